Source: an optimization exercise on an open RTL-to-GDS flow (aim: small area and a short achievable clock period). Production flows keep margins and buffers that such runs may drop. Where RTL was checked, it was by simulation tests only, not by an equivalence proof against the original. Runs are listed by start time; runs that overlapped did not see each other's results, and the first one shown may already differ from the original design. Not every run is shown, and edits may drop behaviour that the tests do not exercise. Only the layout flow was run in runs 2, 3, 6 to 8, 10, 15 and 16; the RTL was not checked for function there. The clock cells of runs 8 to 10 and 12 to 32 come from the design's own scripts or RTL, not from TritonCTS. No driver is modelled on the clock port, so clock power and skew are understated where the tree is cut down; a real chip needs a root buffer or a tree. No activity file was given, so power comes from the tool's default toggle rates.

--- design/flow/constraint.sdc ---
create_clock -name core_clock -period 5.0 [get_ports {ACLK}]
set_input_delay 1.0000 -clock core_clock [delete_from_list [all_inputs] [get_ports {ACLK}]]
set_output_delay 1.0000 -clock core_clock [all_outputs]
set_load 0.01 [all_outputs]
--- design/flow/config.mk ---
export PLATFORM = sky130hd
export DESIGN_NAME = axi_csr_fifo_top
export DESIGN_NICKNAME = axi_csr_fifo_top
export VERILOG_FILES = /design/flow/design.v
export SDC_FILE = /design/flow/constraint.sdc
export NUM_CORES = 4
export LEC_CHECK = 0
export CAP_MARGIN = 20
export CORE_MARGIN = 2
export CORE_UTILIZATION = 40
export SLEW_MARGIN = 20
--- design/flow/run.sh ---
#!/bin/bash
# synth_recipe.tcl (not shown) runs the flow's synth.tcl, then flattens the netlist and writes it again
# the make line also repeats each setting of config.mk as NAME=value (left out here)
make -C /OpenROAD-flow-scripts/flow DESIGN_CONFIG=/design/flow/config.mk WORK_HOME=/design/flow/orfs CLKGATE_MAP_FILE= SYNTH_SCRIPT=/design/flow/synth_recipe.tcl finish
--- design/flow/design.v ---
`timescale 1ns / 1ps
module axi4_lite_slave #(
    parameter ADDR_WIDTH = 12,
    parameter DATA_WIDTH = 32
)(
    input  wire                     ACLK,
    input  wire                     ARESETn,
    input  wire [ADDR_WIDTH-1:0]    S_AXI_AWADDR,
    input  wire                     S_AXI_AWVALID,
    output reg                      S_AXI_AWREADY,
    input  wire [DATA_WIDTH-1:0]    S_AXI_WDATA,
    input  wire [(DATA_WIDTH/8)-1:0]S_AXI_WSTRB,
    input  wire                     S_AXI_WVALID,
    output reg                      S_AXI_WREADY,
    output reg  [1:0]               S_AXI_BRESP,
    output reg                      S_AXI_BVALID,
    input  wire                     S_AXI_BREADY,
    input  wire [ADDR_WIDTH-1:0]    S_AXI_ARADDR,
    input  wire                     S_AXI_ARVALID,
    output reg                      S_AXI_ARREADY,
    output reg  [DATA_WIDTH-1:0]    S_AXI_RDATA,
    output reg  [1:0]               S_AXI_RRESP,
    output reg                      S_AXI_RVALID,
    input  wire                     S_AXI_RREADY,
    input  wire                         fifo_empty_i,
    input  wire                         fifo_full_i,
    input  wire [DATA_WIDTH - 1:0]      fifo_level_i,
    output wire [DATA_WIDTH - 1:0]      CONTROL_o
);
    localparam RESP_OKAY   = 2'b00;
    localparam RESP_SLVERR = 2'b10;
    localparam CONTROL_ADDR    = 12'h000;
    localparam STATUS_ADDR     = 12'h004;
    localparam FIFO_LEVEL_ADDR = 12'h008;
    reg [DATA_WIDTH-1:0] CONTROL_reg;
    assign CONTROL_o = CONTROL_reg;
    wire [DATA_WIDTH-1:0] STATUS_reg;
    assign STATUS_reg[0]      = fifo_empty_i;
    assign STATUS_reg[1]      = fifo_full_i;
    assign STATUS_reg[7:2]    = 6'd0;
    assign STATUS_reg[15:8]   = fifo_level_i[7:0];
    assign STATUS_reg[31:16]  = 16'd0;
    reg [ADDR_WIDTH-1:0] awaddr_reg;
    reg [ADDR_WIDTH-1:0] araddr_reg;
    reg aw_en;
    always @(posedge ACLK or negedge ARESETn) begin
        if (!ARESETn) begin
            S_AXI_AWREADY <= 1'b0;
            aw_en         <= 1'b1;
        end else if (!S_AXI_AWREADY && S_AXI_AWVALID && S_AXI_WVALID && aw_en) begin
            S_AXI_AWREADY <= 1'b1;
            awaddr_reg    <= S_AXI_AWADDR;
            aw_en         <= 1'b0;
        end else if (S_AXI_BVALID && S_AXI_BREADY) begin
            aw_en         <= 1'b1;
            S_AXI_AWREADY <= 1'b0;
        end else begin
            S_AXI_AWREADY <= 1'b0;
        end
    end
    always @(posedge ACLK or negedge ARESETn) begin
        if (!ARESETn)
            S_AXI_WREADY <= 1'b0;
        else if (!S_AXI_WREADY && S_AXI_WVALID && S_AXI_AWVALID && aw_en)
            S_AXI_WREADY <= 1'b1;
        else
            S_AXI_WREADY <= 1'b0;
    end
    wire wr_en = S_AXI_AWREADY && S_AXI_AWVALID &&
                 S_AXI_WREADY  && S_AXI_WVALID;
    wire [DATA_WIDTH-1:0] wmask = {
        {8{S_AXI_WSTRB[3]}},
        {8{S_AXI_WSTRB[2]}},
        {8{S_AXI_WSTRB[1]}},
        {8{S_AXI_WSTRB[0]}}
    };
    always @(posedge ACLK or negedge ARESETn) begin
        if (!ARESETn) begin
            CONTROL_reg <= {DATA_WIDTH{1'b0}};
        end else if (wr_en) begin
            case (awaddr_reg)
                CONTROL_ADDR:
                    CONTROL_reg <= (CONTROL_reg & ~wmask) |
                                   (S_AXI_WDATA & wmask);
                default: ;
            endcase
        end
    end
    always @(posedge ACLK or negedge ARESETn) begin
        if (!ARESETn) begin
            S_AXI_BVALID <= 1'b0;
            S_AXI_BRESP  <= RESP_OKAY;
        end else if (wr_en && !S_AXI_BVALID) begin
            S_AXI_BVALID <= 1'b1;
            S_AXI_BRESP  <= (awaddr_reg == CONTROL_ADDR) ?
                             RESP_OKAY : RESP_SLVERR;
        end else if (S_AXI_BVALID && S_AXI_BREADY) begin
            S_AXI_BVALID <= 1'b0;
        end
    end
    always @(posedge ACLK or negedge ARESETn) begin
        if (!ARESETn) begin
            S_AXI_ARREADY <= 1'b0;
        end else if (!S_AXI_ARREADY && S_AXI_ARVALID && !S_AXI_RVALID) begin
            S_AXI_ARREADY <= 1'b1;
            araddr_reg    <= S_AXI_ARADDR;
        end else begin
            S_AXI_ARREADY <= 1'b0;
        end
    end
    reg [DATA_WIDTH-1:0] rdata_reg;
    reg [1:0]            rresp_reg;
    always @(*) begin
        case (araddr_reg)
            CONTROL_ADDR:    begin rdata_reg = CONTROL_reg;     rresp_reg = RESP_OKAY;   end
            STATUS_ADDR:     begin rdata_reg = STATUS_reg;      rresp_reg = RESP_OKAY;   end
            FIFO_LEVEL_ADDR: begin rdata_reg = fifo_level_i;    rresp_reg = RESP_OKAY;   end
            default:         begin rdata_reg = 32'h0;           rresp_reg = RESP_SLVERR; end
        endcase
    end
    always @(posedge ACLK or negedge ARESETn) begin
        if (!ARESETn) begin
            S_AXI_RVALID <= 1'b0;
            S_AXI_RDATA  <= 32'h0;
            S_AXI_RRESP  <= RESP_OKAY;
        end else if (S_AXI_ARREADY && S_AXI_ARVALID && !S_AXI_RVALID) begin
            S_AXI_RVALID <= 1'b1;
            S_AXI_RDATA  <= rdata_reg;
            S_AXI_RRESP  <= rresp_reg;
        end else if (S_AXI_RVALID && S_AXI_RREADY) begin
            S_AXI_RVALID <= 1'b0;
        end
    end
endmodule
`timescale 1ns / 1ps
module fifo_sync
#(
    parameter FIFO_DEPTH = 16,
    parameter DATA_WIDTH = 32,
    parameter FIFO_DEPTH_LOG = $clog2(FIFO_DEPTH)
)
(
    input                           clk,
    input                           rst_n,
    input                           cs,
    input                           wr_en,
    input                           rd_en,
    input  [DATA_WIDTH-1:0]         data_in,
    output reg [DATA_WIDTH-1:0]     data_out,
    output                          fifo_empty,
    output                          fifo_full,
    output [DATA_WIDTH-1:0]         fifo_level
);
    reg [DATA_WIDTH-1:0] fifo_mem [0:FIFO_DEPTH-1];
    reg [FIFO_DEPTH_LOG:0] write_pointer;
    reg [FIFO_DEPTH_LOG:0] read_pointer;
    always @(posedge clk or negedge rst_n) begin
        if (!rst_n) begin
            write_pointer <= 0;
        end
        else if (cs && wr_en && !fifo_full) begin
            fifo_mem[write_pointer[FIFO_DEPTH_LOG-1:0]] <= data_in;
            write_pointer <= write_pointer + 1'b1;
        end
    end
    always @(posedge clk or negedge rst_n) begin
        if (!rst_n) begin
            read_pointer <= 0;
            data_out     <= 0;
        end
        else if (cs && rd_en && !fifo_empty) begin
            data_out <= fifo_mem[read_pointer[FIFO_DEPTH_LOG-1:0]];
            read_pointer <= read_pointer + 1'b1;
        end
    end
    assign fifo_empty = (write_pointer == read_pointer);
    assign fifo_full =
        (write_pointer[FIFO_DEPTH_LOG]     != read_pointer[FIFO_DEPTH_LOG]) &&
        (write_pointer[FIFO_DEPTH_LOG-1:0] == read_pointer[FIFO_DEPTH_LOG-1:0]);
    reg [FIFO_DEPTH_LOG:0] level_count;
    always @(posedge clk) begin
        if (!rst_n)
            level_count <= 0;
        else begin
            case ({cs && wr_en && !fifo_full,
                   cs && rd_en && !fifo_empty})
                2'b10: level_count <= level_count + 1;   
                2'b01: level_count <= level_count - 1;   
                default: level_count <= level_count;     
            endcase
        end
    end
    assign fifo_level = {{(DATA_WIDTH-(FIFO_DEPTH_LOG+1)){1'b0}}, level_count};
endmodule
`timescale 1ns / 1ps
module axi_csr_fifo_top #(
    parameter ADDR_WIDTH = 12,
    parameter DATA_WIDTH = 32,
    parameter FIFO_DEPTH = 16
)(
    input  wire                         ACLK,
    input  wire                         ARESETn,
    input  wire [ADDR_WIDTH - 1:0]      S_AXI_AWADDR,
    input  wire                         S_AXI_AWVALID,
    output wire                         S_AXI_AWREADY,
    input  wire [DATA_WIDTH - 1:0]      S_AXI_WDATA,
    input  wire [(DATA_WIDTH/8) - 1:0]  S_AXI_WSTRB,
    input  wire                         S_AXI_WVALID,
    output wire                         S_AXI_WREADY,
    output wire [1:0]                   S_AXI_BRESP,
    output wire                         S_AXI_BVALID,
    input  wire                         S_AXI_BREADY,
    input  wire [ADDR_WIDTH - 1:0]      S_AXI_ARADDR,
    input  wire                         S_AXI_ARVALID,
    output wire                         S_AXI_ARREADY,
    output wire [DATA_WIDTH - 1:0]      S_AXI_RDATA,
    output wire [1:0]                   S_AXI_RRESP,
    output wire                         S_AXI_RVALID,
    input  wire                         S_AXI_RREADY,
    input  wire                         wr_en,
    input  wire                         rd_en,
    input  wire [DATA_WIDTH - 1:0]      data_in,
    output wire [DATA_WIDTH - 1:0]      data_out
);
    wire fifo_empty;
    wire fifo_full;
    wire [DATA_WIDTH- 1:0]              fifo_level;
    wire [DATA_WIDTH - 1:0]             CONTROL_reg;
    wire fifo_cs;
    assign fifo_cs = CONTROL_reg[0];
    axi4_lite_slave #(
        .ADDR_WIDTH(ADDR_WIDTH),
        .DATA_WIDTH(DATA_WIDTH)
    ) csr_inst (
        .ACLK            (ACLK),
        .ARESETn         (ARESETn),
        .S_AXI_AWADDR    (S_AXI_AWADDR),
        .S_AXI_AWVALID   (S_AXI_AWVALID),
        .S_AXI_AWREADY   (S_AXI_AWREADY),
        .S_AXI_WDATA     (S_AXI_WDATA),
        .S_AXI_WSTRB     (S_AXI_WSTRB),
        .S_AXI_WVALID    (S_AXI_WVALID),
        .S_AXI_WREADY    (S_AXI_WREADY),
        .S_AXI_BRESP     (S_AXI_BRESP),
        .S_AXI_BVALID    (S_AXI_BVALID),
        .S_AXI_BREADY    (S_AXI_BREADY),
        .S_AXI_ARADDR    (S_AXI_ARADDR),
        .S_AXI_ARVALID   (S_AXI_ARVALID),
        .S_AXI_ARREADY   (S_AXI_ARREADY),
        .S_AXI_RDATA     (S_AXI_RDATA),
        .S_AXI_RRESP     (S_AXI_RRESP),
        .S_AXI_RVALID    (S_AXI_RVALID),
        .S_AXI_RREADY    (S_AXI_RREADY),
        .fifo_empty_i    (fifo_empty),
        .fifo_full_i     (fifo_full),
        .fifo_level_i    (fifo_level),
        .CONTROL_o       (CONTROL_reg)
    );
    fifo_sync #(
        .FIFO_DEPTH (FIFO_DEPTH),
        .DATA_WIDTH (DATA_WIDTH)
    ) fifo_inst (
        .clk        (ACLK),
        .rst_n      (ARESETn),
        .cs         (fifo_cs),
        .wr_en      (wr_en),
        .rd_en      (rd_en),
        .data_in    (data_in),
        .data_out   (data_out),
        .fifo_empty (fifo_empty),
        .fifo_full  (fifo_full),
        .fifo_level (fifo_level)
    );
endmodule
==> run_results.csv, run 1 <==
group,metric,value,unit
worst_setup_path,cp_max_fo,28,
yosys,syn_area,25200,sq um
drt,drt_iter0_drc,1342,
floorplan,core_area,62700,sq um
placement,place_inst,2523,
yosys,ys_types,65,
global_route,antenna_found_initial,0,
finish,area_delta_synth_final,20.4,%
global_route,grt_util_all_layers,19.8,%
global_route,use_met3,4.12,%
yosys,yosysTopAreaCell,"edfxtp_1",
global_route,grt_pass1_vias,14800,
worst_setup_path,worst_setup_path_end_kind,"register",
power_and_ir_drop,peakVddDrop,0.000289,V
timing,relSlewSlack,28.8,%
yosys,ys_warn_count,3,
yosys,synthArstFlopShare,17.4,%
timing,slew_viol_final,0,
drt,first_pass_iters,6,
finish,final_common_cell,"edfxtp_1",
global_route,gr-total-overflow,0,
timing,tightest_slew,1.07,ns
worst_setup_path,arrival,4.24,ns
drt,routed_via_density,5.64,
global_route,grt_pass1_wl,95.6,mm
power_and_ir_drop,leakagePower,0.0104,uW
finish,largest_register_ffs,512,
global_route,grt-busiest-layer,"met2",
timing,rsz0062_at_grt,"no",
floorplan,die_w,255,um
floorplan,die_area,65100,sq um
placement,place.gp.congestion,0.781,
yosys,synth_top_area_share,63.8,%
clock_network,cts-root-buf,"clkbuf_16",
drt,drtAntennaViolNets,0,
finish,diodes,0,
drt,drc,0,
clock_network,ctsHoldBuffers,0,
yosys,syn_inst,1579,
status,outcome,"complete, no violations",
timing,fmax,0.270,GHz
job,drv_cap,0,
yosys,ys_top_cells_by_area,"edfxtp_1 (64%), dfrtp_1 (11%), mux2i_1 (2.5%), mux2_2 (1.9%), a22o_1 (1.8%)",
global_route,grt.met1_usage,27.9,%
worst_setup_path,cp_slowest_cell,"dfrtp_4",
finish,final_layout_size_suffix_gt1_share,12.0,%
timing,min_period,3.70,ns
clock_network,clock_latency,0.62,ns
yosys,synth_top_flop_cell,"edfxtp_1",
clock_network,cts_tree,"built",
drt,vias,15000,
worst_setup_path,crit_path_start,"fifo_inst.read_pointer[3]",
yosys,synth_edf_count,536,
yosys,avgSynthCellArea,16.0,sq um
global_route,grt_max_degree,165,
clock_network,cts_max_path_buffers,3,
yosys,yosysSeqAreaShare,75.5,%
worst_setup_path,crit_type,"register to register",
finish,instances_no_fill,2654,
drt,wire_per_inst,24.3,um
clock_network,path_clk_slew,0.06,ns
floorplan,ios,174,
floorplan,num_rows,92,
hold_path,min_path_type,"primary input to asynchronous set/reset pin",
worst_setup_path,cp-start-kind,"register",
drt,routed_wl,64.6,mm
placement,hpwlAfterDp,36.5,mm
clock_network,post_cts_resized,0,
clock_network,h-tree-depth,3,
timing,hold_viol,0,
finish,nets,1863,
worst_setup_path,r2r-start,"fifo_inst.read_pointer[3]",
yosys,ys_seq_elements,655,
worst_setup_path,crit_chain,"xor2_1 -> nor4_4 -> a21o_2 -> clkinv_1 -> ha_1 -> xor2_1 -> ha_1 -> o21a_1 -> o21ai_0 -> nand2b_1 -> a211oi_1 -> mux2i_1",
floorplan,die_y,255,um
clock_network,tritoncts.num_buffers,71,
global_route,gr-usage-met2,31.4,%
clock_network,postCtsSetupBuffers,0,
timing,finClkSkew,0.0297,ns
timing,period_share,74.0,%
power_and_ir_drop,power_density,373,nW/um^2
timing,tns,0,ns
clock_network,cts.sinks,655,
worst_setup_path,critPathMaxStageDelay,0.65,ns
worst_setup_path,crit_required,5.54,ns
floorplan,start_util,40.2,%
timing,setup_violations,0,
placement,port_buffers,171,
finish,layout_common_cells,"edfxtp_1 (536), clkdlybuf4s50_1 (170), dfrtp_1 (111)",
[cells in the mapped netlist, types with 16 or more instances]
| cell | count |
|---|---|
| a21oi_1 | 48 |
| a211oi_1 | 21 |
| a22o_1 | 53 |
| edfxtp_1 | 536 |
| nand2_1 | 103 |
| buf_2 | 23 |
| a311oi_1 | 16 |
| clkbuf_1 | 70 |
| o21ai_0 | 36 |
| nand3_1 | 37 |
| nor2_1 | 76 |
| mux2i_1 | 62 |
| a221oi_1 | 38 |
| o31ai_1 | 18 |
| dfrtp_1 | 113 |
| a22oi_1 | 50 |
| mux2_2 | 42 |
[worst max-delay path, delay by kind of cell (launching register included)]
kind | cells | cell delay, ns
xor gates and xnor gates | 2 | 0.43
buffers and inverters | 1 | 0.35
adders and majority gates | 2 | 0.70
and+or+nand+nor | 2 | 0.47
AOI/OAI and AO/OA | 4 | 0.83
DFF | 1 | 0.65
muxes | 1 | 0.20
[power by group]
part / switching (uW) / internal (uW)
Combinational: 114 / 78.6
Clock: 2150 / 3060
Sequential: 5.24 / 5920
Total: 2260 / 9060
[layer usage]
layer  wire [um]  share of wire [%]
met5           0                  0
met1       28400                 44
met4        1260                2.0
met2       29900                 46
met3        5010                7.8
[cell type report]
cell class,count,area [sq um]
fillers,5280,32400
flip-flops and latches,655,19100
multi-input cells,806,5820
repair buffers,206,2050
clock buffers,99,1990
well taps,846,1060
clock inverters,32,342
inverters,10,37.5
[metrics by stage]
stage               cell area [sq um]  hold WS [ns]  power [uW]  setup WS [ns]  utilization [%]
floorplan                       25200         0.433        6050          0.777                -
global placement                28000         0.445        6220          0.941             44.7
detailed placement              28000         0.455        6230          0.970             44.7
CTS                             30400         0.393       11400           1.30             48.4
global route                    30400         0.414       11600           1.01             48.4
finish                          30400         0.399       11300           1.30             48.4
[worst paths after layout]
kind | cells past startpoint | to | slack, ns
max in group asynchronous | 2 | csr_inst.S_AXI_RDATA[1] | 3.77
min | 1 | fifo_inst.data_out[6] | 0.40
max reg2reg | 12 | fifo_inst.level_count[4] | 1.30
min reg2reg | 1 | csr_inst.S_AXI_WREADY | 0.46
min in group core_clock | 1 | csr_inst.S_AXI_WREADY | 0.46
max | 12 | fifo_inst.level_count[4] | 1.30
[cells by family after synthesis]
group	count (synthesis)	share of synthesized area [%]
AO/OA/AOI/OAI	382	11.3
XOR/XNOR	19	0.660
adder cells (fa/ha/maj)	12	0.595
buffers and inverters	119	2.05
flip-flops	655	75.5
multiplexers	107	4.60
other	1	0.0149
AND/OR/NAND/NOR	284	5.22
==> run 2: changes to the inputs <==
==> design/flow/design.v (replaced) <==
`timescale 1ns / 1ps
module axi_csr_fifo_top #(
    parameter ADDR_WIDTH = 12,
    parameter DATA_WIDTH = 32,
    parameter FIFO_DEPTH = 16
)(
    input  wire                         ACLK,
    input  wire                         ARESETn,
    input  wire [ADDR_WIDTH - 1:0]      S_AXI_AWADDR,
    input  wire                         S_AXI_AWVALID,
    output wire                         S_AXI_AWREADY,
    input  wire [DATA_WIDTH - 1:0]      S_AXI_WDATA,
    input  wire [(DATA_WIDTH/8) - 1:0]  S_AXI_WSTRB,
    input  wire                         S_AXI_WVALID,
    output wire                         S_AXI_WREADY,
    output wire [1:0]                   S_AXI_BRESP,
    output wire                         S_AXI_BVALID,
    input  wire                         S_AXI_BREADY,
    input  wire [ADDR_WIDTH - 1:0]      S_AXI_ARADDR,
    input  wire                         S_AXI_ARVALID,
    output wire                         S_AXI_ARREADY,
    output wire [DATA_WIDTH - 1:0]      S_AXI_RDATA,
    output wire [1:0]                   S_AXI_RRESP,
    output wire                         S_AXI_RVALID,
    input  wire                         S_AXI_RREADY,
    input  wire                         wr_en,
    input  wire                         rd_en,
    input  wire [DATA_WIDTH - 1:0]      data_in,
    output reg  [DATA_WIDTH - 1:0]      data_out
);
    reg        wready;
    reg        aw_en;
    reg        bvalid;
    reg        bresp1;
    reg [31:0] control;
    wire accept   = !wready && S_AXI_AWVALID && S_AXI_WVALID && aw_en;
    wire wr_fire  = wready && S_AXI_AWVALID && S_AXI_WVALID;
    wire bhs      = bvalid && S_AXI_BREADY;
    wire aw_is0   = (S_AXI_AWADDR == 12'h000);
    always @(posedge ACLK or negedge ARESETn) begin
        if (!ARESETn) begin
            wready <= 1'b0;
            aw_en  <= 1'b1;
            bvalid <= 1'b0;
        end else begin
            wready <= accept;
            if (accept)
                aw_en <= 1'b0;
            else if (bhs)
                aw_en <= 1'b1;
            if (wr_fire && !bvalid)
                bvalid <= 1'b1;
            else if (bhs)
                bvalid <= 1'b0;
        end
    end
    always @(posedge ACLK)
        if (wr_fire && !bvalid)
            bresp1 <= !aw_is0;
    integer b;
    always @(posedge ACLK or negedge ARESETn) begin
        if (!ARESETn)
            control <= 32'h0;
        else if (wr_fire && aw_is0)
            for (b = 0; b < 4; b = b + 1)
                if (S_AXI_WSTRB[b])
                    control[b*8 +: 8] <= S_AXI_WDATA[b*8 +: 8];
    end
    assign S_AXI_AWREADY = wready;
    assign S_AXI_WREADY  = wready;
    assign S_AXI_BVALID  = bvalid;
    assign S_AXI_BRESP   = {bresp1, 1'b0};
    reg [31:0] mem [0:15];
    reg [4:0]  wp, rp;
    wire       cs    = control[0];
    wire       empty = (wp == rp);
    wire       full  = (wp[4] != rp[4]) && (wp[3:0] == rp[3:0]);
    wire [4:0] level = wp - rp;
    wire       we    = cs && wr_en && !full;
    wire       re    = cs && rd_en && !empty;
    always @(posedge ACLK or negedge ARESETn) begin
        if (!ARESETn) begin
            wp <= 5'd0;
            rp <= 5'd0;
        end else begin
            if (we) wp <= wp + 5'd1;
            if (re) rp <= rp + 5'd1;
        end
    end
    always @(posedge ACLK)
        if (we)
            mem[wp[3:0]] <= data_in;
    always @(posedge ACLK or negedge ARESETn) begin
        if (!ARESETn)
            data_out <= 32'h0;
        else if (re)
            data_out <= mem[rp[3:0]];
    end
    reg        arready;
    reg        rvalid;
    reg        rresp1;
    reg [31:0] rdata;
    wire rd_fire = arready && S_AXI_ARVALID && !rvalid;
    wire ar_lo   = (S_AXI_ARADDR[11:4] == 8'h00) && (S_AXI_ARADDR[1:0] == 2'b00);
    wire ar_is0  = ar_lo && (S_AXI_ARADDR[3:2] == 2'd0);
    wire ar_is4  = ar_lo && (S_AXI_ARADDR[3:2] == 2'd1);
    wire ar_is8  = ar_lo && (S_AXI_ARADDR[3:2] == 2'd2);
    wire [31:0] status_v = {16'd0, 3'd0, level, 6'd0, full, empty};
    wire [31:0] level_v  = {27'd0, level};
    wire [31:0] rd_val   = ({32{ar_is0}} & control) |
                           ({32{ar_is4}} & status_v) |
                           ({32{ar_is8}} & level_v);
    always @(posedge ACLK or negedge ARESETn) begin
        if (!ARESETn) begin
            arready <= 1'b0;
            rvalid  <= 1'b0;
        end else begin
            arready <= !arready && S_AXI_ARVALID && !rvalid;
            if (rd_fire)
                rvalid <= 1'b1;
            else if (rvalid && S_AXI_RREADY)
                rvalid <= 1'b0;
        end
    end
    always @(posedge ACLK)
        if (rd_fire) begin
            rdata  <= rd_val;
            rresp1 <= !(ar_is0 || ar_is4 || ar_is8);
        end
    assign S_AXI_ARREADY = arready;
    assign S_AXI_RVALID  = rvalid;
    assign S_AXI_RDATA   = rdata;
    assign S_AXI_RRESP   = {rresp1, 1'b0};
endmodule
==> run 2 against run 1 <==
  * Clock power fell by 5.6%
  * Critical path type unchanged
  * Highest routed layer is now met5
  * Via count decreased by 16%
  * Largest cell class unchanged
  * Final area fell by 4.4%
  * Die area shrank 4.3%
  * Non-clock buffer count fell by 2
  * Register-to-register slack worse by 0.14 ns
  * Still clean
  * Global-route usage fell by 1.7 points
  * Sequential power decreased by 3.7%
==> run_results.csv, run 2 <==
group,metric,value,unit
status,outcome,"complete, no violations",
drt,routed_via_density,5.35,
yosys,ys_seq_elements,625,
floorplan,ios,174,
floorplan,die_area,62300,sq um
clock_network,h-tree-depth,3,
floorplan,num_rows,89,
drt,wire_per_inst,23.8,um
timing,slew_viol_final,0,
worst_setup_path,cp_slowest_cell,"nor2_4",
timing,fmax,0.261,GHz
clock_network,path_clk_slew,0.06,ns
yosys,ys_warn_count,1,
yosys,synth_top_flop_cell,"edfxtp_1",
finish,area_delta_synth_final,20.4,%
finish,final_layout_size_suffix_gt1_share,14.2,%
clock_network,ctsHoldBuffers,0,
drt,vias,12600,
yosys,synth_xor_area_share,0.400,%
clock_network,post_cts_resized,0,
timing,min_period,3.84,ns
yosys,syn_inst,1333,
yosys,synth_top_area_share,68.0,%
drt,drc,0,
power_and_ir_drop,power_density,374,nW/um^2
clock_network,clock_latency,0.60,ns
yosys,avgSynthCellArea,18.1,sq um
timing,hold_viol,0,
global_route,gr-total-overflow,0,
power_and_ir_drop,peakVddDrop,0.000292,V
global_route,grt_pass1_wl,83.8,mm
yosys,synth.most_common_cell,"edfxtp_1",
worst_setup_path,cp-start-kind,"register",
clock_network,cts_tree,"built",
placement,hpwlAfterDp,32.3,mm
yosys,synth_compound_area_share,4.97,%
timing,setup_violations,0,
placement,dpl_cell_area,26800,sq um
finish,layout_common_cells,"edfxtp_1 (546), mux2i_1 (195), clkdlybuf4s50_1 (170)",
finish,largest_register_ffs,512,
drt,drt_iter0_drc,956,
floorplan,die_w,250,um
floorplan,die_y,250,um
placement,port_buffers,171,
clock_network,postCtsSetupBuffers,0,
worst_setup_path,critPathMaxStageDelay,0.79,ns
yosys,synth_commonest_cells,"edfxtp_1 (546), mux2i_1 (195), dfrtp_1 (78)",
finish,final_area,29000,sq um
yosys,yosysSeqAreaShare,76.2,%
timing,tns,0,ns
worst_setup_path,cp_max_fo,25,
finish,multi_input_area,5440,sq um
yosys,syn_area,24100,sq um
global_route,grt_pass1_vias,13100,
finish,fill_cells,4899,
worst_setup_path,crit_chain,"inv_1 -> ha_1 -> and4_1 -> a21oi_1 -> nand3_1 -> nor2_4 -> buf_4",
yosys,synth-simple-area-share,3.64,%
worst_setup_path,r2r-start,"rp[2]",
job,drv_cap,0,
drt,first_pass_iters,5,
clock_network,cts-root-buf,"clkbuf_16",
timing,tightest_slew,1.16,ns
worst_setup_path,crit_type,"register to register",
floorplan,start_util,40.6,%
clock_network,cts.sinks,625,
timing,finClkSkew,0.0251,ns
yosys,synthAdderAreaFrac,0.550,%
hold_path,hp-start,"arready",
drt,routed_wl,56.1,mm
placement,place.gp.congestion,0.751,
yosys,ys_types,52,
hold_path,min_path_type,"register to register",
finish,ff_latch_area,18400,sq um
global_route,grt_max_degree,104,
worst_setup_path,reg2reg_slack,1.16,ns
yosys,yosysTopAreaCell,"edfxtp_1",
global_route,grt_util_all_layers,18.1,%
worst_setup_path,crit_path_start,"rp[2]",
finish,final_common_cell,"edfxtp_1",
worst_setup_path,arrival,4.14,ns
global_route,antenna_found_initial,2,
worst_setup_path,crit_required,5.30,ns
clock_network,tritoncts.num_buffers,68,
clock_network,cts_max_path_buffers,3,
finish,nets,1646,
yosys,synth_top_family_by_area,"multiplexers",
yosys,muxShareOfSynthArea,12.7,%
yosys,ys_top_cells_by_area,"edfxtp_1 (68%), dfrtp_1 (8.1%), mux2i_1 (8.1%), mux4_2 (3.0%), o22ai_1 (1.7%)",
timing,rsz0062_at_grt,"no",
yosys,synth_edf_count,546,
drt,drtAntennaViolNets,0,
worst_setup_path,worst_setup_path_end_kind,"register",
timing,relSlewSlack,22.6,%
timing,period_share,76.8,%
yosys,synthArstFlopShare,12.6,%
floorplan,core_area,59400,sq um
power_and_ir_drop,leakagePower,0.0106,uW
## run 2: path summary, 6_finish.rpt
path                           endpoint  cells past startpoint
max                         mem[12][20]                      7
min                             arready                      1
max reg2reg                 mem[12][20]                      7
min reg2reg                     arready                      1
max in group asynchronous  data_out[10]                      2
min in group asynchronous   control[25]                      1
## run 2: worst max-delay path, delay by kind of cell, from the launching register on
kind            cells  cell delay, ns
flops               1            0.70
fa+ha+maj           1            0.33
simple gates        3            1.42
compound gates      1            0.68
buf+inv             2            0.40
## run 2: kinds of logic (layout without fill, tap and decap cells)
group / after synthesis / in the layout
other: 1 / 3
and+or+nand+nor: 159 / 159
xor gates and xnor gates: 11 / 11
buffers and inverters: 85 / 337
AOI/OAI and AO/OA: 183 / 183
adders and majority gates: 10 / 10
muxes: 259 / 259
DFF: 625 / 625
## run 2: per-layer routing
metal / global-route usage, % / up-vias / wire, um
met5: 0 / - / 15
met2: 28.7 / 393 / 26200
met3: 4.05 / 68 / 3740
met4: 5.30 / 2 / 940
li1: - / 5723 / -
met1: 25.0 / 6448 / 25200
## run 2: stage by stage
stage                     hold WS [ns]  util, %  power (uW)  cells  setup WS (ns)
after floorplan                  0.464        -        5840   1334          0.881
after global placement           0.444     45.2        6030   2237          0.998
after detailed placement         0.455     45.2        6040   2237          0.961
after CTS                        0.462     48.9       11000   2358           1.16
after global routing             0.505     48.9       11200   2360          0.992
final                            0.470     48.9       10800   2360           1.16
## run 2: area by class of cell
type / count / area share, %
clock buffers: 92 / 6.64
repair buffers: 204 / 6.85
clock inverters: 29 / 0.927
multi-input cells: 624 / 18.7
diodes: 1 / 0.00862
well taps: 773 / 3.33
inverters: 12 / 0.155
flip-flops and latches: 625 / 63.3
## run 2: report_power, final
part | leakage, uW | total, uW | internal (uW) | switching (uW)
clock | 0.00107 | 4920 | 2920 | 2000
sequential | 0.00598 | 5700 | 5690 | 6.28
combinational | 0.00353 | 226 | 103 | 123
total | 0.0106 | 10800 | 8720 | 2130
==> run 3: changes to the inputs <==
--- a/design/flow/config.mk
+++ b/design/flow/config.mk
@@ -9,3 +9,4 @@
 export CORE_MARGIN = 2
 export CORE_UTILIZATION = 40
+export SETUP_SLACK_MARGIN = 3.0
 export SLEW_MARGIN = 20
==> run 3 against run 2 <==
  * Critical path type unchanged
  * Die area unchanged
  * Critical endpoint is now mem[3][11]
  * Still clean
  * Critical path depth increased by 3
  * Highest routed layer unchanged
  * Register-to-register slack improved by 1.4 ns
==> run_results.csv, run 3 <==
group,metric,value,unit
drt,vias,14300,
drt,drc,0,
job,drv_cap,0,
worst_setup_path,critPathMaxStageDelay,0.50,ns
placement,port_buffers,171,
placement,place_inst,2221,
floorplan,die_area,62300,sq um
finish,area_delta_synth_final,35.2,%
clock_network,tritoncts.num_buffers,68,
global_route,gr-total-overflow,0,
timing,hold_viol,0,
finish,final_common_cell,"edfxtp_1",
timing,setup_violations,0,
drt,routed_wl,70.7,mm
worst_setup_path,worst_setup_path_end_kind,"register",
drt,wl_met2,33.6,mm
floorplan,start_util,40.6,%
yosys,ys_types,52,
yosys,avgSynthCellArea,18.1,sq um
finish,largest_register_ffs,512,
worst_setup_path,cp_top_family,"buffers and inverters",
floorplan,die_w,250,um
finish,layout_common_cells,"edfxtp_1 (546), mux2i_1 (194), clkbuf_16 (87)",
floorplan,num_rows,89,
global_route,grt_util_all_layers,21.0,%
worst_setup_path,crit_chain,"inv_4 -> ha_4 -> and4_4 -> a21oi_4 -> buf_6 -> nor3b_4 -> buf_6 -> buf_6 -> and2_4 -> buf_12",
drt,drtAntennaViolNets,0,
yosys,ys_top_cells_by_area,"edfxtp_1 (68%), dfrtp_1 (8.1%), mux2i_1 (8.1%), mux4_2 (3.0%), o22ai_1 (1.7%)",
drt,drt_iter0_drc,1479,
global_route,antenna_found_initial,4,
clock_network,clock_latency,0.61,ns
drt,wire_per_inst,27.4,um
power_and_ir_drop,switching_share,19.7,%
power_and_ir_drop,power_density,334,nW/um^2
clock_network,cts.sinks,625,
timing,rsz0062_at_grt,"yes",
yosys,synth_edf_count,546,
yosys,synth_top_flop_cell,"edfxtp_1",
global_route,grt_pass1_wl,94.6,mm
yosys,syn_area,24100,sq um
worst_setup_path,cp_max_fo,6,
drt,routed_via_density,5.53,
timing,fmax,0.411,GHz
timing,slew_viol_final,0,
yosys,ys_seq_elements,625,
yosys,synth_top_area_share,68.0,%
finish,instances_no_fill,2584,
worst_setup_path,arrival,2.73,ns
floorplan,die_y,250,um
power_and_ir_drop,internal_power,8730,uW
timing,relSlewSlack,30.0,%
yosys,synth_commonest_cells,"edfxtp_1 (546), mux2i_1 (195), dfrtp_1 (78)",
power_and_ir_drop,seqPwrFrac,52.4,%
worst_setup_path,cp-start-kind,"register",
drt,top_layer_used,"met5",
floorplan,ios,174,
yosys,synthArstFlopShare,12.6,%
drt,first_pass_iters,6,
clock_network,ctsHoldBuffers,0,
power_and_ir_drop,leakagePower,0.0124,uW
worst_setup_path,cp_slowest_cell,"dfrtp_4",
power_and_ir_drop,p_sw,2140,uW
power_and_ir_drop,peakVddDrop,0.000284,V
finish,final_layout_size_suffix_gt1_share,33.9,%
timing,tightest_slew,1.05,ns
worst_setup_path,crit_required,5.30,ns
timing,tns,0,ns
power_and_ir_drop,p_clk_share,45.7,%
yosys,ys_warn_count,1,
finish,nets,1866,
status,outcome,"complete, no violations",
timing,period_share,48.6,%
placement,place.gp.congestion,0.750,
clock_network,cts_tree,"built",
worst_setup_path,crit_buf_inv,5,
timing,min_period,2.43,ns
yosys,syn_inst,1333,
worst_setup_path,cpMostUsedCell,"buf_6",
global_route,grt_pass1_vias,14200,
drt,wl_met1,28.0,mm
timing,finClkSkew,0.0315,ns
worst_setup_path,crit_type,"register to register",
hold_path,min_path_type,"register to register",
global_route,grt_max_degree,61,
clock_network,cts_max_path_buffers,3,
yosys,yosysTopAreaCell,"edfxtp_1",
clock_network,path_clk_slew,0.06,ns
yosys,yosysSeqAreaShare,76.2,%
power_and_ir_drop,p_comb_share,1.9,%
drt,wl_met3,6.40,mm
clock_network,h-tree-depth,3,
clock_network,cts-root-buf,"clkbuf_16",
floorplan,core_area,59400,sq um
placement,hpwlAfterDp,29.4,mm
yosys,synth.most_common_cell,"edfxtp_1",
run 3: cell counts after synthesis:
No cell type changed its count.
run 3: final cells by class:
cell class                      instances  area (sq um)
Tap cell                              773           967
Timing Repair Buffer                  408          4860
Clock buffer                           96          1920
Multi-Input combinational cell        640          6100
Sequential cell                       625         18400
Fill cell                            4515         26800
Inverter                               12          55.1
Antenna cell                            2          5.00
Clock inverter                         28           297
run 3: per-stage QoR:
| stage | hold slack [ns] | utilization [%] | cell area (sq um) | power [uW] | setup WS, ns |
|---|---|---|---|---|---|
| 2_1_floorplan | 0.464 | - | 24300 | 5840 | 2.30 |
| 3_3_place_gp | 0.439 | 45.1 | 26800 | 6020 | 1.62 |
| 3_5_place_dp | 0.452 | 45.1 | 26800 | 6030 | 1.60 |
| 4_1_cts | 0.448 | 52.9 | 31400 | 10900 | 2.70 |
| 5_1_grt | 0.478 | 54.9 | 32600 | 11200 | 2.53 |
| 6_report | 0.446 | 54.9 | 32600 | 10900 | 2.57 |
run 3: cells by family (layout without fill, tap and decap cells):
logic type               after synthesis  in the layout  share of synthesized area (%)
AO/OA/AOI/OAI                        183            184                           4.97
XOR/XNOR                              11             11                          0.400
adder cells (fa/ha/maj)               10             10                          0.550
buffers and inverters                 85            544                           1.52
flip-flops                           625            625                           76.2
multiplexers                         259            259                           12.7
other                                  1              4                         0.0156
AND/OR/NAND/NOR                      159            174                           3.64
run 3: path summary, 6_finish.rpt:
path | start | end | slack [ns] | depth (start not counted)
setup / recovery | rp[3] | mem[3][11] | 2.57 | 10
hold / removal | arready | arready | 0.45 | 1
setup reg to reg | rp[3] | mem[3][11] | 2.57 | 10
hold reg to reg | arready | arready | 0.45 | 1
max in group asynchronous | ARESETn | aw_en | 3.44 | 2
min in group asynchronous | ARESETn | control[5] | 0.56 | 1
run 3: power groups by stage:
stage	Sequential, uW	Combinational [uW]	Clock [uW]
2_1_floorplan	5820	17.6	0
3_5_place_dp	5810	217	0
3_3_place_gp	5810	212	0
5_1_grt	5700	220	5270
4_1_cts	5700	203	5040
6_report	5700	203	4970
run 3: metal layers:
layer,vias to the layer above,track usage (%)
li1,6186,-
met2,678,33.9
met4,4,7.71
met1,7256,27.3
met3,163,5.45
met5,-,0
run 3: timing repair:
action | 4_1_cts | 5_1_grt
buffers inserted | 153 | 37
pin swaps | 30 | 27
resized for setup | 492 | 113
gates cloned | 27 | 20
endpoints found under the setup margin | 691 | 717
run 3: worst reg2reg max path: stages (launching register included):
cell     delay, ns
dfrtp_4       0.50
inv_4         0.08
ha_4          0.20
and4_4        0.19
a21oi_4       0.16
buf_6         0.14
nor3b_4       0.23
buf_6         0.14
buf_6         0.12
and2_4        0.21
buf_12        0.15
==> run 4: changes to the inputs <==
--- a/design/flow/design.v
+++ b/design/flow/design.v
@@ -72,28 +72,37 @@
     assign S_AXI_BRESP   = {bresp1, 1'b0};
     reg [31:0] mem [0:15];
-    reg [4:0]  wp, rp;
+    reg [3:0]  wp, rp;
+    reg        full, empty;
     wire       cs    = control[0];
-    wire       empty = (wp == rp);
-    wire       full  = (wp[4] != rp[4]) && (wp[3:0] == rp[3:0]);
-    wire [4:0] level = wp - rp;
+    wire [3:0] diff  = wp - rp;
+    wire [4:0] level = {full, diff};
     wire       we    = cs && wr_en && !full;
     wire       re    = cs && rd_en && !empty;
     always @(posedge ACLK or negedge ARESETn) begin
         if (!ARESETn) begin
-            wp <= 5'd0;
-            rp <= 5'd0;
+            wp    <= 4'd0;
+            rp    <= 4'd0;
+            full  <= 1'b0;
+            empty <= 1'b1;
         end else begin
-            if (we) wp <= wp + 5'd1;
-            if (re) rp <= rp + 5'd1;
+            if (we) wp <= wp + 4'd1;
+            if (re) rp <= rp + 4'd1;
+            if (we && !re) begin
+                full  <= (diff == 4'd15);
+                empty <= 1'b0;
+            end else if (re && !we) begin
+                full  <= 1'b0;
+                empty <= (diff == 4'd1);
+            end
         end
     end
     always @(posedge ACLK)
         if (we)
-            mem[wp[3:0]] <= data_in;
+            mem[wp] <= data_in;
     always @(posedge ACLK or negedge ARESETn) begin
         if (!ARESETn)
             data_out <= 32'h0;
         else if (re)
-            data_out <= mem[rp[3:0]];
+            data_out <= mem[rp];
     end
     reg        arready;
--- a/design/flow/config.mk
+++ b/design/flow/config.mk
@@ -8,5 +8,6 @@
 export CAP_MARGIN = 20
 export CORE_MARGIN = 2
-export CORE_UTILIZATION = 40
+export CORE_UTILIZATION = 65
+export PLACE_DENSITY = 0.75
 export SETUP_SLACK_MARGIN = 3.0
 export SLEW_MARGIN = 20
==> run 4 against run 3 <==
  * Synthesized area down 0.42%
  * Core utilization up 29 points
  * Via count down 2.0%
  * Power down 4.3%
  * Worst hold slack better by 0.038 ns
  * Worst setup slack better by 0.19 ns
  * Combinational power up 6%
  * First-iteration DRC count up 25%
  * Fmax up 8.4%
  * Clock-buffer cell count down 13
  * Critical path depth down 9
==> run_results.csv, run 4 <==
group,metric,value,unit
finish,largest_register_ffs,512,
yosys,synth-simple-area-share,3.17,%
finish,multi_input_area,5870,sq um
timing,period_share,44.9,%
clock_network,clock_latency,0.64,ns
finish,fill_cells,1559,
yosys,ys_types,52,
clock_network,cts_tree,"built",
yosys,muxShareOfSynthArea,16.2,%
timing,holdWs,0.485,ns
worst_setup_path,reg2reg_to,"mem[14][16]",
yosys,syn_inst,1137,
timing,slew_viol_final,0,
yosys,synth_top_area_share,68.3,%
yosys,ys_warn_count,1,
drt,wire_per_inst,35.7,um
global_route,antenna_found_initial,2,
power_and_ir_drop,switching_share,20.5,%
worst_setup_path,reg2reg_slack,2.87,ns
yosys,ys_seq_elements,625,
yosys,synthArstFlopShare,12.6,%
timing,finClkSkew,0.0223,ns
finish,layout_common_cells,"edfxtp_1 (546), mux4_2 (125), clkdlybuf4s50_1 (79)",
global_route,grt_max_degree,62,
clock_network,path_clk_slew,0.07,ns
global_route,grt_pass1_vias,13600,
yosys,synthAdderAreaFrac,0.552,%
timing,tightest_slew,0.980,ns
yosys,synth_xor_area_share,0.328,%
worst_setup_path,crit_path_end,"data_out[9]",
yosys,synth_top_flop_cell,"edfxtp_1",
finish,ff_latch_area,18400,sq um
worst_setup_path,crit_buf_inv,1,
power_and_ir_drop,peakVddDrop,0.000395,V
power_and_ir_drop,internal_power,8270,uW
timing,tns,0,ns
worst_setup_path,r2r_cells,2,
timing,fmax,0.446,GHz
clock_network,cts.sinks,625,
yosys,synth.most_common_cell,"edfxtp_1",
drt,drc,0,
worst_setup_path,crit_required,4.00,ns
finish,nets,1600,
global_route,grt_pass1_wl,93.8,mm
placement,place_inst,1727,
finish,area_delta_synth_final,27.2,%
power_and_ir_drop,power_density,340,nW/um^2
worst_setup_path,crit_type,"register to output pin",
floorplan,core_area,36500,sq um
placement,port_buffers,171,
worst_setup_path,cp-start-kind,"register",
drt,routed_wl,71.7,mm
finish,instances_no_fill,2010,
job,drv_cap,0,
yosys,syn_area,24000,sq um
drt,drt_iter0_drc,1853,
placement,place.gp.congestion,0.779,
drt,drtAntennaViolNets,0,
worst_setup_path,r2r-start,"wp[1]",
global_route,gr-total-overflow,0,
status,outcome,"complete, no violations",
floorplan,ios,174,
power_and_ir_drop,total_power,10400,uW
finish,final_util,83.6,%
clock_network,tritoncts.num_buffers,59,
worst_setup_path,arrival,1.24,ns
worst_setup_path,cp_top_family,"flip-flops",
timing,min_period,2.24,ns
worst_setup_path,cp_max_fo,2,
yosys,synth_commonest_cells,"edfxtp_1 (546), mux4_2 (125), dfrtp_1 (77)",
floorplan,num_rows,70,
yosys,yosysSeqAreaShare,76.5,%
floorplan,die_y,196,um
yosys,yosysTopAreaCell,"edfxtp_1",
worst_setup_path,critPathMaxStageDelay,0.44,ns
finish,final_common_cell,"edfxtp_1",
clock_network,h-tree-depth,2,
yosys,synth_top_family_by_area,"multiplexers",
timing,setup_violations,0,
worst_setup_path,crit_chain,"buf_2",
worst_setup_path,cp_slowest_cell,"dfrtp_1",
clock_network,cts-root-buf,"clkbuf_16",
finish,final_layout_size_suffix_gt1_share,37.7,%
clock_network,cts_max_path_buffers,3,
power_and_ir_drop,p_comb_share,2.1,%
yosys,synth_edf_count,546,
yosys,synth_compound_area_share,1.94,%
global_route,grt_util_all_layers,34.6,%
timing,rsz0062_at_grt,"yes",
drt,vias,14000,
placement,hpwlAfterDp,27.1,mm
power_and_ir_drop,p_sw,2130,uW
worst_setup_path,cp_num_cells,1,
yosys,ys_top_cells_by_area,"edfxtp_1 (68%), mux4_2 (12%), dfrtp_1 (8.0%), mux2i_1 (2.8%), mux2_2 (1.2%)",
power_and_ir_drop,p_clk_share,43.2,%
clock_network,ctsHoldBuffers,0,
power_and_ir_drop,leakagePower,0.0112,uW
drt,first_pass_iters,9,
power_and_ir_drop,seqPwrFrac,54.8,%
yosys,avgSynthCellArea,21.1,sq um
hold_path,min_path_type,"register to register",
worst_setup_path,worst_setup_path_end_kind,"output pin",
floorplan,die_area,38500,sq um
timing,hold_viol,0,
worst_setup_path,crit_path_start,"data_out[9]",
timing,relSlewSlack,34.7,%
drt,routed_via_density,6.97,
floorplan,die_w,196,um
floorplan,start_util,65.7,%
run 4: how the worst min path moves through the flow:
stage | startpoint | to | depth (start not counted)
after floorplan | control[31] | control[31] | 1
after global placement | arready | arready | 1
after detailed placement | arready | arready | 1
after CTS | data_out[25] | data_out[25] | 2
after global routing | control[19] | control[19] | 1
final | data_out[26] | data_out[26] | 2
run 4: cell families (layout without fill, tap and decap cells):
kind of cell | Yosys count | count (layout)
buffers and inverters | 69 | 451
and+or+nand+nor | 137 | 156
DFF | 625 | 625
adders and majority gates | 10 | 10
AOI/OAI and AO/OA | 59 | 59
xor gates and xnor gates | 9 | 9
other | 1 | 5
muxes | 227 | 227
run 4: power by group through the flow:
stage               sequential (uW)  combinational (uW)  clock, uW
floorplan                      5820                19.5          0
global placement               5810                 212          0
detailed placement             5810                 218          0
CTS                            5700                 206       4390
global route                   5700                 228       4660
finish                         5700                 215       4490
run 4: routing by layer:
layer	share of wire [%]	vias up	GRT usage (%)
met5	0	-	0
met4	5.6	0	13.7
met3	12	258	7.05
met2	49	1208	55.8
met1	34	7141	47.7
li1	-	5394	-
run 4: per-stage QoR:
step / setup slack (ns) / cell area (sq um)
floorplan: 2.30 / 24300
global placement: 1.71 / 26300
detailed placement: 1.66 / 26300
CTS: 2.77 / 30000
global route: 2.75 / 30500
finish: 2.76 / 30500
run 4: timing repair:
item                       CTS  global route
cloned                      26             7
pin swaps                   14            25
setup buffers              108            28
setup endpoints to repair  683           506
resized for setup          393            51
run 4: area by class of cell:
type,count,share of cell area (%)
sequential,625,60.2
multi-input combinational,463,19.2
timing repair buffer,331,12.3
clock buffer,83,5.36
tap,468,1.92
clock inverter,28,0.827
inverter,8,0.168
timing repair inverter,1,0.0287
antenna,3,0.0246
==> run 5: changes to the inputs <==
--- a/design/flow/config.mk
+++ b/design/flow/config.mk
@@ -8,6 +8,5 @@
 export CAP_MARGIN = 20
 export CORE_MARGIN = 2
-export CORE_UTILIZATION = 65
-export PLACE_DENSITY = 0.75
+export CORE_UTILIZATION = 40
 export SETUP_SLACK_MARGIN = 3.0
 export SLEW_MARGIN = 20
==> run 5 against run 4 <==
  * Power rose by 3.4%
  * First-iteration DRC count shrank 43%
  * Final area grew 0.79%
  * Die area rose by 61%
  * Highest routed layer is now met5
  * Flip-flop and latch count stayed put
  * Global-route usage shrank 15 points
==> run_results.csv, run 5 <==
group,metric,value,unit
worst_setup_path,crit_required,4.00,ns
finish,layout_common_cells,"edfxtp_1 (546), mux4_2 (125), clkdlybuf4s50_1 (79)",
finish,instances_no_fill,2296,
global_route,antenna_found_initial,3,
hold_path,min_path_type,"primary input to asynchronous set/reset pin",
finish,final_util,52.1,%
drt,first_pass_iters,5,
power_and_ir_drop,p_clk_share,45.1,%
finish,fill_cells,4612,
clock_network,path_clk_slew,0.06,ns
floorplan,die_w,249,um
power_and_ir_drop,seqPwrFrac,53.0,%
worst_setup_path,crit_chain,"buf_6",
yosys,ys_top_cells_by_area,"edfxtp_1 (68%), mux4_2 (12%), dfrtp_1 (8.0%), mux2i_1 (2.8%), mux2_2 (1.2%)",
worst_setup_path,crit_type,"register to output pin",
timing,hold_viol,0,
finish,nets,1585,
worst_setup_path,cp_top_family,"flip-flops",
floorplan,ios,174,
worst_setup_path,worst_setup_path_end_kind,"output pin",
yosys,syn_area,24000,sq um
power_and_ir_drop,power_density,349,nW/um^2
clock_network,tritoncts.num_buffers,66,
power_and_ir_drop,peakVddDrop,0.000256,V
yosys,ys_types,52,
yosys,synth_top_area_share,68.3,%
drt,wire_per_inst,27.0,um
global_route,grt_util_all_layers,20.0,%
yosys,ys_warn_count,1,
clock_network,h-tree-depth,3,
worst_setup_path,cp_max_fo,2,
timing,tightest_slew,0.726,ns
floorplan,start_util,40.6,%
worst_setup_path,cp-start-kind,"register",
drt,routed_wl,61.9,mm
power_and_ir_drop,internal_power,8660,uW
finish,final_area,30800,sq um
timing,tns,0,ns
clock_network,cts-root-buf,"clkbuf_16",
yosys,synth_edf_count,546,
timing,finClkSkew,0.0268,ns
timing,fmax,0.463,GHz
yosys,ys_seq_elements,625,
placement,place.gp.congestion,0.732,
floorplan,num_rows,89,
drt,drc,0,
power_and_ir_drop,p_sw,2090,uW
floorplan,core_area,59100,sq um
yosys,synth.most_common_cell,"edfxtp_1",
power_and_ir_drop,switching_share,19.4,%
timing,slew_viol_final,0,
worst_setup_path,crit_buf_inv,1,
yosys,yosysSeqAreaShare,76.5,%
timing,min_period,2.16,ns
yosys,synthArstFlopShare,12.6,%
yosys,avgSynthCellArea,21.1,sq um
drt,routed_via_density,5.50,
placement,port_buffers,171,
power_and_ir_drop,p_comb_share,1.9,%
floorplan,die_y,249,um
drt,drt_iter0_drc,1050,
worst_setup_path,cp_slowest_cell,"dfrtp_2",
clock_network,clock_latency,0.60,ns
global_route,grt_pass1_vias,13200,
timing,rsz0062_at_grt,"yes",
finish,area_delta_synth_final,28.2,%
timing,setup_violations,0,
yosys,synth_commonest_cells,"edfxtp_1 (546), mux4_2 (125), dfrtp_1 (77)",
placement,hpwlAfterDp,28.6,mm
finish,largest_register_ffs,512,
worst_setup_path,critPathMaxStageDelay,0.44,ns
clock_network,cts_max_path_buffers,3,
drt,drtAntennaViolNets,0,
finish,final_common_cell,"edfxtp_1",
yosys,syn_inst,1137,
global_route,grt_pass1_wl,90.7,mm
timing,period_share,43.2,%
placement,dpl_cell_area,26700,sq um
status,outcome,"complete, no violations",
job,drv_cap,0,
yosys,yosysTopAreaCell,"edfxtp_1",
timing,holdWs,0.473,ns
placement,place_inst,2030,
timing,relSlewSlack,51.6,%
finish,diodes,0,
clock_network,cts.sinks,625,
finish,final_layout_size_suffix_gt1_share,36.3,%
drt,vias,12600,
global_route,gr-total-overflow,0,
yosys,synth_top_flop_cell,"edfxtp_1",
global_route,grt_max_degree,48,
clock_network,cts_tree,"built",
floorplan,die_area,62000,sq um
worst_setup_path,arrival,1.16,ns
power_and_ir_drop,leakagePower,0.0111,uW
## run 5: cell counts after synthesis
Identical to the previous run, type by type.
## run 5: layout make-up
| class | instances | area (sq um) | share of cell area (%) |
|---|---|---|---|
| clock inverters | 23 | 239 | 0.776 |
| inverters | 8 | 57.6 | 0.187 |
| flip-flops and latches | 625 | 18400 | 59.7 |
| clock buffers | 94 | 1890 | 6.14 |
| well taps | 773 | 967 | 3.14 |
| repair inverters | 2 | 15.0 | 0.0488 |
| repair buffers | 307 | 3430 | 11.1 |
| multi-input cells | 464 | 5800 | 18.8 |
## run 5: worst paths after layout
kind / from / end / slack (ns) / cells after the start
max reg2reg: rp[1] / rdata[11] / 3.06 / 6
max in group asynchronous: ARESETn / rp[0] / 3.42 / 2
max: data_out[22] / data_out[22] / 2.84 / 1
min in group core_clock: control[20] / control[20] / 0.50 / 1
min reg2reg: control[20] / control[20] / 0.50 / 1
min: ARESETn / control[9] / 0.47 / 1
## run 5: power by group through the flow
stage	logic [uW]	clock network (uW)	registers, uW
2_1_floorplan	19.5	0	5820
3_3_place_gp	215	0	5810
3_5_place_dp	221	0	5810
4_1_cts	205	4920	5700
5_1_grt	222	5150	5700
6_report	205	4850	5700
## run 5: routing by layer
metal / track usage [%] / routed length, um / part of all wire [%] / vias to the layer above
met5: 0 / 31 / 0.050 / -
met4: 5.47 / 1590 / 2.6 / 4
met3: 4.00 / 4160 / 6.7 / 96
met2: 33.1 / 30400 / 49 / 482
met1: 27.3 / 25800 / 42 / 6700
li1: - / - / - / 5343
## run 5: metrics by stage
step                      total power [uW]  worst slack [ns]
final                                10800              2.84
after global routing                 11100              2.79
after CTS                            10800              2.79
after detailed placement              6030              1.61
after global placement                6020              1.65
after floorplan                       5840              2.30
## run 5: kinds of logic (layout without fill, tap and decap cells)
group	Yosys count	in the layout	synth area share [%]
flops	625	625	76.5
compound gates	59	59	1.94
xor+xnor	9	9	0.328
fa+ha+maj	10	10	0.552
mux	227	227	16.2
simple gates	137	157	3.17
other cells	1	2	0.0156
buf+inv	69	434	1.20
## run 5: what timing repair did
item	in CTS	in global routing
setup endpoints to repair	694	184
hold buffers	0	0
resized for setup	389	31
cloned	21	5
pin swaps	8	15
buffers inserted	105	18
==> run 6: changes to the inputs <==
--- a/design/flow/design.v
+++ b/design/flow/design.v
@@ -33,9 +33,9 @@
     reg        bvalid;
     reg        bresp1;
+    reg        aw_is0;       
     reg [31:0] control;
-    wire accept   = !wready && S_AXI_AWVALID && S_AXI_WVALID && aw_en;
-    wire wr_fire  = wready && S_AXI_AWVALID && S_AXI_WVALID;
-    wire bhs      = bvalid && S_AXI_BREADY;
-    wire aw_is0   = (S_AXI_AWADDR == 12'h000);
+    wire accept  = !wready && S_AXI_AWVALID && S_AXI_WVALID && aw_en;
+    wire wr_fire = wready && S_AXI_AWVALID && S_AXI_WVALID;
+    wire bhs     = bvalid && S_AXI_BREADY;
     always @(posedge ACLK or negedge ARESETn) begin
         if (!ARESETn) begin
@@ -55,7 +55,10 @@
         end
     end
-    always @(posedge ACLK)
+    always @(posedge ACLK) begin
+        if (accept)
+            aw_is0 <= (S_AXI_AWADDR == 12'h000);
         if (wr_fire && !bvalid)
             bresp1 <= !aw_is0;
+    end
     integer b;
     always @(posedge ACLK or negedge ARESETn) begin
@@ -100,19 +103,31 @@
         if (we)
             mem[wp] <= data_in;
+    reg [31:0] rd_next;
+    integer k;
+    always @(*) begin
+        rd_next = {32{!re}} & data_out;
+        for (k = 0; k < 16; k = k + 1)
+            rd_next = rd_next | ({32{re && (rp == k)}} & mem[k]);
+    end
     always @(posedge ACLK or negedge ARESETn) begin
         if (!ARESETn)
             data_out <= 32'h0;
-        else if (re)
-            data_out <= mem[rp];
+        else
+            data_out <= rd_next;
     end
     reg        arready;
     reg        rvalid;
     reg        rresp1;
+    reg        ar_is0, ar_is4, ar_is8;    
     reg [31:0] rdata;
+    wire ar_take = !arready && S_AXI_ARVALID && !rvalid;
     wire rd_fire = arready && S_AXI_ARVALID && !rvalid;
     wire ar_lo   = (S_AXI_ARADDR[11:4] == 8'h00) && (S_AXI_ARADDR[1:0] == 2'b00);
-    wire ar_is0  = ar_lo && (S_AXI_ARADDR[3:2] == 2'd0);
-    wire ar_is4  = ar_lo && (S_AXI_ARADDR[3:2] == 2'd1);
-    wire ar_is8  = ar_lo && (S_AXI_ARADDR[3:2] == 2'd2);
+    always @(posedge ACLK)
+        if (ar_take) begin
+            ar_is0 <= ar_lo && (S_AXI_ARADDR[3:2] == 2'd0);
+            ar_is4 <= ar_lo && (S_AXI_ARADDR[3:2] == 2'd1);
+            ar_is8 <= ar_lo && (S_AXI_ARADDR[3:2] == 2'd2);
+        end
     wire [31:0] status_v = {16'd0, 3'd0, level, 6'd0, full, empty};
     wire [31:0] level_v  = {27'd0, level};
@@ -125,5 +140,5 @@
             rvalid  <= 1'b0;
         end else begin
-            arready <= !arready && S_AXI_ARVALID && !rvalid;
+            arready <= ar_take;
             if (rd_fire)
                 rvalid <= 1'b1;
==> run 6 against run 5 <==
  * Still clean on timing, DRC and antenna
  * First-iteration DRC count rose by 84%
  * Clock power up 5.4%
  * Critical path depth is 8 higher
  * Highest routed layer unchanged
==> run_results.csv, run 6 <==
group,metric,value,unit
worst_setup_path,crit_required,5.49,ns
global_route,grt_pass1_vias,15300,
status,outcome,"complete, no violations",
yosys,yosysTopAreaCell,"edfxtp_1",
floorplan,ios,174,
clock_network,path_clk_slew,0.06,ns
yosys,ys_warn_count,1,
timing,fmax,0.439,GHz
clock_network,ctsHoldBuffers,0,
yosys,synth_top_flop_cell,"edfxtp_1",
placement,hpwlAfterDp,34.5,mm
yosys,ys_types,62,
global_route,antenna_found_initial,3,
timing,tns,0,ns
drt,drc,0,
floorplan,start_util,40.6,%
drt,drtAntennaViolNets,0,
global_route,grt_max_degree,58,
floorplan,die_y,246,um
finish,layout_common_cells,"edfxtp_1 (550), a22oi_1 (130), buf_4 (122)",
drt,wire_per_inst,30.4,um
drt,routed_via_density,6.01,
yosys,synth_top_area_share,70.2,%
finish,final_layout_size_suffix_gt1_share,35.3,%
drt,routed_wl,77.8,mm
yosys,syn_inst,1295,
yosys,yosysSeqAreaShare,78.6,%
drt,first_pass_iters,5,
global_route,grt_util_all_layers,25.5,%
drt,vias,15400,
clock_network,tritoncts.num_buffers,67,
power_and_ir_drop,peakVddDrop,0.000308,V
worst_setup_path,cp_max_fo,20,
finish,final_util,55.0,%
drt,drt_iter0_drc,1937,
placement,port_buffers,171,
worst_setup_path,crit_type,"register to register",
finish,largest_register_ffs,512,
clock_network,cts-root-buf,"clkbuf_16",
timing,relSlewSlack,38.9,%
worst_setup_path,crit_path_start,"empty",
hold_path,min_path_type,"register to register",
timing,min_period,2.28,ns
clock_network,cts_max_path_buffers,3,
timing,period_share,45.6,%
yosys,ys_top_cells_by_area,"edfxtp_1 (70%), dfrtp_1 (8.2%), a22oi_1 (5.3%), mux2_2 (2.1%), a22o_1 (1.4%)",
yosys,avgSynthCellArea,18.2,sq um
global_route,grt_pass1_wl,109,mm
worst_setup_path,r2r-start,"empty",
clock_network,cts_tree,"built",
finish,area_delta_synth_final,35.4,%
yosys,synthArstFlopShare,12.6,%
timing,tightest_slew,0.917,ns
clock_network,cts.sinks,629,
worst_setup_path,cp-start-kind,"register",
timing,worst_slack,2.72,ns
finish,final_common_cell,"edfxtp_1",
worst_setup_path,arrival,2.77,ns
power_and_ir_drop,power_density,347,nW/um^2
placement,pre_cts_ws,1.34,ns
yosys,syn_area,23500,sq um
finish,nets,1850,
floorplan,core_area,57900,sq um
job,drv_cap,0,
timing,rsz0062_at_grt,"yes",
yosys,ys_seq_elements,629,
yosys,synth_commonest_cells,"edfxtp_1 (550), a22oi_1 (165), dfrtp_1 (77)",
placement,place.gp.congestion,0.751,
finish,final_area,31800,sq um
timing,finClkSkew,0.0296,ns
floorplan,num_rows,88,
placement,dpl_cell_area,26100,sq um
clock_network,clock_latency,0.63,ns
clock_network,h-tree-depth,3,
power_and_ir_drop,leakagePower,0.0113,uW
yosys,synth_edf_count,550,
hold_path,hp-start,"mem[0][31]",
timing,setup_violations,0,
power_and_ir_drop,total_power,11100,uW
timing,hold_viol,0,
floorplan,die_w,246,um
yosys,synth.most_common_cell,"edfxtp_1",
worst_setup_path,worst_setup_path_end_kind,"register",
global_route,gr-total-overflow,0,
finish,fill_cells,4425,
timing,slew_viol_final,0,
floorplan,die_area,60800,sq um
[run 6: changes by cell type in the layout (fill, tap and decap cells not counted), sizes merged, moves of 20 or more]
| cell | change |
|---|---|
| a221oi | +25 |
| buf | +103 |
| a22oi | +165 |
| a222oi | +20 |
| nand4 | +30 |
| mux4 | -125 |
| a22o | +37 |
| o221ai | -30 |
| mux2i | -63 |
| nand2 | -21 |
[run 6: layout make-up]
| class | instances | area, sq um | area share (%) |
|---|---|---|---|
| Timing Repair Buffer | 422 | 4700 | 14.7 |
| Clock inverter | 36 | 459 | 1.44 |
| Tap cell | 765 | 957 | 3.01 |
| Antenna cell | 1 | 2.50 | 0.00786 |
| Inverter | 14 | 67.6 | 0.212 |
| Sequential cell | 629 | 18500 | 58.1 |
| Clock buffer | 87 | 1790 | 5.63 |
| Multi-Input combinational cell | 602 | 5360 | 16.8 |
[run 6: path summary, 6_finish.rpt]
path,depth (start not counted),to,slack [ns]
min in group asynchronous,1,control[8],0.51
max,9,data_out[10],2.72
max in group asynchronous,2,data_out[21],3.49
max reg2reg,9,data_out[10],2.72
min reg2reg,2,data_out[31],0.48
min,2,data_out[31],0.48
[run 6: power breakdown]
part           total (uW)  internal, uW  switching [uW]  leakage (uW)
logic                 205          88.6             117       0.00422
registers            5750          5730            14.0       0.00601
clock network        5110          2990            2130       0.00110
total               11100          8810            2260        0.0113
[run 6: critical path, stage by stage, from the launching register on]
cell and delay [ns]:
dfstp_4 0.63, buf_6 0.12, buf_6 0.09, nand2b_4 0.16, buf_12 0.12, nor2_2 0.05, buf_6 0.20, a22oi_2 0.26
nand2_1 0.11, or3_1 0.39
[run 6: cells by family (layout without fill, tap and decap cells)]
family / after synthesis / after routing / share of synthesized area, %
flip-flops: 629 / 629 / 78.6
AO/OA/AOI/OAI: 302 / 302 / 10.0
AND/OR/NAND/NOR: 211 / 228 / 6.04
buffers and inverters: 82 / 559 / 1.94
multiplexers: 48 / 48 / 2.27
adder cells (fa/ha/maj): 13 / 13 / 0.723
XOR/XNOR: 9 / 9 / 0.335
other: 1 / 3 / 0.0159
[run 6: per-stage QoR]
stage | instances | hold WS, ns
after global routing | 2556 | 0.499
after detailed placement | 2191 | 0.468
final | 2556 | 0.482
after CTS | 2522 | 0.481
after global placement | 2191 | 0.465
after floorplan | 1296 | 0.444
[run 6: routing by layer]
metal	routed length, um	track usage [%]
met5	22	0
met4	4170	12.0
met3	9620	6.25
met2	35000	39.4
met1	29000	34.0
[run 6: repair_timing]
| action | in CTS | in global routing |
|---|---|---|
| pin swaps | 67 | 43 |
| endpoints found under the setup margin | 655 | 581 |
| setup buffers | 181 | 32 |
| gates resized for setup | 455 | 61 |
| cloned | 27 | 1 |
==> run 7: changes to the inputs <==
--- a/design/flow/config.mk
+++ b/design/flow/config.mk
@@ -9,4 +9,4 @@
 export CORE_MARGIN = 2
 export CORE_UTILIZATION = 40
-export SETUP_SLACK_MARGIN = 3.0
+export SETUP_SLACK_MARGIN = 2.8
 export SLEW_MARGIN = 20
==> run 7 against run 6 <==
  * Synthesized cell count is the same
  * Register-to-register slack better by 0.12 ns
  * Combinational power is essentially flat
  * Non-clock buffer count shrank 105
  * Critical path type is now register to output pin
  * Critical endpoint is now data_out[13]
  * Largest cell class unchanged
==> run_results.csv, run 7 <==
group,metric,value,unit
yosys,synth_top_area_share,70.2,%
yosys,synth_top_flop_cell,"edfxtp_1",
global_route,grt_util_all_layers,23.2,%
worst_setup_path,cp_slowest_cell,"dfrtp_1",
timing,relSlewSlack,37.8,%
floorplan,die_y,246,um
timing,rsz0062_at_grt,"yes",
timing,worst_slack,2.78,ns
yosys,synth.most_common_cell,"edfxtp_1",
finish,fill_cells,4691,
yosys,ys_seq_elements,629,
drt,wire_per_inst,29.4,um
worst_setup_path,crit_buf_inv,1,
timing,fmax,0.451,GHz
timing,slew_viol_final,0,
worst_setup_path,critPathMaxStageDelay,0.43,ns
floorplan,start_util,40.6,%
floorplan,die_w,246,um
worst_setup_path,crit_path_start,"data_out[13]",
timing,setup_violations,0,
finish,area_delta_synth_final,27.1,%
drt,routed_wl,71.8,mm
power_and_ir_drop,peakVddDrop,0.000271,V
clock_network,h-tree-depth,3,
worst_setup_path,cp_top_family,"flip-flops",
drt,vias,14400,
global_route,grt_pass1_vias,14000,
global_route,grt_pass1_wl,99.7,mm
yosys,yosysSeqAreaShare,78.6,%
worst_setup_path,cp_max_fo,2,
placement,hpwlAfterDp,34.7,mm
yosys,ys_warn_count,1,
worst_setup_path,cp-start-kind,"register",
clock_network,tritoncts.num_buffers,66,
yosys,ys_top_cells_by_area,"edfxtp_1 (70%), dfrtp_1 (8.2%), a22oi_1 (5.3%), mux2_2 (2.1%), a22o_1 (1.4%)",
drt,first_pass_iters,6,
yosys,synth_edf_count,550,
finish,largest_register_ffs,512,
placement,place.gp.congestion,0.753,
clock_network,path_clk_slew,0.06,ns
yosys,synth_commonest_cells,"edfxtp_1 (550), a22oi_1 (165), dfrtp_1 (77)",
placement,dpl_cell_area,26100,sq um
power_and_ir_drop,seqPwrFrac,54.2,%
placement,port_buffers,171,
placement,pre_cts_ws,1.32,ns
clock_network,clock_latency,0.62,ns
clock_network,cts-root-buf,"clkbuf_16",
yosys,yosysTopAreaCell,"edfxtp_1",
placement,place_inst,2190,
worst_setup_path,crit_required,4.00,ns
floorplan,core_area,57900,sq um
clock_network,ctsHoldBuffers,0,
yosys,synthArstFlopShare,12.6,%
drt,drtAntennaViolNets,0,
global_route,gr-total-overflow,0,
worst_setup_path,crit_chain,"buf_2",
floorplan,num_rows,88,
power_and_ir_drop,internal_power,8460,uW
worst_setup_path,arrival,1.22,ns
timing,hold_viol,0,
floorplan,die_area,60800,sq um
job,drv_cap,0,
worst_setup_path,crit_type,"register to output pin",
global_route,grt_max_degree,57,
timing,tns,0,ns
hold_path,hp-start,"mem[10][21]",
power_and_ir_drop,leakagePower,0.0104,uW
floorplan,ios,174,
finish,final_area,29900,sq um
power_and_ir_drop,p_comb_share,1.9,%
timing,tightest_slew,0.933,ns
drt,routed_via_density,5.90,
power_and_ir_drop,total_power,10600,uW
timing,min_period,2.22,ns
yosys,syn_area,23500,sq um
clock_network,cts.sinks,629,
power_and_ir_drop,switching_share,20.2,%
finish,layout_common_cells,"edfxtp_1 (550), a22oi_1 (160), clkdlybuf4s50_1 (97)",
timing,period_share,44.3,%
worst_setup_path,worst_setup_path_end_kind,"output pin",
finish,instances_no_fill,2445,
finish,final_layout_size_suffix_gt1_share,26.7,%
clock_network,cts_max_path_buffers,3,
power_and_ir_drop,p_clk_share,43.9,%
drt,drt_iter0_drc,1900,
clock_network,cts_tree,"built",
power_and_ir_drop,power_density,355,nW/um^2
timing,finClkSkew,0.0372,ns
drt,drc,0,
global_route,antenna_found_initial,2,
worst_setup_path,r2r-start,"empty",
power_and_ir_drop,p_sw,2140,uW
yosys,ys_types,62,
yosys,avgSynthCellArea,18.2,sq um
finish,nets,1743,
finish,final_common_cell,"edfxtp_1",
hold_path,min_path_type,"register to register",
status,outcome,"complete, no violations",
yosys,syn_inst,1295,
==> run 7: power groups by stage <==
| stage | combinational [uW] | sequential [uW] | clock [uW] |
|---|---|---|---|
| 2_1_floorplan | 22.1 | 5860 | 0 |
| 3_3_place_gp | 212 | 5860 | 0 |
| 3_5_place_dp | 217 | 5860 | 0 |
| 4_1_cts | 208 | 5750 | 4700 |
| 5_1_grt | 218 | 5750 | 4910 |
| 6_report | 202 | 5750 | 4650 |
==> run 7: final timing paths <==
path / endpoint / slack (ns) / cells past startpoint
worst max-delay path: data_out[13] / 2.78 / 1
worst min-delay path: data_out[21] / 0.48 / 2
worst max register to register: data_out[10] / 2.84 / 8
worst min register to register: data_out[21] / 0.48 / 2
max in group asynchronous: data_out[25] / 3.41 / 2
min in group asynchronous: data_out[19] / 0.52 / 1
==> run 7: timing repair <==
item,CTS,global route
endpoints found under the setup margin,635,193
cloned,19,2
resized for setup,328,38
pin swaps,26,6
buffers inserted,92,23
==> run 7: final cells by class <==
cell class                 instances  area (sq um)  share of cell area (%)
tap                              765           957                    3.20
inverter                          14          52.6                   0.176
antenna                            2          5.00                  0.0167
clock buffer                     100          1860                    6.22
sequential                       629         18500                    61.9
clock inverter                    17           164                   0.548
timing repair buffer             317          3370                    11.3
multi-input combinational        601          4970                    16.6
==> run 7: per-layer routing <==
| layer | up-vias | routed length [um] | global-route usage, % |
|---|---|---|---|
| met1 | 7380 | 29300 | 32.8 |
| li1 | 6007 | - | - |
| met4 | 0 | 1930 | 7.41 |
| met5 | - | 0 | 0 |
| met2 | 895 | 32600 | 35.4 |
| met3 | 134 | 7950 | 5.76 |
==> run 7: cell families (layout without fill, tap and decap cells) <==
kind of cell / count (synthesis) / count (layout) / share of synthesized area, %
flip-flops: 629 / 629 / 78.6
multiplexers: 48 / 48 / 2.27
buffers and inverters: 82 / 448 / 1.94
XOR/XNOR: 9 / 9 / 0.335
adder cells (fa/ha/maj): 13 / 13 / 0.723
AO/OA/AOI/OAI: 302 / 302 / 10.0
other: 1 / 4 / 0.0159
AND/OR/NAND/NOR: 211 / 227 / 6.04
==> run 7: stage by stage <==
stage / hold slack [ns] / util [%]
after detailed placement: 0.460 / 45.1
after global placement: 0.451 / 45.1
final: 0.483 / 51.6
after floorplan: 0.444 / -
after global routing: 0.499 / 51.6
after CTS: 0.476 / 51.0
==> run 7: worst register-to-register path, stage by stage (launching register included) <==
cell	delay, ns
dfstp_4	0.65
buf_4	0.16
nand2b_2	0.26
nor2_4	0.07
buf_12	0.16
buf_4	0.17
a22oi_1	0.18
nand4_1	0.10
or3_1	0.32
==> run 8: changes to the inputs <==
==> design/flow/flow/run.sh (new file) <==
#!/bin/bash
# The standard layout, with two changes:
#  - ports are buffered with buf_2 instead of the default pick;
#  - the clock tree is a balanced two-level tree built by flow/pre_cts.tcl
#    (4 root buffers fed by the clock port, each driving leaf buffers that
#    drive equal-sized spatial clusters of flip-flops).
set -euo pipefail
here=$(pwd)
export PRE_CTS_TCL=$here/flow/pre_cts.tcl
export BUFFER_PORTS_ARGS="-buffer_cell sky130_fd_sc_hd__buf_2"
bash standard.sh > standard.log 2>&1
==> design/flow/flow/clock_tree.tcl (new file) <==
# Two-level clock tree built before the standard CTS step, which is then
# skipped: clock port -> NROOT root buffers -> NLEAF leaf buffers -> flops.
# Flops are split into NLEAF spatial clusters of (nearly) equal size, each
# driven by one leaf buffer at its centre; leaves are split the same way
# among the root buffers. Every flop sees the same two buffer stages.

proc ct_centres {pts k} {
  # k-means seeds spread along the sorted point list
  set n [llength $pts]
  set cs {}
  for {set i 0} {$i < $k} {incr i} { lappend cs [lindex $pts [expr {int(($i + 0.5) * $n / $k)}]] }
  return $cs
}

# Capacity-limited k-means: every cluster gets at most cap points.
proc ct_cluster {pts k iters} {
  set n [llength $pts]
  set cap [expr {int(ceil(double($n) / $k))}]
  set cs [ct_centres [lsort -real -index 0 $pts] $k]
  set asg {}
  for {set it 0} {$it < $iters} {incr it} {
    set pairs {}
    set j 0
    foreach p $pts {
      lassign $p x y
      set c 0
      foreach q $cs {
        lassign $q cx cy
        lappend pairs [list [expr {($x-$cx)*($x-$cx)+($y-$cy)*($y-$cy)}] $j $c]
        incr c
      }
      incr j
    }
    set pairs [lsort -real -index 0 $pairs]
    set asg [lrepeat $n -1]
    set cnt [lrepeat $k 0]
    set left $n
    foreach pr $pairs {
      lassign $pr d j c
      if {[lindex $asg $j] >= 0 || [lindex $cnt $c] >= $cap} continue
      lset asg $j $c
      lset cnt $c [expr {[lindex $cnt $c] + 1}]
      if {[incr left -1] == 0} break
    }
    set sx [lrepeat $k 0.0]; set sy [lrepeat $k 0.0]
    set j 0
    foreach p $pts {
      set a [lindex $asg $j]
      lset sx $a [expr {[lindex $sx $a] + [lindex $p 0]}]
      lset sy $a [expr {[lindex $sy $a] + [lindex $p 1]}]
      incr j
    }
    set ncs {}
    for {set c 0} {$c < $k} {incr c} {
      set m [lindex $cnt $c]
      if {$m > 0} {
        lappend ncs [list [expr {[lindex $sx $c] / $m}] [expr {[lindex $sy $c] / $m}]]
      } else {
        lappend ncs [lindex $cs $c]
      }
    }
    set cs $ncs
  }
  return [list $asg $cs]
}

proc ct_place {inst xy} {
  lassign $xy x y
  set m [$inst getMaster]
  $inst setLocation [expr {int($x - [$m getWidth] / 2)}] [expr {int($y - [$m getHeight] / 2)}]
  $inst setPlacementStatus PLACED
}

proc ct_build {clkport nleaf nroot leafbuf rootbuf} {
  set db [ord::get_db]
  set block [ord::get_db_block]
  set clknet [$block findNet $clkport]
  set sinks {}
  set pts {}
  foreach it [$clknet getITerms] {
    set bb [[$it getInst] getBBox]
    lappend sinks $it
    lappend pts [list [expr {([$bb xMin] + [$bb xMax]) / 2.0}] [expr {([$bb yMin] + [$bb yMax]) / 2.0}]]
  }
  puts "clock_tree: [llength $sinks] sinks, $nleaf leaves, $nroot roots"
  lassign [ct_cluster $pts $nleaf 12] asg cs
  set leaves {}
  for {set c 0} {$c < $nleaf} {incr c} {
    set inst [odb::dbInst_create $block [$db findMaster $leafbuf] "clkbuf_leaf_$c"]
    ct_place $inst [lindex $cs $c]
    set net [odb::dbNet_create $block "clknet_leaf_$c"]
    $net setSigType CLOCK
    [$inst findITerm X] connect $net
    lappend leaves $inst
  }
  set j 0
  foreach it $sinks {
    $it disconnect
    $it connect [$block findNet "clknet_leaf_[lindex $asg $j]"]
    incr j
  }
  lassign [ct_cluster $cs $nroot 12] rasg rcs
  for {set r 0} {$r < $nroot} {incr r} {
    set inst [odb::dbInst_create $block [$db findMaster $rootbuf] "clkbuf_root_$r"]
    ct_place $inst [lindex $rcs $r]
    set net [odb::dbNet_create $block "clknet_root_$r"]
    $net setSigType CLOCK
    [$inst findITerm X] connect $net
    [$inst findITerm A] connect $clknet
  }
  set j 0
  foreach l $leaves {
    [$l findITerm A] connect [$block findNet "clknet_root_[lindex $rasg $j]"]
    incr j
  }
  $clknet setSigType CLOCK
}
==> design/flow/flow/pre_cts.tcl (new file) <==
# Runs before the standard CTS step: build the clock tree here and turn the
# standard clock_tree_synthesis call into a no-op.
source [file join [file dirname [info script]] clock_tree.tcl]
ct_build ACLK 28 4 sky130_fd_sc_hd__clkbuf_16 sky130_fd_sc_hd__clkbuf_16
rename clock_tree_synthesis ct_standard_cts
proc clock_tree_synthesis {args} {
  puts "clock_tree_synthesis skipped: the tree was built by pre_cts.tcl"
  set_propagated_clock [all_clocks]
}
==> design/flow/standard.sh (new file) <==
#!/bin/bash
# synth_recipe.tcl (not shown) runs the flow's synth.tcl, then flattens the netlist and writes it again
# the make line also repeats each setting of config.mk as NAME=value (left out here)
make -C /OpenROAD-flow-scripts/flow DESIGN_CONFIG=/design/flow/config.mk WORK_HOME=/design/flow/orfs CLKGATE_MAP_FILE= SYNTH_SCRIPT=/design/flow/synth_recipe.tcl "${@:-finish}"
--- a/design/flow/config.mk
+++ b/design/flow/config.mk
@@ -9,4 +9,4 @@
 export CORE_MARGIN = 2
 export CORE_UTILIZATION = 40
-export SETUP_SLACK_MARGIN = 2.8
+export SETUP_SLACK_MARGIN = 3.1
 export SLEW_MARGIN = 20
removed: design/flow/run.sh
==> run 8 against run 7 <==
  * Power shrank 19%
  * Final area increased by 2.5%
  * Clock skew decreased by 0.0058 ns
  * Synthesized cell count did not move
  * First-iteration DRC count increased by 21%
  * Highest routed layer is now met5
  * Via count grew 5.0%
  * Synthesized area did not move
  * Largest cell class unchanged
  * Fmax rose by 1.8%
  * Still clean on timing, DRC and antenna
  * Final cell count up 1.1%
==> run_results.csv, run 8 <==
group,metric,value,unit
floorplan,num_rows,88,
finish,final_area,30600,sq um
drt,drc,0,
worst_setup_path,crit_chain,"ha_4 -> buf_12 -> nand2b_4 -> nor4_4 -> buf_6 -> buf_12 -> a222oi_1 -> and3_1 -> nand4_1",
yosys,yosysSeqAreaShare,78.6,%
power_and_ir_drop,peakVddDrop,0.000252,V
drt,routed_via_density,6.12,
hold_path,min_path_type,"register to register",
finish,ff_latch_area,18500,sq um
global_route,grt_pass1_wl,106,mm
timing,hold_viol,0,
finish,instances_no_fill,2473,
yosys,yosysTopAreaCell,"edfxtp_1",
timing,holdWs,0.487,ns
worst_setup_path,cp_slowest_cell,"dfrtp_2",
timing,tightest_slew,1.03,ns
finish,nets,1823,
worst_setup_path,r2r-start,"rp[1]",
timing,finClkSkew,0.0314,ns
power_and_ir_drop,leakagePower,0.0108,uW
drt,vias,15100,
global_route,gr-total-overflow,0,
finish,multi_input_area,5530,sq um
timing,slew_viol_final,0,
hold_path,hp-start,"mem[13][13]",
drt,drt_iter0_drc,2308,
finish,area_delta_synth_final,30.3,%
worst_setup_path,crit_buf_inv,3,
floorplan,ios,174,
drt,first_pass_iters,6,
global_route,grt_pass1_vias,14400,
worst_setup_path,reg2reg_slack,2.82,ns
drt,wire_per_inst,31.6,um
finish,fill_cells,4532,
worst_setup_path,cp-start-kind,"register",
timing,relSlewSlack,31.3,%
yosys,synth_top_area_share,70.2,%
worst_setup_path,cp_max_fo,19,
hold_path,hold_path_depth,2,
timing,fmax,0.459,GHz
yosys,ys_types,62,
clock_network,path_clk_slew,0.10,ns
worst_setup_path,crit_required,5.26,ns
yosys,synth_edf_count,550,
yosys,ys_seq_elements,629,
floorplan,start_util,40.6,%
yosys,syn_area,23500,sq um
worst_setup_path,reg2reg_to,"data_out[21]",
floorplan,core_area,57900,sq um
timing,rsz0062_at_grt,"yes",
timing,min_period,2.18,ns
job,drv_cap,0,
finish,final_util,52.9,%
worst_setup_path,critPathMaxStageDelay,0.49,ns
floorplan,die_w,246,um
placement,port_buffers,171,
finish,final_layout_size_suffix_gt1_share,40.2,%
worst_setup_path,worst_setup_path_end_kind,"register",
floorplan,die_y,246,um
yosys,syn_inst,1295,
placement,hpwlAfterDp,34.6,mm
hold_path,worstHoldEndpoint,"data_out[13]",
clock_network,ctsHoldBuffers,0,
worst_setup_path,cp_top_family,"flip-flops",
finish,largest_register_ffs,512,
floorplan,die_area,60800,sq um
power_and_ir_drop,power_density,280,nW/um^2
placement,place_inst,2190,
clock_network,clock_latency,0.39,ns
timing,setup_violations,0,
yosys,synthArstFlopShare,12.6,%
worst_setup_path,r2r_cells,9,
yosys,synth_top_flop_cell,"edfxtp_1",
global_route,grt_max_degree,62,
yosys,ys_warn_count,1,
finish,final_common_cell,"edfxtp_1",
yosys,synth_commonest_cells,"edfxtp_1 (550), a22oi_1 (165), dfrtp_1 (77)",
placement,dpl_cell_area,25300,sq um
yosys,avgSynthCellArea,18.2,sq um
yosys,synth.most_common_cell,"edfxtp_1",
global_route,grt_util_all_layers,24.5,%
yosys,ys_top_cells_by_area,"edfxtp_1 (70%), dfrtp_1 (8.2%), a22oi_1 (5.3%), mux2_2 (2.1%), a22o_1 (1.4%)",
placement,place.gp.congestion,0.744,
drt,routed_wl,78.1,mm
global_route,antenna_found_initial,3,
status,outcome,"complete, no violations",
timing,period_share,43.5,%
drt,drtAntennaViolNets,0,
worst_setup_path,cpMostUsedCell,"buf_12",
worst_setup_path,arrival,2.44,ns
worst_setup_path,crit_type,"register to register",
finish,layout_common_cells,"edfxtp_1 (550), buf_2 (159), a22oi_1 (122)",
timing,tns,0,ns
==> run 8: tightest hold or removal path, stage by stage (launching register included) <==
cell and delay [ns]:
edfxtp_1 0.34, a22oi_1 0.06, nand3_1 0.08
==> run 8: report_power, final <==
group	internal [uW]	switching (uW)	leakage, uW
clock network	1150	1540	0.000394
logic	49.9	115	0.00444
registers	5720	13.8	0.00601
==> run 8: layout make-up <==
cell class / count / share of cell area (%)
Tap cell: 765 / 3.12
Sequential cell: 629 / 60.4
Buffer: 32 / 2.61
Timing Repair Buffer: 428 / 15.6
Antenna cell: 1 / 0.00817
Inverter: 14 / 0.233
Multi-Input combinational cell: 603 / 18.0
Timing Repair inverter: 1 / 0.0286
==> run 8: worst max-delay path by stage <==
stage | from | cells after the start | endpoint
floorplan | rd_en | 9 | empty
global placement | rd_en | 7 | data_out[8]
detailed placement | rd_en | 7 | data_out[21]
CTS | empty | 8 | data_out[20]
global route | rp[0] | 10 | data_out[20]
finish | rp[1] | 9 | data_out[21]
==> run 8: per-layer routing <==
layer / global-route usage (%) / vias up / wire length [um]
li1: - / 6123 / -
met1: 33.9 / 7625 / 29100
met2: 37.9 / 1169 / 35000
met3: 5.68 / 222 / 10100
met4: 9.18 / 2 / 3760
met5: 0 / - / 12
==> run 8: what timing repair did <==
action	CTS	global route
cloned	32	8
endpoints found under the setup margin	618	617
buffers inserted	175	35
pin swaps	67	44
gates resized for setup	235	70
==> run 8: metrics by stage <==
| stage | setup slack [ns] | total power (uW) |
|---|---|---|
| after floorplan | 2.70 | 5880 |
| after global placement | 1.69 | 6010 |
| after detailed placement | 1.72 | 6010 |
| after CTS | 2.95 | 8580 |
| after global routing | 2.77 | 8790 |
| final | 2.82 | 8590 |
==> run 8: cells by family (layout without fill, tap and decap cells) <==
logic type,after synthesis,after routing,synth area share [%]
other cells,1,3,0.0159
fa+ha+maj,13,13,0.723
simple gates,211,229,6.04
buf+inv,82,475,1.94
xor+xnor,9,9,0.335
compound gates,302,302,10.0
flops,629,629,78.6
mux,48,48,2.27
==> run 9: changes to the inputs <==
==> design/flow/design.v: back to that of run 4 <==
==> run 9 against run 8 <==
  * Die area increased by 2.0%
  * Highest routed layer unchanged
  * Sequential power down 0.9%
  * Clock skew fell by 0.0060 ns
  * Combinational power increased by 8%
  * Critical path type is now primary input to register
  * Critical endpoint is now mem[2][19]
  * Sequential share of layout area decreased by 0.53 points
  * Fmax shrank 5.3%
==> run_results.csv, run 9 <==
group,metric,value,unit
drt,drtAntennaViolNets,0,
hold_path,min_path_type,"register to register",
power_and_ir_drop,internal_power,6890,uW
power_and_ir_drop,switching_share,19.3,%
timing,min_period,2.30,ns
timing,hold_viol,0,
timing,fmax,0.435,GHz
worst_setup_path,crit_required,5.11,ns
clock_network,clock_latency,0.37,ns
floorplan,start_util,40.6,%
power_and_ir_drop,p_sw,1650,uW
drt,drc,0,
global_route,grt_pass1_wl,89.3,mm
worst_setup_path,critPathMaxStageDelay,0.28,ns
worst_setup_path,reg2reg_slack,2.84,ns
timing,tns,0,ns
power_and_ir_drop,power_density,278,nW/um^2
placement,place_inst,2029,
yosys,yosysSeqAreaShare,76.5,%
placement,place.gp.congestion,0.748,
global_route,grt_util_all_layers,19.5,%
power_and_ir_drop,leakagePower,0.0112,uW
timing,rsz0062_at_grt,"yes",
finish,diodes,0,
timing,slew_viol_final,0,
floorplan,core_area,59100,sq um
floorplan,die_area,62000,sq um
status,outcome,"complete, no violations",
placement,pre_cts_ws,2.01,ns
floorplan,ios,174,
yosys,ys_seq_elements,625,
drt,vias,12900,
yosys,synth_top_flop_cell,"edfxtp_1",
worst_setup_path,crit_chain,"buf_6 -> and3b_2 -> buf_6 -> nor3b_4 -> buf_12 -> buf_12 -> and2_4 -> buf_6 -> buf_12",
drt,first_pass_iters,5,
timing,relSlewSlack,43.9,%
worst_setup_path,cp_slowest_cell,"nor3b_4",
yosys,synth_edf_count,546,
yosys,synthArstFlopShare,12.6,%
floorplan,die_y,249,um
yosys,ys_types,52,
worst_setup_path,arrival,2.41,ns
finish,final_area,30700,sq um
worst_setup_path,cp_max_fo,5,
yosys,yosysTopAreaCell,"edfxtp_1",
timing,period_share,46.0,%
global_route,grt_max_degree,57,
yosys,ys_top_cells_by_area,"edfxtp_1 (68%), mux4_2 (12%), dfrtp_1 (8.0%), mux2i_1 (2.8%), mux2_2 (1.2%)",
finish,final_layout_size_suffix_gt1_share,44.3,%
clock_network,path_clk_slew,0.09,ns
worst_setup_path,worst_setup_path_end_kind,"register",
timing,tightest_slew,0.842,ns
global_route,gr-total-overflow,0,
finish,final_common_cell,"edfxtp_1",
power_and_ir_drop,p_comb_share,2.1,%
placement,port_buffers,171,
finish,area_delta_synth_final,27.9,%
yosys,syn_area,24000,sq um
global_route,antenna_found_initial,2,
floorplan,die_w,249,um
drt,drt_iter0_drc,1492,
finish,layout_common_cells,"edfxtp_1 (546), buf_2 (151), mux4_2 (125)",
power_and_ir_drop,peakVddDrop,0.000300,V
yosys,synth_commonest_cells,"edfxtp_1 (546), mux4_2 (125), dfrtp_1 (77)",
placement,hpwlAfterDp,28.0,mm
yosys,synth.most_common_cell,"edfxtp_1",
yosys,ys_warn_count,1,
drt,wire_per_inst,28.7,um
yosys,avgSynthCellArea,21.1,sq um
yosys,syn_inst,1137,
yosys,synth_top_area_share,68.3,%
finish,largest_register_ffs,512,
drt,routed_wl,65.7,mm
worst_setup_path,cp-start-kind,"primary input",
timing,finClkSkew,0.0255,ns
worst_setup_path,crit_type,"primary input to register",
placement,dpl_cell_area,25800,sq um
drt,routed_via_density,5.65,
finish,nets,1624,
timing,setup_violations,0,
finish,fill_cells,4559,
job,drv_cap,0,
finish,instances_no_fill,2284,
floorplan,num_rows,89,
timing,worst_slack,2.70,ns
global_route,grt_pass1_vias,12900,
power_and_ir_drop,p_clk_share,31.3,%
timing,holdWs,0.505,ns
power_and_ir_drop,seqPwrFrac,66.6,%
[run 9: cell types whose count changed after synthesis, sizes merged, moves of 21 or more]
cell    delta
buf       -21
o221ai    +30
nand4     -30
mux4     +125
a22oi    -165
nand2     +22
a221oi    -25
a22o      -37
mux2i     +63
[run 9: final timing paths]
check,endpoint,from,cells past startpoint
worst max-delay path,mem[2][19],wr_en,9
worst min-delay path,control[28],control[28],1
worst max register to register,mem[2][19],full,8
worst min register to register,control[28],control[28],1
max in group asynchronous,data_out[2],ARESETn,2
min in group asynchronous,arready,ARESETn,1
[run 9: repair_timing]
action	CTS	global route
buffers inserted	130	31
hold buffers	0	0
pin swaps	14	39
setup endpoints to repair	667	679
resized for setup	145	58
gates cloned	43	19
[run 9: layout make-up]
class                   count  area [sq um]  share of cell area, %
repair inverters            1          8.76                 0.0285
inverters                   8          56.3                  0.183
repair buffers            380          4600                   15.0
flip-flops and latches    625         18400                   59.9
well taps                 773           967                   3.15
multi-input cells         465          5900                   19.2
plain buffers              32           801                   2.61
[run 9: cell families after synthesis]
logic type      Yosys count  synth area share, %
compound gates           59                 1.94
xor+xnor                  9                0.328
fa+ha+maj                10                0.552
buf+inv                  69                 1.20
flops                   625                 76.5
mux                     227                 16.2
other cells               1               0.0156
simple gates            137                 3.17
[run 9: critical path, delay by kind of cell]
family                 cells  cell delay, ns
and+or+nand+nor            3            0.73
buffers and inverters      6            0.67
[run 9: per-layer routing]
layer	vias up	share of wire (%)	routed length, um	GRT usage, %
met1	6824	40	26000	27.1
li1	5400	-	-	-
met5	-	0.012	8	0
met4	2	3.2	2130	4.81
met2	587	49	32000	32.7
met3	101	8.4	5490	2.79
[run 9: power by group through the flow]
stage	logic (uW)	registers, uW	clock network (uW)
2_1_floorplan	20.5	5820	0
3_3_place_gp	158	5810	0
3_5_place_dp	165	5810	0
4_1_cts	175	5690	2720
5_1_grt	194	5690	2890
6_report	178	5690	2670
[run 9: per-stage QoR]
step                utilization (%)  power, uW
floorplan                         -       5840
global placement               43.7       5960
detailed placement             43.7       5970
CTS                            50.3       8580
global route                   51.9       8780
finish                         51.9       8530
==> run 10: changes to the inputs <==
--- a/design/flow/design.v
+++ b/design/flow/design.v
@@ -33,9 +33,9 @@
     reg        bvalid;
     reg        bresp1;
+    reg        aw_is0;       
     reg [31:0] control;
-    wire accept   = !wready && S_AXI_AWVALID && S_AXI_WVALID && aw_en;
-    wire wr_fire  = wready && S_AXI_AWVALID && S_AXI_WVALID;
-    wire bhs      = bvalid && S_AXI_BREADY;
-    wire aw_is0   = (S_AXI_AWADDR == 12'h000);
+    wire accept  = !wready && S_AXI_AWVALID && S_AXI_WVALID && aw_en;
+    wire wr_fire = wready && S_AXI_AWVALID && S_AXI_WVALID;
+    wire bhs     = bvalid && S_AXI_BREADY;
     always @(posedge ACLK or negedge ARESETn) begin
         if (!ARESETn) begin
@@ -55,7 +55,10 @@
         end
     end
-    always @(posedge ACLK)
+    always @(posedge ACLK) begin
+        if (accept)
+            aw_is0 <= (S_AXI_AWADDR == 12'h000);
         if (wr_fire && !bvalid)
             bresp1 <= !aw_is0;
+    end
     integer b;
     always @(posedge ACLK or negedge ARESETn) begin
@@ -100,19 +103,31 @@
         if (we)
             mem[wp] <= data_in;
+    reg [31:0] rd_word;
+    integer k;
+    always @(*) begin
+        rd_word = 32'h0;
+        for (k = 0; k < 16; k = k + 1)
+            rd_word = rd_word | ({32{rp == k}} & mem[k]);
+    end
     always @(posedge ACLK or negedge ARESETn) begin
         if (!ARESETn)
             data_out <= 32'h0;
         else if (re)
-            data_out <= mem[rp];
+            data_out <= rd_word;
     end
     reg        arready;
     reg        rvalid;
     reg        rresp1;
+    reg        ar_is0, ar_is4, ar_is8;    
     reg [31:0] rdata;
+    wire ar_take = !arready && S_AXI_ARVALID && !rvalid;
     wire rd_fire = arready && S_AXI_ARVALID && !rvalid;
     wire ar_lo   = (S_AXI_ARADDR[11:4] == 8'h00) && (S_AXI_ARADDR[1:0] == 2'b00);
-    wire ar_is0  = ar_lo && (S_AXI_ARADDR[3:2] == 2'd0);
-    wire ar_is4  = ar_lo && (S_AXI_ARADDR[3:2] == 2'd1);
-    wire ar_is8  = ar_lo && (S_AXI_ARADDR[3:2] == 2'd2);
+    always @(posedge ACLK)
+        if (ar_take) begin
+            ar_is0 <= ar_lo && (S_AXI_ARADDR[3:2] == 2'd0);
+            ar_is4 <= ar_lo && (S_AXI_ARADDR[3:2] == 2'd1);
+            ar_is8 <= ar_lo && (S_AXI_ARADDR[3:2] == 2'd2);
+        end
     wire [31:0] status_v = {16'd0, 3'd0, level, 6'd0, full, empty};
     wire [31:0] level_v  = {27'd0, level};
@@ -125,5 +140,5 @@
             rvalid  <= 1'b0;
         end else begin
-            arready <= !arready && S_AXI_ARVALID && !rvalid;
+            arready <= ar_take;
             if (rd_fire)
                 rvalid <= 1'b1;
--- a/design/flow/config.mk
+++ b/design/flow/config.mk
@@ -9,4 +9,4 @@
 export CORE_MARGIN = 2
 export CORE_UTILIZATION = 40
-export SETUP_SLACK_MARGIN = 3.1
+export SETUP_SLACK_MARGIN = 3.05
 export SLEW_MARGIN = 20
==> run 10 against run 9 <==
  * Still clean
  * Worst hold slack worse by 0.0019 ns
  * Register-to-register slack worse by 0.04 ns
  * Sequential share of layout area up 0.34 points
  * Flip-flop and latch count up 4
  * Power up 0.66%
  * Global-route usage up 4.3 points
  * Highest routed layer unchanged
==> run_results.csv, run 10 <==
group,metric,value,unit
drt,routed_via_density,6.13,
global_route,grt_pass1_wl,108,mm
power_and_ir_drop,p_clk_share,31.3,%
finish,instances_no_fill,2586,
power_and_ir_drop,leakagePower,0.0106,uW
yosys,avgSynthCellArea,16.7,sq um
global_route,gr-total-overflow,0,
drt,routed_wl,78.8,mm
global_route,antenna_found_initial,5,
power_and_ir_drop,p_sw,1670,uW
global_route,grt_pass1_vias,15400,
yosys,ys_warn_count,1,
finish,final_layout_size_suffix_gt1_share,35.5,%
placement,pre_cts_ws,1.92,ns
clock_network,path_clk_slew,0.09,ns
worst_setup_path,crit_required,5.25,ns
floorplan,start_util,40.3,%
floorplan,ios,174,
floorplan,die_w,250,um
yosys,ys_seq_elements,629,
hold_path,min_path_type,"register to register",
power_and_ir_drop,seqPwrFrac,66.8,%
power_and_ir_drop,switching_share,19.4,%
placement,port_buffers,171,
worst_setup_path,crit_type,"register to register",
yosys,syn_area,24300,sq um
finish,largest_register_ffs,512,
timing,finClkSkew,0.0269,ns
yosys,yosysSeqAreaShare,76.1,%
timing,slew_viol_final,0,
drt,drc,0,
timing,setup_violations,0,
timing,tightest_slew,1.04,ns
timing,fmax,0.455,GHz
floorplan,die_y,250,um
floorplan,core_area,60200,sq um
clock_network,clock_latency,0.38,ns
global_route,grt_max_degree,60,
placement,place.gp.congestion,0.751,
drt,drtAntennaViolNets,0,
yosys,synth_top_flop_cell,"edfxtp_1",
drt,vias,15900,
yosys,ys_top_cells_by_area,"edfxtp_1 (68%), dfrtp_1 (7.9%), a22oi_1 (2.3%), mux2_2 (1.5%), mux2i_1 (1.4%)",
finish,layout_common_cells,"edfxtp_1 (550), buf_2 (158), buf_12 (81)",
yosys,ys_types,71,
timing,hold_viol,0,
worst_setup_path,worst_setup_path_end_kind,"register",
worst_setup_path,cp_max_fo,8,
timing,min_period,2.20,ns
yosys,synth_edf_count,550,
worst_setup_path,cp-start-kind,"register",
placement,place_inst,2322,
finish,final_common_cell,"edfxtp_1",
power_and_ir_drop,power_density,279,nW/um^2
drt,wire_per_inst,30.5,um
finish,fill_cells,4752,
floorplan,die_area,62700,sq um
finish,nets,1919,
timing,rsz0062_at_grt,"yes",
yosys,synth_commonest_cells,"edfxtp_1 (550), dfrtp_1 (77), a22oi_1 (76)",
timing,worst_slack,2.80,ns
floorplan,num_rows,90,
yosys,synth.most_common_cell,"edfxtp_1",
placement,hpwlAfterDp,33.0,mm
worst_setup_path,arrival,2.44,ns
clock_network,ctsHoldBuffers,0,
yosys,synth_top_area_share,68.0,%
yosys,synthArstFlopShare,12.6,%
finish,final_util,51.0,%
yosys,yosysTopAreaCell,"edfxtp_1",
power_and_ir_drop,p_comb_share,1.9,%
drt,drt_iter0_drc,2234,
status,outcome,"complete, no violations",
power_and_ir_drop,peakVddDrop,0.000233,V
timing,period_share,43.9,%
timing,tns,0,ns
yosys,syn_inst,1457,
finish,area_delta_synth_final,26.5,%
job,drv_cap,0,
timing,relSlewSlack,30.9,%
global_route,grt_util_all_layers,23.8,%
power_and_ir_drop,internal_power,6920,uW
drt,first_pass_iters,8,
[run 10: changes by cell type after synthesis, moves of 21 or more]
cell and delta:
buf_2 +48, a31oi_1 +29, o21ai_0 +29, o221ai_1 -21
clkbuf_1 -21, a21oi_1 +39, nand3_1 +43, a22o_1 +21
mux4_2 -119, a222oi_1 +23, mux2i_1 -34, a22oi_1 +76
[run 10: area by class of cell]
type                       count  area [sq um]  share of cell area, %
sequential                   629         18500                   60.2
multi-input combinational    726          5940                   19.3
timing repair buffer         401          4440                   14.4
tap                          782           978                   3.18
buffer                        32           801                   2.60
inverter                      14          77.6                  0.252
timing repair inverter         1          8.76                 0.0285
antenna                        1          2.50                0.00814
[run 10: cell families after synthesis]
family,count (synthesis),synth area share (%)
AOI/OAI and AO/OA,369,11.3
adders and majority gates,13,0.700
muxes,74,3.53
buffers and inverters,119,2.80
other,1,0.0154
DFF,629,76.1
and+or+nand+nor,243,5.24
xor gates and xnor gates,9,0.324
[run 10: metal layers]
metal / track usage [%] / vias up / wire length (um)
met5: 0 / - / 49
met4: 9.43 / 8 / 3650
met3: 6.21 / 207 / 9470
met2: 37.4 / 1104 / 36400
met1: 31.6 / 7981 / 29200
li1: - / 6564 / -
[run 10: worst max-delay path, stage by stage (launching register included)]
cell	delay, ns
dfrtp_2	0.42
clkinvlp_4	0.17
ha_4	0.26
buf_12	0.17
buf_4	0.14
a22o_1	0.22
a221oi_2	0.27
a21oi_2	0.06
o32a_1	0.34
[run 10: path summary, 6_finish.rpt]
kind                             start           end  slack, ns  cells after the start
setup / recovery                 rp[1]  data_out[16]       2.80                      8
hold / removal             control[31]   control[31]       0.50                      1
setup reg to reg                 rp[1]  data_out[16]       2.80                      8
hold reg to reg            control[31]   control[31]       0.50                      1
max in group asynchronous      ARESETn         empty       3.21                      2
min in group asynchronous      ARESETn        rvalid       0.77                      1
[run 10: power groups by stage]
stage	Sequential, uW	Clock [uW]	Combinational [uW]
floorplan	5860	0	19.1
finish	5740	2690	161
detailed placement	5860	0	157
CTS	5740	2690	160
global route	5740	2880	177
global placement	5860	0	152
[run 10: stage by stage]
step	area [sq um]	total power, uW	hold WS (ns)
2_1_floorplan	24400	5880	0.467
3_3_place_gp	25800	6010	0.469
3_5_place_dp	25800	6010	0.485
4_1_cts	29800	8590	0.505
5_1_grt	30800	8790	0.521
6_report	30800	8590	0.503
[run 10: timing repair]
item / 4_1_cts / 5_1_grt
buffers inserted: 149 / 40
pin swaps: 78 / 83
cloned: 34 / 8
setup endpoints to repair: 609 / 526
resized for setup: 172 / 104
==> run 11: changes to the inputs <==
==> design/flow/design.v: back to that of run 4 <==
==> design/flow/run.sh (new file) <==
#!/bin/bash
# synth_recipe.tcl (not shown) runs the flow's synth.tcl, then flattens the netlist and writes it again
# the make line also repeats each setting of config.mk as NAME=value (left out here)
make -C /OpenROAD-flow-scripts/flow DESIGN_CONFIG=/design/flow/config.mk WORK_HOME=/design/flow/orfs CLKGATE_MAP_FILE= SYNTH_SCRIPT=/design/flow/synth_recipe.tcl finish
--- a/design/flow/config.mk
+++ b/design/flow/config.mk
@@ -9,4 +9,4 @@
 export CORE_MARGIN = 2
 export CORE_UTILIZATION = 40
-export SETUP_SLACK_MARGIN = 3.05
+export SETUP_SLACK_MARGIN = 2.8
 export SLEW_MARGIN = 20
removed: design/flow/flow/run.sh
removed: design/flow/flow/clock_tree.tcl
removed: design/flow/flow/pre_cts.tcl
removed: design/flow/standard.sh
==> run 11 against run 10 <==
  * Still clean
  * Sequential share of layout area increased by 1.8 points
  * Worst setup slack got worse by 0.0049 ns
  * Die area decreased by 1.2%
  * Clock power increased by 66%
  * Synthesized cell count decreased by 22%
==> run_results.csv, run 11 <==
group,metric,value,unit
status,outcome,"complete, no violations",
global_route,gr-total-overflow,0,
timing,period_share,44.0,%
drt,vias,12100,
timing,hold_viol,0,
clock_network,tritoncts.num_buffers,61,
power_and_ir_drop,peakVddDrop,0.000272,V
clock_network,cts_tree,"built",
floorplan,ios,174,
placement,hpwlAfterDp,27.4,mm
clock_network,ctsHoldBuffers,0,
drt,first_pass_iters,5,
clock_network,h-tree-depth,2,
yosys,ys_warn_count,1,
timing,holdWs,0.442,ns
finish,nets,1524,
floorplan,core_area,59100,sq um
placement,place.gp.congestion,0.714,
floorplan,die_area,62000,sq um
worst_setup_path,crit_type,"primary input to register",
placement,port_buffers,171,
clock_network,clock_latency,0.63,ns
clock_network,cts.sinks,625,
timing,fmax,0.454,GHz
finish,ff_latch_area,18400,sq um
global_route,antenna_found_initial,1,
worst_setup_path,cp-start-kind,"primary input",
timing,tns,0,ns
clock_network,cts-root-buf,"clkbuf_16",
worst_setup_path,arrival,2.69,ns
finish,final_util,50.1,%
drt,wire_per_inst,25.0,um
yosys,syn_area,24000,sq um
power_and_ir_drop,total_power,10400,uW
clock_network,path_clk_slew,0.06,ns
finish,largest_register_ffs,512,
global_route,grt_pass1_vias,12600,
timing,setup_violations,0,
global_route,grt_pass1_wl,82.3,mm
floorplan,num_rows,89,
yosys,avgSynthCellArea,21.1,sq um
finish,final_layout_size_suffix_gt1_share,32.0,%
yosys,syn_inst,1137,
drt,drc,0,
timing,slew_viol_final,0,
job,drv_cap,0,
drt,routed_via_density,5.40,
finish,diodes,0,
timing,min_period,2.20,ns
clock_network,cts_max_path_buffers,3,
global_route,grt_util_all_layers,18.0,%
drt,routed_wl,55.9,mm
global_route,grt_max_degree,55,
power_and_ir_drop,power_density,349,nW/um^2
hold_path,min_path_type,"register to register",
finish,layout_common_cells,"edfxtp_1 (546), mux4_2 (125), clkdlybuf4s50_1 (85)",
finish,multi_input_area,5660,sq um
yosys,ys_seq_elements,625,
finish,area_delta_synth_final,23.5,%
yosys,yosysSeqAreaShare,76.5,%
worst_setup_path,worst_setup_path_end_kind,"register",
floorplan,die_w,249,um
power_and_ir_drop,leakagePower,0.0106,uW
floorplan,die_y,249,um
finish,fill_cells,4763,
worst_setup_path,cp_max_fo,8,
yosys,ys_types,52,
floorplan,start_util,40.6,%
yosys,synth_commonest_cells,"edfxtp_1 (546), mux4_2 (125), dfrtp_1 (77)",
drt,drtAntennaViolNets,0,
timing,relSlewSlack,38.3,%
timing,rsz0062_at_grt,"yes",
yosys,yosysTopAreaCell,"edfxtp_1",
yosys,synth_top_flop_cell,"edfxtp_1",
yosys,synthArstFlopShare,12.6,%
yosys,synth_top_area_share,68.3,%
drt,drt_iter0_drc,1023,
timing,tightest_slew,0.926,ns
finish,final_common_cell,"edfxtp_1",
yosys,ys_top_cells_by_area,"edfxtp_1 (68%), mux4_2 (12%), dfrtp_1 (8.0%), mux2i_1 (2.8%), mux2_2 (1.2%)",
worst_setup_path,crit_required,5.49,ns
yosys,synth_edf_count,546,
timing,finClkSkew,0.0156,ns
yosys,synth.most_common_cell,"edfxtp_1",
run 11: critical path, cell delays in order:
cell	delay, ns
dlygate4sd2_1	0.23
or4_4	0.50
nor4_4	0.35
buf_12	0.20
nand2_8	0.09
mux2_1	0.33
run 11: per-layer routing:
| metal | share of wire (%) | global-route usage (%) | up-vias | wire length [um] |
|---|---|---|---|---|
| li1 | - | - | 5216 | - |
| met1 | 42 | 24.5 | 6364 | 23300 |
| met2 | 50 | 29.9 | 409 | 27900 |
| met3 | 5.9 | 2.95 | 93 | 3300 |
| met4 | 2.5 | 5.54 | 2 | 1420 |
| met5 | 0.023 | 0 | - | 13 |
run 11: path summary, 6_finish.rpt:
kind	start	to	slack (ns)	cells after the start
min	arready	arready	0.44	1
min in group asynchronous	ARESETn	wready	0.46	1
min reg2reg	arready	arready	0.44	1
max in group asynchronous	ARESETn	rp[0]	3.54	2
max reg2reg	rp[2]	data_out[6]	2.86	4
max	S_AXI_AWADDR[3]	control[25]	2.80	6
run 11: area by class of cell:
type                       instances  area share (%)
clock buffer                      85            5.73
clock inverter                    29           0.785
inverter                           8           0.131
multi-input combinational        461            19.1
sequential                       625            62.0
tap                              773            3.26
timing repair buffer             256            8.98
run 11: what timing repair did:
item                                    CTS  global route
endpoints found under the setup margin  680           315
cloned                                   17             2
pin swaps                                11             5
setup buffers                            64            10
resized for setup                       337            15
run 11: where the power goes:
part | switching, uW | leakage [uW] | internal, uW
Clock | 1940 | 0.000955 | 2520
Sequential | 5.07 | 0.00598 | 5690
Combinational | 118 | 0.00369 | 85.1
run 11: stage by stage:
step,instance area (sq um),instances,worst slack [ns]
after floorplan,24200,1138,2.30
after global placement,26600,2030,1.67
after detailed placement,26600,2030,1.62
after CTS,29500,2225,2.66
after global routing,29600,2237,2.73
final,29600,2237,2.80
run 11: cell families after synthesis:
kind of cell	synth area share, %
flip-flops	76.5
buffers and inverters	1.20
adder cells (fa/ha/maj)	0.552
AND/OR/NAND/NOR	3.17
multiplexers	16.2
AO/OA/AOI/OAI	1.94
XOR/XNOR	0.328
other	0.0156
==> run 12: changes to the inputs <==
--- a/design/flow/design.v
+++ b/design/flow/design.v
@@ -33,9 +33,9 @@
     reg        bvalid;
     reg        bresp1;
+    reg        aw_is0;       
     reg [31:0] control;
-    wire accept   = !wready && S_AXI_AWVALID && S_AXI_WVALID && aw_en;
-    wire wr_fire  = wready && S_AXI_AWVALID && S_AXI_WVALID;
-    wire bhs      = bvalid && S_AXI_BREADY;
-    wire aw_is0   = (S_AXI_AWADDR == 12'h000);
+    wire accept  = !wready && S_AXI_AWVALID && S_AXI_WVALID && aw_en;
+    wire wr_fire = wready && S_AXI_AWVALID && S_AXI_WVALID;
+    wire bhs     = bvalid && S_AXI_BREADY;
     always @(posedge ACLK or negedge ARESETn) begin
         if (!ARESETn) begin
@@ -55,7 +55,10 @@
         end
     end
-    always @(posedge ACLK)
+    always @(posedge ACLK) begin
+        if (accept)
+            aw_is0 <= (S_AXI_AWADDR == 12'h000);
         if (wr_fire && !bvalid)
             bresp1 <= !aw_is0;
+    end
     integer b;
     always @(posedge ACLK or negedge ARESETn) begin
@@ -72,47 +75,60 @@
     assign S_AXI_BRESP   = {bresp1, 1'b0};
     reg [31:0] mem [0:15];
-    reg [3:0]  wp, rp;
-    reg        full, empty;
-    wire       cs    = control[0];
-    wire [3:0] diff  = wp - rp;
-    wire [4:0] level = {full, diff};
-    wire       we    = cs && wr_en && !full;
-    wire       re    = cs && rd_en && !empty;
+    reg [15:0] wsel, rsel;
+    reg [4:0]  level;
+    reg        empty;
+    wire       cs   = control[0];
+    wire       full = level[4];
+    wire       we   = cs && wr_en && !full;
+    wire       re   = cs && rd_en && !empty;
     always @(posedge ACLK or negedge ARESETn) begin
         if (!ARESETn) begin
-            wp    <= 4'd0;
-            rp    <= 4'd0;
-            full  <= 1'b0;
+            wsel  <= 16'h0001;
+            rsel  <= 16'h0001;
+            level <= 5'd0;
             empty <= 1'b1;
         end else begin
-            if (we) wp <= wp + 4'd1;
-            if (re) rp <= rp + 4'd1;
+            if (we) wsel <= {wsel[14:0], wsel[15]};
+            if (re) rsel <= {rsel[14:0], rsel[15]};
             if (we && !re) begin
-                full  <= (diff == 4'd15);
+                level <= level + 5'd1;
                 empty <= 1'b0;
             end else if (re && !we) begin
-                full  <= 1'b0;
-                empty <= (diff == 4'd1);
+                level <= level - 5'd1;
+                empty <= (level == 5'd1);
             end
         end
     end
+    integer k;
     always @(posedge ACLK)
-        if (we)
-            mem[wp] <= data_in;
+        for (k = 0; k < 16; k = k + 1)
+            if (we && wsel[k])
+                mem[k] <= data_in;
+    reg [31:0] rd_word;
+    always @(*) begin
+        rd_word = 32'h0;
+        for (k = 0; k < 16; k = k + 1)
+            rd_word = rd_word | ({32{rsel[k]}} & mem[k]);
+    end
     always @(posedge ACLK or negedge ARESETn) begin
         if (!ARESETn)
             data_out <= 32'h0;
         else if (re)
-            data_out <= mem[rp];
+            data_out <= rd_word;
     end
     reg        arready;
     reg        rvalid;
     reg        rresp1;
+    reg        ar_is0, ar_is4, ar_is8;    
     reg [31:0] rdata;
+    wire ar_take = !arready && S_AXI_ARVALID && !rvalid;
     wire rd_fire = arready && S_AXI_ARVALID && !rvalid;
     wire ar_lo   = (S_AXI_ARADDR[11:4] == 8'h00) && (S_AXI_ARADDR[1:0] == 2'b00);
-    wire ar_is0  = ar_lo && (S_AXI_ARADDR[3:2] == 2'd0);
-    wire ar_is4  = ar_lo && (S_AXI_ARADDR[3:2] == 2'd1);
-    wire ar_is8  = ar_lo && (S_AXI_ARADDR[3:2] == 2'd2);
+    always @(posedge ACLK)
+        if (ar_take) begin
+            ar_is0 <= ar_lo && (S_AXI_ARADDR[3:2] == 2'd0);
+            ar_is4 <= ar_lo && (S_AXI_ARADDR[3:2] == 2'd1);
+            ar_is8 <= ar_lo && (S_AXI_ARADDR[3:2] == 2'd2);
+        end
     wire [31:0] status_v = {16'd0, 3'd0, level, 6'd0, full, empty};
     wire [31:0] level_v  = {27'd0, level};
@@ -125,5 +141,5 @@
             rvalid  <= 1'b0;
         end else begin
-            arready <= !arready && S_AXI_ARVALID && !rvalid;
+            arready <= ar_take;
             if (rd_fire)
                 rvalid <= 1'b1;
==> design/flow/flow/run.sh (new file) <==
#!/bin/bash
# The standard layout, with two changes:
#  - ports are buffered with buf_2 instead of the default pick;
#  - the clock tree is a balanced two-level tree built by flow/pre_cts.tcl
#    (4 root buffers fed by the clock port, each driving leaf buffers that
#    drive equal-sized spatial clusters of flip-flops).
set -euo pipefail
here=$(pwd)
export PRE_CTS_TCL=$here/flow/pre_cts.tcl
export BUFFER_PORTS_ARGS="-buffer_cell sky130_fd_sc_hd__buf_2"
bash standard.sh > standard.log 2>&1
==> design/flow/flow/clock_tree.tcl: back to that of run 8 <==
==> design/flow/flow/pre_cts.tcl (new file) <==
# Runs before the standard CTS step: build the clock tree here and turn the
# standard clock_tree_synthesis call into a no-op.
source [file join [file dirname [info script]] clock_tree.tcl]
ct_build ACLK 28 4 sky130_fd_sc_hd__clkbuf_16 sky130_fd_sc_hd__clkbuf_16
rename clock_tree_synthesis ct_standard_cts
proc clock_tree_synthesis {args} {
  puts "clock_tree_synthesis skipped: the tree was built by pre_cts.tcl"
  set_propagated_clock [all_clocks]
}
==> design/flow/standard.sh (new file) <==
#!/bin/bash
# synth_recipe.tcl (not shown) runs the flow's synth.tcl, then flattens the netlist and writes it again
# the make line also repeats each setting of config.mk as NAME=value (left out here)
make -C /OpenROAD-flow-scripts/flow DESIGN_CONFIG=/design/flow/config.mk WORK_HOME=/design/flow/orfs CLKGATE_MAP_FILE= SYNTH_SCRIPT=/design/flow/synth_recipe.tcl "${@:-finish}"
--- a/design/flow/config.mk
+++ b/design/flow/config.mk
@@ -9,4 +9,5 @@
 export CORE_MARGIN = 2
 export CORE_UTILIZATION = 40
-export SETUP_SLACK_MARGIN = 2.8
+export PLACE_DENSITY = 0.55
+export SETUP_SLACK_MARGIN = 3.05
 export SLEW_MARGIN = 20
removed: design/flow/run.sh
==> run 12 against run 11 <==
  * Final area down 7.9%
  * Critical endpoint is now level[4]
  * Largest power group unchanged
  * Critical path depth up 2
  * Still clean
  * First-iteration DRC count up 9.9%
  * Core utilization down 4.0 points
  * Global-route usage up 0.60 points
  * Flip-flop and latch count up 32
  * Clock skew up 0.0015 ns
  * Via count up 4.7%
  * Highest routed layer is now met4
==> run_results.csv, run 12 <==
group,metric,value,unit
status,outcome,"complete, no violations",
power_and_ir_drop,internal_power,7150,uW
timing,fmax,0.509,GHz
floorplan,die_y,249,um
floorplan,num_rows,89,
worst_setup_path,worst_setup_path_end_kind,"register",
hold_path,min_path_type,"register to register",
power_and_ir_drop,peakVddDrop,0.000198,V
timing,rsz0062_at_grt,"yes",
worst_setup_path,cp-start-kind,"primary input",
finish,nets,1578,
floorplan,ios,174,
job,drv_cap,0,
worst_setup_path,crit_required,5.30,ns
placement,pre_cts_ws,1.95,ns
clock_network,path_clk_slew,0.09,ns
worst_setup_path,r2r_cells,4,
finish,fill_cells,5075,
clock_network,clock_latency,0.37,ns
timing,hold_viol,0,
power_and_ir_drop,seqPwrFrac,67.5,%
finish,largest_register_ffs,512,
worst_setup_path,crit_type,"primary input to register",
worst_setup_path,r2r-start,"rsel[7]",
drt,drt_iter0_drc,1124,
timing,tightest_slew,0.959,ns
yosys,synth_edf_count,550,
yosys,synth_commonest_cells,"edfxtp_1 (550), a22o_1 (135), a221oi_1 (128)",
hold_path,worstHoldEndpoint,"data_out[23]",
yosys,ys_top_cells_by_area,"edfxtp_1 (69%), dfrtp_1 (11%), a22o_1 (4.9%), a221oi_1 (4.7%), mux2_1 (1.6%)",
placement,place.gp.congestion,0.722,
drt,wire_per_inst,26.3,um
yosys,synthArstFlopShare,16.3,%
global_route,grt_pass1_wl,87.1,mm
finish,final_common_cell,"edfxtp_1",
hold_path,hp-start,"data_out[23]",
finish,final_util,46.2,%
power_and_ir_drop,p_sw,1680,uW
yosys,syn_area,24000,sq um
floorplan,core_area,59100,sq um
worst_setup_path,cp_max_fo,4,
timing,setup_violations,0,
floorplan,die_w,249,um
finish,layout_common_cells,"edfxtp_1 (550), buf_2 (166), a22o_1 (135)",
timing,period_share,39.3,%
finish,instances_no_fill,2245,
global_route,grt_max_degree,65,
floorplan,die_area,61900,sq um
power_and_ir_drop,switching_share,19.0,%
timing,slew_viol_final,0,
global_route,grt_util_all_layers,18.6,%
yosys,yosysTopAreaCell,"edfxtp_1",
yosys,ys_warn_count,2,
power_and_ir_drop,total_power,8840,uW
worst_setup_path,reg2reg_to,"data_out[7]",
drt,routed_via_density,5.64,
worst_setup_path,arrival,2.27,ns
placement,hpwlAfterDp,31.5,mm
yosys,yosysSeqAreaShare,80.1,%
floorplan,start_util,40.5,%
yosys,ys_types,41,
global_route,gr-total-overflow,0,
drt,routed_wl,59.1,mm
placement,port_buffers,171,
yosys,syn_inst,1264,
hold_path,hold_path_depth,2,
power_and_ir_drop,p_clk_share,30.6,%
finish,final_layout_size_suffix_gt1_share,25.5,%
global_route,antenna_found_initial,0,
placement,place_inst,2141,
finish,area_delta_synth_final,13.9,%
yosys,avgSynthCellArea,19.0,sq um
drt,first_pass_iters,27,
power_and_ir_drop,leakagePower,0.00947,uW
timing,relSlewSlack,36.0,%
timing,tns,0,ns
yosys,ys_seq_elements,657,
worst_setup_path,reg2reg_slack,3.05,ns
global_route,grt_pass1_vias,12800,
yosys,synth_top_area_share,68.9,%
power_and_ir_drop,p_comb_share,1.9,%
drt,drc,0,
worst_setup_path,crit_path_start,"wr_en",
drt,drtAntennaViolNets,0,
yosys,synth_top_flop_cell,"edfxtp_1",
power_and_ir_drop,power_density,324,nW/um^2
timing,min_period,1.97,ns
timing,worst_slack,3.03,ns
drt,vias,12700,
yosys,synth.most_common_cell,"edfxtp_1",
timing,finClkSkew,0.0170,ns
run 12: critical path: stages:
cell	delay, ns
buf_6	0.10
nand2_4	0.07
nor2_4	0.05
buf_6	0.14
ha_4	0.15
or4b_4	0.48
a21oi_2	0.14
xor2_1	0.14
run 12: metal layers:
| layer | wire length (um) | share of wire [%] | global-route usage, % | up-vias |
|---|---|---|---|---|
| met5 | 0 | 0 | 0 | - |
| met4 | 1210 | 2.0 | 3.31 | 0 |
| met3 | 2910 | 4.9 | 2.00 | 71 |
| met2 | 28900 | 49 | 31.8 | 330 |
| met1 | 26000 | 44 | 26.2 | 6660 |
| li1 | - | - | - | 5591 |
run 12: kinds of logic (layout without fill, tap and decap cells):
kind of cell	count (synthesis)	after routing	synth area share (%)
buf+inv	91	279	2.25
fa+ha+maj	4	4	0.209
simple gates	136	154	3.53
compound gates	304	304	10.6
xor+xnor	5	5	0.183
other cells	1	3	0.0157
mux	66	66	3.09
flops	657	657	80.1
run 12: worst max path at each step:
stage | endpoint | slack, ns | depth (start not counted)
3_5_place_dp | mem[7][17] | 1.95 | 4
2_1_floorplan | level[4] | 2.59 | 6
5_1_grt | level[4] | 2.98 | 6
6_report | level[4] | 3.03 | 8
4_1_cts | rsel[4] | 2.97 | 4
3_3_place_gp | mem[5][14] | 1.93 | 4
run 12: area by class of cell:
type	count	area [sq um]	area share, %
Antenna cell	1	2.50	0.00917
Buffer	32	801	2.93
Inverter	6	22.5	0.0825
Multi-Input combinational cell	535	4500	16.5
Sequential cell	657	19200	70.4
Tap cell	773	967	3.54
Timing Repair Buffer	241	1770	6.50
run 12: power by group through the flow:
stage	sequential (uW)	clock [uW]	combinational, uW
2_1_floorplan	6090	0	19.8
3_5_place_dp	6090	0	168
3_3_place_gp	6090	0	163
6_report	5960	2700	171
4_1_cts	5960	2760	169
5_1_grt	5970	2940	190
run 12: what timing repair did:
action,4_1_cts,5_1_grt
pin swaps,29,5
cloned,18,1
gates resized for setup,42,13
hold buffers,0,0
setup buffers,43,9
setup endpoints to repair,580,243
run 12: per-stage QoR:
step	instance area [sq um]	hold slack, ns
2_1_floorplan	24000	0.456
3_3_place_gp	25500	0.463
3_5_place_dp	25500	0.472
4_1_cts	27100	0.492
5_1_grt	27300	0.526
6_report	27300	0.488
==> run 13: changes to the inputs <==
--- a/design/flow/config.mk
+++ b/design/flow/config.mk
@@ -8,6 +8,5 @@
 export CAP_MARGIN = 20
 export CORE_MARGIN = 2
-export CORE_UTILIZATION = 40
-export PLACE_DENSITY = 0.55
+export CORE_UTILIZATION = 42
 export SETUP_SLACK_MARGIN = 3.05
 export SLEW_MARGIN = 20
==> run 13 against run 12 <==
  * Fmax fell by 0.23%
  * Synthesized cell count is the same
  * Sequential share of layout area up 0.34 points
  * First-iteration DRC count rose by 19%
  * Power hardly changed
  * Largest cell class unchanged
  * Worst setup slack got worse by 0.0045 ns
  * Critical path depth shrank 2
  * Clock power barely moved
  * Flip-flop and latch count stayed put
==> run_results.csv, run 13 <==
group,metric,value,unit
status,outcome,"complete, no violations",
timing,worst_slack,3.03,ns
finish,nets,1562,
yosys,syn_area,24000,sq um
floorplan,core_area,56400,sq um
yosys,synth_top_family_by_area,"compound AO/OA/AOI/OAI gates",
drt,vias,12800,
clock_network,ctsHoldBuffers,0,
floorplan,ios,174,
finish,final_layout_size_suffix_gt1_share,25.4,%
placement,place.gp.congestion,0.747,
yosys,ys_warn_count,2,
yosys,synth_xor_area_share,0.183,%
hold_path,hp-start,"data_out[23]",
yosys,synth.most_common_cell,"edfxtp_1",
worst_setup_path,crit_type,"primary input to register",
power_and_ir_drop,leakagePower,0.00940,uW
worst_setup_path,crit_path_start,"wr_en",
power_and_ir_drop,power_density,326,nW/um^2
hold_path,min_path_type,"register to register",
worst_setup_path,cp_max_fo,16,
clock_network,path_clk_slew,0.09,ns
global_route,gr-total-overflow,0,
yosys,synthAdderAreaFrac,0.209,%
worst_setup_path,critPathMaxStageDelay,0.38,ns
yosys,synth_compound_area_share,10.6,%
clock_network,clock_latency,0.38,ns
worst_setup_path,cp-start-kind,"primary input",
worst_setup_path,cp_slowest_cell,"and2_4",
yosys,synth_top_flop_cell,"edfxtp_1",
yosys,syn_inst,1264,
yosys,yosysTopAreaCell,"edfxtp_1",
placement,dpl_cell_area,25400,sq um
timing,hold_viol,0,
finish,diodes,0,
timing,finClkSkew,0.0308,ns
worst_setup_path,crit_required,5.02,ns
finish,layout_common_cells,"edfxtp_1 (550), buf_2 (167), a22o_1 (135)",
timing,min_period,1.97,ns
yosys,ys_top_cells_by_area,"edfxtp_1 (69%), dfrtp_1 (11%), a22o_1 (4.9%), a221oi_1 (4.7%), mux2_1 (1.6%)",
finish,largest_register_ffs,512,
timing,holdWs,0.487,ns
drt,wire_per_inst,27.0,um
finish,area_delta_synth_final,13.4,%
yosys,synth_commonest_cells,"edfxtp_1 (550), a22o_1 (135), a221oi_1 (128)",
timing,relSlewSlack,36.5,%
yosys,avgSynthCellArea,19.0,sq um
floorplan,num_rows,87,
timing,rsz0062_at_grt,"yes",
timing,setup_violations,0,
timing,slew_viol_final,0,
yosys,yosysSeqAreaShare,80.1,%
worst_setup_path,arrival,1.99,ns
yosys,synth_top_area_share,68.9,%
yosys,synthArstFlopShare,16.3,%
placement,port_buffers,171,
power_and_ir_drop,peakVddDrop,0.000257,V
placement,pre_cts_ws,1.98,ns
drt,routed_via_density,5.79,
drt,drtAntennaViolNets,0,
global_route,grt_util_all_layers,19.7,%
yosys,ys_types,41,
yosys,muxShareOfSynthArea,3.09,%
floorplan,die_w,243,um
timing,period_share,39.4,%
worst_setup_path,crit_chain,"buf_8 -> nand2_8 -> buf_4 -> nor2_4 -> buf_12 -> and2_4",
placement,hpwlAfterDp,32.1,mm
timing,tns,0,ns
floorplan,die_y,243,um
finish,fill_cells,4761,
global_route,antenna_found_initial,0,
timing,tightest_slew,0.953,ns
drt,drc,0,
yosys,ys_seq_elements,657,
drt,routed_wl,59.7,mm
floorplan,die_area,59000,sq um
worst_setup_path,r2r-start,"rsel[15]",
floorplan,start_util,42.5,%
yosys,synth_edf_count,550,
job,drv_cap,0,
drt,drt_iter0_drc,1338,
drt,first_pass_iters,5,
global_route,grt_pass1_wl,87.3,mm
worst_setup_path,worst_setup_path_end_kind,"register",
finish,final_common_cell,"edfxtp_1",
yosys,synth-simple-area-share,3.53,%
finish,final_area,27200,sq um
global_route,grt_pass1_vias,12900,
timing,fmax,0.507,GHz
global_route,grt_max_degree,81,
## run 13: changes by cell type in the layout (fill, tap and decap cells not counted), sizes merged
cell / change
diode: -1
clkbuf: -1
nor2: +1
buf: -16
## run 13: power by group
group	switching (uW)	leakage, uW	internal (uW)
clock network	1560	0.000394	1150
logic	123	0.00259	45.0
registers	14.9	0.00641	5950
## run 13: routing by layer
| metal | share of wire [%] | routed length [um] | up-vias | track usage, % |
|---|---|---|---|---|
| met1 | 42 | 25100 | 6703 | 27.3 |
| met5 | 0 | 0 | - | 0 |
| met2 | 49 | 29500 | 474 | 34.1 |
| met3 | 6.4 | 3820 | 65 | 2.16 |
| met4 | 2.0 | 1180 | 0 | 3.63 |
| li1 | - | - | 5555 | - |
## run 13: critical path, delay by kind of cell
family | cells | cell delay [ns]
and+or+nand+nor | 3 | 0.57
buffers and inverters | 3 | 0.40
## run 13: timing repair
item / in CTS / in global routing
pin swaps: 28 / 1
setup endpoints to repair: 584 / 40
cloned: 19 / 0
resized for setup: 51 / 17
buffers inserted: 28 / 6
## run 13: final timing paths
path,endpoint,slack (ns),depth (start not counted)
setup / recovery,mem[6][12],3.03,6
hold / removal,data_out[23],0.49,2
setup reg to reg,data_out[9],3.10,5
hold reg to reg,data_out[23],0.49,2
max in group asynchronous,rsel[14],3.29,2
min in group asynchronous,data_out[30],0.75,1
## run 13: layout make-up
cell class | count | area (sq um) | share of cell area (%)
well taps | 756 | 946 | 3.48
inverters | 6 | 22.5 | 0.0829
flip-flops and latches | 657 | 19200 | 70.8
multi-input cells | 536 | 4620 | 17.0
repair buffers | 224 | 1550 | 5.72
plain buffers | 32 | 801 | 2.95
## run 13: cells by family (layout without fill, tap and decap cells)
logic type                 after synthesis  in the layout
and+or+nand+nor                        136            155
other                                    1              2
xor gates and xnor gates                 5              5
buffers and inverters                   91            262
adders and majority gates                4              4
AOI/OAI and AO/OA                      304            304
DFF                                    657            657
muxes                                   66             66
## run 13: per-stage QoR
stage / instances / power (uW) / util (%)
detailed placement: 2126 / 6260 / 45.1
global placement: 2126 / 6250 / 45.1
floorplan: 1265 / 6110 / -
CTS: 2205 / 8890 / 47.9
finish: 2211 / 8840 / 48.2
global route: 2211 / 9080 / 48.2
==> run 14: changes to the inputs <==
--- a/design/flow/flow/pre_cts.tcl
+++ b/design/flow/flow/pre_cts.tcl
@@ -2,5 +2,5 @@
 # standard clock_tree_synthesis call into a no-op.
 source [file join [file dirname [info script]] clock_tree.tcl]
-ct_build ACLK 28 4 sky130_fd_sc_hd__clkbuf_16 sky130_fd_sc_hd__clkbuf_16
+ct_build ACLK 28 4 sky130_fd_sc_hd__buf_12 sky130_fd_sc_hd__buf_12
 rename clock_tree_synthesis ct_standard_cts
 proc clock_tree_synthesis {args} {
==> run 14 against run 13 <==
  * Still clean on timing, DRC and antenna
  * Fmax is 0.38% lower
  * Combinational power barely moved
  * First-iteration DRC count down 9.9%
  * Core utilization is 0.11 points lower
  * Final cell count is 0.41% higher
  * Flip-flop and latch count unchanged
  * Clock power fell by 4%
  * Synthesized area unchanged
  * Synthesized cell count stayed put
  * Routed wire length down 0.54%
  * Register-to-register slack got worse by 0.02 ns
  * Worst hold slack hardly changed
  * Critical endpoint is now mem[2][28]
  * Largest power group unchanged
==> run_results.csv, run 14 <==
group,metric,value,unit
yosys,syn_inst,1264,
worst_setup_path,reg2reg_slack,3.08,ns
floorplan,die_w,243,um
clock_network,path_clk_slew,0.09,ns
global_route,grt_max_degree,81,
drt,wire_per_inst,26.7,um
yosys,synth.most_common_cell,"edfxtp_1",
hold_path,hp-start,"data_out[23]",
floorplan,num_rows,87,
drt,routed_wl,59.3,mm
finish,ff_latch_area,19200,sq um
timing,slew_viol_final,0,
timing,fmax,0.505,GHz
power_and_ir_drop,p_clk_share,29.7,%
global_route,grt_pass1_wl,86.7,mm
yosys,syn_area,24000,sq um
finish,multi_input_area,4610,sq um
placement,dpl_cell_area,25400,sq um
drt,drt_iter0_drc,1206,
timing,period_share,39.6,%
power_and_ir_drop,internal_power,7010,uW
worst_setup_path,crit_type,"primary input to register",
finish,area_delta_synth_final,13.1,%
worst_setup_path,worst_setup_path_end_kind,"register",
power_and_ir_drop,power_density,322,nW/um^2
finish,diodes,0,
power_and_ir_drop,leakagePower,0.00936,uW
yosys,synthArstFlopShare,16.3,%
timing,tightest_slew,0.965,ns
yosys,yosysSeqAreaShare,80.1,%
yosys,synth_edf_count,550,
finish,layout_common_cells,"edfxtp_1 (550), buf_2 (168), a22o_1 (135)",
finish,final_area,27100,sq um
worst_setup_path,reg2reg_to,"data_out[6]",
global_route,grt_pass1_vias,12900,
power_and_ir_drop,switching_share,19.7,%
finish,final_layout_size_suffix_gt1_share,25.9,%
placement,place.gp.congestion,0.747,
worst_setup_path,arrival,1.97,ns
finish,nets,1571,
power_and_ir_drop,p_comb_share,1.9,%
hold_path,worstHoldEndpoint,"data_out[23]",
worst_setup_path,r2r-start,"rsel[10]",
yosys,ys_top_cells_by_area,"edfxtp_1 (69%), dfrtp_1 (11%), a22o_1 (4.9%), a221oi_1 (4.7%), mux2_1 (1.6%)",
yosys,ys_types,41,
worst_setup_path,r2r_cells,5,
worst_setup_path,cp-start-kind,"primary input",
worst_setup_path,cp_max_fo,16,
yosys,ys_warn_count,2,
drt,drtAntennaViolNets,0,
power_and_ir_drop,p_sw,1720,uW
timing,finClkSkew,0.0294,ns
global_route,gr-total-overflow,0,
timing,setup_violations,0,
yosys,synth_top_area_share,68.9,%
finish,fill_cells,4760,
yosys,synth_top_flop_cell,"edfxtp_1",
timing,relSlewSlack,35.7,%
floorplan,die_y,243,um
placement,hpwlAfterDp,32.1,mm
finish,largest_register_ffs,512,
drt,first_pass_iters,7,
drt,vias,12800,
drt,routed_via_density,5.78,
hold_path,min_path_type,"register to register",
worst_setup_path,crit_required,4.99,ns
global_route,grt_util_all_layers,19.6,%
timing,min_period,1.98,ns
clock_network,clock_latency,0.34,ns
placement,port_buffers,171,
yosys,avgSynthCellArea,19.0,sq um
drt,drc,0,
finish,final_common_cell,"edfxtp_1",
timing,rsz0062_at_grt,"yes",
hold_path,hold_path_depth,2,
power_and_ir_drop,seqPwrFrac,68.4,%
floorplan,start_util,42.5,%
yosys,ys_seq_elements,657,
status,outcome,"complete, no violations",
yosys,synth_commonest_cells,"edfxtp_1 (550), a22o_1 (135), a221oi_1 (128)",
floorplan,die_area,59000,sq um
timing,tns,0,ns
floorplan,ios,174,
power_and_ir_drop,peakVddDrop,0.000264,V
floorplan,core_area,56400,sq um
yosys,yosysTopAreaCell,"edfxtp_1",
job,drv_cap,0,
timing,hold_viol,0,
global_route,antenna_found_initial,1,
## run 14: worst max path at each step
stage	start	endpoint	cells past startpoint	slack [ns]
2_1_floorplan	rd_en	level[4]	6	2.59
4_1_cts	rd_en	level[4]	6	2.97
3_3_place_gp	wr_en	mem[9][14]	4	1.98
3_5_place_dp	wr_en	mem[9][20]	4	1.98
5_1_grt	rd_en	level[3]	9	2.99
6_report	wr_en	mem[2][28]	6	3.02
## run 14: kinds of logic after synthesis
family,share of synthesized area [%]
AND/OR/NAND/NOR,3.53
other,0.0157
multiplexers,3.09
adder cells (fa/ha/maj),0.209
buffers and inverters,2.25
flip-flops,80.1
AO/OA/AOI/OAI,10.6
XOR/XNOR,0.183
## run 14: cell type report
| class | instances | share of cell area [%] |
|---|---|---|
| inverter | 6 | 0.0831 |
| tap | 756 | 3.49 |
| timing repair buffer | 232 | 6.11 |
| buffer | 32 | 2.36 |
| sequential | 657 | 70.9 |
| multi-input combinational | 537 | 17.0 |
## run 14: per-stage QoR
| stage | worst slack [ns] | utilization (%) | total power, uW | cells | hold slack, ns |
|---|---|---|---|---|---|
| final | 3.02 | 48.1 | 8730 | 2220 | 0.487 |
| after global routing | 2.99 | 48.1 | 8960 | 2220 | 0.514 |
| after detailed placement | 1.98 | 45.1 | 6260 | 2126 | 0.471 |
| after floorplan | 2.59 | - | 6110 | 1265 | 0.456 |
| after global placement | 1.98 | 45.1 | 6250 | 2126 | 0.464 |
| after CTS | 2.97 | 47.7 | 8770 | 2210 | 0.493 |
## run 14: worst max-delay path: stages
cell and delay [ns]:
buf_8 0.08, nand2_8 0.06, buf_4 0.15, nor2_4 0.12
buf_12 0.16, and2_4 0.38
## run 14: routing by layer
layer	share of wire, %	track usage, %
met1	43	27.3
met2	48	33.5
met5	0	0
met4	2.3	3.39
met3	6.6	2.60
## run 14: power by group through the flow
stage / registers (uW) / logic [uW] / clock network (uW)
2_1_floorplan: 6090 / 19.8 / 0
3_3_place_gp: 6090 / 164 / 0
3_5_place_dp: 6090 / 170 / 0
4_1_cts: 5970 / 172 / 2630
5_1_grt: 5970 / 186 / 2810
6_report: 5970 / 169 / 2590
## run 14: repair_timing
item	CTS	global route
endpoints found under the setup margin	582	149
hold buffers	0	0
endpoints found under the hold margin	0	0
setup buffers	32	10
cloned	20	0
resized for setup	47	19
pin swaps	25	4
==> run 15: changes to the inputs <==
--- a/design/flow/design.v
+++ b/design/flow/design.v
@@ -75,5 +75,6 @@
     assign S_AXI_BRESP   = {bresp1, 1'b0};
     reg [31:0] mem [0:15];
-    reg [15:0] wsel, rsel;
+    reg [7:0]  wj;
+    reg [15:0] rsel;
     reg [4:0]  level;
     reg        empty;
@@ -84,10 +85,10 @@
     always @(posedge ACLK or negedge ARESETn) begin
         if (!ARESETn) begin
-            wsel  <= 16'h0001;
+            wj    <= 8'h00;
             rsel  <= 16'h0001;
             level <= 5'd0;
             empty <= 1'b1;
         end else begin
-            if (we) wsel <= {wsel[14:0], wsel[15]};
+            if (we) wj <= {wj[6:0], ~wj[7]};
             if (re) rsel <= {rsel[14:0], rsel[15]};
             if (we && !re) begin
@@ -100,4 +101,14 @@
         end
     end
+    wire [15:0] wsel;
+    assign wsel[0] = !wj[0] && !wj[7];
+    assign wsel[8] =  wj[0] &&  wj[7];
+    genvar g;
+    generate
+        for (g = 1; g < 8; g = g + 1) begin : g_wdec
+            assign wsel[g]     =  wj[g-1] && !wj[g];
+            assign wsel[g + 8] = !wj[g-1] &&  wj[g];
+        end
+    endgenerate
     integer k;
     always @(posedge ACLK)
--- a/design/flow/config.mk
+++ b/design/flow/config.mk
@@ -9,4 +9,4 @@
 export CORE_MARGIN = 2
 export CORE_UTILIZATION = 42
-export SETUP_SLACK_MARGIN = 3.05
+export SETUP_SLACK_MARGIN = 3.1
 export SLEW_MARGIN = 20
==> run 15 against run 14 <==
  * Sequential power shrank 1%
  * Routed wire length grew 4.7%
  * Clock skew grew 0.0085 ns
  * Final area grew 4.0%
  * Highest routed layer is now met5
  * Worst setup slack lost 0.17 ns
  * Largest power group unchanged
  * Sequential share of layout area shrank 3.5 points
  * Largest cell class unchanged
  * Register-to-register slack is essentially flat
==> run_results.csv, run 15 <==
group,metric,value,unit
finish,fill_cells,4483,
worst_setup_path,crit_type,"primary input to register",
job,drv_cap,0,
drt,first_pass_iters,5,
floorplan,die_y,241,um
power_and_ir_drop,leakagePower,0.00975,uW
worst_setup_path,crit_required,5.06,ns
floorplan,die_area,58100,sq um
global_route,grt_max_degree,63,
worst_setup_path,cp-start-kind,"primary input",
global_route,antenna_found_initial,6,
floorplan,num_rows,86,
worst_setup_path,crit_buf_inv,4,
finish,final_layout_size_suffix_gt1_share,31.1,%
global_route,grt_util_all_layers,20.6,%
placement,port_buffers,171,
timing,min_period,2.15,ns
placement,hpwlAfterDp,34.4,mm
yosys,ys_types,43,
worst_setup_path,cp_slowest_cell,"or2_4",
yosys,syn_area,23600,sq um
finish,final_common_cell,"edfxtp_1",
power_and_ir_drop,peakVddDrop,0.000206,V
yosys,synth_xor_area_share,0.186,%
global_route,grt-busiest-layer,"met2",
timing,slew_viol_final,0,
global_route,grt.met1_usage,30.1,%
yosys,ys_top_cells_by_area,"edfxtp_1 (70%), dfrtp_1 (10%), a22o_1 (5.0%), a221oi_1 (4.8%), mux2_2 (1.6%)",
drt,routed_via_density,5.80,
yosys,synth_top_area_share,70.0,%
worst_setup_path,worst_setup_path_end_kind,"register",
finish,area_delta_synth_final,19.5,%
yosys,synthArstFlopShare,15.3,%
yosys,muxShareOfSynthArea,2.38,%
floorplan,start_util,42.6,%
yosys,synth_edf_count,550,
timing,hold_viol,0,
placement,place_inst,2121,
timing,tns,0,ns
timing,relSlewSlack,34.5,%
floorplan,die_w,241,um
timing,finClkSkew,0.0378,ns
yosys,synth_top_flop_cell,"edfxtp_1",
power_and_ir_drop,power_density,308,nW/um^2
finish,largest_register_ffs,512,
hold_path,min_path_type,"register to register",
yosys,synth_top_family_by_area,"compound AO/OA/AOI/OAI gates",
yosys,synth-simple-area-share,3.81,%
global_route,gr-total-overflow,0,
placement,place.gp.congestion,0.774,
yosys,yosysSeqAreaShare,80.5,%
timing,rsz0062_at_grt,"yes",
drt,routed_wl,62.1,mm
drt,vias,13200,
global_route,grt_pass1_vias,12800,
yosys,syn_inst,1265,
yosys,ys_warn_count,2,
yosys,ys_seq_elements,649,
worst_setup_path,cp_max_fo,6,
drt,wire_per_inst,27.4,um
worst_setup_path,cpMostUsedCell,"buf_8",
yosys,yosysTopAreaCell,"edfxtp_1",
worst_setup_path,critPathMaxStageDelay,0.32,ns
timing,fmax,0.465,GHz
yosys,synth_compound_area_share,10.8,%
worst_setup_path,reg2reg_slack,3.09,ns
finish,instances_no_fill,2268,
floorplan,ios,174,
finish,nets,1627,
yosys,synth_commonest_cells,"edfxtp_1 (550), a22o_1 (135), a221oi_1 (128)",
worst_setup_path,crit_chain,"buf_8 -> nand2_4 -> or2_4 -> clkinv_8 -> nand2_8 -> nor2_4 -> buf_8 -> clkbuf_16",
finish,layout_common_cells,"edfxtp_1 (550), buf_2 (164), a22o_1 (135)",
drt,drtAntennaViolNets,0,
timing,period_share,43.0,%
timing,tightest_slew,0.982,ns
yosys,synthAdderAreaFrac,0.212,%
worst_setup_path,cp_top_family,"simple AND/OR/NAND/NOR gates",
global_route,gr-usage-met2,32.5,%
global_route,use_met3,3.71,%
finish,diodes,0,
yosys,synth.most_common_cell,"edfxtp_1",
yosys,avgSynthCellArea,18.6,sq um
floorplan,core_area,55300,sq um
status,outcome,"complete, no violations",
drt,drc,0,
worst_setup_path,arrival,2.21,ns
clock_network,clock_latency,0.35,ns
timing,setup_violations,0,
drt,drt_iter0_drc,1601,
global_route,grt_pass1_wl,86.9,mm
clock_network,path_clk_slew,0.09,ns
## run 15: repair_timing
action | 4_1_cts | 5_1_grt
pin swaps | 30 | 16
gates cloned | 19 | 6
setup buffers | 70 | 20
hold buffers | 0 | 0
endpoints found under the setup margin | 589 | 574
resized for setup | 141 | 40
## run 15: layout make-up
type	instances	area, sq um	area share (%)
Buffer	32	641	2.27
Inverter	7	38.8	0.138
Multi-Input combinational cell	539	4980	17.7
Sequential cell	649	19000	67.5
Tap cell	748	936	3.32
Timing Repair Buffer	292	2560	9.08
Timing Repair inverter	1	16.3	0.0577
## run 15: worst reg2reg max path, delay by kind of cell, from the launching register on
| family | cells | cell delay, ns |
|---|---|---|
| simple gates | 3 | 0.65 |
| flops | 1 | 0.49 |
| buf+inv | 3 | 0.47 |
## run 15: power breakdown
group          total (uW)  switching (uW)  internal (uW)  leakage (uW)
Clock                2580            1570           1010      0.000301
Sequential           5900            14.3           5890       0.00630
Combinational         188             138           49.4       0.00315
## run 15: layer usage
layer,vias to the layer above,share of wire (%),routed length (um)
met5,-,0.021,13
met4,2,2.5,1540
met3,84,8.8,5490
met2,542,47,28900
met1,6853,42,26100
li1,5680,-,-
## run 15: kinds of logic after synthesis
| logic type | Yosys count |
|---|---|
| adder cells (fa/ha/maj) | 4 |
| buffers and inverters | 92 |
| AND/OR/NAND/NOR | 159 |
| XOR/XNOR | 5 |
| other | 1 |
| flip-flops | 649 |
| multiplexers | 50 |
| AO/OA/AOI/OAI | 305 |
## run 15: per-stage QoR
| stage | hold slack, ns | util (%) | setup slack, ns | power (uW) | instance area (sq um) |
|---|---|---|---|---|---|
| 6_report | 0.485 | 51.0 | 2.85 | 8670 | 28200 |
| 5_1_grt | 0.510 | 51.0 | 2.86 | 8890 | 28200 |
| 4_1_cts | 0.491 | 50.1 | 2.91 | 8720 | 27700 |
| 3_5_place_dp | 0.466 | 45.6 | 1.73 | 6200 | 25200 |
| 3_3_place_gp | 0.466 | 45.6 | 1.75 | 6200 | 25200 |
| 2_1_floorplan | 0.456 | - | 2.36 | 6050 | 23800 |
## run 15: path summary, 6_finish.rpt
kind                                 to         start  cells after the start
max in group asynchronous      rsel[12]       ARESETn                      2
min in group asynchronous  data_out[23]       ARESETn                      1
min reg2reg                data_out[24]  data_out[24]                      2
max reg2reg                  mem[5][30]      level[4]                      6
min                        data_out[24]  data_out[24]                      2
max                          mem[5][30]         wr_en                      8
==> run 16: changes to the inputs <==
--- a/design/flow/design.v
+++ b/design/flow/design.v
@@ -79,8 +79,12 @@
     reg [4:0]  level;
     reg        empty;
+    reg        wok, rok;     
     wire       cs   = control[0];
     wire       full = level[4];
-    wire       we   = cs && wr_en && !full;
-    wire       re   = cs && rd_en && !empty;
+    wire       we   = wr_en && wok;
+    wire       re   = rd_en && rok;
+    wire cs_next    = (wr_fire && aw_is0 && S_AXI_WSTRB[0]) ? S_AXI_WDATA[0] : cs;
+    wire full_next  = (we && !re) ? (level == 5'd15) : (re && !we) ? 1'b0 : full;
+    wire empty_next = (we && !re) ? 1'b0 : (re && !we) ? (level == 5'd1) : empty;
     always @(posedge ACLK or negedge ARESETn) begin
         if (!ARESETn) begin
@@ -89,5 +93,9 @@
             level <= 5'd0;
             empty <= 1'b1;
+            wok   <= 1'b0;
+            rok   <= 1'b0;
         end else begin
+            wok <= cs_next && !full_next;
+            rok <= cs_next && !empty_next;
             if (we) wj <= {wj[6:0], ~wj[7]};
             if (re) rsel <= {rsel[14:0], rsel[15]};
==> run 16 against run 15 <==
  * Largest power group unchanged
  * Worst setup slack improved by 0.16 ns
  * Critical path depth shrank 2
  * Final area shrank 2.9%
==> run_results.csv, run 16 <==
group,metric,value,unit
power_and_ir_drop,leakagePower,0.00943,uW
finish,fill_cells,4709,
yosys,syn_area,23800,sq um
worst_setup_path,cp-start-kind,"primary input",
worst_setup_path,reg2reg_to,"data_out[31]",
yosys,ys_top_cells_by_area,"edfxtp_1 (69%), dfrtp_1 (10%), a22o_1 (4.9%), a221oi_1 (4.7%), mux2_2 (2.2%)",
global_route,grt_util_all_layers,20.1,%
clock_network,path_clk_slew,0.09,ns
floorplan,die_area,58500,sq um
finish,final_common_cell,"edfxtp_1",
drt,routed_wl,63.1,mm
yosys,synthArstFlopShare,15.5,%
timing,hold_viol,0,
drt,drtAntennaViolNets,0,
yosys,synth_edf_count,550,
worst_setup_path,cp_max_fo,16,
hold_path,hold_path_depth,2,
placement,pre_cts_ws,1.87,ns
finish,final_area,27400,sq um
timing,finClkSkew,0.0227,ns
finish,final_layout_size_suffix_gt1_share,27.4,%
timing,slew_viol_final,0,
yosys,yosysTopAreaCell,"edfxtp_1",
placement,hpwlAfterDp,32.9,mm
finish,nets,1600,
global_route,grt_max_degree,41,
worst_setup_path,r2r-start,"rsel[6]",
drt,drc,0,
worst_setup_path,crit_required,5.03,ns
placement,dpl_cell_area,25500,sq um
timing,period_share,39.8,%
worst_setup_path,crit_type,"primary input to register",
global_route,antenna_found_initial,4,
job,drv_cap,0,
floorplan,core_area,56200,sq um
finish,instances_no_fill,2251,
yosys,ys_types,43,
drt,vias,13200,
hold_path,min_path_type,"register to register",
floorplan,ios,174,
floorplan,die_w,242,um
finish,largest_register_ffs,512,
worst_setup_path,arrival,2.02,ns
power_and_ir_drop,power_density,316,nW/um^2
yosys,ys_seq_elements,651,
status,outcome,"complete, no violations",
floorplan,num_rows,87,
worst_setup_path,reg2reg_slack,3.14,ns
timing,tns,0,ns
power_and_ir_drop,peakVddDrop,0.000248,V
worst_setup_path,worst_setup_path_end_kind,"register",
hold_path,worstHoldEndpoint,"data_out[20]",
global_route,gr-total-overflow,0,
yosys,synth_top_flop_cell,"edfxtp_1",
drt,routed_via_density,5.86,
yosys,synth_commonest_cells,"edfxtp_1 (550), a22o_1 (134), a221oi_1 (128)",
yosys,synth.most_common_cell,"edfxtp_1",
timing,tightest_slew,0.934,ns
placement,place.gp.congestion,0.759,
finish,layout_common_cells,"edfxtp_1 (550), buf_2 (167), a22o_1 (134)",
yosys,syn_inst,1278,
timing,rsz0062_at_grt,"yes",
power_and_ir_drop,total_power,8660,uW
placement,port_buffers,171,
global_route,grt_pass1_wl,88.1,mm
floorplan,start_util,42.3,%
timing,worst_slack,3.01,ns
finish,area_delta_synth_final,15.2,%
drt,drt_iter0_drc,1413,
worst_setup_path,r2r_cells,5,
yosys,avgSynthCellArea,18.6,sq um
yosys,ys_warn_count,2,
drt,wire_per_inst,28.0,um
yosys,synth_top_area_share,69.5,%
floorplan,die_y,242,um
timing,relSlewSlack,37.8,%
timing,fmax,0.503,GHz
drt,first_pass_iters,7,
hold_path,hp-start,"data_out[20]",
timing,setup_violations,0,
yosys,yosysSeqAreaShare,80.1,%
clock_network,clock_latency,0.33,ns
placement,place_inst,2148,
timing,min_period,1.99,ns
global_route,grt_pass1_vias,12800,
run 16: what timing repair did:
action / 4_1_cts / 5_1_grt
setup buffers: 32 / 19
endpoints found under the setup margin: 567 / 277
gates resized for setup: 75 / 22
hold buffers: 0 / 0
gates cloned: 6 / 10
pin swaps: 15 / 8
run 16: metrics by stage:
stage | hold slack (ns) | utilization [%]
2_1_floorplan | 0.470 | -
3_3_place_gp | 0.465 | 45.4
5_1_grt | 0.512 | 48.8
4_1_cts | 0.491 | 47.7
3_5_place_dp | 0.470 | 45.4
6_report | 0.483 | 48.8
run 16: critical path: stages:
cell and delay, ns:
buf_4 0.13, nand2_8 0.07, buf_12 0.16, nor3b_4 0.23, buf_4 0.19, clkbuf_16 0.21
run 16: metal layers:
layer	vias up	track usage [%]	share of wire, %
li1	5639	-	-
met1	6894	28.5	41
met2	571	33.7	49
met3	86	2.10	7.3
met4	0	4.18	2.5
met5	-	0	0
run 16: final cells by class:
| class | count | area (sq um) | area share (%) |
|---|---|---|---|
| diodes | 4 | 10.0 | 0.0365 |
| multi-input cells | 537 | 4520 | 16.5 |
| plain buffers | 32 | 641 | 2.34 |
| well taps | 756 | 946 | 3.45 |
| flip-flops and latches | 651 | 19100 | 69.7 |
| repair buffers | 261 | 2120 | 7.76 |
| inverters | 10 | 50.0 | 0.183 |
run 16: worst max-delay path by stage:
stage                   end  cells past startpoint    start  slack (ns)
3_3_place_gp       level[3]                      6    rd_en        1.88
4_1_cts        data_out[19]                      3  rsel[9]        2.99
2_1_floorplan     mem[2][0]                      3    wr_en        2.44
3_5_place_dp     mem[3][21]                      6    wr_en        1.87
5_1_grt            level[3]                      7    wr_en        3.00
6_report         mem[2][31]                      6    wr_en        3.01
run 16: logic make-up after synthesis:
family | count (synthesis) | share of synthesized area, %
other | 1 | 0.0158
XOR/XNOR | 4 | 0.147
flip-flops | 651 | 80.1
multiplexers | 51 | 2.40
buffers and inverters | 97 | 2.33
adder cells (fa/ha/maj) | 6 | 0.316
AO/OA/AOI/OAI | 307 | 10.7
AND/OR/NAND/NOR | 161 | 3.93
run 16: report_power, final:
part | switching [uW] | internal (uW)
clock | 1560 | 1010
sequential | 13.9 | 5900
combinational | 125 | 47.6
==> run 17: changes to the inputs <==
--- a/design/flow/design.v
+++ b/design/flow/design.v
@@ -75,6 +75,5 @@
     assign S_AXI_BRESP   = {bresp1, 1'b0};
     reg [31:0] mem [0:15];
-    reg [7:0]  wj;
-    reg [15:0] rsel;
+    reg [15:0] wsel, rsel;
     reg [4:0]  level;
     reg        empty;
@@ -89,5 +88,5 @@
     always @(posedge ACLK or negedge ARESETn) begin
         if (!ARESETn) begin
-            wj    <= 8'h00;
+            wsel  <= 16'h0001;
             rsel  <= 16'h0001;
             level <= 5'd0;
@@ -98,5 +97,5 @@
             wok <= cs_next && !full_next;
             rok <= cs_next && !empty_next;
-            if (we) wj <= {wj[6:0], ~wj[7]};
+            if (we) wsel <= {wsel[14:0], wsel[15]};
             if (re) rsel <= {rsel[14:0], rsel[15]};
             if (we && !re) begin
@@ -109,14 +108,4 @@
         end
     end
-    wire [15:0] wsel;
-    assign wsel[0] = !wj[0] && !wj[7];
-    assign wsel[8] =  wj[0] &&  wj[7];
-    genvar g;
-    generate
-        for (g = 1; g < 8; g = g + 1) begin : g_wdec
-            assign wsel[g]     =  wj[g-1] && !wj[g];
-            assign wsel[g + 8] = !wj[g-1] &&  wj[g];
-        end
-    endgenerate
     integer k;
     always @(posedge ACLK)
==> design/flow/flow/run.sh (replaced) <==
#!/bin/bash
# The standard layout (standard.sh), with two changes:
#  - ports are buffered with buf_2 instead of the default pick;
#  - the clock tree is a balanced two-level tree built by flow/pre_cts.tcl:
#    the clock port feeds 4 root buffers (buf_12), which feed 28 leaf
#    buffers (clkbuf_16), each driving an equal-sized spatial cluster of
#    flip-flops. The standard clock_tree_synthesis call is skipped; the rest
#    of the CTS step (timing repair, legalisation) runs as usual.
# Each step's full log is in orfs/logs/; standard.sh's own output goes to
# standard.log.
set -euo pipefail
here=$(pwd)
export PRE_CTS_TCL=$here/flow/pre_cts.tcl
export BUFFER_PORTS_ARGS="-buffer_cell sky130_fd_sc_hd__buf_2"
bash standard.sh > standard.log 2>&1
--- a/design/flow/flow/pre_cts.tcl
+++ b/design/flow/flow/pre_cts.tcl
@@ -2,5 +2,5 @@
 # standard clock_tree_synthesis call into a no-op.
 source [file join [file dirname [info script]] clock_tree.tcl]
-ct_build ACLK 28 4 sky130_fd_sc_hd__buf_12 sky130_fd_sc_hd__buf_12
+ct_build ACLK 28 4 sky130_fd_sc_hd__clkbuf_16 sky130_fd_sc_hd__buf_12
 rename clock_tree_synthesis ct_standard_cts
 proc clock_tree_synthesis {args} {
==> run 17 against run 16 <==
  * Critical path depth down 5
  * First-iteration DRC count up 7.7%
  * Worst setup slack better by 0.050 ns
  * Synthesized area up 0.98%
  * Global-route usage up 0.92 points
  * Combinational power about the same
  * Sequential share of layout area up 1.5 points
  * Flip-flop and latch count up 8
  * Via count up 0.41%
  * Final cell count down 1.1%
  * Synthesized cell count up 0.23%
  * Fmax up 2.6%
==> run_results.csv, run 17 <==
group,metric,value,unit
timing,slew_viol_final,0,
timing,setup_violations,0,
yosys,synthArstFlopShare,16.5,%
timing,rsz0062_at_grt,"yes",
worst_setup_path,cp_max_fo,2,
power_and_ir_drop,leakagePower,0.00949,uW
worst_setup_path,cp-start-kind,"register",
yosys,yosysSeqAreaShare,80.2,%
clock_network,clock_latency,0.37,ns
finish,final_common_cell,"edfxtp_1",
yosys,ys_seq_elements,659,
status,outcome,"complete, no violations",
clock_network,ctsHoldBuffers,0,
worst_setup_path,cp_slowest_cell,"dfrtp_1",
worst_setup_path,arrival,0.94,ns
drt,vias,13200,
yosys,synth_commonest_cells,"edfxtp_1 (550), a22o_1 (134), a221oi_1 (128)",
global_route,antenna_found_initial,5,
hold_path,min_path_type,"register to register",
yosys,ys_types,42,
worst_setup_path,crit_type,"register to output pin",
global_route,grt_max_degree,57,
drt,routed_wl,63.6,mm
drt,routed_via_density,5.95,
worst_setup_path,crit_required,4.00,ns
clock_network,path_clk_slew,0.09,ns
global_route,grt_util_all_layers,21.0,%
power_and_ir_drop,power_density,327,nW/um^2
yosys,ys_warn_count,2,
floorplan,num_rows,87,
worst_setup_path,worst_setup_path_end_kind,"output pin",
worst_setup_path,crit_buf_inv,1,
global_route,grt_pass1_wl,91.3,mm
finish,final_layout_size_suffix_gt1_share,25.8,%
timing,tns,0,ns
timing,tightest_slew,0.991,ns
timing,finClkSkew,0.0446,ns
yosys,syn_area,24000,sq um
timing,hold_viol,0,
timing,relSlewSlack,33.9,%
floorplan,core_area,56500,sq um
yosys,yosysTopAreaCell,"edfxtp_1",
worst_setup_path,critPathMaxStageDelay,0.44,ns
worst_setup_path,crit_chain,"buf_2",
global_route,gr-total-overflow,0,
finish,multi_input_area,4570,sq um
placement,hpwlAfterDp,31.3,mm
finish,layout_common_cells,"edfxtp_1 (550), buf_2 (161), a22o_1 (134)",
drt,drt_iter0_drc,1522,
timing,worst_slack,3.06,ns
placement,pre_cts_ws,1.93,ns
finish,largest_register_ffs,512,
power_and_ir_drop,peakVddDrop,0.000269,V
finish,fill_cells,4694,
floorplan,die_w,243,um
placement,place.gp.congestion,0.765,
yosys,synth.most_common_cell,"edfxtp_1",
placement,port_buffers,171,
floorplan,ios,174,
worst_setup_path,cp_top_family,"flip-flops",
drt,drc,0,
floorplan,start_util,42.5,%
yosys,ys_top_cells_by_area,"edfxtp_1 (69%), dfrtp_1 (11%), a22o_1 (4.9%), a221oi_1 (4.7%), mux2_2 (2.2%)",
yosys,syn_inst,1281,
timing,min_period,1.94,ns
yosys,avgSynthCellArea,18.7,sq um
job,drv_cap,0,
yosys,synth_top_flop_cell,"edfxtp_1",
timing,period_share,38.8,%
finish,nets,1578,
floorplan,die_y,243,um
drt,drtAntennaViolNets,0,
floorplan,die_area,59100,sq um
yosys,synth_top_area_share,68.8,%
global_route,grt_pass1_vias,13100,
yosys,synth_edf_count,550,
finish,ff_latch_area,19300,sq um
timing,fmax,0.516,GHz
drt,wire_per_inst,28.6,um
finish,area_delta_synth_final,12.8,%
drt,first_pass_iters,5,
run 17: changes by cell type in the layout (fill, tap and decap cells not counted), moves of 11 or more:
cell,change
nor2_4,-11
a21o_1,+16
clkbuf_16,+19
nand2_1,-19
buf_12,-52
and3_4,+25
run 17: kinds of logic after synthesis:
group	share of synthesized area (%)
xor gates and xnor gates	0.146
muxes	2.37
and+or+nand+nor	3.62
buffers and inverters	2.23
DFF	80.2
adders and majority gates	0.313
other	0.0156
AOI/OAI and AO/OA	11.1
run 17: final timing paths:
path                             startpoint      endpoint  slack (ns)  cells after the start
worst max-delay path            data_out[3]   data_out[3]        3.06                      1
worst min-delay path               wsel[12]      wsel[12]        0.48                      1
worst max register to register     rsel[14]  data_out[13]        3.14                      5
worst min register to register     wsel[12]      wsel[12]        0.48                      1
max in group asynchronous           ARESETn      rsel[14]        3.30                      2
min in group asynchronous           ARESETn   control[14]        0.72                      1
run 17: timing repair:
action / CTS / global route
gates cloned: 16 / 1
resized for setup: 60 / 28
setup buffers: 13 / 22
setup endpoints to repair: 584 / 130
pin swaps: 17 / 4
run 17: stage by stage:
| stage | area, sq um | hold WS [ns] | instances | utilization (%) | total power, uW |
|---|---|---|---|---|---|
| after floorplan | 24200 | 0.442 | 1282 | - | 6130 |
| after global placement | 25600 | 0.452 | 2141 | 45.3 | 6260 |
| after detailed placement | 25600 | 0.458 | 2141 | 45.3 | 6270 |
| after CTS | 26800 | 0.480 | 2202 | 47.4 | 8900 |
| after global routing | 27100 | 0.489 | 2226 | 47.9 | 9120 |
| final | 27100 | 0.479 | 2227 | 47.9 | 8870 |
run 17: routing by layer:
| metal | GRT usage [%] | vias up | share of wire [%] |
|---|---|---|---|
| met5 | 0 | - | 0.058 |
| met4 | 5.09 | 6 | 3.0 |
| met3 | 3.26 | 107 | 7.7 |
| met2 | 35.5 | 561 | 49 |
| met1 | 28.5 | 6939 | 41 |
| li1 | - | 5631 | - |
run 17: power breakdown:
group	internal [uW]	leakage, uW	switching [uW]
clock	1140	0.000383	1570
combinational	51.6	0.00268	124
sequential	5960	0.00643	14.3
run 17: layout make-up:
class | instances | share of cell area (%)
inverter | 10 | 0.139
antenna | 2 | 0.0185
sequential | 659 | 71.3
multi-input combinational | 540 | 16.9
buffer | 32 | 2.88
tap | 756 | 3.49
timing repair buffer | 228 | 5.32
==> run 18: changes to the inputs <==
--- a/design/flow/flow/run.sh
+++ b/design/flow/flow/run.sh
@@ -3,6 +3,6 @@
 #  - ports are buffered with buf_2 instead of the default pick;
 #  - the clock tree is a balanced two-level tree built by flow/pre_cts.tcl:
-#    the clock port feeds 4 root buffers (buf_12), which feed 28 leaf
-#    buffers (clkbuf_16), each driving an equal-sized spatial cluster of
+#    the clock port feeds 4 root buffers (buf_12), which feed 32 leaf
+#    buffers (clkbuf_16), each driving a spatial cluster of about 20
 #    flip-flops. The standard clock_tree_synthesis call is skipped; the rest
 #    of the CTS step (timing repair, legalisation) runs as usual.
--- a/design/flow/flow/clock_tree.tcl
+++ b/design/flow/flow/clock_tree.tcl
@@ -13,8 +13,9 @@
 }
 
-# Capacity-limited k-means: every cluster gets at most cap points.
+# Capacity-limited k-means: every cluster gets at most cap points, 10%
+# over the average so that no point is pushed into a far cluster.
 proc ct_cluster {pts k iters} {
   set n [llength $pts]
-  set cap [expr {int(ceil(double($n) / $k))}]
+  set cap [expr {int(ceil(1.1 * $n / $k))}]
   set cs [ct_centres [lsort -real -index 0 $pts] $k]
   set asg {}
--- a/design/flow/flow/pre_cts.tcl
+++ b/design/flow/flow/pre_cts.tcl
@@ -2,5 +2,5 @@
 # standard clock_tree_synthesis call into a no-op.
 source [file join [file dirname [info script]] clock_tree.tcl]
-ct_build ACLK 28 4 sky130_fd_sc_hd__clkbuf_16 sky130_fd_sc_hd__buf_12
+ct_build ACLK 32 4 sky130_fd_sc_hd__clkbuf_16 sky130_fd_sc_hd__buf_12
 rename clock_tree_synthesis ct_standard_cts
 proc clock_tree_synthesis {args} {
--- a/design/flow/config.mk
+++ b/design/flow/config.mk
@@ -9,4 +9,4 @@
 export CORE_MARGIN = 2
 export CORE_UTILIZATION = 42
-export SETUP_SLACK_MARGIN = 3.1
+export SETUP_SLACK_MARGIN = 3.05
 export SLEW_MARGIN = 20
==> run 18 against run 17 <==
  * Largest cell class unchanged
  * Die area unchanged
  * Still clean
  * Combinational power about the same
  * Sequential power about the same
  * Power increased by 1.5%
  * Worst setup slack got worse by 0.019 ns
  * Flip-flop and latch count unchanged
  * Fmax decreased by 0.99%
  * First-iteration DRC count decreased by 8.6%
  * Synthesized area unchanged
  * Critical path depth unchanged
  * Final cell count decreased by 1.1%
  * Final area decreased by 0.94%
==> run_results.csv, run 18 <==
group,metric,value,unit
floorplan,start_util,42.5,%
worst_setup_path,cp-start-kind,"register",
floorplan,die_y,243,um
worst_setup_path,cp_top_family,"simple AND/OR/NAND/NOR gates",
yosys,ys_types,42,
drt,routed_wl,63.4,mm
yosys,synth_top_area_share,68.8,%
timing,relSlewSlack,46.2,%
power_and_ir_drop,switching_share,19.0,%
power_and_ir_drop,peakVddDrop,0.000228,V
yosys,syn_inst,1281,
yosys,yosysTopAreaCell,"edfxtp_1",
worst_setup_path,crit_type,"register to register",
job,drv_cap,0,
floorplan,ios,174,
hold_path,min_path_type,"register to register",
placement,hpwlAfterDp,31.1,mm
floorplan,num_rows,87,
worst_setup_path,worst_setup_path_end_kind,"register",
yosys,ys_top_cells_by_area,"edfxtp_1 (69%), dfrtp_1 (11%), a22o_1 (4.9%), a221oi_1 (4.7%), mux2_2 (2.2%)",
worst_setup_path,cp_slowest_cell,"and3_2",
drt,drc,0,
finish,area_delta_synth_final,11.8,%
power_and_ir_drop,leakagePower,0.00936,uW
clock_network,clock_latency,0.37,ns
finish,final_layout_size_suffix_gt1_share,24.0,%
timing,tightest_slew,0.807,ns
power_and_ir_drop,p_sw,1710,uW
worst_setup_path,cp_max_fo,27,
timing,rsz0062_at_grt,"yes",
timing,fmax,0.511,GHz
global_route,grt_max_degree,50,
power_and_ir_drop,internal_power,7290,uW
global_route,antenna_found_initial,4,
yosys,syn_area,24000,sq um
finish,fill_cells,4743,
power_and_ir_drop,p_comb_share,2.0,%
worst_setup_path,critPathMaxStageDelay,0.82,ns
global_route,grt_util_all_layers,20.9,%
finish,final_common_cell,"edfxtp_1",
power_and_ir_drop,total_power,9000,uW
drt,drt_iter0_drc,1391,
timing,tns,0,ns
global_route,gr-total-overflow,0,
worst_setup_path,crit_chain,"and3_2",
power_and_ir_drop,p_clk_share,31.6,%
yosys,ys_seq_elements,659,
yosys,synth_top_flop_cell,"edfxtp_1",
yosys,synthArstFlopShare,16.5,%
floorplan,core_area,56500,sq um
floorplan,die_area,59100,sq um
timing,period_share,39.1,%
drt,vias,13200,
yosys,synth_commonest_cells,"edfxtp_1 (550), a22o_1 (134), a221oi_1 (128)",
timing,min_period,1.96,ns
yosys,avgSynthCellArea,18.7,sq um
timing,slew_viol_final,0,
floorplan,die_w,243,um
global_route,grt_pass1_vias,13200,
status,outcome,"complete, no violations",
clock_network,path_clk_slew,0.08,ns
yosys,synth_edf_count,550,
power_and_ir_drop,power_density,335,nW/um^2
yosys,synth.most_common_cell,"edfxtp_1",
finish,nets,1554,
timing,setup_violations,0,
placement,port_buffers,171,
drt,routed_via_density,5.99,
drt,drtAntennaViolNets,0,
timing,finClkSkew,0.0465,ns
yosys,yosysSeqAreaShare,80.2,%
global_route,grt_pass1_wl,91.8,mm
worst_setup_path,crit_required,4.99,ns
worst_setup_path,crit_buf_inv,0,
clock_network,ctsHoldBuffers,0,
placement,place.gp.congestion,0.735,
timing,hold_viol,0,
drt,first_pass_iters,5,
yosys,ys_warn_count,2,
drt,wire_per_inst,28.8,um
finish,largest_register_ffs,512,
power_and_ir_drop,seqPwrFrac,66.4,%
worst_setup_path,arrival,1.95,ns
finish,layout_common_cells,"edfxtp_1 (550), buf_2 (167), a22o_1 (134)",
run 18: metal layers:
metal / GRT usage (%) / up-vias / routed length [um]
met5: 0 / - / 28
met4: 4.33 / 4 / 1560
met3: 2.40 / 102 / 4430
met2: 35.7 / 573 / 30900
met1: 29.2 / 6935 / 26400
li1: - / 5589 / -
run 18: layout make-up:
cell class                      instances  area [sq um]  share of cell area (%)
Antenna cell                            2          5.00                  0.0187
Multi-Input combinational cell        537          4490                    16.7
Buffer                                 36           881                    3.28
Timing Repair Buffer                  203          1190                    4.43
Tap cell                              756           946                    3.53
Inverter                               10          40.0                   0.149
Sequential cell                       659         19300                    71.9
run 18: per-stage QoR:
step | utilization, % | setup WS (ns) | hold WS [ns] | cell area [sq um] | instances
2_1_floorplan | - | 2.69 | 0.442 | 24100 | 1282
4_1_cts | 47.2 | 3.04 | 0.486 | 26700 | 2193
5_1_grt | 47.5 | 3.04 | 0.515 | 26800 | 2202
6_report | 47.5 | 3.04 | 0.484 | 26800 | 2203
3_5_place_dp | 45.2 | 1.99 | 0.460 | 25600 | 2140
3_3_place_gp | 45.2 | 2.05 | 0.453 | 25600 | 2140
run 18: what timing repair did:
item,4_1_cts,5_1_grt
pin swaps,12,5
endpoints found under the setup margin,565,153
gates resized for setup,34,15
buffers inserted,4,7
gates cloned,13,1
hold endpoints to repair,0,0
run 18: path summary, 6_finish.rpt:
| check | endpoint | cells past startpoint | slack, ns | from |
|---|---|---|---|---|
| hold / removal | data_out[17] | 2 | 0.48 | data_out[17] |
| setup / recovery | mem[2][5] | 1 | 3.04 | wok |
| min in group asynchronous | control[15] | 1 | 0.65 | ARESETn |
| hold reg to reg | data_out[17] | 2 | 0.48 | data_out[17] |
| setup reg to reg | mem[2][5] | 1 | 3.04 | wok |
| max in group asynchronous | rsel[4] | 2 | 3.30 | ARESETn |
run 18: cell families after synthesis:
group                      Yosys count  share of synthesized area (%)
muxes                               51                           2.37
and+or+nand+nor                    139                           3.62
adders and majority gates            6                          0.313
other                                1                         0.0156
buffers and inverters               99                           2.23
DFF                                659                           80.2
xor gates and xnor gates             4                          0.146
AOI/OAI and AO/OA                  322                           11.1
run 18: power by group through the flow:
stage | Combinational [uW] | Sequential, uW | Clock (uW)
6_report | 176 | 5970 | 2850
5_1_grt | 196 | 5980 | 3050
4_1_cts | 175 | 5980 | 2890
3_5_place_dp | 170 | 6100 | 0
3_3_place_gp | 164 | 6100 | 0
2_1_floorplan | 21.0 | 6110 | 0
==> run 19: changes to the inputs <==
--- a/design/flow/config.mk
+++ b/design/flow/config.mk
@@ -9,4 +9,4 @@
 export CORE_MARGIN = 2
 export CORE_UTILIZATION = 42
-export SETUP_SLACK_MARGIN = 3.05
+export SETUP_SLACK_MARGIN = 3.1
 export SLEW_MARGIN = 20
==> run 19 against run 18 <==
  * Via count is 1.5% higher
  * Core utilization is 0.62 points higher
  * Global-route usage is 0.61 points lower
  * Die area stayed put
  * Routed wire length is 2.7% higher
  * Worst setup slack worse by 0.050 ns
  * Synthesized cell count stayed put
==> run_results.csv, run 19 <==
group,metric,value,unit
floorplan,ios,174,
worst_setup_path,crit_chain,"and3_2",
clock_network,clock_latency,0.37,ns
worst_setup_path,reg2reg_slack,2.99,ns
finish,final_area,27200,sq um
timing,min_period,2.01,ns
timing,holdWs,0.474,ns
global_route,grt_pass1_vias,13000,
timing,slew_viol_final,0,
finish,layout_common_cells,"edfxtp_1 (550), buf_2 (163), a22o_1 (134)",
yosys,ys_warn_count,2,
hold_path,worstHoldEndpoint,"wsel[12]",
yosys,avgSynthCellArea,18.7,sq um
yosys,synth_commonest_cells,"edfxtp_1 (550), a22o_1 (134), a221oi_1 (128)",
hold_path,hold_path_depth,1,
floorplan,num_rows,87,
floorplan,start_util,42.5,%
drt,routed_via_density,5.99,
timing,tightest_slew,0.984,ns
yosys,ys_seq_elements,659,
drt,drc,0,
finish,multi_input_area,4550,sq um
drt,drtAntennaViolNets,0,
drt,first_pass_iters,7,
worst_setup_path,worst_setup_path_end_kind,"register",
clock_network,ctsHoldBuffers,0,
timing,setup_violations,0,
clock_network,path_clk_slew,0.09,ns
finish,final_common_cell,"edfxtp_1",
floorplan,die_area,59100,sq um
worst_setup_path,cp-start-kind,"register",
worst_setup_path,cp_slowest_cell,"dfrtp_2",
finish,final_layout_size_suffix_gt1_share,26.1,%
timing,rsz0062_at_grt,"yes",
global_route,antenna_found_initial,8,
placement,dpl_cell_area,25600,sq um
timing,tns,0,ns
worst_setup_path,crit_buf_inv,0,
yosys,syn_area,24000,sq um
worst_setup_path,arrival,2.00,ns
drt,wire_per_inst,29.1,um
worst_setup_path,cp_max_fo,30,
finish,fill_cells,4698,
worst_setup_path,crit_type,"register to register",
yosys,synth.most_common_cell,"edfxtp_1",
yosys,synth_top_area_share,68.8,%
worst_setup_path,crit_required,5.00,ns
global_route,grt_max_degree,57,
yosys,syn_inst,1281,
timing,hold_viol,0,
job,drv_cap,0,
floorplan,die_y,243,um
drt,drt_iter0_drc,1579,
yosys,synthArstFlopShare,16.5,%
timing,period_share,40.1,%
yosys,yosysSeqAreaShare,80.2,%
finish,nets,1586,
yosys,ys_types,42,
placement,hpwlAfterDp,31.3,mm
hold_path,min_path_type,"register to register",
finish,largest_register_ffs,512,
yosys,synth_top_flop_cell,"edfxtp_1",
power_and_ir_drop,leakagePower,0.00956,uW
floorplan,core_area,56500,sq um
drt,vias,13400,
yosys,synth_edf_count,550,
hold_path,hp-start,"wsel[12]",
power_and_ir_drop,power_density,331,nW/um^2
worst_setup_path,critPathMaxStageDelay,0.83,ns
placement,place.gp.congestion,0.765,
timing,fmax,0.498,GHz
global_route,gr-total-overflow,0,
drt,routed_wl,65.1,mm
worst_setup_path,reg2reg_to,"mem[5][8]",
finish,area_delta_synth_final,13.2,%
yosys,yosysTopAreaCell,"edfxtp_1",
power_and_ir_drop,peakVddDrop,0.000305,V
yosys,ys_top_cells_by_area,"edfxtp_1 (69%), dfrtp_1 (11%), a22o_1 (4.9%), a221oi_1 (4.7%), mux2_2 (2.2%)",
worst_setup_path,cp_top_family,"flip-flops",
global_route,grt_pass1_wl,89.4,mm
finish,ff_latch_area,19300,sq um
worst_setup_path,r2r-start,"wok",
placement,port_buffers,171,
status,outcome,"complete, no violations",
timing,relSlewSlack,34.4,%
timing,finClkSkew,0.0444,ns
global_route,grt_util_all_layers,20.3,%
floorplan,die_w,243,um
worst_setup_path,r2r_cells,1,
## run 19: cell count changes in the layout (fill, tap and decap cells not counted), moves of 3 or more
cell and delta:
and3_4 +3, buf_2 -4, buf_4 +26, dfrtp_4 +6, nand2_4 +3, buf_6 +5
nand2_2 -3, dfrtp_1 -4
## run 19: kinds of logic (layout without fill, tap and decap cells)
family          Yosys count  count (layout)  synth area share [%]
compound gates          322             322                  11.1
xor+xnor                  4               4                 0.146
fa+ha+maj                 6               6                 0.313
buf+inv                  99             278                  2.23
flops                   659             659                  80.2
mux                      51              51                  2.37
other cells               1               6                0.0156
simple gates            139             155                  3.62
## run 19: layer usage
layer | part of all wire (%) | track usage [%] | vias to the layer above
li1 | - | - | 5654
met3 | 7.5 | 2.28 | 104
met1 | 41 | 28.5 | 7039
met2 | 48 | 34.9 | 588
met5 | 0.10 | 0 | -
met4 | 2.9 | 3.21 | 10
## run 19: through the flow
stage	setup WS (ns)	instances	utilization, %	power, uW
after global routing	2.99	2235	48.1	9260
final	2.99	2237	48.1	9000
after floorplan	2.69	1282	-	6130
after detailed placement	1.93	2141	45.3	6270
after global placement	2.01	2141	45.3	6260
after CTS	2.95	2203	47.4	9030
## run 19: power breakdown
part           total [uW]  internal, uW  switching (uW)
combinational         175          51.2             124
clock                2840          1270            1570
sequential           5980          5960            14.2
## run 19: how the worst max path moves through the flow
stage	startpoint	cells after the start	endpoint	slack, ns
floorplan	wr_en	8	level[3]	2.69
global placement	rd_en	6	level[3]	2.01
detailed placement	rd_en	6	level[3]	1.93
CTS	wr_en	2	mem[2][6]	2.95
global route	wok	1	mem[5][4]	2.99
finish	wok	1	mem[5][8]	2.99
## run 19: final cells by class
cell class | instances | area share [%]
flip-flops and latches | 659 | 71.0
repair buffers | 232 | 5.35
multi-input cells | 540 | 16.7
well taps | 756 | 3.48
plain buffers | 36 | 3.24
diodes | 4 | 0.0368
inverters | 10 | 0.147
## run 19: repair_timing
item | CTS | global route
pin swaps | 12 | 9
cloned | 8 | 9
setup buffers | 18 | 21
endpoints found under the setup margin | 595 | 378
resized for setup | 47 | 31
==> run 20: changes to the inputs <==
--- a/design/flow/flow/run.sh
+++ b/design/flow/flow/run.sh
@@ -3,6 +3,6 @@
 #  - ports are buffered with buf_2 instead of the default pick;
 #  - the clock tree is a balanced two-level tree built by flow/pre_cts.tcl:
-#    the clock port feeds 4 root buffers (buf_12), which feed 32 leaf
-#    buffers (clkbuf_16), each driving a spatial cluster of about 20
+#    the clock port feeds 4 root buffers (buf_12), which feed 28 leaf
+#    buffers (clkbuf_16), each driving an equal-sized spatial cluster of
 #    flip-flops. The standard clock_tree_synthesis call is skipped; the rest
 #    of the CTS step (timing repair, legalisation) runs as usual.
--- a/design/flow/flow/clock_tree.tcl
+++ b/design/flow/flow/clock_tree.tcl
@@ -13,9 +13,8 @@
 }
 
-# Capacity-limited k-means: every cluster gets at most cap points, 10%
-# over the average so that no point is pushed into a far cluster.
+# Capacity-limited k-means: every cluster gets at most cap points.
 proc ct_cluster {pts k iters} {
   set n [llength $pts]
-  set cap [expr {int(ceil(1.1 * $n / $k))}]
+  set cap [expr {int(ceil(double($n) / $k))}]
   set cs [ct_centres [lsort -real -index 0 $pts] $k]
   set asg {}
--- a/design/flow/flow/pre_cts.tcl
+++ b/design/flow/flow/pre_cts.tcl
@@ -2,5 +2,5 @@
 # standard clock_tree_synthesis call into a no-op.
 source [file join [file dirname [info script]] clock_tree.tcl]
-ct_build ACLK 32 4 sky130_fd_sc_hd__clkbuf_16 sky130_fd_sc_hd__buf_12
+ct_build ACLK 28 4 sky130_fd_sc_hd__clkbuf_16 sky130_fd_sc_hd__buf_12
 rename clock_tree_synthesis ct_standard_cts
 proc clock_tree_synthesis {args} {
--- a/design/flow/config.mk
+++ b/design/flow/config.mk
@@ -9,4 +9,4 @@
 export CORE_MARGIN = 2
 export CORE_UTILIZATION = 42
-export SETUP_SLACK_MARGIN = 3.1
+export SETUP_SLACK_MARGIN = 3.05
 export SLEW_MARGIN = 20
==> run 20 against run 19 <==
  * Critical endpoint is now data_out[28]
  * Still clean
  * Sequential power about the same
  * Via count shrank 3.6%
  * Highest routed layer unchanged
  * Clock skew shrank 0.023 ns
  * Worst hold slack better by 0.011 ns
==> run_results.csv, run 20 <==
group,metric,value,unit
timing,rsz0062_at_grt,"yes",
yosys,ys_seq_elements,659,
worst_setup_path,crit_chain,"buf_6",
clock_network,ctsHoldBuffers,0,
timing,worst_slack,3.05,ns
drt,first_pass_iters,5,
drt,vias,12900,
worst_setup_path,worst_setup_path_end_kind,"output pin",
floorplan,die_y,243,um
power_and_ir_drop,peakVddDrop,0.000255,V
hold_path,hold_path_depth,1,
timing,period_share,39.0,%
clock_network,path_clk_slew,0.09,ns
timing,setup_violations,0,
drt,routed_wl,60.2,mm
global_route,grt_pass1_wl,89.0,mm
worst_setup_path,cp-start-kind,"register",
placement,place.gp.congestion,0.735,
global_route,gr-total-overflow,0,
floorplan,die_area,59100,sq um
global_route,grt_max_degree,50,
timing,tightest_slew,0.797,ns
worst_setup_path,critPathMaxStageDelay,0.46,ns
placement,place_inst,2140,
timing,min_period,1.95,ns
timing,finClkSkew,0.0210,ns
finish,nets,1542,
global_route,grt_util_all_layers,20.1,%
drt,drc,0,
yosys,synth_edf_count,550,
floorplan,core_area,56500,sq um
hold_path,min_path_type,"register to register",
worst_setup_path,cp_max_fo,2,
floorplan,start_util,42.5,%
finish,largest_register_ffs,512,
yosys,synthArstFlopShare,16.5,%
timing,slew_viol_final,0,
yosys,synth_top_area_share,68.8,%
worst_setup_path,arrival,0.95,ns
yosys,ys_top_cells_by_area,"edfxtp_1 (69%), dfrtp_1 (11%), a22o_1 (4.9%), a221oi_1 (4.7%), mux2_2 (2.2%)",
yosys,avgSynthCellArea,18.7,sq um
drt,routed_via_density,5.89,
yosys,ys_types,42,
worst_setup_path,r2r_cells,1,
yosys,ys_warn_count,2,
yosys,synth.most_common_cell,"edfxtp_1",
global_route,antenna_found_initial,4,
job,drv_cap,0,
floorplan,num_rows,87,
timing,tns,0,ns
placement,port_buffers,171,
drt,drtAntennaViolNets,0,
timing,relSlewSlack,46.8,%
drt,wire_per_inst,27.5,um
worst_setup_path,cp_slowest_cell,"dfrtp_2",
yosys,synth_top_flop_cell,"edfxtp_1",
timing,hold_viol,0,
status,outcome,"complete, no violations",
yosys,syn_inst,1281,
yosys,syn_area,24000,sq um
placement,pre_cts_ws,1.99,ns
worst_setup_path,crit_required,4.00,ns
global_route,grt_pass1_vias,13100,
timing,holdWs,0.486,ns
worst_setup_path,cp_top_family,"flip-flops",
power_and_ir_drop,leakagePower,0.00927,uW
timing,fmax,0.513,GHz
floorplan,die_w,243,um
clock_network,clock_latency,0.35,ns
drt,drt_iter0_drc,1442,
power_and_ir_drop,power_density,332,nW/um^2
worst_setup_path,crit_type,"register to output pin",
finish,final_layout_size_suffix_gt1_share,23.4,%
finish,instances_no_fill,2191,
worst_setup_path,cp_num_cells,1,
worst_setup_path,crit_buf_inv,1,
yosys,yosysSeqAreaShare,80.2,%
finish,final_common_cell,"edfxtp_1",
finish,area_delta_synth_final,10.9,%
yosys,yosysTopAreaCell,"edfxtp_1",
yosys,synth_commonest_cells,"edfxtp_1 (550), a22o_1 (134), a221oi_1 (128)",
floorplan,ios,174,
finish,layout_common_cells,"edfxtp_1 (550), buf_2 (167), a22o_1 (134)",
placement,hpwlAfterDp,31.1,mm
[run 20: cell counts after synthesis]
No cell type changed its count.
[run 20: cell type report]
class	count	area, sq um
flip-flops and latches	659	19300
multi-input cells	530	4420
well taps	756	946
diodes	2	5.00
plain buffers	32	781
inverters	10	37.5
fillers	4771	29900
repair buffers	202	1160
[run 20: final timing paths]
path,to,start,slack [ns]
worst max-delay path,data_out[28],data_out[28],3.05
worst min-delay path,wsel[9],wsel[9],0.49
worst max register to register,mem[4][27],wok,3.11
worst min register to register,wsel[9],wsel[9],0.49
max in group asynchronous,rsel[14],ARESETn,3.32
min in group asynchronous,bvalid,ARESETn,0.68
[run 20: stage by stage]
| stage | utilization, % | power [uW] | area [sq um] |
|---|---|---|---|
| after CTS | 47.0 | 8880 | 26500 |
| after global placement | 45.2 | 6260 | 25600 |
| after floorplan | - | 6130 | 24100 |
| after global routing | 47.1 | 9080 | 26600 |
| final | 47.1 | 8830 | 26600 |
| after detailed placement | 45.2 | 6270 | 25600 |
[run 20: repair_timing]
action | CTS | global route
resized for setup | 30 | 13
pin swaps | 9 | 5
gates cloned | 6 | 0
buffers inserted | 6 | 5
setup endpoints to repair | 564 | 372
[run 20: power by group]
group	switching [uW]	internal (uW)	total, uW
registers	9.97	5960	5970
logic	125	47.3	173
clock network	1550	1140	2680
[run 20: logic make-up after synthesis]
logic type / synth area share, %
mux: 2.37
xor+xnor: 0.146
buf+inv: 2.23
simple gates: 3.62
compound gates: 11.1
fa+ha+maj: 0.313
other cells: 0.0156
flops: 80.2
[run 20: layer usage]
metal | share of wire, % | wire, um | global-route usage (%)
met3 | 6.5 | 3900 | 2.34
met2 | 49 | 29200 | 33.9
met4 | 1.8 | 1070 | 3.16
met1 | 43 | 26000 | 28.7
met5 | 0.042 | 25 | 0
==> run 21: changes to the inputs <==
--- a/design/flow/flow/clock_tree.tcl
+++ b/design/flow/flow/clock_tree.tcl
@@ -1,5 +1,5 @@
 # Two-level clock tree built before the standard CTS step, which is then
 # skipped: clock port -> NROOT root buffers -> NLEAF leaf buffers -> flops.
-# Flops are split into NLEAF spatial clusters of (nearly) equal size, each
+# Flops are split into NLEAF spatial clusters of equal size (up to one), each
 # driven by one leaf buffer at its centre; leaves are split the same way
 # among the root buffers. Every flop sees the same two buffer stages.
@@ -43,4 +43,5 @@
       if {[incr left -1] == 0} break
     }
+    if {$it >= $iters - 2} { set asg [ct_swap $pts $asg $cs $k] }
     set sx [lrepeat $k 0.0]; set sy [lrepeat $k 0.0]
     set j 0
@@ -63,4 +64,52 @@
   }
   return [list $asg $cs]
+}
+
+# Pairwise swaps between clusters that shorten the summed point-to-centre
+# distance; sizes stay the same, and points the greedy pass pushed into a
+# far cluster are traded back towards their own area.
+proc ct_dist {p c} {
+  lassign $p x y
+  lassign $c cx cy
+  return [expr {abs($x - $cx) + abs($y - $cy)}]
+}
+proc ct_swap {pts asg cs k} {
+  set n [llength $pts]
+  for {set pass 0} {$pass < 4} {incr pass} {
+    set members {}
+    for {set c 0} {$c < $k} {incr c} { lappend members {} }
+    for {set j 0} {$j < $n} {incr j} {
+      set a [lindex $asg $j]
+      lset members $a [concat [lindex $members $a] $j]
+    }
+    set moved 0
+    for {set j 0} {$j < $n} {incr j} {
+      set p [lindex $pts $j]
+      set a [lindex $asg $j]
+      set dpa [ct_dist $p [lindex $cs $a]]
+      set best 0.0; set bq -1; set bb -1
+      for {set b 0} {$b < $k} {incr b} {
+        if {$b == $a} continue
+        set gain0 [expr {$dpa - [ct_dist $p [lindex $cs $b]]}]
+        if {$gain0 <= $best} continue
+        foreach q [lindex $members $b] {
+          set qp [lindex $pts $q]
+          set g [expr {$gain0 + [ct_dist $qp [lindex $cs $b]] - [ct_dist $qp [lindex $cs $a]]}]
+          if {$g > $best} { set best $g; set bq $q; set bb $b }
+        }
+      }
+      if {$bq >= 0} {
+        lset asg $j $bb
+        lset asg $bq $a
+        set mj [lsearch -exact [lindex $members $a] $j]
+        lset members $a [lreplace [lindex $members $a] $mj $mj $bq]
+        set mq [lsearch -exact [lindex $members $bb] $bq]
+        lset members $bb [lreplace [lindex $members $bb] $mq $mq $j]
+        incr moved
+      }
+    }
+    if {$moved == 0} break
+  }
+  return $asg
 }
 
==> run 21 against run 20 <==
  * Synthesized area unchanged
  * Final area down 0.13%
  * Clock skew shrank 0.0073 ns
  * First-iteration DRC count up 0.97%
  * Largest power group unchanged
  * Critical endpoint is now mem[2][25]
  * Final cell count is 0.18% lower
  * Clock power is essentially flat
  * Sequential power about the same
  * Combinational power about the same
  * Via count decreased by 0.13%
  * Routed wire length decreased by 0.33%
  * Still clean
  * Highest routed layer unchanged
==> run_results.csv, run 21 <==
group,metric,value,unit
timing,relSlewSlack,47.5,%
yosys,yosysSeqAreaShare,80.2,%
finish,largest_register_ffs,512,
yosys,syn_area,24000,sq um
timing,hold_viol,0,
yosys,syn_inst,1281,
floorplan,start_util,42.5,%
placement,place.gp.congestion,0.735,
timing,fmax,0.490,GHz
drt,drtAntennaViolNets,0,
clock_network,clock_latency,0.35,ns
yosys,synth_top_area_share,68.8,%
power_and_ir_drop,p_sw,1680,uW
hold_path,min_path_type,"register to register",
floorplan,die_w,243,um
power_and_ir_drop,p_comb_share,1.9,%
drt,routed_via_density,5.90,
timing,min_period,2.04,ns
finish,final_layout_size_suffix_gt1_share,23.3,%
hold_path,hp-start,"wsel[9]",
worst_setup_path,crit_type,"primary input to register",
yosys,synth.most_common_cell,"edfxtp_1",
global_route,grt_pass1_vias,13000,
yosys,ys_types,42,
yosys,synth_commonest_cells,"edfxtp_1 (550), a22o_1 (134), a221oi_1 (128)",
drt,drc,0,
floorplan,ios,174,
yosys,ys_top_cells_by_area,"edfxtp_1 (69%), dfrtp_1 (11%), a22o_1 (4.9%), a221oi_1 (4.7%), mux2_2 (2.2%)",
placement,hpwlAfterDp,31.1,mm
worst_setup_path,cp_slowest_cell,"and3_4",
timing,finClkSkew,0.0138,ns
worst_setup_path,cp-start-kind,"primary input",
placement,dpl_cell_area,25600,sq um
floorplan,die_area,59100,sq um
worst_setup_path,reg2reg_slack,3.10,ns
power_and_ir_drop,peakVddDrop,0.000254,V
floorplan,core_area,56500,sq um
worst_setup_path,r2r_cells,5,
finish,final_common_cell,"edfxtp_1",
drt,routed_wl,60.0,mm
worst_setup_path,crit_required,4.98,ns
drt,wire_per_inst,27.4,um
power_and_ir_drop,switching_share,19.0,%
floorplan,die_y,243,um
yosys,ys_seq_elements,659,
finish,area_delta_synth_final,10.8,%
worst_setup_path,cp_top_family,"simple AND/OR/NAND/NOR gates",
global_route,grt_util_all_layers,20.0,%
worst_setup_path,crit_chain,"buf_4 -> and3_4",
yosys,synthArstFlopShare,16.5,%
worst_setup_path,r2r-start,"rsel[10]",
job,drv_cap,0,
drt,drt_iter0_drc,1456,
finish,final_util,47.1,%
finish,layout_common_cells,"edfxtp_1 (550), buf_2 (167), a22o_1 (134)",
clock_network,ctsHoldBuffers,0,
timing,rsz0062_at_grt,"yes",
global_route,antenna_found_initial,4,
placement,port_buffers,171,
clock_network,path_clk_slew,0.09,ns
timing,period_share,40.8,%
power_and_ir_drop,p_clk_share,30.4,%
yosys,yosysTopAreaCell,"edfxtp_1",
worst_setup_path,worst_setup_path_end_kind,"register",
yosys,avgSynthCellArea,18.7,sq um
yosys,ys_warn_count,2,
power_and_ir_drop,power_density,332,nW/um^2
power_and_ir_drop,seqPwrFrac,67.7,%
hold_path,hold_path_depth,1,
worst_setup_path,reg2reg_to,"data_out[4]",
timing,slew_viol_final,0,
hold_path,worstHoldEndpoint,"wsel[9]",
timing,tightest_slew,0.788,ns
global_route,grt_max_degree,50,
worst_setup_path,arrival,2.02,ns
power_and_ir_drop,leakagePower,0.00925,uW
yosys,synth_top_flop_cell,"edfxtp_1",
drt,first_pass_iters,5,
timing,tns,0,ns
floorplan,num_rows,87,
drt,vias,12900,
status,outcome,"complete, no violations",
finish,final_area,26600,sq um
global_route,gr-total-overflow,0,
worst_setup_path,cp_max_fo,33,
yosys,synth_edf_count,550,
finish,nets,1539,
global_route,grt_pass1_wl,88.8,mm
timing,setup_violations,0,
power_and_ir_drop,internal_power,7150,uW
worst_setup_path,crit_buf_inv,1,
worst_setup_path,critPathMaxStageDelay,0.72,ns
worst_setup_path,crit_path_start,"wr_en",
## run 21: through the flow
stage	power, uW	worst slack [ns]	std cells	hold WS [ns]
final	8830	2.96	2187	0.485
after global routing	9080	2.94	2186	0.507
after CTS	8880	2.96	2183	0.488
after detailed placement	6270	1.99	2140	0.460
after global placement	6260	2.05	2140	0.453
after floorplan	6130	2.69	1282	0.442
## run 21: cells by family after synthesis
family                   count (synthesis)  synth area share (%)
flip-flops                             659                  80.2
AO/OA/AOI/OAI                          322                  11.1
AND/OR/NAND/NOR                        139                  3.62
buffers and inverters                   99                  2.23
multiplexers                            51                  2.37
adder cells (fa/ha/maj)                  6                 0.313
XOR/XNOR                                 4                 0.146
other                                    1                0.0156
## run 21: power groups by stage
stage               logic [uW]  clock network [uW]  registers, uW
finish                     171                2680           5970
global route               190                2910           5980
CTS                        174                2730           5970
detailed placement         170                   0           6100
global placement           164                   0           6100
floorplan                 21.0                   0           6110
## run 21: final cells by class
cell class                 count  area, sq um
sequential                   659        19300
fill                        4781        29900
tap                          756          946
inverter                      10         37.5
antenna                        1         2.50
timing repair buffer         199         1120
buffer                        32          781
multi-input combinational    530         4420
## run 21: worst max path at each step
stage	to	slack, ns	depth (start not counted)
finish	mem[2][25]	2.96	2
global route	mem[4][29]	2.94	2
CTS	mem[7][27]	2.96	2
detailed placement	level[4]	1.99	7
global placement	level[3]	2.05	6
floorplan	level[3]	2.69	8
## run 21: routing by layer
| layer | part of all wire [%] | GRT usage, % | vias to the layer above |
|---|---|---|---|
| met3 | 6.7 | 2.08 | 70 |
| met1 | 43 | 28.7 | 6816 |
| met4 | 1.8 | 3.01 | 4 |
| met2 | 49 | 33.9 | 471 |
| li1 | - | - | 5534 |
| met5 | 0.038 | 0 | - |
## run 21: timing repair
item | 4_1_cts | 5_1_grt
cloned | 6 | 0
gates resized for setup | 29 | 12
buffers inserted | 5 | 3
setup endpoints to repair | 564 | 405
pin swaps | 9 | 3
==> run 22: changes to the inputs <==
--- a/design/flow/design.v
+++ b/design/flow/design.v
@@ -32,6 +32,5 @@
     reg        aw_en;
     reg        bvalid;
-    reg        bresp1;
-    reg        aw_is0;       
+    reg        aw_bad;       
     reg [31:0] control;
     wire accept  = !wready && S_AXI_AWVALID && S_AXI_WVALID && aw_en;
@@ -55,15 +54,12 @@
         end
     end
-    always @(posedge ACLK) begin
+    always @(posedge ACLK)
         if (accept)
-            aw_is0 <= (S_AXI_AWADDR == 12'h000);
-        if (wr_fire && !bvalid)
-            bresp1 <= !aw_is0;
-    end
+            aw_bad <= (S_AXI_AWADDR != 12'h000);
     integer b;
     always @(posedge ACLK or negedge ARESETn) begin
         if (!ARESETn)
             control <= 32'h0;
-        else if (wr_fire && aw_is0)
+        else if (wr_fire && !aw_bad)
             for (b = 0; b < 4; b = b + 1)
                 if (S_AXI_WSTRB[b])
@@ -73,5 +69,5 @@
     assign S_AXI_WREADY  = wready;
     assign S_AXI_BVALID  = bvalid;
-    assign S_AXI_BRESP   = {bresp1, 1'b0};
+    assign S_AXI_BRESP   = {aw_bad, 1'b0};
     reg [31:0] mem [0:15];
     reg [15:0] wsel, rsel;
@@ -83,5 +79,5 @@
     wire       we   = wr_en && wok;
     wire       re   = rd_en && rok;
-    wire cs_next    = (wr_fire && aw_is0 && S_AXI_WSTRB[0]) ? S_AXI_WDATA[0] : cs;
+    wire cs_next    = (wr_fire && !aw_bad && S_AXI_WSTRB[0]) ? S_AXI_WDATA[0] : cs;
     wire full_next  = (we && !re) ? (level == 5'd15) : (re && !we) ? 1'b0 : full;
     wire empty_next = (we && !re) ? 1'b0 : (re && !we) ? (level == 5'd1) : empty;
@@ -127,6 +123,5 @@
     reg        arready;
     reg        rvalid;
-    reg        rresp1;
-    reg        ar_is0, ar_is4, ar_is8;    
+    reg        ar_is0, ar_is4, ar_bad;    
     reg [31:0] rdata;
     wire ar_take = !arready && S_AXI_ARVALID && !rvalid;
@@ -137,6 +132,7 @@
             ar_is0 <= ar_lo && (S_AXI_ARADDR[3:2] == 2'd0);
             ar_is4 <= ar_lo && (S_AXI_ARADDR[3:2] == 2'd1);
-            ar_is8 <= ar_lo && (S_AXI_ARADDR[3:2] == 2'd2);
+            ar_bad <= !(ar_lo && (S_AXI_ARADDR[3] == 1'b0 || S_AXI_ARADDR[2] == 1'b0));
         end
+    wire        ar_is8   = !ar_is0 && !ar_is4 && !ar_bad;
     wire [31:0] status_v = {16'd0, 3'd0, level, 6'd0, full, empty};
     wire [31:0] level_v  = {27'd0, level};
@@ -157,11 +153,9 @@
     end
     always @(posedge ACLK)
-        if (rd_fire) begin
-            rdata  <= rd_val;
-            rresp1 <= !(ar_is0 || ar_is4 || ar_is8);
-        end
+        if (rd_fire)
+            rdata <= rd_val;
     assign S_AXI_ARREADY = arready;
     assign S_AXI_RVALID  = rvalid;
     assign S_AXI_RDATA   = rdata;
-    assign S_AXI_RRESP   = {rresp1, 1'b0};
+    assign S_AXI_RRESP   = {ar_bad, 1'b0};
 endmodule
--- a/design/flow/config.mk
+++ b/design/flow/config.mk
@@ -10,3 +10,3 @@
 export CORE_UTILIZATION = 42
 export SETUP_SLACK_MARGIN = 3.05
-export SLEW_MARGIN = 20
+export SLEW_MARGIN = 60
==> run 22 against run 21 <==
  * Final area grew 1.7%
  * Synthesized cell count rose by 0.31%
  * Critical path depth shrank 1
  * Routed wire length down 7.1%
  * Final cell count rose by 1.1%
  * Register-to-register slack better by 0.05 ns
  * First-iteration DRC count shrank 23%
  * Critical endpoint is now S_AXI_WREADY
  * Clock skew grew 0.017 ns
  * Die area grew 0.39%
  * Synthesized area increased by 0.40%
  * Sequential share of layout area fell by 1.4 points
  * Largest cell class unchanged
  * Worst setup slack better by 0.12 ns
==> run_results.csv, run 22 <==
group,metric,value,unit
power_and_ir_drop,p_clk_share,30.4,%
global_route,grt_pass1_vias,12600,
yosys,synth_top_flop_cell,"edfxtp_1",
placement,hpwlAfterDp,34.2,mm
yosys,synth_edf_count,548,
worst_setup_path,worst_setup_path_end_kind,"output pin",
worst_setup_path,critPathMaxStageDelay,0.41,ns
finish,multi_input_area,4370,sq um
global_route,antenna_found_initial,3,
yosys,synth.most_common_cell,"edfxtp_1",
worst_setup_path,reg2reg_slack,3.15,ns
yosys,syn_area,24100,sq um
yosys,ys_seq_elements,657,
finish,final_common_cell,"edfxtp_1",
power_and_ir_drop,internal_power,7130,uW
finish,largest_register_ffs,512,
finish,final_layout_size_suffix_gt1_share,24.3,%
finish,nets,1562,
placement,dpl_cell_area,26100,sq um
drt,wire_per_inst,25.2,um
worst_setup_path,crit_required,4.00,ns
worst_setup_path,crit_chain,"buf_2",
timing,finClkSkew,0.0312,ns
drt,routed_wl,55.7,mm
global_route,grt_max_degree,67,
drt,first_pass_iters,5,
floorplan,num_rows,87,
yosys,synthArstFlopShare,16.6,%
worst_setup_path,crit_type,"register to output pin",
yosys,synth_commonest_cells,"edfxtp_1 (548), a22o_1 (132), a221oi_1 (128)",
yosys,ys_top_cells_by_area,"edfxtp_1 (68%), dfrtp_1 (11%), a22o_1 (4.8%), a221oi_1 (4.7%), mux2_2 (2.2%)",
finish,final_area,27000,sq um
drt,drtAntennaViolNets,0,
finish,area_delta_synth_final,12.2,%
timing,slew_viol_final,0,
worst_setup_path,cp_top_family,"flip-flops",
floorplan,core_area,56600,sq um
finish,layout_common_cells,"edfxtp_1 (548), buf_2 (169), a22o_1 (132)",
worst_setup_path,crit_buf_inv,1,
hold_path,min_path_type,"register to register",
global_route,grt_pass1_wl,83.0,mm
yosys,synth_top_area_share,68.3,%
power_and_ir_drop,p_sw,1660,uW
finish,fill_cells,4755,
timing,min_period,1.92,ns
job,drv_cap,0,
timing,tightest_slew,0.564,ns
yosys,yosysTopAreaCell,"edfxtp_1",
clock_network,path_clk_slew,0.10,ns
drt,drc,0,
yosys,syn_inst,1285,
floorplan,ios,174,
floorplan,die_w,244,um
power_and_ir_drop,leakagePower,0.00941,uW
power_and_ir_drop,power_density,325,nW/um^2
timing,fmax,0.520,GHz
worst_setup_path,cp_max_fo,3,
worst_setup_path,arrival,0.92,ns
worst_setup_path,cp_slowest_cell,"dfrtp_1",
timing,rsz0062_at_grt,"yes",
timing,hold_viol,0,
power_and_ir_drop,peakVddDrop,0.000228,V
finish,ff_latch_area,19200,sq um
drt,drt_iter0_drc,1127,
worst_setup_path,cp-start-kind,"register",
floorplan,die_y,244,um
timing,tns,0,ns
placement,port_buffers,171,
yosys,yosysSeqAreaShare,79.6,%
status,outcome,"complete, no violations",
timing,relSlewSlack,62.4,%
clock_network,ctsHoldBuffers,0,
yosys,ys_types,41,
power_and_ir_drop,switching_share,18.9,%
drt,vias,12700,
floorplan,die_area,59300,sq um
power_and_ir_drop,p_comb_share,1.9,%
timing,period_share,38.4,%
yosys,ys_warn_count,2,
clock_network,clock_latency,0.36,ns
placement,place.gp.congestion,0.744,
global_route,gr-total-overflow,0,
power_and_ir_drop,seqPwrFrac,67.7,%
global_route,grt_util_all_layers,18.4,%
yosys,avgSynthCellArea,18.8,sq um
floorplan,start_util,42.6,%
timing,setup_violations,0,
drt,routed_via_density,5.74,
[run 22: cell types whose count changed after synthesis, moves of 3 or more]
cell / previous run / this run
o21ai_0: 1 / 4
clkbuf_1: 34 / 20
buf_2: 35 / 30
buf_6: 12 / 33
nand2_1: 35 / 41
[run 22: power groups by stage]
stage                     Clock (uW)  Sequential [uW]  Combinational, uW
final                           2670             5950                170
after global routing            2890             5960                188
after CTS                       2720             5950                169
after detailed placement           0             6080                169
after global placement             0             6080                154
after floorplan                    0             6090               20.9
[run 22: timing repair]
item	in CTS	in global routing
gates resized for setup	12	10
endpoints found under the setup margin	300	48
buffers inserted	6	7
pin swaps	3	2
[run 22: layout make-up]
cell class              instances  area share, %
plain buffers                  32           2.89
diodes                          2         0.0185
multi-input cells             530           16.2
inverters                       9          0.134
flip-flops and latches        657           71.1
well taps                     756           3.50
repair buffers                225           6.24
[run 22: per-layer routing]
layer / wire (um) / global-route usage (%)
met5: 13 / 0
met4: 829 / 2.44
met3: 3150 / 1.76
met2: 27500 / 31.7
met1: 24200 / 26.1
[run 22: per-stage QoR]
stage	utilization, %	setup slack (ns)	total power [uW]	hold slack (ns)	instances
final	47.8	3.08	8790	0.488	2211
after global routing	47.8	3.04	9040	0.504	2210
after CTS	47.6	3.05	8840	0.489	2202
after detailed placement	46.1	2.16	6250	0.468	2164
after global placement	45.1	2.23	6240	0.453	2142
after floorplan	-	2.73	6110	0.442	1286
[run 22: kinds of logic (layout without fill, tap and decap cells)]
kind of cell    count (synthesis)  count (layout)  share of synthesized area [%]
simple gates                  144             144                           3.67
compound gates                323             323                           11.0
fa+ha+maj                       6               6                          0.312
flops                         657             657                           79.6
mux                            51              51                           2.36
buf+inv                        99             266                           2.84
xor+xnor                        4               4                          0.145
other cells                     1               4                         0.0156
[run 22: final timing paths]
kind                              start           end  cells past startpoint
max in group asynchronous       ARESETn      rsel[14]                      2
min                        data_out[25]  data_out[25]                      2
min reg2reg                data_out[25]  data_out[25]                      2
min in group asynchronous       ARESETn        wready                      1
max reg2reg                    rsel[14]  data_out[27]                      5
max                              wready  S_AXI_WREADY                      1
==> run 23: changes to the inputs <==
--- a/design/flow/config.mk
+++ b/design/flow/config.mk
@@ -9,4 +9,4 @@
 export CORE_MARGIN = 2
 export CORE_UTILIZATION = 42
-export SETUP_SLACK_MARGIN = 3.05
-export SLEW_MARGIN = 60
+export SETUP_SLACK_MARGIN = 3.1
+export SLEW_MARGIN = 20
==> run 23 against run 22 <==
  * Flip-flop and latch count stayed put
  * Critical path type unchanged
  * Critical endpoint is now data_out[27]
  * Routed wire length is 6.6% higher
  * Final area hardly changed
  * Still clean
  * Critical path depth stayed put
  * Sequential power hardly changed
==> run_results.csv, run 23 <==
group,metric,value,unit
status,outcome,"complete, no violations",
power_and_ir_drop,total_power,8790,uW
power_and_ir_drop,p_comb_share,2.0,%
floorplan,start_util,42.6,%
global_route,grt_pass1_wl,85.9,mm
finish,diodes,0,
global_route,grt.met1_usage,27.0,%
yosys,ys_seq_elements,657,
floorplan,die_w,244,um
hold_path,hp-start,"data_out[6]",
global_route,grt_util_all_layers,19.5,%
drt,wire_per_inst,26.6,um
worst_setup_path,cp_top_family,"flip-flops",
worst_setup_path,reg2reg_slack,3.17,ns
global_route,grt_max_degree,64,
finish,layout_common_cells,"edfxtp_1 (548), buf_2 (164), a22o_1 (132)",
yosys,yosysTopAreaCell,"edfxtp_1",
yosys,syn_area,24100,sq um
global_route,use_met3,2.79,%
power_and_ir_drop,power_density,325,nW/um^2
worst_setup_path,crit_type,"register to output pin",
worst_setup_path,crit_required,4.00,ns
yosys,synth_xor_area_share,0.145,%
yosys,synth_edf_count,548,
job,drv_cap,0,
hold_path,worstHoldEndpoint,"data_out[6]",
drt,routed_wl,59.4,mm
power_and_ir_drop,internal_power,7130,uW
power_and_ir_drop,seqPwrFrac,67.7,%
worst_setup_path,cp_num_cells,1,
drt,drc,0,
drt,first_pass_iters,7,
worst_setup_path,r2r_cells,4,
yosys,synthArstFlopShare,16.6,%
yosys,ys_types,41,
clock_network,ctsHoldBuffers,0,
power_and_ir_drop,p_clk_share,30.2,%
yosys,synth_commonest_cells,"edfxtp_1 (548), a22o_1 (132), a221oi_1 (128)",
finish,area_delta_synth_final,12.3,%
yosys,muxShareOfSynthArea,2.36,%
worst_setup_path,crit_buf_inv,1,
worst_setup_path,crit_chain,"buf_2",
worst_setup_path,arrival,0.91,ns
clock_network,clock_latency,0.35,ns
drt,routed_via_density,5.81,
placement,place.gp.congestion,0.750,
finish,final_layout_size_suffix_gt1_share,26.4,%
global_route,gr-total-overflow,0,
power_and_ir_drop,p_sw,1660,uW
timing,rsz0062_at_grt,"yes",
global_route,antenna_found_initial,2,
hold_path,min_path_type,"register to register",
worst_setup_path,worst_setup_path_end_kind,"output pin",
finish,fill_cells,4795,
worst_setup_path,cp-start-kind,"register",
timing,tightest_slew,0.701,ns
timing,hold_viol,0,
placement,port_buffers,171,
yosys,synth_top_area_share,68.3,%
finish,final_common_cell,"edfxtp_1",
floorplan,core_area,56600,sq um
floorplan,ios,174,
clock_network,path_clk_slew,0.09,ns
worst_setup_path,cp_max_fo,2,
floorplan,num_rows,87,
yosys,ys_warn_count,2,
yosys,synth_top_flop_cell,"edfxtp_1",
timing,fmax,0.522,GHz
floorplan,die_area,59300,sq um
power_and_ir_drop,leakagePower,0.00950,uW
yosys,synthAdderAreaFrac,0.312,%
yosys,synth_compound_area_share,11.0,%
timing,tns,0,ns
worst_setup_path,reg2reg_to,"data_out[15]",
yosys,avgSynthCellArea,18.8,sq um
yosys,synth_top_family_by_area,"compound AO/OA/AOI/OAI gates",
finish,nets,1588,
placement,hpwlAfterDp,30.2,mm
global_route,grt-busiest-layer,"met2",
finish,largest_register_ffs,512,
global_route,grt_pass1_vias,12700,
yosys,syn_inst,1285,
yosys,synth.most_common_cell,"edfxtp_1",
worst_setup_path,r2r-start,"rsel[0]",
timing,setup_violations,0,
drt,drtAntennaViolNets,0,
drt,vias,13000,
power_and_ir_drop,peakVddDrop,0.000226,V
worst_setup_path,critPathMaxStageDelay,0.42,ns
worst_setup_path,cp_slowest_cell,"dfrtp_1",
timing,min_period,1.91,ns
yosys,yosysSeqAreaShare,79.6,%
global_route,gr-usage-met2,32.3,%
hold_path,hold_path_depth,2,
yosys,ys_top_cells_by_area,"edfxtp_1 (68%), dfrtp_1 (11%), a22o_1 (4.8%), a221oi_1 (4.7%), mux2_2 (2.2%)",
timing,relSlewSlack,53.3,%
yosys,synth-simple-area-share,3.67,%
power_and_ir_drop,switching_share,18.8,%
timing,finClkSkew,0.0267,ns
timing,slew_viol_final,0,
timing,period_share,38.3,%
floorplan,die_y,244,um
drt,drt_iter0_drc,1332,
-- run 23: cell counts after synthesis --
Identical to the previous run, type by type.
-- run 23: final cells by class --
class / instances / area [sq um] / area share [%]
buffer: 32 / 781 / 2.89
inverter: 9 / 36.3 / 0.134
multi-input combinational: 545 / 4610 / 17.0
sequential: 657 / 19200 / 71.1
tap: 756 / 946 / 3.50
timing repair buffer: 236 / 1460 / 5.39
-- run 23: per-stage QoR --
stage,hold slack [ns],cells,cell area (sq um),worst slack (ns),utilization [%]
after floorplan,0.442,1286,24300,2.73,-
after global routing,0.515,2235,27100,3.05,47.8
final,0.489,2235,27100,3.09,47.8
after CTS,0.491,2210,26700,3.07,47.2
after detailed placement,0.460,2141,25500,2.20,45.1
after global placement,0.451,2141,25500,2.22,45.1
-- run 23: worst max-delay path by stage --
stage | slack (ns) | endpoint | from
2_1_floorplan | 2.73 | level[3] | wr_en
3_3_place_gp | 2.22 | mem[15][26] | wr_en
3_5_place_dp | 2.20 | mem[15][31] | wr_en
4_1_cts | 3.07 | data_out[15] | data_out[15]
5_1_grt | 3.05 | data_out[14] | data_out[14]
6_report | 3.09 | data_out[27] | data_out[27]
-- run 23: logic make-up after synthesis --
kind of cell    Yosys count
flops                   657
compound gates          323
simple gates            144
buf+inv                  99
mux                      51
fa+ha+maj                 6
xor+xnor                  4
other cells               1
-- run 23: per-layer routing --
metal / wire [um] / part of all wire [%]
met1: 24800 / 42
met2: 28300 / 48
met3: 4390 / 7.4
met4: 1900 / 3.2
met5: 26 / 0.044
-- run 23: timing repair --
item | CTS | global route
cloned | 15 | 1
setup buffers | 22 | 24
endpoints found under the setup margin | 593 | 260
gates resized for setup | 42 | 27
pin swaps | 17 | 4
-- run 23: power by group through the flow --
stage / clock (uW) / sequential, uW / combinational (uW)
after global placement: 0 / 6080 / 156
after floorplan: 0 / 6090 / 22.3
after global routing: 2880 / 5960 / 198
after CTS: 2720 / 5960 / 170
final: 2660 / 5950 / 178
after detailed placement: 0 / 6080 / 162
==> run 24: changes to the inputs <==
--- a/design/flow/config.mk
+++ b/design/flow/config.mk
@@ -9,4 +9,4 @@
 export CORE_MARGIN = 2
 export CORE_UTILIZATION = 42
-export SETUP_SLACK_MARGIN = 3.1
+export SETUP_SLACK_MARGIN = 3.05
 export SLEW_MARGIN = 20
==> run 24 against run 23 <==
  * Still clean
  * Worst setup slack improved by 0.011 ns
  * Fmax up 0.55%
  * Core utilization is 0.86 points lower
  * Largest cell class unchanged
==> run_results.csv, run 24 <==
group,metric,value,unit
job,drv_cap,0,
yosys,avgSynthCellArea,18.8,sq um
yosys,yosysTopAreaCell,"edfxtp_1",
floorplan,core_area,56600,sq um
clock_network,path_clk_slew,0.10,ns
floorplan,die_y,244,um
drt,drtAntennaViolNets,0,
worst_setup_path,cp-start-kind,"register",
floorplan,ios,174,
finish,ff_latch_area,19200,sq um
global_route,gr-total-overflow,0,
worst_setup_path,crit_chain,"buf_2",
drt,drc,0,
finish,multi_input_area,4400,sq um
power_and_ir_drop,power_density,331,nW/um^2
finish,fill_cells,4809,
global_route,antenna_found_initial,5,
worst_setup_path,cp_top_family,"flip-flops",
yosys,synthArstFlopShare,16.6,%
yosys,ys_seq_elements,657,
worst_setup_path,crit_type,"register to output pin",
hold_path,min_path_type,"register to register",
global_route,grt_pass1_wl,82.6,mm
yosys,yosysSeqAreaShare,79.6,%
power_and_ir_drop,leakagePower,0.00921,uW
yosys,synth_edf_count,548,
global_route,grt_util_all_layers,18.3,%
drt,vias,12600,
timing,setup_violations,0,
timing,slew_viol_final,0,
clock_network,clock_latency,0.36,ns
global_route,grt_pass1_vias,12500,
floorplan,die_w,244,um
timing,relSlewSlack,48.4,%
drt,routed_via_density,5.75,
placement,port_buffers,171,
floorplan,num_rows,87,
timing,period_share,38.1,%
placement,place_inst,2142,
yosys,ys_top_cells_by_area,"edfxtp_1 (68%), dfrtp_1 (11%), a22o_1 (4.8%), a221oi_1 (4.7%), mux2_2 (2.2%)",
finish,area_delta_synth_final,10.3,%
worst_setup_path,critPathMaxStageDelay,0.41,ns
global_route,grt_max_degree,67,
finish,layout_common_cells,"edfxtp_1 (548), buf_2 (168), a22o_1 (132)",
finish,nets,1545,
drt,drt_iter0_drc,1143,
placement,place.gp.congestion,0.744,
timing,min_period,1.90,ns
timing,tns,0,ns
finish,final_common_cell,"edfxtp_1",
worst_setup_path,crit_buf_inv,1,
floorplan,start_util,42.6,%
yosys,synth.most_common_cell,"edfxtp_1",
status,outcome,"complete, no violations",
yosys,synth_top_area_share,68.3,%
yosys,synth_commonest_cells,"edfxtp_1 (548), a22o_1 (132), a221oi_1 (128)",
clock_network,ctsHoldBuffers,0,
timing,tightest_slew,0.774,ns
yosys,syn_area,24100,sq um
worst_setup_path,crit_required,4.00,ns
drt,routed_wl,56.5,mm
drt,wire_per_inst,25.8,um
yosys,syn_inst,1285,
floorplan,die_area,59300,sq um
timing,finClkSkew,0.0342,ns
yosys,synth_top_flop_cell,"edfxtp_1",
timing,fmax,0.525,GHz
worst_setup_path,arrival,0.90,ns
drt,first_pass_iters,5,
power_and_ir_drop,peakVddDrop,0.000217,V
worst_setup_path,worst_setup_path_end_kind,"output pin",
worst_setup_path,cp_max_fo,3,
placement,hpwlAfterDp,30.3,mm
timing,rsz0062_at_grt,"yes",
worst_setup_path,cp_slowest_cell,"dfrtp_1",
yosys,ys_types,41,
finish,final_layout_size_suffix_gt1_share,23.5,%
timing,hold_viol,0,
finish,instances_no_fill,2194,
yosys,ys_warn_count,2,
finish,largest_register_ffs,512,
-- run 24: per-layer routing --
layer  track usage, %  vias up  routed length, um  part of all wire [%]
met4             2.82        6                879                   1.6
met1             25.9     6589              24600                    43
met2             31.1      404              27700                    49
met3             2.17       59               3370                   6.0
li1                 -     5550                  -                     -
met5                0        -                 41                 0.073
-- run 24: cell families (layout without fill, tap and decap cells) --
family          after synthesis  count (layout)  share of synthesized area [%]
xor+xnor                      4               4                          0.145
compound gates              323             323                           11.0
other cells                   1               4                         0.0156
flops                       657             657                           79.6
buf+inv                      99             247                           2.84
fa+ha+maj                     6               6                          0.312
mux                          51              51                           2.36
simple gates                144             146                           3.67
-- run 24: area by class of cell --
class / count / area share, %
inverters: 9 / 0.137
multi-input cells: 532 / 16.5
repair buffers: 206 / 4.47
well taps: 756 / 3.56
plain buffers: 32 / 2.94
flip-flops and latches: 657 / 72.3
diodes: 2 / 0.0188
-- run 24: per-stage QoR --
stage	hold slack (ns)	instance area, sq um	setup WS [ns]	utilization (%)	total power, uW
2_1_floorplan	0.442	24200	2.73	-	6110
3_3_place_gp	0.453	25500	2.23	45.1	6240
3_5_place_dp	0.460	25500	2.20	45.1	6240
4_1_cts	0.483	26400	2.99	46.6	8840
5_1_grt	0.507	26600	3.03	46.9	9060
6_report	0.481	26600	3.10	46.9	8800
-- run 24: final timing paths --
path | start | endpoint | slack (ns) | cells after the start
min | wsel[8] | wsel[8] | 0.48 | 1
max | bvalid | S_AXI_BVALID | 3.10 | 1
min in group asynchronous | ARESETn | control[31] | 0.66 | 1
min reg2reg | wsel[8] | wsel[8] | 0.48 | 1
max in group asynchronous | ARESETn | rsel[14] | 3.42 | 2
max reg2reg | rsel[14] | data_out[27] | 3.12 | 5
-- run 24: what timing repair did --
item	4_1_cts	5_1_grt
gates cloned	0	2
endpoints found under the setup margin	569	532
buffers inserted	5	11
resized for setup	29	14
pin swaps	11	8
-- run 24: report_power, final --
group	internal, uW	switching [uW]	total (uW)	leakage, uW
Combinational	48.2	119	167	0.00242
Sequential	5940	10.0	5950	0.00641
Clock	1140	1540	2680	0.000383
Total	7130	1670	8800	0.00921
==> run 25: changes to the inputs <==
--- a/design/flow/config.mk
+++ b/design/flow/config.mk
@@ -8,5 +8,5 @@
 export CAP_MARGIN = 20
 export CORE_MARGIN = 2
-export CORE_UTILIZATION = 42
+export CORE_UTILIZATION = 36
 export SETUP_SLACK_MARGIN = 3.05
 export SLEW_MARGIN = 20
==> run 25 against run 24 <==
  * Synthesized cell count unchanged
  * Via count rose by 2.1%
  * Final area increased by 0.23%
  * Global-route usage shrank 1.8 points
  * Die area up 16%
  * Clock skew fell by 0.013 ns
  * Largest cell class unchanged
==> run_results.csv, run 25 <==
group,metric,value,unit
status,outcome,"complete, no violations",
global_route,grt_pass1_vias,12800,
yosys,ys_seq_elements,657,
yosys,synth_top_area_share,68.3,%
drt,vias,12900,
yosys,ys_warn_count,2,
worst_setup_path,cp_slowest_cell,"nor3b_1",
yosys,ys_top_cells_by_area,"edfxtp_1 (68%), dfrtp_1 (11%), a22o_1 (4.8%), a221oi_1 (4.7%), mux2_2 (2.2%)",
worst_setup_path,r2r-start,"rsel[4]",
timing,tns,0,ns
global_route,grt_pass1_wl,86.0,mm
worst_setup_path,cp_num_cells,2,
clock_network,clock_latency,0.35,ns
finish,fill_cells,5860,
global_route,grt_util_all_layers,16.5,%
worst_setup_path,crit_path_end,"ar_is4",
yosys,muxShareOfSynthArea,2.36,%
yosys,synth_top_family_by_area,"compound AO/OA/AOI/OAI gates",
drt,wire_per_inst,25.9,um
placement,place.gp.congestion,0.748,
timing,rsz0062_at_grt,"yes",
finish,final_layout_size_suffix_gt1_share,22.8,%
worst_setup_path,r2r_cells,5,
yosys,avgSynthCellArea,18.8,sq um
power_and_ir_drop,peakVddDrop,0.000285,V
drt,first_pass_iters,5,
timing,worst_slack,3.03,ns
yosys,synth_commonest_cells,"edfxtp_1 (548), a22o_1 (132), a221oi_1 (128)",
placement,hpwlAfterDp,31.3,mm
timing,period_share,39.3,%
power_and_ir_drop,power_density,330,nW/um^2
power_and_ir_drop,leakagePower,0.00919,uW
clock_network,path_clk_slew,0.09,ns
yosys,syn_area,24100,sq um
yosys,synth-simple-area-share,3.67,%
worst_setup_path,crit_type,"primary input to register",
placement,pre_cts_ws,1.99,ns
floorplan,num_rows,94,
finish,largest_register_ffs,512,
placement,port_buffers,171,
worst_setup_path,crit_path_start,"S_AXI_ARVALID",
worst_setup_path,critPathMaxStageDelay,0.86,ns
floorplan,ios,174,
yosys,synthArstFlopShare,16.6,%
finish,nets,1537,
timing,finClkSkew,0.0209,ns
worst_setup_path,reg2reg_to,"data_out[26]",
hold_path,hp-start,"wsel[6]",
worst_setup_path,cp_max_fo,4,
yosys,yosysSeqAreaShare,79.6,%
drt,drt_iter0_drc,1378,
finish,instances_no_fill,2293,
worst_setup_path,arrival,1.94,ns
timing,relSlewSlack,27.3,%
floorplan,core_area,66000,sq um
global_route,gr-total-overflow,0,
yosys,synth_top_flop_cell,"edfxtp_1",
floorplan,start_util,36.5,%
drt,drtAntennaViolNets,0,
finish,layout_common_cells,"edfxtp_1 (548), buf_2 (168), a22o_1 (132)",
hold_path,min_path_type,"register to register",
drt,routed_wl,59.4,mm
yosys,synth_edf_count,548,
placement,place_inst,2247,
timing,fmax,0.508,GHz
yosys,synth_xor_area_share,0.145,%
yosys,syn_inst,1285,
floorplan,die_area,69000,sq um
worst_setup_path,crit_chain,"buf_2 -> nor3b_1",
floorplan,die_w,263,um
timing,slew_viol_final,0,
worst_setup_path,cp_top_family,"simple AND/OR/NAND/NOR gates",
yosys,synth_compound_area_share,11.0,%
timing,min_period,1.97,ns
yosys,synthAdderAreaFrac,0.312,%
timing,setup_violations,0,
worst_setup_path,worst_setup_path_end_kind,"register",
yosys,yosysTopAreaCell,"edfxtp_1",
drt,drc,0,
hold_path,hold_path_depth,1,
floorplan,die_y,263,um
timing,hold_viol,0,
yosys,synth.most_common_cell,"edfxtp_1",
job,drv_cap,0,
worst_setup_path,reg2reg_slack,3.05,ns
yosys,ys_types,41,
worst_setup_path,crit_required,4.98,ns
finish,final_common_cell,"edfxtp_1",
timing,tightest_slew,1.09,ns
global_route,grt_max_degree,88,
drt,routed_via_density,5.61,
finish,area_delta_synth_final,10.5,%
finish,final_util,40.4,%
worst_setup_path,cp-start-kind,"primary input",
global_route,antenna_found_initial,6,
worst_setup_path,crit_buf_inv,1,
## run 25: where the power goes
group	switching (uW)	total (uW)	internal (uW)
registers	11.1	5960	5940
clock network	1530	2660	1140
logic	127	175	47.8
total	1660	8790	7130
## run 25: timing repair
action,4_1_cts,5_1_grt
gates cloned,4,1
setup endpoints to repair,580,61
pin swaps,4,2
hold buffers,0,0
buffers inserted,4,4
resized for setup,25,11
## run 25: logic make-up (layout without fill, tap and decap cells)
logic type      count (synthesis)  in the layout
mux                            51             51
fa+ha+maj                       6              6
compound gates                323            323
buf+inv                        99            236
flops                         657            657
xor+xnor                        4              4
simple gates                  144            149
other cells                     1              3
## run 25: per-layer routing
layer / wire length, um / track usage, % / vias to the layer above
met5: 55 / 0 / -
met4: 1540 / 3.63 / 8
met3: 3720 / 2.28 / 97
met2: 28600 / 28.0 / 423
met1: 25500 / 22.6 / 6821
li1: - / - / 5522
## run 25: cell type report
class                   instances  area, sq um  area share (%)
flip-flops and latches        657        19200            72.1
plain buffers                  32          781            2.93
inverters                       9         36.3           0.136
repair buffers                195         1090            4.10
diodes                          1         2.50         0.00940
multi-input cells             535         4430            16.6
well taps                     864         1080            4.06
## run 25: through the flow
step | power, uW | cell area [sq um] | hold slack, ns
after detailed placement | 6250 | 25600 | 0.458
after global routing | 9040 | 26600 | 0.496
after floorplan | 6110 | 24200 | 0.442
final | 8790 | 26600 | 0.486
after global placement | 6240 | 25600 | 0.452
after CTS | 8850 | 26500 | 0.486
## run 25: worst min-delay path by stage
stage	to	slack, ns
3_3_place_gp	wsel[11]	0.45
3_5_place_dp	wsel[13]	0.46
5_1_grt	wsel[13]	0.50
6_report	wsel[6]	0.49
4_1_cts	wsel[2]	0.49
2_1_floorplan	wsel[10]	0.44
==> run 26: changes to the inputs <==
--- a/design/flow/config.mk
+++ b/design/flow/config.mk
@@ -8,5 +8,5 @@
 export CAP_MARGIN = 20
 export CORE_MARGIN = 2
-export CORE_UTILIZATION = 36
+export CORE_UTILIZATION = 48
 export SETUP_SLACK_MARGIN = 3.05
 export SLEW_MARGIN = 20
==> run 26 against run 25 <==
  * Via count grew 1.5%
  * Fmax shrank 1.3%
  * Sequential power is essentially flat
  * Synthesized area is the same
  * Power is essentially flat
  * Sequential share of layout area grew 0.34 points
  * Highest routed layer unchanged
  * Worst hold slack is essentially flat
  * Clock power is essentially flat
  * First-iteration DRC count grew 8.0%
==> run_results.csv, run 26 <==
group,metric,value,unit
power_and_ir_drop,leakagePower,0.00926,uW
worst_setup_path,reg2reg_slack,3.07,ns
drt,drc,0,
yosys,synth_top_area_share,68.3,%
drt,drt_iter0_drc,1488,
yosys,synth_xor_area_share,0.145,%
worst_setup_path,cp-start-kind,"primary input",
global_route,grt_util_all_layers,23.2,%
yosys,synth-simple-area-share,3.67,%
drt,wire_per_inst,29.1,um
floorplan,core_area,49900,sq um
job,drv_cap,0,
finish,nets,1551,
yosys,synthArstFlopShare,16.6,%
yosys,ys_seq_elements,657,
yosys,syn_inst,1285,
floorplan,num_rows,82,
timing,setup_violations,0,
global_route,gr-total-overflow,0,
finish,final_layout_size_suffix_gt1_share,23.8,%
yosys,synth.most_common_cell,"edfxtp_1",
timing,finClkSkew,0.0233,ns
global_route,antenna_found_initial,6,
global_route,grt_max_degree,86,
yosys,syn_area,24100,sq um
global_route,grt_pass1_vias,12800,
drt,routed_via_density,6.17,
drt,drtAntennaViolNets,0,
yosys,avgSynthCellArea,18.8,sq um
placement,port_buffers,171,
drt,routed_wl,61.6,mm
clock_network,ctsHoldBuffers,0,
floorplan,die_w,228,um
timing,holdWs,0.486,ns
worst_setup_path,cp_top_family,"simple AND/OR/NAND/NOR gates",
timing,tns,0,ns
timing,rsz0062_at_grt,"yes",
timing,relSlewSlack,46.9,%
yosys,synth_commonest_cells,"edfxtp_1 (548), a22o_1 (132), a221oi_1 (128)",
hold_path,min_path_type,"register to register",
worst_setup_path,critPathMaxStageDelay,0.71,ns
yosys,ys_top_cells_by_area,"edfxtp_1 (68%), dfrtp_1 (11%), a22o_1 (4.8%), a221oi_1 (4.7%), mux2_2 (2.2%)",
power_and_ir_drop,p_clk_share,30.3,%
power_and_ir_drop,power_density,331,nW/um^2
timing,period_share,39.9,%
worst_setup_path,arrival,1.98,ns
floorplan,die_area,52000,sq um
drt,vias,13100,
yosys,yosysTopAreaCell,"edfxtp_1",
worst_setup_path,cp_max_fo,29,
power_and_ir_drop,p_comb_share,1.9,%
yosys,ys_types,41,
finish,area_delta_synth_final,10.1,%
finish,layout_common_cells,"edfxtp_1 (548), buf_2 (167), a22o_1 (132)",
power_and_ir_drop,peakVddDrop,0.000253,V
placement,place.gp.congestion,0.774,
finish,largest_register_ffs,512,
yosys,synth_top_flop_cell,"edfxtp_1",
status,outcome,"complete, no violations",
clock_network,clock_latency,0.35,ns
timing,min_period,1.99,ns
finish,final_common_cell,"edfxtp_1",
yosys,synth_top_family_by_area,"compound AO/OA/AOI/OAI gates",
worst_setup_path,crit_required,4.98,ns
timing,hold_viol,0,
yosys,ys_warn_count,2,
worst_setup_path,crit_chain,"buf_6 -> and3_2",
power_and_ir_drop,p_sw,1660,uW
global_route,grt_pass1_wl,89.5,mm
placement,hpwlAfterDp,29.9,mm
drt,first_pass_iters,5,
floorplan,ios,174,
worst_setup_path,cp_slowest_cell,"and3_2",
yosys,synth_compound_area_share,11.0,%
power_and_ir_drop,switching_share,18.9,%
yosys,synthAdderAreaFrac,0.312,%
floorplan,start_util,48.3,%
yosys,yosysSeqAreaShare,79.6,%
timing,slew_viol_final,0,
worst_setup_path,crit_type,"primary input to register",
worst_setup_path,crit_buf_inv,1,
floorplan,die_y,228,um
power_and_ir_drop,seqPwrFrac,67.8,%
clock_network,path_clk_slew,0.09,ns
worst_setup_path,worst_setup_path_end_kind,"register",
yosys,synth_edf_count,548,
timing,tightest_slew,0.796,ns
power_and_ir_drop,internal_power,7130,uW
timing,fmax,0.502,GHz
yosys,muxShareOfSynthArea,2.36,%
run 26: cell counts after synthesis:
No cell type changed its count.
run 26: final cells by class:
| cell class | instances | area (sq um) |
|---|---|---|
| tap | 672 | 841 |
| multi-input combinational | 545 | 4520 |
| sequential | 657 | 19200 |
| buffer | 32 | 781 |
| inverter | 9 | 36.3 |
| fill | 4053 | 23300 |
| antenna | 2 | 5.00 |
| timing repair buffer | 199 | 1120 |
run 26: power by group through the flow:
stage / logic, uW / registers [uW] / clock network (uW)
after global routing: 187 / 5960 / 2900
final: 170 / 5960 / 2660
after global placement: 156 / 6080 / 0
after CTS: 166 / 5960 / 2710
after floorplan: 20.9 / 6090 / 0
after detailed placement: 162 / 6080 / 0
run 26: timing repair:
action                     in CTS  in global routing
pin swaps                      13                  5
setup endpoints to repair     564                236
gates cloned                   14                  1
resized for setup              35                 12
setup buffers                   3                  8
run 26: kinds of logic (layout without fill, tap and decap cells):
logic type      Yosys count  after routing
fa+ha+maj                 6              6
compound gates          323            323
flops                   657            657
other cells               1              4
mux                      51             51
buf+inv                  99            240
simple gates            144            159
xor+xnor                  4              4
run 26: path summary, 6_finish.rpt:
check,startpoint,end,depth (start not counted)
worst max-delay path,wr_en,mem[8][31],2
min in group asynchronous,ARESETn,data_out[2],1
worst min register to register,data_out[2],data_out[2],2
worst min-delay path,data_out[2],data_out[2],2
max in group asynchronous,ARESETn,rsel[13],2
worst max register to register,wok,mem[8][31],1
run 26: per-layer routing:
metal | share of wire [%] | vias to the layer above | track usage, %
li1 | - | 5572 | -
met1 | 42 | 6831 | 33.1
met2 | 48 | 553 | 38.7
met3 | 7.3 | 95 | 3.31
met4 | 2.4 | 8 | 4.74
met5 | 0.089 | - | 0
run 26: metrics by stage:
stage | instances | utilization, % | instance area [sq um] | setup slack (ns) | total power, uW
2_1_floorplan | 1286 | - | 24200 | 2.73 | 6110
3_3_place_gp | 2056 | 50.9 | 25400 | 1.99 | 6240
3_5_place_dp | 2056 | 50.9 | 25400 | 1.99 | 6240
4_1_cts | 2105 | 53.0 | 26400 | 2.90 | 8830
5_1_grt | 2115 | 53.2 | 26500 | 2.98 | 9040
6_report | 2116 | 53.2 | 26500 | 3.01 | 8790
==> run 27: changes to the inputs <==
--- a/design/flow/config.mk
+++ b/design/flow/config.mk
@@ -8,5 +8,6 @@
 export CAP_MARGIN = 20
 export CORE_MARGIN = 2
-export CORE_UTILIZATION = 48
-export SETUP_SLACK_MARGIN = 3.05
+export CORE_UTILIZATION = 42
+export SETUP_SLACK_MARGIN = 3.1
 export SLEW_MARGIN = 20
+export TNS_END_PERCENT = 10
==> run 27 against run 26 <==
  * Still clean on timing, DRC and antenna
  * Critical path depth is 5 higher
  * Final area rose by 0.58%
  * Global-route usage shrank 3.6 points
  * Via count shrank 0.75%
  * Sequential power is essentially flat
  * Core utilization decreased by 6.1 points
  * Largest cell class unchanged
  * Largest power group unchanged
==> run_results.csv, run 27 <==
group,metric,value,unit
floorplan,die_w,244,um
floorplan,core_area,56600,sq um
timing,relSlewSlack,33.5,%
finish,fill_cells,4788,
drt,routed_wl,59.8,mm
job,drv_cap,0,
worst_setup_path,worst_setup_path_end_kind,"register",
floorplan,die_area,59300,sq um
finish,largest_register_ffs,512,
drt,drt_iter0_drc,1382,
global_route,grt_pass1_wl,86.5,mm
yosys,yosysSeqAreaShare,79.6,%
worst_setup_path,crit_type,"primary input to register",
finish,nets,1558,
timing,hold_viol,0,
floorplan,ios,174,
drt,drc,0,
yosys,ys_seq_elements,657,
timing,fmax,0.516,GHz
drt,drtAntennaViolNets,0,
timing,min_period,1.94,ns
clock_network,path_clk_slew,0.09,ns
finish,area_delta_synth_final,10.7,%
floorplan,num_rows,87,
drt,wire_per_inst,27.1,um
timing,setup_violations,0,
drt,vias,13000,
power_and_ir_drop,p_clk_share,30.4,%
yosys,ys_types,41,
power_and_ir_drop,power_density,330,nW/um^2
yosys,synth_top_area_share,68.3,%
yosys,syn_area,24100,sq um
timing,tightest_slew,0.998,ns
global_route,gr-total-overflow,0,
timing,rsz0062_at_grt,"yes",
finish,final_util,47.1,%
global_route,antenna_found_initial,3,
worst_setup_path,reg2reg_slack,3.16,ns
global_route,grt_pass1_vias,12700,
worst_setup_path,arrival,2.22,ns
finish,final_common_cell,"edfxtp_1",
yosys,ys_warn_count,2,
yosys,synth_edf_count,548,
drt,first_pass_iters,5,
yosys,syn_inst,1285,
yosys,avgSynthCellArea,18.8,sq um
power_and_ir_drop,internal_power,7130,uW
yosys,ys_top_cells_by_area,"edfxtp_1 (68%), dfrtp_1 (11%), a22o_1 (4.8%), a221oi_1 (4.7%), mux2_2 (2.2%)",
finish,final_layout_size_suffix_gt1_share,23.9,%
finish,layout_common_cells,"edfxtp_1 (548), buf_2 (168), a22o_1 (132)",
power_and_ir_drop,total_power,8800,uW
placement,port_buffers,171,
timing,period_share,38.8,%
status,outcome,"complete, no violations",
worst_setup_path,cp_max_fo,22,
global_route,grt_max_degree,55,
placement,hpwlAfterDp,31.2,mm
power_and_ir_drop,seqPwrFrac,67.7,%
yosys,yosysTopAreaCell,"edfxtp_1",
timing,holdWs,0.486,ns
power_and_ir_drop,peakVddDrop,0.000288,V
power_and_ir_drop,p_sw,1670,uW
hold_path,min_path_type,"register to register",
power_and_ir_drop,leakagePower,0.00930,uW
clock_network,ctsHoldBuffers,0,
placement,place.gp.congestion,0.743,
power_and_ir_drop,switching_share,19.0,%
yosys,synthArstFlopShare,16.6,%
floorplan,start_util,42.6,%
power_and_ir_drop,p_comb_share,1.9,%
yosys,synth.most_common_cell,"edfxtp_1",
timing,slew_viol_final,0,
worst_setup_path,crit_required,5.28,ns
drt,routed_via_density,5.88,
global_route,grt_util_all_layers,19.6,%
clock_network,clock_latency,0.36,ns
yosys,synth_commonest_cells,"edfxtp_1 (548), a22o_1 (132), a221oi_1 (128)",
worst_setup_path,cp-start-kind,"primary input",
floorplan,die_y,244,um
timing,tns,0,ns
yosys,synth_top_flop_cell,"edfxtp_1",
timing,finClkSkew,0.0258,ns
## run 27: changes by cell type in the layout (fill, tap and decap cells not counted), moves of 2 or more
cell | previous run | this run
dfrtp_2 | 7 | 5
and3_4 | 22 | 16
buf_8 | 0 | 4
buf_4 | 22 | 31
dfrtp_4 | 5 | 7
## run 27: path summary, 6_finish.rpt
kind,cells after the start,startpoint,endpoint
setup reg to reg,5,rsel[5],data_out[9]
max in group asynchronous,2,ARESETn,rsel[10]
hold / removal,2,data_out[20],data_out[20]
hold reg to reg,2,data_out[20],data_out[20]
setup / recovery,7,wr_en,level[3]
min in group asynchronous,1,ARESETn,control[27]
## run 27: metrics by stage
stage	setup WS (ns)	std cells	cell area, sq um
4_1_cts	2.99	2189	26500
3_3_place_gp	2.01	2147	25500
5_1_grt	3.03	2205	26700
2_1_floorplan	2.72	1286	24200
3_5_place_dp	2.00	2147	25500
6_report	3.06	2206	26700
## run 27: area by class of cell
type	count	area [sq um]	area share (%)
inverters	9	33.8	0.127
flip-flops and latches	657	19200	72.1
plain buffers	32	781	2.93
diodes	1	2.50	0.00938
well taps	756	946	3.55
multi-input cells	538	4440	16.7
repair buffers	213	1250	4.67
## run 27: power groups by stage
stage / logic [uW] / registers (uW) / clock network [uW]
floorplan: 20.5 / 6090 / 0
CTS: 167 / 5960 / 2710
finish: 164 / 5960 / 2680
detailed placement: 162 / 6080 / 0
global placement: 158 / 6080 / 0
global route: 183 / 5960 / 2890
## run 27: logic make-up after synthesis
group | Yosys count | synth area share, %
XOR/XNOR | 4 | 0.145
AND/OR/NAND/NOR | 144 | 3.67
other | 1 | 0.0156
adder cells (fa/ha/maj) | 6 | 0.312
AO/OA/AOI/OAI | 323 | 11.0
flip-flops | 657 | 79.6
multiplexers | 51 | 2.36
buffers and inverters | 99 | 2.84
## run 27: repair_timing
| action | 4_1_cts | 5_1_grt |
|---|---|---|
| cloned | 8 | 0 |
| pin swaps | 9 | 3 |
| buffers inserted | 2 | 16 |
| gates resized for setup | 36 | 23 |
| setup endpoints to repair | 562 | 414 |
## run 27: worst max-delay path, cell delays in order
cell     delay, ns
buf_8         0.15
nand2_8       0.11
inv_2         0.05
ha_4          0.18
or4_4         0.43
a21oi_4       0.14
xor2_1        0.15
## run 27: routing by layer
| metal | GRT usage [%] | wire length [um] |
|---|---|---|
| met3 | 1.97 | 4090 |
| met2 | 32.8 | 28800 |
| met1 | 28.4 | 25700 |
| met5 | 0 | 12 |
| met4 | 3.53 | 1150 |
==> run 28: changes to the inputs <==
--- a/design/flow/config.mk
+++ b/design/flow/config.mk
@@ -9,5 +9,5 @@
 export CORE_MARGIN = 2
 export CORE_UTILIZATION = 42
-export SETUP_SLACK_MARGIN = 3.1
+export SETUP_SLACK_MARGIN = 3.15
 export SLEW_MARGIN = 20
-export TNS_END_PERCENT = 10
+export TNS_END_PERCENT = 5
==> run 28 against run 27 <==
  * Critical path depth unchanged
  * Clock skew decreased by 0.0043 ns
  * Die area unchanged
  * Sequential power is essentially flat
  * Final cell count is 0.32% higher
  * Power decreased by 0.11%
  * Worst hold slack worse by 0.0065 ns
  * Largest power group unchanged
==> run_results.csv, run 28 <==
group,metric,value,unit
hold_path,hp-start,"wsel[4]",
timing,hold_viol,0,
finish,fill_cells,4786,
finish,final_common_cell,"edfxtp_1",
finish,area_delta_synth_final,11.3,%
drt,vias,13000,
worst_setup_path,crit_buf_inv,2,
worst_setup_path,crit_required,5.27,ns
timing,slew_viol_final,0,
finish,nets,1565,
worst_setup_path,critPathMaxStageDelay,0.48,ns
worst_setup_path,worst_setup_path_end_kind,"register",
yosys,synthArstFlopShare,16.6,%
yosys,ys_warn_count,2,
clock_network,ctsHoldBuffers,0,
global_route,grt_util_all_layers,19.6,%
worst_setup_path,crit_chain,"buf_16 -> nand2_8 -> inv_4 -> ha_4 -> or4_4 -> a21oi_2 -> xor2_1",
global_route,grt_max_degree,68,
worst_setup_path,arrival,2.19,ns
power_and_ir_drop,leakagePower,0.00936,uW
yosys,synth_top_flop_cell,"edfxtp_1",
timing,min_period,1.92,ns
finish,layout_common_cells,"edfxtp_1 (548), buf_2 (169), a22o_1 (132)",
timing,rsz0062_at_grt,"yes",
power_and_ir_drop,total_power,8790,uW
timing,finClkSkew,0.0215,ns
floorplan,die_w,244,um
floorplan,die_y,244,um
drt,drtAntennaViolNets,0,
yosys,synth_top_area_share,68.3,%
yosys,ys_seq_elements,657,
global_route,antenna_found_initial,1,
timing,setup_violations,0,
floorplan,die_area,59300,sq um
yosys,syn_area,24100,sq um
hold_path,worstHoldEndpoint,"wsel[4]",
timing,period_share,38.4,%
drt,first_pass_iters,6,
timing,relSlewSlack,50.4,%
yosys,ys_types,41,
worst_setup_path,r2r-start,"rsel[4]",
drt,drc,0,
placement,place.gp.congestion,0.736,
status,outcome,"complete, no violations",
worst_setup_path,cp_top_family,"simple AND/OR/NAND/NOR gates",
worst_setup_path,reg2reg_slack,3.11,ns
power_and_ir_drop,power_density,328,nW/um^2
worst_setup_path,cp_slowest_cell,"or4_4",
yosys,avgSynthCellArea,18.8,sq um
worst_setup_path,cp-start-kind,"primary input",
clock_network,clock_latency,0.35,ns
worst_setup_path,reg2reg_to,"data_out[7]",
placement,place_inst,2143,
placement,port_buffers,171,
hold_path,hold_path_depth,1,
yosys,synth_edf_count,548,
yosys,synth_commonest_cells,"edfxtp_1 (548), a22o_1 (132), a221oi_1 (128)",
placement,hpwlAfterDp,30.6,mm
timing,tightest_slew,0.744,ns
clock_network,path_clk_slew,0.09,ns
global_route,gr-total-overflow,0,
worst_setup_path,r2r_cells,5,
finish,largest_register_ffs,512,
power_and_ir_drop,peakVddDrop,0.000226,V
timing,fmax,0.521,GHz
worst_setup_path,cp_max_fo,6,
worst_setup_path,crit_type,"primary input to register",
hold_path,min_path_type,"register to register",
floorplan,start_util,42.6,%
drt,wire_per_inst,27.6,um
yosys,yosysSeqAreaShare,79.6,%
yosys,synth.most_common_cell,"edfxtp_1",
yosys,syn_inst,1285,
drt,routed_wl,61.0,mm
finish,final_layout_size_suffix_gt1_share,24.8,%
job,drv_cap,0,
floorplan,ios,174,
global_route,grt_pass1_vias,12800,
finish,instances_no_fill,2213,
drt,routed_via_density,5.87,
drt,drt_iter0_drc,1425,
floorplan,core_area,56600,sq um
yosys,yosysTopAreaCell,"edfxtp_1",
global_route,grt_pass1_wl,86.8,mm
floorplan,num_rows,87,
yosys,ys_top_cells_by_area,"edfxtp_1 (68%), dfrtp_1 (11%), a22o_1 (4.8%), a221oi_1 (4.7%), mux2_2 (2.2%)",
timing,tns,0,ns
-- run 28: worst max-delay path by stage --
stage	start	depth (start not counted)	to	slack, ns
after CTS	rd_en	4	rsel[12]	3.06
after global placement	wr_en	2	mem[5][5]	2.24
after global routing	rsel[4]	5	data_out[7]	3.03
after detailed placement	wr_en	2	mem[5][5]	2.19
final	wr_en	7	level[3]	3.08
after floorplan	wr_en	8	level[3]	2.72
-- run 28: cells by family after synthesis --
family | Yosys count | share of synthesized area (%)
XOR/XNOR | 4 | 0.145
buffers and inverters | 99 | 2.84
other | 1 | 0.0156
adder cells (fa/ha/maj) | 6 | 0.312
multiplexers | 51 | 2.36
AO/OA/AOI/OAI | 323 | 11.0
flip-flops | 657 | 79.6
AND/OR/NAND/NOR | 144 | 3.67
-- run 28: power by group --
| part | total [uW] | internal, uW | switching [uW] |
|---|---|---|---|
| sequential | 5960 | 5940 | 11.2 |
| combinational | 175 | 51.2 | 124 |
| clock | 2660 | 1140 | 1520 |
-- run 28: timing repair --
item                       CTS  global route
setup endpoints to repair  677           412
pin swaps                   14             7
gates cloned                10             3
setup buffers                5            19
resized for setup           51            19
-- run 28: final cells by class --
cell class / instances / area, sq um / share of cell area, %
antenna: 1 / 2.50 / 0.00933
buffer: 32 / 781 / 2.91
inverter: 9 / 36.3 / 0.135
multi-input combinational: 542 / 4510 / 16.8
sequential: 657 / 19200 / 71.7
tap: 756 / 946 / 3.53
timing repair buffer: 216 / 1320 / 4.92
-- run 28: stage by stage --
| step | hold WS (ns) | cell area [sq um] | util (%) | setup slack, ns |
|---|---|---|---|---|
| 2_1_floorplan | 0.442 | 24200 | - | 2.72 |
| 3_3_place_gp | 0.451 | 25500 | 45.0 | 2.24 |
| 3_5_place_dp | 0.458 | 25500 | 45.0 | 2.19 |
| 4_1_cts | 0.480 | 26500 | 46.9 | 3.06 |
| 5_1_grt | 0.505 | 26800 | 47.4 | 3.03 |
| 6_report | 0.480 | 26800 | 47.4 | 3.08 |
-- run 28: worst register-to-register path: stages, from the launching register on --
cell	delay, ns
dfrtp_2	0.59
buf_6	0.29
a22o_1	0.23
a221oi_1	0.32
and4_1	0.28
o21ai_1	0.06
-- run 28: metal layers --
metal | vias to the layer above | global-route usage, % | wire length (um)
li1 | 5597 | - | -
met1 | 6854 | 27.4 | 26100
met2 | 458 | 33.4 | 29700
met3 | 73 | 2.88 | 3970
met4 | 2 | 2.96 | 1220
met5 | - | 0 | 11
==> run 29: changes to the inputs <==
--- a/design/flow/config.mk
+++ b/design/flow/config.mk
@@ -9,5 +9,5 @@
 export CORE_MARGIN = 2
 export CORE_UTILIZATION = 42
-export SETUP_SLACK_MARGIN = 3.15
+export GPL_ROUTABILITY_DRIVEN = 0
+export SETUP_SLACK_MARGIN = 3.05
 export SLEW_MARGIN = 20
-export TNS_END_PERCENT = 5
==> run 29 against run 28 <==
  * Clock skew up 0.013 ns
  * Worst setup slack better by 0.016 ns
  * Synthesized area is the same
  * Power rose by 0.11%
  * Worst hold slack improved by 0.0013 ns
  * First-iteration DRC count fell by 20%
  * Die area unchanged
  * Fmax is 0.85% higher
  * Final cell count decreased by 0.86%
  * Clock power barely moved
==> run_results.csv, run 29 <==
group,metric,value,unit
worst_setup_path,reg2reg_to,"data_out[27]",
worst_setup_path,cp_max_fo,3,
worst_setup_path,reg2reg_slack,3.12,ns
yosys,synth_top_flop_cell,"edfxtp_1",
floorplan,die_area,59300,sq um
timing,tns,0,ns
power_and_ir_drop,leakagePower,0.00921,uW
placement,dpl_cell_area,25500,sq um
yosys,yosysSeqAreaShare,79.6,%
global_route,grt_max_degree,67,
drt,drc,0,
yosys,synth_compound_area_share,11.0,%
global_route,antenna_found_initial,5,
yosys,avgSynthCellArea,18.8,sq um
finish,largest_register_ffs,512,
finish,final_util,46.9,%
worst_setup_path,cp_slowest_cell,"dfrtp_1",
finish,layout_common_cells,"edfxtp_1 (548), buf_2 (168), a22o_1 (132)",
global_route,gr-total-overflow,0,
timing,rsz0062_at_grt,"yes",
drt,routed_wl,56.5,mm
yosys,synthAdderAreaFrac,0.312,%
clock_network,clock_latency,0.36,ns
timing,tightest_slew,0.774,ns
job,drv_cap,0,
floorplan,core_area,56600,sq um
timing,finClkSkew,0.0342,ns
worst_setup_path,r2r_cells,5,
yosys,ys_top_cells_by_area,"edfxtp_1 (68%), dfrtp_1 (11%), a22o_1 (4.8%), a221oi_1 (4.7%), mux2_2 (2.2%)",
timing,hold_viol,0,
drt,drt_iter0_drc,1143,
floorplan,num_rows,87,
power_and_ir_drop,switching_share,19.0,%
worst_setup_path,crit_buf_inv,1,
timing,relSlewSlack,48.4,%
drt,first_pass_iters,5,
timing,min_period,1.90,ns
yosys,synth_xor_area_share,0.145,%
yosys,synthArstFlopShare,16.6,%
global_route,grt_pass1_vias,12500,
worst_setup_path,crit_type,"register to output pin",
finish,nets,1545,
floorplan,start_util,42.6,%
placement,hpwlAfterDp,30.3,mm
yosys,synth.most_common_cell,"edfxtp_1",
timing,fmax,0.525,GHz
finish,final_common_cell,"edfxtp_1",
yosys,synth-simple-area-share,3.67,%
worst_setup_path,cp_num_cells,1,
timing,slew_viol_final,0,
worst_setup_path,cp-start-kind,"register",
global_route,grt_pass1_wl,82.6,mm
power_and_ir_drop,peakVddDrop,0.000217,V
floorplan,ios,174,
worst_setup_path,arrival,0.90,ns
power_and_ir_drop,p_comb_share,1.9,%
worst_setup_path,crit_path_end,"S_AXI_BVALID",
yosys,syn_area,24100,sq um
clock_network,path_clk_slew,0.10,ns
worst_setup_path,worst_setup_path_end_kind,"output pin",
global_route,grt_util_all_layers,18.3,%
finish,final_layout_size_suffix_gt1_share,23.5,%
yosys,syn_inst,1285,
yosys,synth_top_family_by_area,"compound AO/OA/AOI/OAI gates",
timing,period_share,38.1,%
finish,final_area,26600,sq um
yosys,synth_top_area_share,68.3,%
clock_network,ctsHoldBuffers,0,
finish,area_delta_synth_final,10.3,%
status,outcome,"complete, no violations",
worst_setup_path,crit_chain,"buf_2",
placement,port_buffers,171,
placement,place_inst,2142,
yosys,ys_warn_count,2,
yosys,synth_commonest_cells,"edfxtp_1 (548), a22o_1 (132), a221oi_1 (128)",
worst_setup_path,cp_top_family,"flip-flops",
hold_path,min_path_type,"register to register",
worst_setup_path,crit_path_start,"bvalid",
drt,wire_per_inst,25.8,um
drt,drtAntennaViolNets,0,
worst_setup_path,r2r-start,"rsel[14]",
worst_setup_path,crit_required,4.00,ns
drt,routed_via_density,5.75,
power_and_ir_drop,power_density,331,nW/um^2
timing,setup_violations,0,
floorplan,die_w,244,um
drt,vias,12600,
power_and_ir_drop,seqPwrFrac,67.7,%
yosys,ys_seq_elements,657,
yosys,ys_types,41,
power_and_ir_drop,p_clk_share,30.4,%
floorplan,die_y,244,um
yosys,muxShareOfSynthArea,2.36,%
yosys,synth_edf_count,548,
yosys,yosysTopAreaCell,"edfxtp_1",
worst_setup_path,critPathMaxStageDelay,0.41,ns
power_and_ir_drop,internal_power,7130,uW
finish,instances_no_fill,2194,
power_and_ir_drop,p_sw,1670,uW
run 29: cell counts after synthesis:
No cell type changed its count.
run 29: cell families after synthesis:
group / count (synthesis)
other: 1
buffers and inverters: 99
adder cells (fa/ha/maj): 6
multiplexers: 51
AND/OR/NAND/NOR: 144
flip-flops: 657
AO/OA/AOI/OAI: 323
XOR/XNOR: 4
run 29: timing repair:
item	4_1_cts	5_1_grt
endpoints found under the setup margin	569	532
buffers inserted	5	11
resized for setup	29	14
gates cloned	0	2
pin swaps	11	8
run 29: power by group through the flow:
stage / Clock (uW) / Sequential (uW) / Combinational, uW
after global placement: 0 / 6080 / 154
after global routing: 2920 / 5960 / 186
final: 2680 / 5950 / 167
after floorplan: 0 / 6090 / 20.9
after detailed placement: 0 / 6080 / 160
after CTS: 2720 / 5960 / 161
run 29: worst min-delay path by stage:
stage,end,cells after the start,startpoint,slack [ns]
detailed placement,wsel[10],1,wsel[10],0.46
global route,wsel[3],1,wsel[3],0.51
finish,wsel[8],1,wsel[8],0.48
global placement,wsel[13],1,wsel[13],0.45
CTS,wsel[8],1,wsel[8],0.48
floorplan,wsel[10],1,wsel[10],0.44
run 29: routing by layer:
layer  wire length, um  global-route usage (%)  vias to the layer above  part of all wire (%)
li1                  -                       -                     5550                     -
met1             24600                    25.9                     6589                    43
met2             27700                    31.1                      404                    49
met3              3370                    2.17                       59                   6.0
met4               879                    2.82                        6                   1.6
met5                41                       0                        -                 0.073
run 29: layout make-up:
type	count	area [sq um]
Timing Repair Buffer	206	1190
Inverter	9	36.3
Fill cell	4809	30000
Sequential cell	657	19200
Multi-Input combinational cell	532	4400
Buffer	32	781
Antenna cell	2	5.00
Tap cell	756	946
run 29: stage by stage:
stage	total power [uW]	hold WS, ns	setup WS, ns
2_1_floorplan	6110	0.442	2.73
3_3_place_gp	6240	0.453	2.23
3_5_place_dp	6240	0.460	2.20
4_1_cts	8840	0.483	2.99
5_1_grt	9060	0.507	3.03
6_report	8800	0.481	3.10
==> run 30: changes to the inputs <==
--- a/design/flow/config.mk
+++ b/design/flow/config.mk
@@ -9,5 +9,5 @@
 export CORE_MARGIN = 2
 export CORE_UTILIZATION = 42
-export GPL_ROUTABILITY_DRIVEN = 0
+export PLACE_DENSITY = 0.7
 export SETUP_SLACK_MARGIN = 3.05
 export SLEW_MARGIN = 20
==> run 30 against run 29 <==
  * Clock power is essentially flat
  * Sequential power about the same
  * Power down 0.24%
  * Highest routed layer unchanged
==> run_results.csv, run 30 <==
group,metric,value,unit
floorplan,die_y,244,um
yosys,ys_seq_elements,657,
global_route,gr-total-overflow,0,
yosys,synth_edf_count,548,
placement,place.gp.congestion,0.747,
timing,setup_violations,0,
worst_setup_path,cp_max_fo,32,
worst_setup_path,reg2reg_slack,3.06,ns
finish,final_common_cell,"edfxtp_1",
timing,tns,0,ns
worst_setup_path,arrival,1.92,ns
worst_setup_path,critPathMaxStageDelay,0.79,ns
yosys,synthArstFlopShare,16.6,%
timing,finClkSkew,0.0175,ns
yosys,synth_top_area_share,68.3,%
floorplan,die_w,244,um
drt,routed_via_density,6.03,
drt,first_pass_iters,5,
timing,fmax,0.517,GHz
timing,worst_slack,3.06,ns
drt,routed_wl,61.5,mm
job,drv_cap,0,
worst_setup_path,cp_slowest_cell,"dfrtp_2",
clock_network,path_clk_slew,0.09,ns
worst_setup_path,crit_required,4.99,ns
clock_network,clock_latency,0.35,ns
power_and_ir_drop,total_power,8780,uW
timing,min_period,1.94,ns
worst_setup_path,crit_chain,"and3_2",
finish,final_layout_size_suffix_gt1_share,23.9,%
yosys,synth_commonest_cells,"edfxtp_1 (548), a22o_1 (132), a221oi_1 (128)",
placement,port_buffers,171,
timing,relSlewSlack,49.8,%
floorplan,start_util,42.6,%
yosys,syn_area,24100,sq um
hold_path,min_path_type,"register to register",
timing,tightest_slew,0.754,ns
global_route,grt_pass1_vias,13000,
yosys,syn_inst,1285,
global_route,grt_max_degree,57,
floorplan,ios,174,
hold_path,hold_path_depth,2,
global_route,antenna_found_initial,2,
worst_setup_path,cp_top_family,"flip-flops",
finish,nets,1559,
global_route,grt_util_all_layers,20.1,%
drt,drtAntennaViolNets,0,
yosys,avgSynthCellArea,18.8,sq um
worst_setup_path,cp-start-kind,"register",
timing,period_share,38.7,%
yosys,yosysTopAreaCell,"edfxtp_1",
yosys,synth_top_flop_cell,"edfxtp_1",
worst_setup_path,worst_setup_path_end_kind,"register",
timing,rsz0062_at_grt,"yes",
finish,layout_common_cells,"edfxtp_1 (548), buf_2 (168), a22o_1 (132)",
timing,slew_viol_final,0,
drt,drt_iter0_drc,1489,
drt,vias,13300,
yosys,ys_top_cells_by_area,"edfxtp_1 (68%), dfrtp_1 (11%), a22o_1 (4.8%), a221oi_1 (4.7%), mux2_2 (2.2%)",
worst_setup_path,crit_type,"register to register",
timing,hold_viol,0,
power_and_ir_drop,peakVddDrop,0.000311,V
finish,area_delta_synth_final,10.7,%
worst_setup_path,crit_buf_inv,0,
worst_setup_path,r2r-start,"wok",
placement,pre_cts_ws,2.04,ns
placement,hpwlAfterDp,30.4,mm
drt,drc,0,
finish,largest_register_ffs,512,
power_and_ir_drop,leakagePower,0.00931,uW
yosys,yosysSeqAreaShare,79.6,%
worst_setup_path,reg2reg_to,"mem[13][5]",
worst_setup_path,r2r_cells,1,
yosys,synth.most_common_cell,"edfxtp_1",
floorplan,die_area,59300,sq um
drt,wire_per_inst,27.9,um
global_route,grt_pass1_wl,88.2,mm
status,outcome,"complete, no violations",
power_and_ir_drop,power_density,329,nW/um^2
finish,fill_cells,4714,
hold_path,worstHoldEndpoint,"data_out[25]",
yosys,ys_warn_count,2,
timing,holdWs,0.488,ns
floorplan,num_rows,87,
hold_path,hp-start,"data_out[25]",
yosys,ys_types,41,
floorplan,core_area,56600,sq um
## run 30: cell counts after synthesis
Identical to the previous run, type by type.
## run 30: worst max-delay path by stage
stage / from / end / slack (ns) / depth (start not counted)
after floorplan: wr_en / level[3] / 2.73 / 8
after global routing: wok / mem[13][29] / 3.01 / 1
after CTS: ar_bad / S_AXI_RRESP[1] / 3.05 / 1
after detailed placement: rd_en / level[4] / 2.04 / 7
after global placement: rd_en / level[4] / 2.04 / 7
final: wok / mem[13][5] / 3.06 / 1
## run 30: final cells by class
| class | count | area, sq um | area share [%] |
|---|---|---|---|
| buffer | 32 | 781 | 2.93 |
| inverter | 9 | 36.3 | 0.136 |
| antenna | 1 | 2.50 | 0.00938 |
| tap | 756 | 946 | 3.54 |
| timing repair buffer | 204 | 1190 | 4.45 |
| multi-input combinational | 548 | 4520 | 16.9 |
| sequential | 657 | 19200 | 72.0 |
## run 30: layer usage
metal | track usage (%) | share of wire, %
met4 | 4.41 | 2.4
met1 | 28.0 | 40
met2 | 32.7 | 47
met5 | 0 | 0.033
met3 | 4.23 | 11
## run 30: repair_timing
action | 4_1_cts | 5_1_grt
hold buffers | 0 | 0
resized for setup | 31 | 10
setup buffers | 7 | 7
setup endpoints to repair | 571 | 100
gates cloned | 18 | 1
pin swaps | 17 | 1
## run 30: power breakdown
| group | internal [uW] | switching [uW] | leakage [uW] |
|---|---|---|---|
| Sequential | 5940 | 11.7 | 0.00641 |
| Combinational | 49.8 | 123 | 0.00251 |
| Clock | 1140 | 1520 | 0.000383 |
## run 30: metrics by stage
stage	util [%]	instances	area, sq um
global route	47.1	2206	26700
floorplan	-	1286	24200
CTS	46.9	2198	26600
detailed placement	45.0	2141	25500
global placement	45.0	2141	25500
finish	47.1	2207	26700
## run 30: logic make-up (layout without fill, tap and decap cells)
kind of cell,Yosys count,count (layout),synth area share (%)
buffers and inverters,99,245,2.84
AOI/OAI and AO/OA,323,323,11.0
other,1,3,0.0156
adders and majority gates,6,6,0.312
and+or+nand+nor,144,162,3.67
xor gates and xnor gates,4,4,0.145
muxes,51,51,2.36
DFF,657,657,79.6
==> run 31: changes to the inputs <==
--- a/design/flow/flow/run.sh
+++ b/design/flow/flow/run.sh
@@ -1,5 +1,5 @@
 #!/bin/bash
 # The standard layout (standard.sh), with two changes:
-#  - ports are buffered with buf_2 instead of the default pick;
+#  - ports are buffered with buf_1 (upsized later where timing needs it);
 #  - the clock tree is a balanced two-level tree built by flow/pre_cts.tcl:
 #    the clock port feeds 4 root buffers (buf_12), which feed 28 leaf
@@ -12,4 +12,4 @@
 here=$(pwd)
 export PRE_CTS_TCL=$here/flow/pre_cts.tcl
-export BUFFER_PORTS_ARGS="-buffer_cell sky130_fd_sc_hd__buf_2"
+export BUFFER_PORTS_ARGS="-buffer_cell sky130_fd_sc_hd__buf_1"
 bash standard.sh > standard.log 2>&1
--- a/design/flow/config.mk
+++ b/design/flow/config.mk
@@ -9,5 +9,4 @@
 export CORE_MARGIN = 2
 export CORE_UTILIZATION = 42
-export PLACE_DENSITY = 0.7
 export SETUP_SLACK_MARGIN = 3.05
 export SLEW_MARGIN = 20
==> run 31 against run 30 <==
  * Still clean
  * Die area stayed put
  * Worst setup slack better by 0.0099 ns
  * Sequential power hardly changed
  * Routed wire length is 7.3% lower
  * Final area is 1.3% lower
  * Synthesized cell count stayed put
  * Clock skew is 0.0024 ns higher
  * Largest cell class unchanged
  * Largest power group unchanged
==> run_results.csv, run 31 <==
group,metric,value,unit
power_and_ir_drop,leakagePower,0.00871,uW
yosys,synth_commonest_cells,"edfxtp_1 (548), a22o_1 (132), a221oi_1 (128)",
power_and_ir_drop,peakVddDrop,0.000411,V
drt,wl_met1,25.0,mm
timing,finClkSkew,0.0199,ns
floorplan,die_w,244,um
drt,wl_met2,28.0,mm
drt,wl_met3,3.29,mm
finish,layout_common_cells,"edfxtp_1 (548), buf_1 (164), a22o_1 (132)",
placement,port_buffers,171,
timing,setup_violations,0,
global_route,grt_pass1_vias,12500,
timing,min_period,1.93,ns
yosys,syn_area,24100,sq um
worst_setup_path,worst_setup_path_end_kind,"output pin",
finish,ff_latch_area,19200,sq um
yosys,synthAdderAreaFrac,0.312,%
yosys,muxShareOfSynthArea,2.36,%
yosys,ys_seq_elements,657,
worst_setup_path,critPathMaxStageDelay,0.43,ns
timing,relSlewSlack,42.4,%
finish,final_common_cell,"edfxtp_1",
floorplan,die_y,244,um
finish,nets,1540,
timing,hold_viol,0,
timing,tns,0,ns
worst_setup_path,crit_required,4.00,ns
yosys,synth-simple-area-share,3.67,%
floorplan,start_util,42.6,%
worst_setup_path,crit_chain,"clkbuf_2",
finish,multi_input_area,4420,sq um
global_route,grt_max_degree,59,
placement,place.gp.congestion,0.735,
placement,hpwlAfterDp,30.5,mm
worst_setup_path,cp_max_fo,2,
yosys,synth_edf_count,548,
clock_network,clock_latency,0.36,ns
finish,area_delta_synth_final,9.30,%
drt,wire_per_inst,26.1,um
worst_setup_path,arrival,0.93,ns
drt,drt_iter0_drc,1005,
yosys,ys_top_cells_by_area,"edfxtp_1 (68%), dfrtp_1 (11%), a22o_1 (4.8%), a221oi_1 (4.7%), mux2_2 (2.2%)",
worst_setup_path,crit_type,"register to output pin",
yosys,synth_xor_area_share,0.145,%
worst_setup_path,cp-start-kind,"register",
finish,diodes,0,
timing,holdWs,0.487,ns
drt,top_layer_used,"met5",
floorplan,ios,174,
yosys,synth_top_flop_cell,"edfxtp_1",
yosys,synthArstFlopShare,16.6,%
yosys,syn_inst,1285,
yosys,synth.most_common_cell,"edfxtp_1",
yosys,yosysTopAreaCell,"edfxtp_1",
drt,routed_wl,57.0,mm
finish,fill_cells,4846,
global_route,antenna_found_initial,2,
finish,final_layout_size_suffix_gt1_share,11.7,%
global_route,grt_util_all_layers,18.5,%
yosys,synth_top_family_by_area,"compound AO/OA/AOI/OAI gates",
worst_setup_path,crit_buf_inv,1,
yosys,yosysSeqAreaShare,79.6,%
drt,drtAntennaViolNets,0,
yosys,avgSynthCellArea,18.8,sq um
global_route,gr-total-overflow,0,
job,drv_cap,0,
power_and_ir_drop,power_density,334,nW/um^2
floorplan,num_rows,87,
timing,slew_viol_final,0,
status,outcome,"complete, no violations",
worst_setup_path,cp_top_family,"flip-flops",
clock_network,path_clk_slew,0.10,ns
yosys,synth_compound_area_share,11.0,%
global_route,grt_pass1_wl,83.0,mm
timing,fmax,0.519,GHz
yosys,ys_types,41,
finish,largest_register_ffs,512,
floorplan,core_area,56600,sq um
drt,first_pass_iters,5,
timing,rsz0062_at_grt,"yes",
yosys,synth_top_area_share,68.3,%
floorplan,die_area,59300,sq um
yosys,ys_warn_count,2,
drt,drc,0,
worst_setup_path,cp_slowest_cell,"edfxtp_1",
drt,vias,12600,
drt,routed_via_density,5.74,
timing,period_share,38.5,%
hold_path,min_path_type,"register to register",
timing,tightest_slew,0.865,ns
==> run 31: per-stage QoR <==
step / std cells / power, uW / setup WS [ns] / area, sq um / util, %
floorplan: 1286 / 6110 / 2.73 / 24200 / -
global placement: 2141 / 6220 / 1.83 / 25300 / 44.7
detailed placement: 2141 / 6230 / 1.78 / 25300 / 44.7
CTS: 2179 / 8840 / 3.00 / 26200 / 46.3
global route: 2187 / 9020 / 3.04 / 26300 / 46.5
finish: 2187 / 8790 / 3.07 / 26300 / 46.5
==> run 31: final cells by class <==
type / instances / area share, %
multi-input cells: 533 / 16.8
well taps: 756 / 3.59
inverters: 9 / 0.138
flip-flops and latches: 657 / 72.9
repair buffers: 200 / 3.59
plain buffers: 32 / 2.96
==> run 31: routing by layer <==
layer	global-route usage, %	up-vias
met1	26.0	6588
met2	31.9	408
met3	2.43	48
met5	0	-
met4	2.39	4
li1	-	5515
==> run 31: kinds of logic (layout without fill, tap and decap cells) <==
logic type / count (synthesis) / in the layout
mux: 51 / 51
other cells: 1 / 2
xor+xnor: 4 / 4
flops: 657 / 657
compound gates: 323 / 323
simple gates: 144 / 147
fa+ha+maj: 6 / 6
buf+inv: 99 / 241
==> run 31: timing repair <==
| action | 4_1_cts | 5_1_grt |
|---|---|---|
| pin swaps | 8 | 4 |
| endpoints found under the setup margin | 592 | 501 |
| buffers inserted | 4 | 7 |
| cloned | 2 | 1 |
| gates resized for setup | 34 | 16 |
| hold buffers | 0 | 0 |
| endpoints found under the hold margin | 0 | 0 |
==> run 31: path summary, 6_finish.rpt <==
| path | start | endpoint | cells after the start | slack [ns] |
|---|---|---|---|---|
| max in group asynchronous | ARESETn | aw_en | 2 | 3.33 |
| worst min register to register | wsel[8] | wsel[8] | 1 | 0.49 |
| worst max-delay path | ar_bad | S_AXI_RRESP[1] | 1 | 3.07 |
| worst min-delay path | wsel[8] | wsel[8] | 1 | 0.49 |
| min in group asynchronous | ARESETn | control[28] | 1 | 0.78 |
| worst max register to register | rsel[11] | data_out[28] | 5 | 3.09 |
==> run 31: where the power goes <==
| part | switching (uW) | internal (uW) | total (uW) |
|---|---|---|---|
| Sequential | 11.8 | 5950 | 5960 |
| Combinational | 121 | 31.8 | 153 |
| Clock | 1540 | 1140 | 2680 |
==> run 32: changes to the inputs <==
==> design/flow/flow/run.sh (replaced) <==
#!/bin/bash
# The standard layout (standard.sh), with two changes:
#  - ports are buffered with buf_2 instead of the default pick;
#  - the clock tree is a balanced two-level tree built by flow/pre_cts.tcl:
#    the clock port feeds 4 root buffers (buf_12), which feed 24 leaf
#    buffers (clkbuf_16), each driving an equal-sized spatial cluster of
#    flip-flops. The standard clock_tree_synthesis call is skipped; the rest
#    of the CTS step (timing repair, legalisation) runs as usual.
# Each step's full log is in orfs/logs/; standard.sh's own output goes to
# standard.log.
set -euo pipefail
here=$(pwd)
export PRE_CTS_TCL=$here/flow/pre_cts.tcl
export BUFFER_PORTS_ARGS="-buffer_cell sky130_fd_sc_hd__buf_2"
bash standard.sh > standard.log 2>&1
--- a/design/flow/flow/pre_cts.tcl
+++ b/design/flow/flow/pre_cts.tcl
@@ -2,5 +2,5 @@
 # standard clock_tree_synthesis call into a no-op.
 source [file join [file dirname [info script]] clock_tree.tcl]
-ct_build ACLK 28 4 sky130_fd_sc_hd__clkbuf_16 sky130_fd_sc_hd__buf_12
+ct_build ACLK 24 4 sky130_fd_sc_hd__clkbuf_16 sky130_fd_sc_hd__buf_12
 rename clock_tree_synthesis ct_standard_cts
 proc clock_tree_synthesis {args} {
==> run 32 against run 31 <==
  * Via count is 1.1% higher
  * Register-to-register slack hardly changed
  * Worst setup slack worse by 0.0035 ns
  * Critical path depth did not move
  * Largest cell class unchanged
==> run_results.csv, run 32 <==
group,metric,value,unit
power_and_ir_drop,power_density,325,nW/um^2
worst_setup_path,crit_required,4.00,ns
worst_setup_path,arrival,0.93,ns
floorplan,core_area,56600,sq um
finish,nets,1545,
yosys,ys_types,41,
worst_setup_path,cp_slowest_cell,"dfrtp_1",
placement,hpwlAfterDp,30.3,mm
yosys,synth.most_common_cell,"edfxtp_1",
power_and_ir_drop,peakVddDrop,0.000253,V
global_route,gr-total-overflow,0,
yosys,synth_top_flop_cell,"edfxtp_1",
placement,pre_cts_ws,2.20,ns
hold_path,min_path_type,"register to register",
global_route,grt_util_all_layers,18.9,%
worst_setup_path,reg2reg_slack,3.10,ns
yosys,avgSynthCellArea,18.8,sq um
drt,wire_per_inst,26.6,um
power_and_ir_drop,total_power,8620,uW
finish,largest_register_ffs,512,
timing,min_period,1.93,ns
yosys,ys_top_cells_by_area,"edfxtp_1 (68%), dfrtp_1 (11%), a22o_1 (4.8%), a221oi_1 (4.7%), mux2_2 (2.2%)",
yosys,synth_commonest_cells,"edfxtp_1 (548), a22o_1 (132), a221oi_1 (128)",
yosys,ys_warn_count,2,
worst_setup_path,cp_top_family,"flip-flops",
worst_setup_path,worst_setup_path_end_kind,"output pin",
timing,setup_violations,0,
floorplan,die_w,244,um
timing,worst_slack,3.07,ns
floorplan,die_y,244,um
clock_network,path_clk_slew,0.10,ns
finish,ff_latch_area,19200,sq um
finish,final_common_cell,"edfxtp_1",
worst_setup_path,r2r_cells,1,
timing,tns,0,ns
clock_network,ctsHoldBuffers,0,
finish,fill_cells,4812,
yosys,synthArstFlopShare,16.6,%
yosys,synth_top_area_share,68.3,%
yosys,yosysSeqAreaShare,79.6,%
timing,finClkSkew,0.0266,ns
drt,first_pass_iters,5,
timing,hold_viol,0,
drt,routed_via_density,5.79,
finish,area_delta_synth_final,9.97,%
floorplan,num_rows,87,
worst_setup_path,cp_num_cells,1,
global_route,grt_max_degree,67,
worst_setup_path,critPathMaxStageDelay,0.42,ns
global_route,antenna_found_initial,5,
timing,slew_viol_final,0,
timing,rsz0062_at_grt,"yes",
timing,period_share,38.6,%
power_and_ir_drop,leakagePower,0.00918,uW
placement,place.gp.congestion,0.744,
yosys,syn_area,24100,sq um
worst_setup_path,cp-start-kind,"register",
placement,port_buffers,171,
timing,fmax,0.518,GHz
floorplan,start_util,42.6,%
hold_path,hold_path_depth,1,
drt,drt_iter0_drc,1060,
worst_setup_path,crit_chain,"buf_2",
worst_setup_path,cp_max_fo,5,
drt,routed_wl,58.4,mm
finish,final_layout_size_suffix_gt1_share,23.5,%
yosys,yosysTopAreaCell,"edfxtp_1",
timing,relSlewSlack,49.0,%
drt,drtAntennaViolNets,0,
worst_setup_path,crit_type,"register to output pin",
floorplan,die_area,59300,sq um
yosys,syn_inst,1285,
timing,tightest_slew,0.765,ns
global_route,grt_pass1_vias,12500,
yosys,synth_edf_count,548,
finish,layout_common_cells,"edfxtp_1 (548), buf_2 (169), a22o_1 (132)",
yosys,ys_seq_elements,657,
clock_network,clock_latency,0.35,ns
status,outcome,"complete, no violations",
finish,multi_input_area,4460,sq um
drt,drc,0,
drt,vias,12700,
worst_setup_path,crit_buf_inv,1,
global_route,grt_pass1_wl,84.5,mm
floorplan,ios,174,
job,drv_cap,0,
[run 32: cell counts after synthesis]
Identical to the previous run, type by type.
[run 32: through the flow]
step | hold slack, ns | util (%) | instance area (sq um) | std cells
floorplan | 0.442 | - | 24200 | 1286
global placement | 0.453 | 45.1 | 25500 | 2142
detailed placement | 0.460 | 45.1 | 25500 | 2142
CTS | 0.491 | 46.5 | 26300 | 2181
global route | 0.508 | 46.8 | 26500 | 2193
finish | 0.488 | 46.8 | 26500 | 2193
[run 32: final timing paths]
kind / from / to
max: wready / S_AXI_WREADY
min: wsel[10] / wsel[10]
max reg2reg: wok / mem[0][26]
min reg2reg: wsel[10] / wsel[10]
max in group asynchronous: ARESETn / rsel[14]
min in group asynchronous: ARESETn / control[31]
[run 32: kinds of logic after synthesis]
group                      Yosys count  synth area share (%)
muxes                               51                  2.36
and+or+nand+nor                    144                  3.67
buffers and inverters               99                  2.84
other                                1                0.0156
adders and majority gates            6                 0.312
AOI/OAI and AO/OA                  323                  11.0
xor gates and xnor gates             4                 0.145
DFF                                657                  79.6
[run 32: where the power goes]
group	switching, uW	internal (uW)	leakage [uW]
clock network	1500	1000	0.000333
registers	10.7	5950	0.00641
logic	119	46.1	0.00244
total	1630	6990	0.00918
[run 32: metal layers]
metal | vias up | routed length (um) | GRT usage, %
met5 | - | 52 | 0
met4 | 8 | 1250 | 3.25
met3 | 76 | 3920 | 2.42
met1 | 6593 | 24800 | 26.8
met2 | 460 | 28400 | 32.0
li1 | 5560 | - | -
[run 32: repair_timing]
action	CTS	global route
resized for setup	29	16
buffers inserted	5	9
pin swaps	11	9
cloned	6	2
setup endpoints to repair	569	181
[run 32: final cells by class]
class                           instances  share of cell area (%)
Inverter                                9                   0.137
Sequential cell                       657                    72.5
Antenna cell                            1                 0.00944
Tap cell                              756                    3.57
Buffer                                 28                    2.57
Timing Repair Buffer                  204                    4.39
Multi-Input combinational cell        538                    16.8

[port drivers added, routing unchanged]
Ports are ideal in the flow. The routed layouts listed here were re-timed in OpenROAD. Step 1 assumes that a clkbuf_16 drives the clock port and a buf_2 every other input. Step 2 times the ports against the registers' clock, not the clock port: input delays grow and output delays shrink by t, the midpoint of the rising clock arrivals with the driver on. Slacks: ideal ports / drivers / drivers and shift; pairs: ideal ports / drivers.
run	t (ns)	slack for setup (ns)	worst setup path at the end
run 1	0.665	1.301 / 1.301 / 0.965	input to register
run 2	0.652	1.162 / 1.162 / 0.943	input to register
run 3	0.652	2.568 / 2.557 / 1.905	input to register
run 4	0.674	2.757 / 2.705 / 2.257	input to register
run 5	0.645	2.839 / 2.778 / 2.250	input to register
run 6	0.671	2.722 / 2.703 / 2.119	input to register
run 7	0.655	2.785 / 2.726 / 2.158	input to register
run 8	0.505	2.824 / 2.823 / 2.435	input to register
run 9	0.493	2.702 / 2.776 / 2.283	input to register
run 10	0.511	2.803 / 2.803 / 2.469	input to register
run 11	0.676	2.798 / 2.752 / 2.159	input to register
run 12	0.490	3.034 / 2.942 / 2.633	input to register
run 13	0.487	3.029 / 2.931 / 2.602	input to register
run 14	0.449	3.022 / 2.972 / 2.635	input to register
run 15	0.455	2.851 / 2.899 / 2.444	input to register
run 16	0.454	3.012 / 2.953 / 2.667	input to register
run 17	0.470	3.062 / 2.939 / 2.614	input to register
run 18	0.473	3.043 / 2.944 / 2.624	input to register
run 19	0.466	2.993 / 2.912 / 2.606	input to register
run 20	0.471	3.052 / 2.924 / 2.658	input to register
run 21	0.472	2.959 / 2.925 / 2.560	input to register
run 22	0.472	3.078 / 2.952 / 2.713	input to register
run 23	0.455	3.086 / 2.967 / 2.699	input to register
run 24	0.460	3.096 / 2.974 / 2.698	input to register
run 25	0.464	3.033 / 2.953 / 2.652	input to register
run 26	0.460	3.007 / 2.956 / 2.597	input to register
run 27	0.466	3.061 / 2.949 / 2.635	input to register
run 28	0.459	3.080 / 2.967 / 2.549	input to register
run 29	0.460	3.096 / 2.974 / 2.698	input to register
run 30	0.464	3.065 / 2.959 / 2.677	input to register
run 31	0.459	3.075 / 2.959 / 2.675	input to register
run 32	0.460	3.071 / 2.952 / 2.664	input to register
After both steps every run listed still meets setup and hold. For run 3, which loses most, drivers alone change the setup slack by -0.011 ns; drivers and shift together by -0.663 ns.
